This is an optimization exercise on Yosys and OpenROAD, whose aim is small area, not a production implementation. Where RTL was checked, it was by simulation tests only, not by an equivalence proof against the original. Order is by start time. A run may have started before the one above it ended, and the first run may already hold edits. Some runs may be left out. An edit can pass the tests and still lose a function that they never use. Only the layout flow was run in runs 3 to 5 and 13 to 15; the RTL was not checked for function there. In runs 10 to 12 and 14 to 20 the design's own scripts or RTL, not TritonCTS, make the clock network. The flow treats the clock pin as an ideal source. Dropping or thinning the clock tree relies on that and would not hold on a real chip. Power is estimated from default activity; no workload was simulated.

File: flow/design.v
module puls_gen(CLK, RST_N, KEY, PULS);
	input CLK;
	input RST_N;
	input KEY;
	output PULS;
	reg delay_KEY;
	always @(posedge CLK) begin
		if(!RST_N) begin
			delay_KEY <= 1'b1;
		end else begin
			delay_KEY <= KEY;
		end
	end
	assign PULS = ({delay_KEY, KEY} == 2'b10) ? 1'b0 : 1'b1;
endmodule
module dec_7seg(IN, OUT);
	input [3:0] IN;
	output [6:0] OUT;
	function [6:0] dec;
		input [3:0] data;
		case (data)
			4'h0: dec = 7'b1000000;
			4'h1: dec = 7'b1111001;
			4'h2: dec = 7'b0100100;
			4'h3: dec = 7'b0110000;
			4'h4: dec = 7'b0011001;
			4'h5: dec = 7'b0010010;
			4'h6: dec = 7'b0000010;
			4'h7: dec = 7'b1011000;
			4'h8: dec = 7'b0000000;
			4'h9: dec = 7'b0010000;
			4'ha: dec = 7'b0001000;
			4'hb: dec = 7'b0000011;
			4'hc: dec = 7'b1000110;
			4'hd: dec = 7'b0100001;
			4'he: dec = 7'b0000110;
			4'hf: dec = 7'b0001110;
			default: dec = 7'b1111111;
		endcase
	endfunction
	assign OUT = dec(IN);
endmodule
module bin2dec(BIN, DEC1, DEC0);
	input [6:0] BIN;
	output [3:0] DEC1, DEC0;
	assign DEC1 = (BIN >= 7'd90) ? 4'h9 : 
				  (BIN >= 7'd80) ? 4'h8 : 
				  (BIN >= 7'd70) ? 4'h7 : 
				  (BIN >= 7'd60) ? 4'h6 : 
				  (BIN >= 7'd50) ? 4'h5 : 
				  (BIN >= 7'd40) ? 4'h4 : 
				  (BIN >= 7'd30) ? 4'h3 : 
				  (BIN >= 7'd20) ? 4'h2 : 
				  (BIN >= 7'd10) ? 4'h1 : 4'h0;
	assign DEC0 = (BIN >= 7'd90) ? BIN - 7'd90 : 
				  (BIN >= 7'd80) ? BIN - 7'd80 : 
				  (BIN >= 7'd70) ? BIN - 7'd70 : 
				  (BIN >= 7'd60) ? BIN - 7'd60 : 
				  (BIN >= 7'd50) ? BIN - 7'd50 : 
				  (BIN >= 7'd40) ? BIN - 7'd40 : 
				  (BIN >= 7'd30) ? BIN - 7'd30 : 
				  (BIN >= 7'd20) ? BIN - 7'd20 : 
				  (BIN >= 7'd10) ? BIN - 7'd10 : BIN;
endmodule
module game(CLK, DEBUG, CHANGE, STOP, ENTER, RESET, LEDR, LEDG, HEX7, HEX6, HEX5, HEX4, HEX3, HEX2, HEX1, HEX0);
	input CLK, DEBUG;
	input CHANGE, STOP, ENTER, RESET;
	output [17:0] LEDR;
	output [8:0] LEDG;
	output [6:0] HEX7, HEX6, HEX5, HEX4, HEX3, HEX2, HEX1, HEX0;
	reg [1:0] state;
	reg [17:0] ledr;
	reg lr;
	reg [25:0] counter;
	reg [25:0] counter2;
	reg [4:0] count_sec;
	reg [6:0] count_10msec;
	reg [31:0] speed;
	wire change, enter, stop;
	wire [3:0] sec_10, sec_1, msec_10, msec_1;
	parameter cnt_speed = 5000;
	parameter cnt_1sec = 100;
	parameter cnt_10msec = 500;
	parameter speed_step = 15;
	puls_gen puls_change(CLK, RESET, CHANGE, change);
	puls_gen puls_enter(CLK, RESET, ENTER, enter);
	puls_gen puls_stop(CLK, RESET, STOP, stop);
	always @(posedge CLK) begin
		if(!RESET) begin
			ledr <= 0;
			lr <= 0;
			state <= 2'd0;
			counter <= 0;
			counter2 <= 0;
			count_sec <= 0;
			count_10msec <= 0;
			speed <= 0;
		end else begin
			if (state == 2'd0) begin
				state <= (!enter)? 2'd1 : 2'd0; 
				ledr <= {1'b1, 7'b0, 1'b1, 8'b0, 1'b1};
				speed <= cnt_speed;
			end
			if (state == 2'd1) begin
				if (counter >= speed - 1) begin
					ledr[16:1] <= (lr)? {ledr[15:1], ledr[16]} : {ledr[1], ledr[16:2]};  
					speed <= speed - speed_step;
					counter <= 0;
				end else begin
					counter <= counter + 1;
				end
				if(counter2 >= cnt_10msec - 1'b1) begin
					count_10msec <= count_10msec + 7'd1;
					counter2 <= 0; 
					if (count_10msec >= cnt_1sec - 1'b1) begin
						count_sec <= count_sec + 5'd1;
						count_10msec <= 0;
					end
				end else begin
					counter2 <= counter2 + 1'b1;
				end
				state <= (ledr[1] == 1 || ledr[16] == 1)? 2'd3 : (!stop)? 2'd2 : 2'd1;
				lr <= (!change)? ~lr : lr;
			end
			if (state == 2'd2) begin
				state <= (!stop)? 2'd1 : 2'd2;
			end
			if (state == 2'd3) begin
				state <= (!RESET)? 2'd0 : 2'd3;
			end
		end
	end
	assign LEDR = ledr;
	assign LEDG = 9'd0;
	assign HEX6 = 7'h7f;
	assign HEX5 = 7'h7f;
	assign HEX4 = 7'h7f;
	bin2dec sec({2'b0, count_sec}, sec_10, sec_1);
	bin2dec msec(count_10msec, msec_10, msec_1);
	dec_7seg dec_state({2'b0, state}, HEX7);
	dec_7seg HEX_sec_10(sec_10, HEX3);
	dec_7seg HEX_sec_1(sec_1, HEX2);
	dec_7seg HEX_msec_10(msec_10, HEX1);
	dec_7seg HEX_msec_1(msec_1, HEX0);
endmodule			
File: flow/run.sh
#!/bin/bash
# synth_recipe.tcl (not shown) runs the flow's synth.tcl, then flattens the netlist and writes it again
# the make line also repeats each setting of config.mk as NAME=value (left out here)
make -C /OpenROAD-flow-scripts/flow DESIGN_CONFIG=/design/flow/config.mk WORK_HOME=/design/flow/orfs CLKGATE_MAP_FILE= SYNTH_SCRIPT=/design/flow/synth_recipe.tcl finish
File: flow/config.mk
export PLATFORM = sky130hd
export DESIGN_NAME = game
export DESIGN_NICKNAME = game
export VERILOG_FILES = /design/flow/design.v
export SDC_FILE = /design/flow/constraint.sdc
export NUM_CORES = 4
export LEC_CHECK = 0
export CAP_MARGIN = 20
export CORE_MARGIN = 2
export CORE_UTILIZATION = 40
export SLEW_MARGIN = 20
File: flow/constraint.sdc
create_clock -name core_clock -period 10.0 [get_ports {CLK}]
set_input_delay 2.0000 -clock core_clock [delete_from_list [all_inputs] [get_ports {CLK}]]
set_output_delay 2.0000 -clock core_clock [all_outputs]
set_load 0.01 [all_outputs]
==> summary.md, run 1 <==
| Metric | Value |
|---|---|
| Int Power | `0.0009157 W` |
| Total power | `approximately 0.0012 W` |
| Final min period | `approximately 6800 ps` |
| Initial drt markers | `around 430` |
| Yosys reg bits | `124` |
| Average wire per standard cell | `roughly 14 µm` |
| Clock Pin Slew Worst Setup and Hold Paths | `60 ps` |
| Sequential share of power | `about two fifths` |
| Peak VDD IR | `~0.11 mV` |
| Setup Buffers After CTS | `0` |
| Vias in the first global route | `about 6800` |
| Avg Cell Area, Syn | `7.926 µm²` |
| Final Hold Fails | `0` |
| Antenna-violating nets left | `0` |
| CP max FO | `18` |
| Tightest Hold Check Type | `reg2reg` |
| RSZ-0062 raised after global routing | `false` |
| Comb pwr share | `slightly below 10%` |
| CTS sink count | `about 120` |
| Ys Warns | `3` |
| Critical Path RT | `8000 ps` |
| DR vias | `~7300` |
| Total Wirelength | `19.70 mm` |
| Asr flop ratio synth | `0%` |
| Clk_skew | `roughly 12 ps` |
| MaxCap Viol Count | `0` |
| Ranking of synthesized cells by area | `dfxtp_1, ha_1, nor2_1` |
| Core Area | `20960 µm²` |
| Post-synth top flop | `dfxtp_1` |
| Total negative slack | `0 ps` |
| Place WS | `roughly 3600 ps` |
| DIE HEIGHT | `about 150 µm` |
| Multi-input logic area | `roughly 5500 µm²` |
| Skew-Pair Late Insertion Delay | `420 ps` |
| Layout cell share with drive strength beyond 1 | `roughly 6.3%` |
| Initial DRT Pass Iterations | `5` |
| Yosys top cell area share | `29.11%` |
| Slew margin rel. | `between 30% and 40%` |
| Routability cong. | `0.8459` |
| FP Rows | `53` |
| Hold-fix buffers, CTS | `0` |
| Largest net degree at the start of global routing | `36` |
| CP endpoint kind | `output port` |
| DR vias/cell | `between 5 and 6` |
| Worst Setup Slack, final | `between 3000 and 4000 ps` |
| Final setup violation count | `0` |
| Commonest non-fill, non-tap cell in the layout | `nor2_1` |
| Psw | `between 0.0003 and 0.0004 W` |
| Die width | `between 150 and 200 µm` |
| Worst slew pin tran | `~930 ps` |
| Leakage | `between 3 and 4 nW` |
| Gr usage total | `between 15 and 20%` |
| Total grt overflow | `0` |
| Residual DRC | `0` |
| Most frequent cells in the layout | `nor2_1, dfxtp_1, nand2_1` |
| Ant. Diodes | `0` |
| Pins Over Slew Limit | `0` |
| Final period utilization | `68.21%` |
| Num CTS Buffers | `17` |
| Sw Share | `26.25%` |
| Synthesis-to-finish area growth | `13.13%` |
| Initial antenna violation count | `0` |
| Library cells used by synthesis | `70` |
| TritonCTS clock tree | `built` |
| CTS Root Cell | `clkbuf_16` |
| Die footprint | `22500 µm²` |
| Initial Util | `around two fifths` |
| Synthesized area | `roughly 8500 µm²` |
| First-pass GRT wire length | `between 30 and 40 mm` |
| # IOs | `just under 90` |
| Nets | `~1200` |
| Post-synth EDFFs | `0` |
| Status | `timing/DRC/antenna clean` |
| Register area | `roughly 2500 µm²` |
| Kind of start point of the critical path | `register` |
| Longest Clk Path Bufs | `2` |
| PortBufs | `55` |
| Sequential share of the synthesized area | `~29%` |
| Critical Path AT | `between 4000 and 5000 ps` |
| Clock share of power | `between 40% and 50%` |
| Fill cells | `approximately 2100` |
| H-tree depth | `4` |
| FMAX | `approximately 150 MHz` |
| # resized after CTS | `0` |
| Power Density | `128.7 nW/µm²` |
| Synth area leader | `dfxtp_1` |
| Crit Path Class | `reg2out` |
| HPWL Detailed | `approximately 14 mm` |
| Mapped Cells | `around 1100` |
metal layers:
layer  share of wire, %  routed length (µm)  vias up  global-route usage, %
met5                  0                   0        -                      0
met4                1.3                 255        0                  5.236
met3                3.6                 718       17                  3.354
met2                 46                9061      151                  29.04
met1                 49                9665     3374                  23.90
li1                   -                   -     3797                      -
power by group through the flow:
stage                     clock network [W]  logic (W)  registers [W]
after floorplan                           0   0.000104       0.000518
after global placement                    0   0.000121       0.000527
after detailed placement                  0   0.000122       0.000527
after CTS                          0.000617   0.000123       0.000516
after global routing               0.000642   0.000137       0.000518
final                              0.000603   0.000123       0.000517
Yosys cell counts, types with 18 or more instances:
library cell	count
a21oi_1	35
a31oi_1	18
buf_4	35
clkbuf_1	48
dfxtp_1	124
ha_1	62
inv_1	34
mux2i_1	19
nand2_1	93
nand3_1	52
nand4_1	26
nor2_1	136
nor3_1	29
o21ai_0	35
xnor2_1	41
xor2_1	41
critical path: stages (launching register included):
cell	delay, ps
dfxtp_1	680
inv_1	280
ha_1	240
nor3b_1	130
o31a_1	280
or3_1	400
o221a_2	310
o21ai_0	530
xnor2_1	300
inv_1	140
ha_1	290
mux2i_1	130
a22o_1	160
clkdlybuf4s50_1	530
logic make-up (layout without fill, tap and decap cells):
| kind of cell | count (synthesis) | in the layout | synth area share [%] |
|---|---|---|---|
| other | 2 | 32 | 0.08806 |
| multiplexers | 31 | 31 | 3.815 |
| buffers and inverters | 136 | 133 | 7.893 |
| flip-flops | 124 | 124 | 29.11 |
| XOR/XNOR | 82 | 82 | 8.421 |
| AO/OA/AOI/OAI | 193 | 193 | 15.83 |
| AND/OR/NAND/NOR | 446 | 446 | 25.75 |
| adder cells (fa/ha/maj) | 62 | 62 | 9.096 |
stage by stage:
step / instances / hold WS (ps) / instance area [µm²] / utilization [%]
6_report: 1378 / 454.4 / 9648 / 46.04
5_1_grt: 1378 / 476.8 / 9648 / 46.04
4_1_cts: 1378 / 451.6 / 9648 / 46.04
3_5_place_dp: 1346 / 437.6 / 9072 / 43.29
3_3_place_gp: 1346 / 431.1 / 9072 / 43.29
2_1_floorplan: 1106 / 416.7 / 8641 / -
area by class of cell:
| cell class | instances | share of cell area (%) |
|---|---|---|
| clock buffer | 19 | 4.487 |
| inverter | 36 | 1.401 |
| timing repair buffer | 65 | 6.484 |
| tap | 275 | 3.566 |
| clock inverter | 13 | 1.478 |
| sequential | 124 | 25.73 |
| multi-input combinational | 846 | 56.85 |
flip-flops by register name, summed over array words and instances, names as in the netlist:
| register | cells |
|---|---|
| HEX7 | 5 |
| count_10msec | 7 |
| count_sec | 5 |
| counter | 26 |
| counter2 | 26 |
| ledr | 17 |
| lr | 1 |
| puls_change.delay_KEY | 1 |
| puls_enter.delay_KEY | 1 |
| puls_stop.delay_KEY | 1 |
| speed | 32 |
| state | 2 |
path summary, 6_finish.rpt:
path         slack (ps)  depth (start not counted)          end            start
max                3180                         13      HEX0[1]  count_10msec[3]
min                 450                          2    speed[29]        speed[29]
min reg2reg         450                          2    speed[29]        speed[29]
max reg2reg        4780                         17  counter[22]         speed[0]
==> run 2: changes to the inputs <==
==> flow/design.v (replaced) <==
module puls_gen(CLK, RST_N, KEY, PULS);
	input CLK;
	input RST_N;
	input KEY;
	output PULS;
	reg delay_KEY;
	always @(posedge CLK) begin
		if(!RST_N) begin
			delay_KEY <= 1'b1;
		end else begin
			delay_KEY <= KEY;
		end
	end
	assign PULS = ({delay_KEY, KEY} == 2'b10) ? 1'b0 : 1'b1;
endmodule
module dec_7seg(IN, OUT);
	input [3:0] IN;
	output [6:0] OUT;
	wire [3:0] d = IN;
	assign OUT[0] = (~d[3] & ~d[2] & ~d[1] & d[0]) | (d[2] & ~d[1] & ~d[0]);
	assign OUT[1] = (d[2] & ~d[1] & d[0]) | (d[2] & d[1] & ~d[0]);
	assign OUT[2] = ~d[2] & d[1] & ~d[0];
	assign OUT[3] = (~d[3] & ~d[2] & ~d[1] & d[0]) | (d[2] & ~d[1] & ~d[0]) | (d[2] & d[1] & d[0]);
	assign OUT[4] = (d[2] & ~d[1]) | d[0];
	assign OUT[5] = (~d[3] & ~d[2] & d[0]) | (~d[2] & d[1]);
	assign OUT[6] = (~d[3] & ~d[2] & ~d[1]) | (d[2] & d[1] & d[0]);
endmodule
module bin2dec(BIN, DEC1, DEC0);
	input [6:0] BIN;
	output [3:0] DEC1, DEC0;
	assign DEC1 = (BIN >= 7'd90) ? 4'h9 : 
				  (BIN >= 7'd80) ? 4'h8 : 
				  (BIN >= 7'd70) ? 4'h7 : 
				  (BIN >= 7'd60) ? 4'h6 : 
				  (BIN >= 7'd50) ? 4'h5 : 
				  (BIN >= 7'd40) ? 4'h4 : 
				  (BIN >= 7'd30) ? 4'h3 : 
				  (BIN >= 7'd20) ? 4'h2 : 
				  (BIN >= 7'd10) ? 4'h1 : 4'h0;
	assign DEC0 = (BIN >= 7'd90) ? BIN - 7'd90 : 
				  (BIN >= 7'd80) ? BIN - 7'd80 : 
				  (BIN >= 7'd70) ? BIN - 7'd70 : 
				  (BIN >= 7'd60) ? BIN - 7'd60 : 
				  (BIN >= 7'd50) ? BIN - 7'd50 : 
				  (BIN >= 7'd40) ? BIN - 7'd40 : 
				  (BIN >= 7'd30) ? BIN - 7'd30 : 
				  (BIN >= 7'd20) ? BIN - 7'd20 : 
				  (BIN >= 7'd10) ? BIN - 7'd10 : BIN;
endmodule
module game(CLK, DEBUG, CHANGE, STOP, ENTER, RESET, LEDR, LEDG, HEX7, HEX6, HEX5, HEX4, HEX3, HEX2, HEX1, HEX0);
	input CLK, DEBUG;
	input CHANGE, STOP, ENTER, RESET;
	output [17:0] LEDR;
	output [8:0] LEDG;
	output [6:0] HEX7, HEX6, HEX5, HEX4, HEX3, HEX2, HEX1, HEX0;
	reg [1:0] state;
	reg v;             
	reg [3:0] pos;     
	reg lr;
	reg [12:0] cnt;    
	reg [13:0] spd;    
	reg [8:0] pre;     
	reg [3:0] h0, h1;  
	reg [3:0] s0;      
	reg [1:0] s1;      
	wire change, enter, stop;
	puls_gen puls_change(CLK, RESET, CHANGE, change);
	puls_gen puls_enter(CLK, RESET, ENTER, enter);
	puls_gen puls_stop(CLK, RESET, STOP, stop);
	wire run  = (state == 2'd1);
	wire over = (pos == 4'd0) || (pos == 4'd15);
	wire mv   = run && !spd[13] && (cnt == spd[12:0]);
	wire tick = run && (pre[8:4] == 5'b11111) && pre[1] && pre[0];
	wire h0w  = h0[3] && h0[0];
	wire h1w  = h1[3] && h1[0];
	wire sw   = (s1 == 2'd3) && (s0 == 4'd1);
	wire s0w  = s0[3] && s0[0];
	always @(posedge CLK) begin
		if (!RESET) begin
			state <= 2'd0;
			v <= 1'b0;
			lr <= 1'b0;
			cnt <= 13'd0;
			spd <= 14'd4999;
			pre <= 9'd0;
			h0 <= 4'd0; h1 <= 4'd0; s0 <= 4'd0; s1 <= 2'd0;
		end else begin
			case (state)
				2'd0: begin
					state <= enter ? 2'd0 : 2'd1;
					v <= 1'b1;
					pos <= 4'd8;
				end
				2'd1: state <= over ? 2'd3 : (!stop) ? 2'd2 : 2'd1;
				2'd2: state <= (!stop) ? 2'd1 : 2'd2;
				default: ;
			endcase
			if (run) begin
				if (!change) lr <= ~lr;
				if (mv) begin
					pos <= lr ? pos + 4'd1 : pos - 4'd1;
					spd <= spd - 14'd15;
					cnt <= 13'd0;
				end else
					cnt <= cnt + 13'd1;
				if (tick) pre <= 9'd0; else pre <= pre + 9'd1;
			end
			if (tick) begin
				h0 <= h0w ? 4'd0 : h0 + 4'd1;
				if (h0w) begin
					h1 <= h1w ? 4'd0 : h1 + 4'd1;
					if (h1w) begin
						s0 <= sw ? 4'd0 : s0w ? 4'd0 : s0 + 4'd1;
						s1 <= sw ? 2'd0 : s0w ? s1 + 2'd1 : s1;
					end
				end
			end
		end
	end
	genvar i;
	generate for (i = 0; i < 16; i = i + 1) begin : led
		assign LEDR[i+1] = v && (pos == i);
	end endgenerate
	assign LEDR[0] = v;
	assign LEDR[17] = v;
	assign LEDG = 9'd0;
	assign HEX6 = 7'h7f;
	assign HEX5 = 7'h7f;
	assign HEX4 = 7'h7f;
	dec_7seg dec_state({2'b0, state}, HEX7);
	dec_7seg HEX_sec_10({2'b0, s1}, HEX3);
	dec_7seg HEX_sec_1(s0, HEX2);
	dec_7seg HEX_msec_10(h1, HEX1);
	dec_7seg HEX_msec_1(h0, HEX0);
endmodule
--- a/flow/config.mk
+++ b/flow/config.mk
@@ -5,7 +5,8 @@
 export SDC_FILE = /design/flow/constraint.sdc
 export NUM_CORES = 4
 export LEC_CHECK = 0
+export ABC_AREA = 1
 export CAP_MARGIN = 20
 export CORE_MARGIN = 2
-export CORE_UTILIZATION = 40
+export CORE_UTILIZATION = 60
 export SLEW_MARGIN = 20
==> run 2 against run 1 <==
Critical endpoint is now HEX7[3]; cell area shrank 50%; critical path depth fell by 10; still clean on timing, DRC and antenna; utilization increased by 25 points; first-iteration DRC count down 46%; sequential power is 51% lower; fmax increased by 70%; die area down 66%; synthesized cell count fell by 40%; non-clock buffer count is 9 lower.
==> summary.md, run 2 <==
| Metric | Value |
|---|---|
| Synthesis-to-finish area growth | `15.74%` |
| Vias in the first global route | `3689 (-46%)` |
| Cell family with most CP delay | `buffers and inverters` |
| Residual DRC | `0 (unchanged)` |
| Leakage | `2.156 nW (-42%)` |
| CP endpoint kind | `output port` |
| Post-Layout Inst Area | `4831 µm² (-50%)` |
| Layout cell share with drive strength beyond 1 | `4.748% (-1.6 points)` |
| CTS Root Cell | `clkbuf_8` |
| # resized after CTS | `0 (unchanged)` |
| Final period utilization | `40.07% (-28 points)` |
| Worst path buffer plus inverter count | `2 (-1)` |
| Num CTS Buffers | `9 (-8)` |
| Initial Util | `61.78% (+21 points)` |
| PortBufs | `55 (unchanged)` |
| DR vias/cell | `5.166 (-3.0%)` |
| Die width | `87.41 µm (-42%)` |
| Commonest non-fill, non-tap cell in the layout | `nand2_1` |
| Slowest CP cell | `clkdlybuf4s50_1` |
| Avg Cell Area, Syn | `6.491 µm² (-18%)` |
| Longest Clk Path Bufs | `2 (unchanged)` |
| Core Area | `6756 µm² (-68%)` |
| DR vias | `4004 (-45%)` |
| Slew margin rel. | `58.27% (+20 points)` |
| Critical Path RT | `8000 ps (about the same)` |
| Critical Path, Cell by Cell | `inv_1 -> ha_1 -> clkdlybuf4s50_1` |
| Final Hold Fails | `0 (unchanged)` |
| RSZ-0062 raised after global routing | `false` |
| CP peak stage delay | `660 ps (-20 ps)` |
| Total negative slack | `0 ps (unchanged)` |
| Ranking of synthesized cells by area | `dfxtp_1, nand2_1, nor2_1` |
| Fill cells | `606 (-71%)` |
| Post-place instance area | `4608 µm² (-49%)` |
| Tightest Hold Check Type | `reg2reg` |
| Clk_skew | `8.569 ps (-3.649 ps)` |
| Kind of start point of the critical path | `register` |
| Synthesized area | `4174 µm² (-51%)` |
| Most frequent cell after synthesis | `nand2_1` |
| Post-synth EDFFs | `4 (+4)` |
| Nets | `717 (-38%)` |
| Power Density | `113.8 nW/µm² (-12%)` |
| Ys Warns | `2 (-1)` |
| Worst Setup Slack, final | `5993 ps (+2814 ps)` |
| Total Wirelength | `9.422 mm (-52%)` |
| Initial DRT Pass Iterations | `5 (unchanged)` |
| Max FFs per register | `14 (-56%)` |
| Initial antenna violation count | `0 (unchanged)` |
| Library cells used by synthesis | `36 (-49%)` |
| Sequential share of the synthesized area | `30.22% (+1.1 points)` |
| DIE HEIGHT | `87.41 µm (-42%)` |
| Average wire per standard cell | `12.16 µm (-15%)` |
| Setup Buffers After CTS | `0 (unchanged)` |
| Clock Pin Slew Worst Setup and Hold Paths | `70 ps (about the same)` |
| MaxCap Viol Count | `0 (unchanged)` |
| Gr usage total | `25.83% (+8.0 points)` |
| # IOs | `89 (unchanged)` |
| Yosys reg bits | `61 (-51%)` |
| Yosys top cell area share | `27.34% (-1.8 points)` |
| Most frequent cells in the layout | `nand2_1, nor2_1, inv_1` |
| TritonCTS clock tree | `built` |
| H-tree depth | `3 (-1)` |
| Top cells by count, synth | `nand2_1, nor2_1, inv_1, dfxtp_1, nand3_1` |
| Critical Path AT | `2010 ps (-2810 ps)` |
| Place WS | `6353 ps (+2733 ps)` |
| Post-synth top flop | `dfxtp_1` |
| FMAX | `249.6 MHz (+70%)` |
| Asr flop ratio synth | `0% (unchanged)` |
| Mapped Cells | `643 (-40%)` |
| Routability cong. | `0.9171 (+8.4%)` |
| Fin util | `71.50% (+25 points)` |
| Final min period | `4007 ps (-2814 ps)` |
| Reg with most FFs | `spd` |
| Synth area leader | `dfxtp_1` |
| FP Rows | `30 (-43%)` |
| Peak VDD IR | `0.08224 mV (-25%)` |
| CTS sink count | `61 (-51%)` |
| Pins Over Slew Limit | `0 (unchanged)` |
| Skew-Pair Late Insertion Delay | `350 ps (-70 ps)` |
| Ant. Diodes | `0 (unchanged)` |
| HPWL Detailed | `7.014 mm (-49%)` |
| Hold-fix buffers, CTS | `0 (unchanged)` |
| Status | `timing/DRC/antenna clean` |
| Top flop regs | `spd x14, cnt x13, pre x9` |
| Final setup violation count | `0 (unchanged)` |
| First-pass GRT wire length | `15.82 mm (-52%)` |
| Initial drt markers | `232 (-46%)` |
| CP max FO | `14 (-4)` |
| Total grt overflow | `0 (unchanged)` |
| Crit Path Class | `reg2out` |
| Worst slew pin tran | `625.9 ps (-302.1 ps)` |
| Largest net degree at the start of global routing | `35 (-2.8%)` |
| Antenna-violating nets left | `0 (unchanged)` |
| Die footprint | `7640 µm² (-66%)` |
run 2: cell count changes in the layout (fill, tap and decap cells not counted), moves of 16 or more:
cell       before  now
mux2i_1        19    0
xor2_1         41   12
nand2_1        93  155
nor2_1        136   91
dfxtp_1       124   57
ha_1           62   20
clkbuf_16      17    1
xnor2_1        41    4
inv_1          34   77
a31oi_1        18    1
run 2: final timing paths:
check / startpoint / endpoint / slack [ps] / depth (start not counted)
worst min register to register: spd[12] / spd[12] / 500 / 2
worst max register to register: state[1] / cnt[1] / 7400 / 11
worst max-delay path: state[1] / HEX7[3] / 5990 / 3
worst min-delay path: spd[12] / spd[12] / 500 / 2
run 2: area by class of cell:
class                           instances  area, µm²  area share (%)
Multi-Input combinational cell        483       2389           49.44
Sequential cell                        61       1261           26.11
Timing Repair Buffer                   56      558.0           11.55
Inverter                               80      300.3           6.216
Clock buffer                           11      152.6           3.160
Tap cell                               80      100.1           2.072
Clock inverter                          4      70.07           1.450
run 2: metrics by stage:
stage	hold WS (ps)	total power [W]	std cells
finish	502.7	0.0005497	775
global route	519.6	0.0005699	775
CTS	502.5	0.0005535	775
detailed placement	490.6	0.0003064	760
global placement	483.4	0.0003051	760
floorplan	459.7	0.0003016	673
run 2: power by group:
part	switching, W	leakage [nW]	internal [W]
clock network	0.0000948	0.114	0.000153
logic	0.0000305	1.54	0.0000164
registers	0.00000486	0.499	0.000250
total	0.000130	2.16	0.000420
run 2: kinds of logic (layout without fill, tap and decap cells):
kind of cell | count (synthesis) | count (layout) | synth area share, %
compound gates | 67 | 67 | 8.513
xor+xnor | 16 | 16 | 3.357
fa+ha+maj | 20 | 20 | 5.995
buf+inv | 129 | 151 | 15.26
flops | 61 | 61 | 30.22
other cells | 2 | 32 | 0.1799
simple gates | 348 | 348 | 36.48
run 2: tightest hold or removal path: cells and delay by family (launching register included):
| family | cells | cell delay (ps) |
|---|---|---|
| simple gates | 2 | 130 |
| flops | 1 | 330 |
run 2: layer usage:
layer  vias to the layer above  GRT usage, %  share of wire [%]  wire, µm
li1                       2074             -                  -         -
met1                      1801         30.68                 44      4134
met2                       115         45.52                 49      4639
met3                        14         6.351                5.4       507
met4                         0         8.112                1.5       142
met5                         -             0                  0         0
==> run 3: changes to the inputs <==
--- a/flow/design.v
+++ b/flow/design.v
@@ -57,8 +57,9 @@
 	reg v;             
 	reg [3:0] pos;     
 	reg lr;
-	reg [12:0] cnt;    
-	reg [13:0] spd;    
+	reg [3:0] ph;      
+	reg [8:0] blk;
+	reg [9:0] m;       
 	reg [8:0] pre;     
 	reg [3:0] h0, h1;  
 	reg [3:0] s0;      
@@ -69,7 +70,9 @@
 	puls_gen puls_stop(CLK, RESET, STOP, stop);
 	wire run  = (state == 2'd1);
 	wire over = (pos == 4'd0) || (pos == 4'd15);
-	wire mv   = run && !spd[13] && (cnt == spd[12:0]);
+	wire ph4  = (ph == 4'b0011);
+	wire ph14 = (ph == 4'b1000);
+	wire mv   = run && !m[9] && ph4 && (blk == m[8:0]);
 	wire tick = run && (pre[8:4] == 5'b11111) && pre[1] && pre[0];
 	wire h0w  = h0[3] && h0[0];
 	wire h1w  = h1[3] && h1[0];
@@ -80,8 +83,9 @@
 			state <= 2'd0;
 			v <= 1'b0;
 			lr <= 1'b0;
-			cnt <= 13'd0;
-			spd <= 14'd4999;
+			ph <= 4'b0001;
+			blk <= 9'd0;
+			m <= 10'd333;
 			pre <= 9'd0;
 			h0 <= 4'd0; h1 <= 4'd0; s0 <= 4'd0; s1 <= 2'd0;
 		end else begin
@@ -99,18 +103,21 @@
 				if (!change) lr <= ~lr;
 				if (mv) begin
 					pos <= lr ? pos + 4'd1 : pos - 4'd1;
-					spd <= spd - 14'd15;
-					cnt <= 13'd0;
-				end else
-					cnt <= cnt + 13'd1;
-				if (tick) pre <= 9'd0; else pre <= pre + 9'd1;
+					m <= m - 10'd1;
+					ph <= 4'b0001;
+					blk <= 9'd0;
+				end else begin
+					ph <= {ph[2:0], ph[3] ^ ph[2]};
+					blk <= blk + {8'd0, ph14};
+				end
+				pre <= tick ? 9'd0 : pre + 9'd1;
 			end
 			if (tick) begin
 				h0 <= h0w ? 4'd0 : h0 + 4'd1;
 				if (h0w) begin
 					h1 <= h1w ? 4'd0 : h1 + 4'd1;
 					if (h1w) begin
-						s0 <= sw ? 4'd0 : s0w ? 4'd0 : s0 + 4'd1;
+						s0 <= (sw || s0w) ? 4'd0 : s0 + 4'd1;
 						s1 <= sw ? 2'd0 : s0w ? s1 + 2'd1 : s1;
 					end
 				end
==> flow/flow/run.sh (new file) <==
#!/bin/bash
# Standard ORFS flow with three changes: an area-oriented ABC script and no
# half/full-adder extraction in synthesis, one shared tie cell per constant,
# and the smallest buffer (buf_1) for the port buffers.
set -euo pipefail
HERE=$PWD
rm -rf "$HERE/myscripts"
cp -r "$FLOW_HOME/scripts" "$HERE/myscripts"
cp "$HERE/flow/abc_area.script" "$HERE/myscripts/abc_area.script"
bash standard.sh SCRIPTS_DIR="$HERE/myscripts" ADDER_MAP_FILE= synth > "$HERE/synth.log" 2>&1
bash standard.sh SKIP_REPAIR_TIE_FANOUT=1 "BUFFER_PORTS_ARGS=-buffer_cell sky130_fd_sc_hd__buf_1" finish > "$HERE/layout.log" 2>&1
==> flow/flow/abc_area.script (new file) <==
strash
dch
amap
topo
==> flow/standard.sh (new file) <==
#!/bin/bash
# synth_recipe.tcl (not shown) runs the flow's synth.tcl, then flattens the netlist and writes it again
# the make line also repeats each setting of config.mk as NAME=value (left out here)
make -C /OpenROAD-flow-scripts/flow DESIGN_CONFIG=/design/flow/config.mk WORK_HOME=/design/flow/orfs CLKGATE_MAP_FILE= SYNTH_SCRIPT=/design/flow/synth_recipe.tcl "${@:-finish}"
removed: flow/run.sh
==> run 3 against run 2 <==
Still clean on timing, DRC and antenna; combinational power is about 30% lower; sequential cell count is 4 lower; utilization is 4.2 points lower; clock-buffer cell count stayed put; die area is 27% lower; via count is 33% lower; worst setup slack better by 76 ps; cell count is 35% lower; non-clock buffer count is 1 lower; cell area is 34% lower; first-iteration DRC count is 29% lower; highest routed layer unchanged.
==> summary.md, run 3 <==
| Metric | Value |
|---|---|
| Int Power | `0.0003823 W (-8.9%)` |
| Clk_skew | `8.320 ps (-0.2484 ps)` |
| # resized after CTS | `0 (unchanged)` |
| Ranking of synthesized cells by area | `dfxtp_1, nor2_1, buf_4` |
| Skew-Pair Late Insertion Delay | `340 ps (about the same)` |
| Hold-fix buffers, CTS | `0 (unchanged)` |
| Sequential share of the synthesized area | `39.58% (+9.4 points)` |
| Worst path buffer plus inverter count | `3 (+1)` |
| CP peak stage delay | `740 ps (+80 ps)` |
| DR vias | `2663 (-33%)` |
| Post-synth EDFFs | `4 (unchanged)` |
| Ys Warns | `2 (unchanged)` |
| Clock Pin Slew Worst Setup and Hold Paths | `70 ps (about the same)` |
| Most frequent cell after synthesis | `nor2_1` |
| Core Area | `4755 µm² (-30%)` |
| Comb pwr share | `6.6% (-1.9 points)` |
| Nets | `441 (-38%)` |
| Leakage | `0.9978 nW (-54%)` |
| Final period utilization | `39.31% (-0.76 points)` |
| Antenna-violating nets left | `0 (unchanged)` |
| Initial drt markers | `164 (-29%)` |
| Final setup violation count | `0 (unchanged)` |
| Clock share of power | `46.0% (+0.9 points)` |
| Power Density | `156.7 nW/µm² (+38%)` |
| Post-place instance area | `2989 µm² (-35%)` |
| Worst slew pin tran | `744.8 ps (+118.8 ps)` |
| Synth area leader | `dfxtp_1` |
| RSZ-0062 raised after global routing | `false` |
| CP max FO | `24 (+10)` |
| Critical Path AT | `4170 ps (+2160 ps)` |
| Fin util | `67.29% (-4.2 points)` |
| Psw | `0.0001190 W (-8.6%)` |
| TritonCTS clock tree | `built` |
| Place WS | `5656 ps (-697.0 ps)` |
| Total grt overflow | `0 (unchanged)` |
| Kind of start point of the critical path | `input pin` |
| Die footprint | `5554 µm² (-27%)` |
| Sequential share of power | `47.4% (+1.1 points)` |
| DIE HEIGHT | `74.53 µm (-15%)` |
| Worst path most repeated cell | `clkinv_1` |
| Layout cell share with drive strength beyond 1 | `3.182% (-1.6 points)` |
| Residual DRC | `0 (unchanged)` |
| Synthesis-to-finish area growth | `7.212%` |
| Top flop regs | `m x10, blk x9, pre x9` |
| Max FFs per register | `10 (-4)` |
| H-tree depth | `3 (unchanged)` |
| Num CTS Buffers | `9 (unchanged)` |
| Die width | `74.53 µm (-15%)` |
| MaxCap Viol Count | `0 (unchanged)` |
| Post-synth top flop | `dfxtp_1` |
| Mapped Cells | `407 (-37%)` |
| Routability cong. | `0.8348 (-9.0%)` |
| CP endpoint kind | `register` |
| Slew margin rel. | `49.97% (-8.3 points)` |
| Gr usage total | `22.98% (-2.8 points)` |
| Final min period | `3931 ps (-76.44 ps)` |
| First-pass GRT wire length | `9.804 mm (-38%)` |
| Synthesized area | `2984 µm² (-29%)` |
| Asr flop ratio synth | `0% (unchanged)` |
| DR vias/cell | `5.252 (+1.7%)` |
| Setup Buffers After CTS | `0 (unchanged)` |
| Library cells used by synthesis | `34 (-5.6%)` |
| Average wire per standard cell | `11.66 µm (-4.1%)` |
| Yosys top cell area share | `35.56% (+8.2 points)` |
| Critical Path, Cell by Cell | `buf_1 -> clkinv_1 -> nor2_1 -> clkinv_1 -> o32ai_1` |
| Largest net degree at the start of global routing | `25 (-29%)` |
| Yosys reg bits | `57 (-6.6%)` |
| HPWL Detailed | `4.335 mm (-38%)` |
| Most frequent cells in the layout | `nor2_1, buf_1, clkinv_1, dfxtp_1, nand2_1` |
| Pins Over Slew Limit | `0 (unchanged)` |
| Ant. Diodes | `0 (unchanged)` |
| Critical Path RT | `10240 ps (+2240 ps)` |
| Tightest Hold Check Type | `reg2reg` |
| Slowest CP cell | `clkinv_1` |
| Final Hold Fails | `0 (unchanged)` |
| Smallest hold slack | `465.1 ps (-37.62 ps)` |
| FMAX | `254.4 MHz (+1.9%)` |
| Total negative slack | `0 ps (unchanged)` |
| Avg Cell Area, Syn | `7.332 µm² (+13%)` |
| Vias in the first global route | `2324 (-37%)` |
| # IOs | `89 (unchanged)` |
| Commonest non-fill, non-tap cell in the layout | `nor2_1` |
| Initial DRT Pass Iterations | `4 (-1)` |
| Top cells by count, synth | `nor2_1, clkinv_1, dfxtp_1, buf_4, nand2_1` |
| CTS sink count | `57 (-6.6%)` |
| Crit Path Class | `in2reg` |
| Sw Share | `23.73% (+0.050 points)` |
| Cell family with most CP delay | `buffers and inverters` |
| Reg with most FFs | `m` |
| Peak VDD IR | `0.08867 mV (+7.8%)` |
| CTS Root Cell | `clkbuf_8` |
| Longest Clk Path Bufs | `2 (unchanged)` |
| Initial antenna violation count | `0 (unchanged)` |
| Initial Util | `62.76% (+0.99 points)` |
| Status | `timing/DRC/antenna clean` |
| Post-Layout Inst Area | `3199 µm² (-34%)` |
| PortBufs | `55 (unchanged)` |
| FP Rows | `25 (-17%)` |
| Total Wirelength | `5.910 mm (-37%)` |
| Worst Setup Slack, final | `6069 ps (+76.44 ps)` |
==> run 3: cell count changes in the layout (fill, tap and decap cells not counted), sizes merged, moves of 12 or more <==
| cell | delta |
|---|---|
| xor2 | -12 |
| nor3 | +12 |
| ha | -20 |
| nand4 | -12 |
| buf | +54 |
| clkinv | +52 |
| conb | -30 |
| nand3 | -43 |
| inv | -79 |
| nand2 | -128 |
| o21ai | -17 |
| nor2 | -13 |
| clkdlybuf4s50 | -55 |
==> run 3: tightest hold or removal path: cells and delay by family, from the launching register on <==
kind / cells / cell delay, ps
AOI/OAI and AO/OA: 1 / 60
buffers and inverters: 1 / 50
DFF: 1 / 310
==> run 3: path summary, 6_finish.rpt <==
kind | startpoint | end | slack [ps] | depth (start not counted)
worst min-delay path | pre[0] | pre[0] | 470 | 2
worst max register to register | state[0] | pos[3] | 6250 | 10
worst max-delay path | RESET | ph[2] | 6070 | 5
worst min register to register | pre[0] | pre[0] | 470 | 2
==> run 3: power groups by stage <==
stage | sequential, W | clock [W] | combinational (W)
detailed placement | 0.000243 | 0 | 0.0000329
global route | 0.000238 | 0.000246 | 0.0000381
global placement | 0.000243 | 0 | 0.0000324
floorplan | 0.000242 | 0 | 0.0000359
CTS | 0.000238 | 0.000237 | 0.0000332
finish | 0.000238 | 0.000231 | 0.0000330
==> run 3: kinds of logic (layout without fill, tap and decap cells) <==
| family | Yosys count | count (layout) | share of synthesized area [%] |
|---|---|---|---|
| AOI/OAI and AO/OA | 71 | 71 | 15.81 |
| buffers and inverters | 91 | 124 | 16.23 |
| DFF | 57 | 57 | 39.58 |
| other | 2 | 2 | 0.2517 |
| and+or+nand+nor | 186 | 186 | 28.13 |
==> run 3: cell type report <==
cell class,count,area [µm²]
Fill cell,445,1555
Multi-Input combinational cell,259,1319
Sequential cell,57,1181
Timing Repair Buffer,55,206.4
Inverter,53,198.9
Clock buffer,11,131.4
Tap cell,67,83.83
Clock inverter,5,78.83
==> run 3: per-stage QoR <==
stage	total power [W]	std cells
after detailed placement	0.0002755	491
final	0.0005012	507
after global placement	0.0002749	491
after floorplan	0.0002777	407
after CTS	0.0005075	507
after global routing	0.0005223	507
==> run 3: routing by layer <==
metal / track usage (%) / routed length [µm] / part of all wire (%)
met1: 26.94 / 2727 / 46
met4: 7.143 / 58 / 0.98
met3: 8.808 / 383 / 6.5
met2: 38.94 / 2741 / 46
met5: 0 / 0 / 0
==> run 4: changes to the inputs <==
--- a/flow/flow/run.sh
+++ b/flow/flow/run.sh
@@ -8,4 +8,5 @@
 cp -r "$FLOW_HOME/scripts" "$HERE/myscripts"
 cp "$HERE/flow/abc_area.script" "$HERE/myscripts/abc_area.script"
 bash standard.sh SCRIPTS_DIR="$HERE/myscripts" ADDER_MAP_FILE= synth > "$HERE/synth.log" 2>&1
-bash standard.sh SKIP_REPAIR_TIE_FANOUT=1 "BUFFER_PORTS_ARGS=-buffer_cell sky130_fd_sc_hd__buf_1" finish > "$HERE/layout.log" 2>&1
+CTSA="-sink_clustering_enable -repair_clock_nets -dont_use_dummy_load -buf_list sky130_fd_sc_hd__clkbuf_4 -root_buf sky130_fd_sc_hd__clkbuf_4 -sink_clustering_size 20 -sink_clustering_max_diameter 300"
+bash standard.sh "CTS_ARGS=$CTSA" SKIP_REPAIR_TIE_FANOUT=1 "BUFFER_PORTS_ARGS=-buffer_cell sky130_fd_sc_hd__buf_1" finish > "$HERE/layout.log" 2>&1
==> run 4 against run 3 <==
Worst hold slack improved by 5.1 ps; wire length fell by 1.3%; still clean on timing, DRC and antenna; clock skew rose by 22 ps; synthesized area did not move; clock power fell by 51%; clock-buffer cell count fell by 2; critical path type unchanged; fmax rose by 0.56%; total power fell by 24%; critical path depth did not move; sequential share of layout area rose by 1.7 points; die area did not move; register-to-register slack improved by 20 ps.
==> summary.md, run 4 <==
| Metric | Value |
|---|---|
| Synthesized area | `2984 µm² (unchanged)` |
| Skew-Pair Late Insertion Delay | `400 ps (+60 ps)` |
| Commonest non-fill, non-tap cell in the layout | `nor2_1` |
| Initial DRT Pass Iterations | `6 (+2)` |
| H-tree depth | `3 (unchanged)` |
| FP Rows | `25 (unchanged)` |
| Die footprint | `5554 µm² (unchanged)` |
| Ys Warns | `2 (unchanged)` |
| Clock Pin Slew Worst Setup and Hold Paths | `100 ps (+30 ps)` |
| TritonCTS clock tree | `built` |
| Clk_skew | `30.36 ps (+22.04 ps)` |
| Asr flop ratio synth | `0% (unchanged)` |
| RSZ-0062 raised after global routing | `false` |
| Top flop regs | `m x10, blk x9, pre x9` |
| # IOs | `89 (unchanged)` |
| Hold-fix buffers, CTS | `0 (unchanged)` |
| Worst Setup Slack, final | `6091 ps (+21.97 ps)` |
| Initial Util | `62.76% (unchanged)` |
| Die width | `74.53 µm (unchanged)` |
| HPWL Detailed | `4.335 mm (unchanged)` |
| Final min period | `3909 ps (-21.97 ps)` |
| Final Hold Fails | `0 (unchanged)` |
| Residual DRC | `0 (unchanged)` |
| Setup Buffers After CTS | `0 (unchanged)` |
| First-pass GRT wire length | `9.625 mm (-1.8%)` |
| Most frequent cell after synthesis | `nor2_1` |
| Yosys top cell area share | `35.56% (unchanged)` |
| Gr usage total | `22.55% (-0.43 points)` |
| Nets | `441 (unchanged)` |
| Final setup violation count | `0 (unchanged)` |
| CTS Root Cell | `clkbuf_4` |
| Layout cell share with drive strength beyond 1 | `2.079% (-1.1 points)` |
| Reg with most FFs | `m` |
| Pins Over Slew Limit | `0 (unchanged)` |
| FMAX | `255.8 MHz (+0.56%)` |
| Tightest Hold Check Type | `reg2reg` |
| Vias in the first global route | `2286 (-1.6%)` |
| Ant. Diodes | `0 (unchanged)` |
| Worst slew pin tran | `739.2 ps (-5.620 ps)` |
| Yosys reg bits | `57 (unchanged)` |
| CTS sink count | `57 (unchanged)` |
| Critical Path RT | `10280 ps (+40 ps)` |
| Ranking of synthesized cells by area | `dfxtp_1, nor2_1, buf_4` |
| Max FFs per register | `10 (unchanged)` |
| DIE HEIGHT | `74.53 µm (unchanged)` |
| Num CTS Buffers | `9 (unchanged)` |
| Initial drt markers | `150 (-8.5%)` |
| Final period utilization | `39.09% (-0.22 points)` |
| Top cells by count, synth | `nor2_1, clkinv_1, dfxtp_1, buf_4, nand2_1` |
| Core Area | `4755 µm² (unchanged)` |
| # resized after CTS | `0 (unchanged)` |
| DR vias/cell | `5.256 (about the same)` |
| Initial antenna violation count | `0 (unchanged)` |
| CP endpoint kind | `register` |
| Total Wirelength | `5.836 mm (-1.3%)` |
| Crit Path Class | `in2reg` |
| Most frequent cells in the layout | `nor2_1, buf_1, clkinv_1, dfxtp_1, nand2_1` |
| Critical Path AT | `4190 ps (+20 ps)` |
| Post-synth EDFFs | `4 (unchanged)` |
| Avg Cell Area, Syn | `7.332 µm² (unchanged)` |
| Synth area leader | `dfxtp_1` |
| Total grt overflow | `0 (unchanged)` |
| MaxCap Viol Count | `0 (unchanged)` |
| DR vias | `2628 (-1.3%)` |
| Longest Clk Path Bufs | `2 (unchanged)` |
| PortBufs | `55 (unchanged)` |
| Total negative slack | `0 ps (unchanged)` |
| Synthesis-to-finish area growth | `2.432%` |
| Kind of start point of the critical path | `input pin` |
| Peak VDD IR | `0.06236 mV (-30%)` |
| Antenna-violating nets left | `0 (unchanged)` |
| Largest net degree at the start of global routing | `25 (unchanged)` |
| Slew margin rel. | `50.34% (+0.38 points)` |
| Post-synth top flop | `dfxtp_1` |
| Place WS | `5656 ps (unchanged)` |
| CP max FO | `24 (unchanged)` |
| Sequential share of the synthesized area | `39.58% (unchanged)` |
| Leakage | `0.9353 nW (-6.3%)` |
| Power Density | `125.2 nW/µm² (-20%)` |
| Library cells used by synthesis | `34 (unchanged)` |
| Average wire per standard cell | `11.67 µm (+0.13%)` |
| Routability cong. | `0.8348 (unchanged)` |
| Fin util | `64.29% (-3.0 points)` |
| Status | `timing/DRC/antenna clean` |
| Mapped Cells | `407 (unchanged)` |
[run 4: cell counts after synthesis]
Identical to the previous run, type by type.
[run 4: metal layers]
metal	vias up	part of all wire [%]	track usage (%)
met5	-	0	0
met4	0	1.1	7.143
met3	7	5.5	7.588
met2	49	46	37.46
met1	1167	47	27.67
li1	1405	-	-
[run 4: report_power, final]
group	internal, W	switching [W]	total (W)
combinational	0.00000802	0.0000247	0.0000327
sequential	0.000234	0.00000338	0.000237
clock	0.0000417	0.0000710	0.000113
total	0.000284	0.0000991	0.000383
[run 4: worst max-delay path: stages]
cell,delay [ps]
buf_1,460
clkinv_1,740
nor2_1,340
clkinv_1,330
o32ai_1,310
[run 4: kinds of logic after synthesis]
group	synth area share (%)
AOI/OAI and AO/OA	15.81
other	0.2517
buffers and inverters	16.23
and+or+nand+nor	28.13
DFF	39.58
[run 4: cell type report]
type | count | area, µm²
flip-flops and latches | 57 | 1181
repair buffers | 55 | 206.4
well taps | 67 | 83.83
clock buffers | 9 | 67.56
fillers | 473 | 1698
inverters | 53 | 198.9
multi-input cells | 259 | 1319
[run 4: final timing paths]
check	from	endpoint	slack, ps	depth (start not counted)
max	RESET	ph[2]	6090	5
min	pre[0]	pre[0]	470	2
max reg2reg	state[0]	pos[3]	6270	10
min reg2reg	pre[0]	pre[0]	470	2
[run 4: per-stage QoR]
step | instance area, µm² | hold slack (ps) | power [W] | std cells
after global routing | 3057 | 493.4 | 0.0004030 | 500
after detailed placement | 2989 | 454.5 | 0.0002755 | 491
final | 3057 | 470.2 | 0.0003828 | 500
after global placement | 2989 | 441.8 | 0.0002749 | 491
after CTS | 3057 | 474.2 | 0.0003898 | 500
after floorplan | 2984 | 428.9 | 0.0002777 | 407
==> run 5: changes to the inputs <==
--- a/flow/flow/run.sh
+++ b/flow/flow/run.sh
@@ -8,5 +8,5 @@
 cp -r "$FLOW_HOME/scripts" "$HERE/myscripts"
 cp "$HERE/flow/abc_area.script" "$HERE/myscripts/abc_area.script"
 bash standard.sh SCRIPTS_DIR="$HERE/myscripts" ADDER_MAP_FILE= synth > "$HERE/synth.log" 2>&1
-CTSA="-sink_clustering_enable -repair_clock_nets -dont_use_dummy_load -buf_list sky130_fd_sc_hd__clkbuf_4 -root_buf sky130_fd_sc_hd__clkbuf_4 -sink_clustering_size 20 -sink_clustering_max_diameter 300"
+CTSA="-sink_clustering_enable -repair_clock_nets -dont_use_dummy_load -buf_list sky130_fd_sc_hd__clkbuf_8 -root_buf sky130_fd_sc_hd__clkbuf_8 -sink_clustering_size 30 -sink_clustering_max_diameter 300"
 bash standard.sh "CTS_ARGS=$CTSA" SKIP_REPAIR_TIE_FANOUT=1 "BUFFER_PORTS_ARGS=-buffer_cell sky130_fd_sc_hd__buf_1" finish > "$HERE/layout.log" 2>&1
==> run 5 against run 4 <==
Sequential cell count unchanged; clock power rose by 38%; sequential share of layout area down 0.70 points; total power increased by 11%; combinational power hardly changed; clock-buffer cell count stayed put; critical path depth is the same; largest cell class unchanged.
==> summary.md, run 5 <==
| Metric | Value |
|---|---|
| # IOs | `89 (unchanged)` |
| Yosys top cell area share | `35.56% (unchanged)` |
| DR vias/cell | `5.266 (+0.19%)` |
| Initial antenna violation count | `0 (unchanged)` |
| TritonCTS clock tree | `built` |
| First-pass GRT wire length | `9.673 mm (+0.50%)` |
| CTS Root Cell | `clkbuf_8` |
| Routability cong. | `0.8348 (unchanged)` |
| Critical Path RT | `10230 ps (-50 ps)` |
| Nets | `441 (unchanged)` |
| Die footprint | `5554 µm² (unchanged)` |
| Combinational family with the most area after synthesis | `simple AND/OR/NAND/NOR gates` |
| Total grt overflow | `0 (unchanged)` |
| Setup Buffers After CTS | `0 (unchanged)` |
| Kind of start point of the critical path | `input pin` |
| CP peak stage delay | `740 ps (about the same)` |
| Post-synth EDFFs | `4 (unchanged)` |
| Critical Path, Cell by Cell | `buf_1 -> clkinv_1 -> nor2_1 -> clkinv_1 -> o32ai_1` |
| Num CTS Buffers | `9 (unchanged)` |
| CTS sink count | `57 (unchanged)` |
| Synthesis-to-finish area growth | `4.319%` |
| Slew margin rel. | `50.20% (-0.14 points)` |
| Ant. Diodes | `0 (unchanged)` |
| Library cells used by synthesis | `34 (unchanged)` |
| Vias in the first global route | `2284 (-0.087%)` |
| Post-synth top flop | `dfxtp_1` |
| Largest net degree at the start of global routing | `25 (unchanged)` |
| Mux cell area share after synthesis | `0% (unchanged)` |
| Die width | `74.53 µm (unchanged)` |
| Status | `timing/DRC/antenna clean` |
| Longest Clk Path Bufs | `2 (unchanged)` |
| Most frequent cell after synthesis | `nor2_1` |
| Initial drt markers | `146 (-2.7%)` |
| Final setup violation count | `0 (unchanged)` |
| Worst slew pin tran | `741.2 ps (+2.091 ps)` |
| Mapped Cells | `407 (unchanged)` |
| H-tree depth | `3 (unchanged)` |
| Hold-fix buffers, CTS | `0 (unchanged)` |
| HPWL Detailed | `4.335 mm (unchanged)` |
| FP Rows | `25 (unchanged)` |
| Reg with most FFs | `m` |
| Synth area leader | `dfxtp_1` |
| Final min period | `3962 ps (+53.26 ps)` |
| CP endpoint kind | `register` |
| Total Wirelength | `5.871 mm (+0.60%)` |
| Asr flop ratio synth | `0% (unchanged)` |
| Smallest hold slack | `465.3 ps (-4.927 ps)` |
| Ys Warns | `2 (unchanged)` |
| Commonest non-fill, non-tap cell in the layout | `nor2_1` |
| Sequential share of the synthesized area | `39.58% (unchanged)` |
| Layout cell share with drive strength beyond 1 | `2.079% (unchanged)` |
| Xor and xnor fraction of the mapped netlist area | `0% (unchanged)` |
| Synthesized area | `2984 µm² (unchanged)` |
| Tightest Hold Check Type | `reg2reg` |
| Fill cells | `458 (-3.2%)` |
| Slowest CP cell | `clkinv_1` |
| Crit Path Class | `in2reg` |
| Ranking of synthesized cells by area | `dfxtp_1, nor2_1, buf_4` |
| DIE HEIGHT | `74.53 µm (unchanged)` |
| # resized after CTS | `0 (unchanged)` |
| Peak VDD IR | `0.07734 mV (+24%)` |
| FMAX | `252.4 MHz (-1.3%)` |
| Initial Util | `62.76% (unchanged)` |
| Clk_skew | `18.69 ps (-11.67 ps)` |
| Antenna-violating nets left | `0 (unchanged)` |
| Core Area | `4755 µm² (unchanged)` |
| Final period utilization | `39.62% (+0.53 points)` |
| Post-synthesis adder-cell area fraction | `0% (unchanged)` |
| DR vias | `2633 (+0.19%)` |
| Gr usage total | `22.61% (+0.056 points)` |
| Average wire per standard cell | `11.74 µm (+0.60%)` |
| Final Hold Fails | `0 (unchanged)` |
| Power Density | `137.0 nW/µm² (+9.4%)` |
| Most frequent cells in the layout | `nor2_1, buf_1, clkinv_1, dfxtp_1, nand2_1` |
| Fin util | `65.47% (+1.2 points)` |
| Yosys reg bits | `57 (unchanged)` |
| Total negative slack | `0 ps (unchanged)` |
| CP max FO | `24 (unchanged)` |
| Skew-Pair Late Insertion Delay | `330 ps (-70 ps)` |
| Simple-Gate Fraction of Synth Area | `28.13% (unchanged)` |
| Pins Over Slew Limit | `0 (unchanged)` |
| Clock Pin Slew Worst Setup and Hold Paths | `70 ps (-30 ps)` |
| Leakage | `0.9586 nW (+2.5%)` |
| Top cells by count, synth | `nor2_1, clkinv_1, dfxtp_1, buf_4, nand2_1` |
| Avg Cell Area, Syn | `7.332 µm² (unchanged)` |
| Top flop regs | `m x10, blk x9, pre x9` |
| RSZ-0062 raised after global routing | `false` |
| PortBufs | `55 (unchanged)` |
| Complex-gate fraction of the synthesized area | `15.81% (unchanged)` |
| MaxCap Viol Count | `0 (unchanged)` |
| Residual DRC | `0 (unchanged)` |
| Max FFs per register | `10 (unchanged)` |
| Critical Path AT | `4190 ps (about the same)` |
| Initial DRT Pass Iterations | `4 (-2)` |
| Worst path most repeated cell | `clkinv_1` |
## run 5: changes by cell type in the layout (fill, tap and decap cells not counted)
cell | before | now
clkbuf_4 | 9 | 0
clkbuf_8 | 0 | 9
## run 5: power breakdown
part | internal [W] | switching [W] | total, W
Clock | 0.0000796 | 0.0000761 | 0.000156
Sequential | 0.000234 | 0.00000342 | 0.000238
Combinational | 0.00000802 | 0.0000249 | 0.0000329
Total | 0.000322 | 0.000104 | 0.000426
## run 5: cell families (layout without fill, tap and decap cells)
group,after synthesis,after routing
other,2,2
flip-flops,57,57
AND/OR/NAND/NOR,186,186
AO/OA/AOI/OAI,71,71
buffers and inverters,91,117
## run 5: worst paths after layout
check	to	slack [ps]	from	cells after the start
setup / recovery	ph[2]	6040	RESET	5
hold / removal	pre[0]	470	pre[0]	2
setup reg to reg	pos[3]	6250	state[0]	10
hold reg to reg	pre[0]	470	pre[0]	2
## run 5: cell type report
cell class | instances | area, µm² | area share, %
Clock buffer | 9 | 123.9 | 3.979
Inverter | 53 | 198.9 | 6.391
Multi-Input combinational cell | 259 | 1319 | 42.36
Sequential cell | 57 | 1181 | 37.94
Tap cell | 67 | 83.83 | 2.693
Timing Repair Buffer | 55 | 206.4 | 6.632
## run 5: per-stage QoR
stage / power [W] / area [µm²] / setup slack, ps / cells
finish: 0.0004264 / 3113 / 6038 / 500
global route: 0.0004454 / 3113 / 5656 / 500
CTS: 0.0004321 / 3113 / 6007 / 500
detailed placement: 0.0002755 / 2989 / 5656 / 491
global placement: 0.0002749 / 2989 / 5706 / 491
floorplan: 0.0002777 / 2984 / 6713 / 407
## run 5: layer usage
| layer | wire length, µm | track usage, % | vias up |
|---|---|---|---|
| li1 | - | - | 1404 |
| met1 | 2756 | 27.59 | 1173 |
| met2 | 2720 | 38.05 | 51 |
| met3 | 348 | 7.182 | 5 |
| met4 | 46 | 7.143 | 0 |
| met5 | 0 | 0 | - |
## run 5: worst max-delay path: cells and delay by family
family / cells / cell delay (ps)
simple gates: 1 / 340
buf+inv: 3 / 1530
compound gates: 1 / 310
==> run 6: changes to the inputs <==
==> flow/design.v (replaced) <==
module puls_gen(CLK, RST_N, KEY, PULS);
	input CLK;
	input RST_N;
	input KEY;
	output PULS;
	reg delay_KEY;
	always @(posedge CLK) begin
		if(!RST_N) begin
			delay_KEY <= 1'b1;
		end else begin
			delay_KEY <= KEY;
		end
	end
	assign PULS = ({delay_KEY, KEY} == 2'b10) ? 1'b0 : 1'b1;
endmodule
module dec_7seg(IN, OUT);
	input [3:0] IN;
	output [6:0] OUT;
	wire [3:0] d = IN;
	assign OUT[0] = (~d[2] & d[0]);
	assign OUT[1] = (~d[3] & d[2] & d[1]) | (d[3] & d[2] & ~d[0]);
	assign OUT[2] = (~d[3] & ~d[2] & ~d[1]);
	assign OUT[3] = (d[3] & ~d[1] & d[0]) | (~d[2] & d[1]);
	assign OUT[4] = (d[3]) | (~d[2] & d[1]);
	assign OUT[5] = (~d[2] & ~d[1]);
	assign OUT[6] = (~d[1] & d[0]);
endmodule
module dig_inc(IN, OUT);
	input [3:0] IN;
	output [3:0] OUT;
	wire [3:0] d = IN;
	assign OUT[0] = ~((~d[3] & ~d[2]) | (d[3] & ~d[1] & d[0]));
	assign OUT[1] = (d[3] & ~d[0]) | (d[2] & ~d[0]);
	assign OUT[2] = ~((~d[3] & ~d[1] & d[0]) | (~d[2] & ~d[1]));
	assign OUT[3] = (~d[3]);
endmodule
module dig_is9(IN, OUT);
	input [3:0] IN;
	output OUT;
	wire [3:0] d = IN;
	assign OUT = (d[3] & d[1]);
endmodule
module dig_is1(IN, OUT);
	input [3:0] IN;
	output OUT;
	wire [3:0] d = IN;
	assign OUT = (d[3] & ~d[2] & d[0]);
endmodule
module dec_2bit(IN, OUT);
	input [1:0] IN;
	output [6:0] OUT;
	assign OUT = (IN == 2'd0) ? 7'b1000000 :
	             (IN == 2'd1) ? 7'b1111001 :
	             (IN == 2'd2) ? 7'b0100100 : 7'b0110000;
endmodule
module game(CLK, DEBUG, CHANGE, STOP, ENTER, RESET, LEDR, LEDG, HEX7, HEX6, HEX5, HEX4, HEX3, HEX2, HEX1, HEX0);
	input CLK, DEBUG;
	input CHANGE, STOP, ENTER, RESET;
	output [17:0] LEDR;
	output [8:0] LEDG;
	output [6:0] HEX7, HEX6, HEX5, HEX4, HEX3, HEX2, HEX1, HEX0;
	reg [1:0] state;
	reg v;             
	reg [3:0] pos;     
	reg lr;
	reg [3:0] ph;      
	reg [8:0] blk;
	reg [8:0] m;
	reg [8:0] pre;     
	reg [3:0] h0, h1;  
	reg [3:0] s0;      
	reg [1:0] s1;      
	localparam [3:0] DIG0 = 4'd5;          
	localparam [8:0] M0   = 9'b000010001;  
	localparam [8:0] PRE0 = 9'b111101111;  
	wire change, enter, stop;
	puls_gen puls_change(CLK, RESET, CHANGE, change);
	puls_gen puls_enter(CLK, RESET, ENTER, enter);
	puls_gen puls_stop(CLK, RESET, STOP, stop);
	wire run  = (state == 2'd1);
	wire over = (pos == 4'd0) || (pos == 4'd15);
	wire ph4  = (ph == 4'b1110);
	wire ph14 = (ph == 4'b1000);
	wire mv   = run && ph4 && (blk == 9'd0);
	wire [8:0] mdn = {~(m[0] ^ m[5]), m[8:1]};
	wire last = (m == 9'd0);
	wire tick = run && pre[8] && pre[7] && pre[6] && pre[4] && pre[3] && pre[2] && pre[0];
	wire [3:0] h0n, h1n, s0n;
	wire h0w, h1w, s0w, s01;
	dig_inc inc_h0(h0, h0n);
	dig_inc inc_h1(h1, h1n);
	dig_inc inc_s0(s0, s0n);
	dig_is9 is9_h0(h0, h0w);
	dig_is9 is9_h1(h1, h1w);
	dig_is9 is9_s0(s0, s0w);
	dig_is1 is1_s0(s0, s01);
	wire sw = (s1 == 2'd3) && s01;
	always @(posedge CLK)
		v <= RESET;
	always @(posedge CLK) begin
		if (!RESET) begin
			state <= 2'd0;
			lr <= 1'b0;
			ph <= 4'b0000;
			blk <= M0;
			m <= M0;
			pre <= PRE0;
			h0 <= DIG0; h1 <= DIG0; s0 <= DIG0; s1 <= 2'd0;
		end else begin
			case (state)
				2'd0: begin
					state <= enter ? 2'd0 : 2'd1;
					pos <= 4'd8;
				end
				2'd1: state <= over ? 2'd3 : (!stop) ? 2'd2 : 2'd1;
				2'd2: state <= (!stop) ? 2'd1 : 2'd2;
				default: ;
			endcase
			if (run) begin
				if (!change) lr <= ~lr;
				if (mv) begin
					pos <= lr ? pos + 4'd1 : pos - 4'd1;
					m <= mdn;
					ph <= last ? 4'b1111 : 4'b0000;
					blk <= mdn;
				end else begin
					ph <= {ph[2:0], ~(ph[3] ^ ph[2])};
					if (ph14) blk <= {~(blk[0] ^ blk[5]), blk[8:1]};
				end
				pre <= tick ? PRE0 : {pre[7:0], ~(pre[8] ^ pre[4])};
			end
			if (tick) begin
				h0 <= h0n;
				if (h0w) begin
					h1 <= h1n;
					if (h1w) begin
						s0 <= sw ? DIG0 : s0n;
						s1 <= sw ? 2'd0 : s0w ? s1 + 2'd1 : s1;
					end
				end
			end
		end
	end
	genvar i;
	generate for (i = 0; i < 16; i = i + 1) begin : led
		assign LEDR[i+1] = v && (pos == i);
	end endgenerate
	assign LEDR[0] = v;
	assign LEDR[17] = v;
	assign LEDG = 9'd0;
	assign HEX6 = 7'h7f;
	assign HEX5 = 7'h7f;
	assign HEX4 = 7'h7f;
	dec_2bit dec_state(state, HEX7);
	dec_2bit HEX_sec_10(s1, HEX3);
	dec_7seg HEX_sec_1(s0, HEX2);
	dec_7seg HEX_msec_10(h1, HEX1);
	dec_7seg HEX_msec_1(h0, HEX0);
endmodule
--- a/flow/flow/run.sh
+++ b/flow/flow/run.sh
@@ -8,5 +8,5 @@
 cp -r "$FLOW_HOME/scripts" "$HERE/myscripts"
 cp "$HERE/flow/abc_area.script" "$HERE/myscripts/abc_area.script"
 bash standard.sh SCRIPTS_DIR="$HERE/myscripts" ADDER_MAP_FILE= synth > "$HERE/synth.log" 2>&1
-CTSA="-sink_clustering_enable -repair_clock_nets -dont_use_dummy_load -buf_list sky130_fd_sc_hd__clkbuf_8 -root_buf sky130_fd_sc_hd__clkbuf_8 -sink_clustering_size 30 -sink_clustering_max_diameter 300"
+CTSA="-repair_clock_nets -dont_use_dummy_load -buf_list sky130_fd_sc_hd__clkbuf_16 -root_buf sky130_fd_sc_hd__clkbuf_16"
 bash standard.sh "CTS_ARGS=$CTSA" SKIP_REPAIR_TIE_FANOUT=1 "BUFFER_PORTS_ARGS=-buffer_cell sky130_fd_sc_hd__buf_1" finish > "$HERE/layout.log" 2>&1
==> flow/flow/abc_area.script (replaced) <==
strash
dch
map -a
topo
==> run 6 against run 5 <==
Still clean on timing, DRC and antenna; clock-buffer cell count decreased by 4; first-iteration DRC count grew 42%; cell area is 5.7% lower; worst hold slack is essentially flat; worst setup slack gained 430 ps; sequential cell count decreased by 1; clock skew is 1.5 ps lower; utilization up 1.1 points.
==> summary.md, run 6 <==
| Metric | Value |
|---|---|
| Peak VDD IR | `0.09799 mV (+27%)` |
| Yosys reg bits | `56 (-1.8%)` |
| Ranking of synthesized cells by area | `dfxtp_1, buf_4, a21oi_1` |
| Nets | `420 (-4.8%)` |
| Leakage | `1.080 nW (+13%)` |
| Die width | `72.26 µm (-3.0%)` |
| Power Density | `156.0 nW/µm² (+14%)` |
| Synthesized area | `2795 µm² (-6.3%)` |
| Status | `timing/DRC/antenna clean` |
| CP endpoint kind | `output port` |
| Setup slack, reg-to-reg | `6480 ps (+230 ps)` |
| Worst Hold Launch | `pre[1]` |
| Setup Buffers After CTS | `0 (unchanged)` |
| Clk_skew | `17.16 ps (-1.528 ps)` |
| Vias in the first global route | `2178 (-4.6%)` |
| Yosys top cell area share | `37.24% (+1.7 points)` |
| Kind of start point of the critical path | `register` |
| Hold-fix buffers, CTS | `0 (unchanged)` |
| Mapped Cells | `387 (-4.9%)` |
| Library cells used by synthesis | `26 (-24%)` |
| Avg Cell Area, Syn | `7.223 µm² (-1.5%)` |
| Antenna-violating nets left | `0 (unchanged)` |
| Final setup violation count | `0 (unchanged)` |
| FF-to-FF Start | `state[0]` |
| CTS Root Cell | `clkbuf_16` |
| Most frequent cells in the layout | `nor2_1, buf_1, nand2_1` |
| HPWL Detailed | `4.058 mm (-6.4%)` |
| TritonCTS clock tree | `built` |
| Tightest Hold Check Type | `reg2reg` |
| Critical Path RT | `8000 ps (-2230 ps)` |
| Residual DRC | `0 (unchanged)` |
| DR vias/cell | `5.442 (+3.3%)` |
| First-pass GRT wire length | `9.687 mm (+0.14%)` |
| Ys Warns | `2 (unchanged)` |
| Skew-Pair Late Insertion Delay | `290 ps (-40 ps)` |
| Ant. Diodes | `0 (unchanged)` |
| CP peak stage delay | `430 ps (-310 ps)` |
| Pins Over Slew Limit | `0 (unchanged)` |
| Layout cell share with drive strength beyond 1 | `1.942% (-0.14 points)` |
| Worst path most repeated cell | `nor2_1` |
| MaxCap Viol Count | `0 (unchanged)` |
| Total Wirelength | `5.844 mm (-0.46%)` |
| Commonest non-fill, non-tap cell in the layout | `nor2_1` |
| H-tree depth | `2 (-1)` |
| Initial Util | `63.32% (+0.56 points)` |
| Asr flop ratio synth | `0% (unchanged)` |
| Gr usage total | `23.14% (+0.53 points)` |
| Post-synth top flop | `dfxtp_1` |
| Total grt overflow | `0 (unchanged)` |
| Synth area leader | `dfxtp_1` |
| Clock Pin Slew Worst Setup and Hold Paths | `80 ps (about the same)` |
| Top cells by count, synth | `nor2_1, nand2_1, dfxtp_1, clkinv_1, a21oi_1` |
| CP startpoint | `pos[0]` |
| Slew margin rel. | `43.90% (-6.3 points)` |
| Post-synth EDFFs | `4 (unchanged)` |
| CP max FO | `5 (-79%)` |
| Largest net degree at the start of global routing | `30 (+20%)` |
| Top flop regs | `blk x9, m x9, pre x9` |
| Most frequent cell after synthesis | `nor2_1` |
| Initial drt markers | `208 (+42%)` |
| Initial DRT Pass Iterations | `4 (unchanged)` |
| Final Hold Fails | `0 (unchanged)` |
| Core Area | `4414 µm² (-7.2%)` |
| CTS sink count | `56 (-1.8%)` |
| # resized after CTS | `0 (unchanged)` |
| RSZ-0062 raised after global routing | `false` |
| Final period utilization | `35.29% (-4.3 points)` |
| Critical Path AT | `1530 ps (-2660 ps)` |
| Crit Path Class | `reg2out` |
| Average wire per standard cell | `12.59 µm (+7.3%)` |
| Longest Clk Path Bufs | `2 (unchanged)` |
| Final min period | `3529 ps (-433.3 ps)` |
| # IOs | `89 (unchanged)` |
| Slowest CP cell | `edfxtp_1` |
| Worst slew pin tran | `836.4 ps (+95.14 ps)` |
| Routability cong. | `0.7960 (-4.6%)` |
| Num CTS Buffers | `5 (-4)` |
| Initial antenna violation count | `0 (unchanged)` |
| Critical Path, Cell by Cell | `clkinv_1 -> nor2_1 -> nand2_1 -> nor2_1 -> buf_1` |
| DR vias | `2525 (-4.1%)` |
| Total negative slack | `0 ps (unchanged)` |
| FP Rows | `24 (-4.0%)` |
| Synthesis-to-finish area growth | `5.058%` |
| Sequential share of the synthesized area | `41.54% (+2.0 points)` |
| PortBufs | `55 (unchanged)` |
| FMAX | `283.4 MHz (+12%)` |
| Die footprint | `5221 µm² (-6.0%)` |
| Smallest hold slack | `465.2 ps (-0.1010 ps)` |
| DIE HEIGHT | `72.26 µm (-3.0%)` |
-- run 6: cell types whose count changed after synthesis, sizes merged, moves of 5 or more --
| cell | delta |
|---|---|
| a21oi | +31 |
| nor2 | -30 |
| nand2 | +24 |
| nor3 | -17 |
| o21ai | +14 |
| clkinv | -9 |
| nand3 | +9 |
| or3 | -9 |
| or2 | -8 |
| or4 | -7 |
| o32ai | -6 |
| o22ai | -5 |
-- run 6: per-stage QoR --
step	std cells	instance area [µm²]	utilization, %	power (W)	worst slack [ps]
4_1_cts	464	2937	66.52	0.0004582	6477
6_report	464	2937	66.52	0.0004581	6471
3_3_place_gp	459	2811	63.69	0.0002980	6279
2_1_floorplan	387	2795	-	0.0002953	6743
5_1_grt	464	2937	66.52	0.0004764	6066
3_5_place_dp	459	2811	63.69	0.0002998	6235
-- run 6: metal layers --
metal | routed length, µm | GRT usage, % | vias up
met1 | 2789 | 30.38 | 1117
met2 | 2643 | 38.94 | 76
met5 | 0 | 0 | -
li1 | - | - | 1325
met3 | 353 | 4.028 | 7
met4 | 57 | 7.128 | 0
-- run 6: report_power, final --
part | leakage [nW] | internal (W) | switching (W)
clock | 0.0616 | 0.0000888 | 0.0000739
sequential | 0.461 | 0.000235 | 0.00000819
combinational | 0.557 | 0.0000156 | 0.0000360
total | 1.08 | 0.000340 | 0.000118
-- run 6: cell type report --
type	count	area [µm²]
clock buffer	5	125.1
timing repair buffer	58	229.0
tap	52	65.06
fill	411	1478
inverter	44	165.2
multi-input combinational	249	1191
sequential	56	1161
-- run 6: worst paths after layout --
path,end,cells past startpoint
worst max-delay path,LEDR[16],5
worst max register to register,s1[1],12
worst min-delay path,pre[1],2
worst min register to register,pre[1],2
-- run 6: critical path: cells and delay by family (launching register included) --
kind | cells | cell delay (ps)
flops | 1 | 430
simple gates | 3 | 530
buf+inv | 2 | 260
-- run 6: cells by family after synthesis --
kind of cell	after synthesis	share of synthesized area, %
buffers and inverters	82	15.85
AOI/OAI and AO/OA	98	19.79
other	2	0.2687
and+or+nand+nor	145	21.31
xor gates and xnor gates	4	1.254
DFF	56	41.54
==> run 7: changes to the inputs <==
--- a/flow/flow/run.sh
+++ b/flow/flow/run.sh
@@ -8,5 +8,5 @@
 cp -r "$FLOW_HOME/scripts" "$HERE/myscripts"
 cp "$HERE/flow/abc_area.script" "$HERE/myscripts/abc_area.script"
 bash standard.sh SCRIPTS_DIR="$HERE/myscripts" ADDER_MAP_FILE= synth > "$HERE/synth.log" 2>&1
-CTSA="-repair_clock_nets -dont_use_dummy_load -buf_list sky130_fd_sc_hd__clkbuf_16 -root_buf sky130_fd_sc_hd__clkbuf_16"
+CTSA="-sink_clustering_enable -repair_clock_nets -dont_use_dummy_load -buf_list sky130_fd_sc_hd__clkbuf_16 -root_buf sky130_fd_sc_hd__clkbuf_16 -sink_clustering_size 100 -sink_clustering_max_diameter 1000"
 bash standard.sh "CTS_ARGS=$CTSA" SKIP_REPAIR_TIE_FANOUT=1 "BUFFER_PORTS_ARGS=-buffer_cell sky130_fd_sc_hd__buf_1" finish > "$HERE/layout.log" 2>&1
==> flow/flow/abc_area.script (replaced) <==
strash
dch -f
map -a
strash
dch -f
map -a
strash
dch -f
map -a
topo
==> run 7 against run 6 <==
Still clean; worst setup slack gained 70 ps; sequential cell count is the same; wire length shrank 7.3%; critical path type unchanged.
==> summary.md, run 7 <==
| Metric | Value |
|---|---|
| Commonest non-fill, non-tap cell in the layout | `nor2_1` |
| R2R cell count | `12 (unchanged)` |
| Avg Cell Area, Syn | `7.244 µm² (+0.29%)` |
| Total Wirelength | `5.417 mm (-7.3%)` |
| DR vias | `2487 (-1.5%)` |
| Vias in the first global route | `2104 (-3.4%)` |
| Kind of start point of the critical path | `register` |
| Sequential share of the synthesized area | `42.18% (+0.64 points)` |
| Pins Over Slew Limit | `0 (unchanged)` |
| Antenna-violating nets left | `0 (unchanged)` |
| Most frequent cells in the layout | `nor2_1, buf_1, dfxtp_1` |
| DIE HEIGHT | `71.73 µm (-0.73%)` |
| Post-place instance area | `2761 µm² (-1.8%)` |
| Post-synth top flop | `dfxtp_1` |
| Initial Util | `62.79% (-0.54 points)` |
| CP endpoint | `LEDR[16]` |
| Ys Warns | `2 (unchanged)` |
| CP max FO | `5 (unchanged)` |
| Clock Pin Slew Worst Setup and Hold Paths | `60 ps (-20 ps)` |
| Worst slew pin tran | `984.8 ps (+148.4 ps)` |
| Total negative slack | `0 ps (unchanged)` |
| Nets | `412 (-1.9%)` |
| Largest net degree at the start of global routing | `32 (+6.7%)` |
| Top cells by count, synth | `nor2_1, dfxtp_1, nand2_1, clkinv_1` |
| Fin util | `65.84% (-0.69 points)` |
| Gr usage total | `21.79% (-1.4 points)` |
| Peak VDD IR | `0.1075 mV (+9.8%)` |
| Routability cong. | `0.8326 (+4.6%)` |
| Synthesized area | `2753 µm² (-1.5%)` |
| RSZ-0062 raised after global routing | `false` |
| Final Hold Fails | `0 (unchanged)` |
| Hold-fix buffers, CTS | `0 (unchanged)` |
| Total grt overflow | `0 (unchanged)` |
| Longest Clk Path Bufs | `2 (unchanged)` |
| FMAX | `289.1 MHz (+2.0%)` |
| Layout cell share with drive strength beyond 1 | `2.228% (+0.29 points)` |
| Initial antenna violation count | `0 (unchanged)` |
| Num CTS Buffers | `5 (unchanged)` |
| # IOs | `89 (unchanged)` |
| Asr flop ratio synth | `0% (unchanged)` |
| Die width | `71.73 µm (-0.73%)` |
| Yosys reg bits | `56 (unchanged)` |
| MaxCap Viol Count | `0 (unchanged)` |
| Die footprint | `5145 µm² (-1.4%)` |
| Ant. Diodes | `0 (unchanged)` |
| Most frequent cell after synthesis | `nor2_1` |
| Slew margin rel. | `34.10% (-9.8 points)` |
| FF-to-FF Start | `state[0]` |
| Library cells used by synthesis | `26 (unchanged)` |
| Clk_skew | `7.671 ps (-9.492 ps)` |
| H-tree depth | `2 (unchanged)` |
| Initial drt markers | `108 (-48%)` |
| FP Rows | `24 (unchanged)` |
| TritonCTS clock tree | `built` |
| Top flop regs | `blk x9, m x9, pre x9` |
| Post-synth EDFFs | `4 (unchanged)` |
| Residual DRC | `0 (unchanged)` |
| Setup slack, reg-to-reg | `6740 ps (+260 ps)` |
| Tightest Hold Check Type | `reg2reg` |
| Final period utilization | `34.59% (-0.70 points)` |
| Reg-to-Reg End | `s1[0]` |
| # resized after CTS | `0 (unchanged)` |
| PortBufs | `55 (unchanged)` |
| Final setup violation count | `0 (unchanged)` |
| CP startpoint | `pos[0]` |
| Ranking of synthesized cells by area | `dfxtp_1, buf_4, nor2_1` |
| Critical Path AT | `1460 ps (-70 ps)` |
| CTS sink count | `56 (unchanged)` |
| Setup Buffers After CTS | `0 (unchanged)` |
| Initial DRT Pass Iterations | `4 (unchanged)` |
| Post-Layout Inst Area | `2887 µm² (-1.7%)` |
| Smallest hold slack | `470.9 ps (+5.763 ps)` |
| Synth area leader | `dfxtp_1` |
| Status | `timing/DRC/antenna clean` |
| Leakage | `1.033 nW (-4.4%)` |
| Critical Path RT | `8000 ps (about the same)` |
| Final min period | `3459 ps (-69.59 ps)` |
| Power Density | `154.3 nW/µm² (-1.1%)` |
| Skew-Pair Late Insertion Delay | `280 ps (about the same)` |
| Synthesis-to-finish area growth | `4.864%` |
| Mapped Cells | `380 (-1.8%)` |
| DR vias/cell | `5.454 (+0.22%)` |
| HPWL Detailed | `3.835 mm (-5.5%)` |
| Crit Path Class | `reg2out` |
| Yosys top cell area share | `37.82% (+0.58 points)` |
| CP endpoint kind | `output port` |
| Core Area | `4384 µm² (-0.68%)` |
| CTS Root Cell | `clkbuf_16` |
| First-pass GRT wire length | `9.190 mm (-5.1%)` |
| Average wire per standard cell | `11.88 µm (-5.7%)` |
[run 7: changes by cell type after synthesis, moves of 2 or more]
cell and delta:
nor3_1 -4, o21ai_0 +10, nor2_1 +2, xor2_1 -2
a221oi_1 -3, a211oi_1 -3, nand2_1 -3, nand3_1 -6
[run 7: how the worst min path moves through the flow]
stage                   to  cells after the start  slack [ps]    from
floorplan           pre[1]                      2         430  pre[1]
global placement    pre[1]                      2         450  pre[1]
detailed placement  pre[1]                      2         450  pre[1]
CTS                 pre[4]                      2         470  pre[3]
global route          m[8]                      2         500    m[8]
finish              pre[4]                      2         470  pre[3]
[run 7: worst max-delay path: stages (launching register included)]
cell      delay, ps
edfxtp_1        410
clkinv_1        110
nor2_1          240
nand2_1         150
nor2_1          120
buf_1           150
[run 7: layer usage]
metal / wire length, µm / up-vias / share of wire, % / global-route usage [%]
li1: - / 1291 / - / -
met1: 2673 / 1113 / 49 / 30.34
met2: 2396 / 75 / 44 / 34.67
met3: 277 / 8 / 5.1 / 3.657
met4: 69 / 0 / 1.3 / 6.918
met5: 0 / - / 0 / 0
[run 7: logic make-up (layout without fill, tap and decap cells)]
| family | count (synthesis) | count (layout) | share of synthesized area (%) |
|---|---|---|---|
| XOR/XNOR | 3 | 3 | 0.9547 |
| AO/OA/AOI/OAI | 104 | 104 | 20.95 |
| buffers and inverters | 81 | 105 | 15.95 |
| other | 2 | 2 | 0.2728 |
| flip-flops | 56 | 56 | 42.18 |
| AND/OR/NAND/NOR | 134 | 134 | 19.68 |
[run 7: layout make-up]
cell class / instances / area (µm²)
multi-input cells: 243 / 1152
fillers: 391 / 1498
inverters: 43 / 161.4
clock buffers: 5 / 125.1
well taps: 52 / 65.06
flip-flops and latches: 56 / 1161
repair buffers: 57 / 221.5
[run 7: stage by stage]
| stage | setup slack [ps] | cells | total power, W |
|---|---|---|---|
| 2_1_floorplan | 6615 | 380 | 0.0002912 |
| 3_3_place_gp | 6322 | 451 | 0.0002938 |
| 3_5_place_dp | 6306 | 451 | 0.0002946 |
| 4_1_cts | 6516 | 456 | 0.0004498 |
| 5_1_grt | 6252 | 456 | 0.0004658 |
| 6_report | 6541 | 456 | 0.0004454 |
[run 7: power by group]
group / switching [W] / internal [W] / total [W]
clock network: 0.0000666 / 0.0000885 / 0.000155
logic: 0.0000322 / 0.0000142 / 0.0000464
registers: 0.00000838 / 0.000235 / 0.000244
total: 0.000107 / 0.000338 / 0.000445
==> run 8: changes to the inputs <==
==> flow/flow/run.sh (replaced) <==
#!/bin/bash
# Standard ORFS flow with three changes: an area-oriented ABC script and no
# half/full-adder extraction in synthesis, one shared tie cell per constant,
# and the smallest buffer (buf_1) for the port buffers.
set -euo pipefail
HERE=$PWD
rm -rf "$HERE/myscripts"
cp -r "$FLOW_HOME/scripts" "$HERE/myscripts"
cp "$HERE/flow/abc_area.script" "$HERE/myscripts/abc_area.script"
bash standard.sh SCRIPTS_DIR="$HERE/myscripts" ADDER_MAP_FILE= synth > "$HERE/synth.log" 2>&1
CTSA="-sink_clustering_enable -repair_clock_nets -dont_use_dummy_load -buf_list sky130_fd_sc_hd__clkbuf_8 -root_buf sky130_fd_sc_hd__clkbuf_8"
bash standard.sh "CTS_ARGS=$CTSA" SKIP_REPAIR_TIE_FANOUT=1 "BUFFER_PORTS_ARGS=-buffer_cell sky130_fd_sc_hd__buf_1" finish > "$HERE/layout.log" 2>&1
==> run 8 against run 7 <==
Cell area down 2.0%; largest power group unchanged; sequential cell count unchanged; synthesized area unchanged; cell count unchanged; highest routed layer unchanged; fmax down 0.76%; critical endpoint unchanged; worst setup slack worse by 26 ps; sequential share of layout area up 0.80 points; synthesized cell count unchanged; sequential power about the same; clock-buffer cell count unchanged; wire length down 0.63%.
==> summary.md, run 8 <==
| Metric | Value |
|---|---|
| Commonest non-fill, non-tap cell in the layout | `nor2_1` |
| MaxCap Viol Count | `0 (unchanged)` |
| Fill cells | `401 (+2.6%)` |
| Library cells used by synthesis | `26 (unchanged)` |
| Tightest Hold Check Type | `reg2reg` |
| DR vias/cell | `5.377 (-1.4%)` |
| Critical Path RT | `8000 ps (about the same)` |
| Slew margin rel. | `35.29% (+1.2 points)` |
| CTS Root Cell | `clkbuf_8` |
| Average wire per standard cell | `11.80 µm (-0.63%)` |
| DR vias | `2452 (-1.4%)` |
| Ys Warns | `2 (unchanged)` |
| Synthesis-to-finish area growth | `2.818%` |
| Num CTS Buffers | `5 (unchanged)` |
| Pins Over Slew Limit | `0 (unchanged)` |
| Leakage | `1.007 nW (-2.5%)` |
| PortBufs | `55 (unchanged)` |
| Worst hold path cell count | `2 (unchanged)` |
| H-tree depth | `2 (unchanged)` |
| CP max FO | `5 (unchanged)` |
| CTS sink count | `56 (unchanged)` |
| Total Wirelength | `5.383 mm (-0.63%)` |
| Kind of start point of the critical path | `register` |
| Hold-fix buffers, CTS | `0 (unchanged)` |
| Final min period | `3485 ps (+26.48 ps)` |
| Initial DRT Pass Iterations | `4 (unchanged)` |
| Core Area | `4384 µm² (unchanged)` |
| Status | `timing/DRC/antenna clean` |
| Initial antenna violation count | `0 (unchanged)` |
| CP endpoint kind | `output port` |
| Yosys top cell area share | `37.82% (unchanged)` |
| Gr usage total | `21.70% (-0.082 points)` |
| FP Rows | `24 (unchanged)` |
| FF-to-FF Start | `state[0]` |
| Top cells by count, synth | `nor2_1, dfxtp_1, nand2_1, clkinv_1` |
| Ant. Diodes | `0 (unchanged)` |
| Crit Path Class | `reg2out` |
| Post-synth top flop | `dfxtp_1` |
| Smallest hold slack | `475.5 ps (+4.571 ps)` |
| Skew-Pair Late Insertion Delay | `300 ps (+20 ps)` |
| Routability cong. | `0.8326 (unchanged)` |
| Layout cell share with drive strength beyond 1 | `2.228% (unchanged)` |
| Most frequent cells in the layout | `nor2_1, buf_1, dfxtp_1` |
| Sequential share of the synthesized area | `42.18% (unchanged)` |
| Final setup violation count | `0 (unchanged)` |
| Nets | `412 (unchanged)` |
| Avg Cell Area, Syn | `7.244 µm² (unchanged)` |
| # IOs | `89 (unchanged)` |
| Antenna-violating nets left | `0 (unchanged)` |
| HPWL Detailed | `3.835 mm (unchanged)` |
| Residual DRC | `0 (unchanged)` |
| Initial drt markers | `109 (+0.93%)` |
| FMAX | `286.9 MHz (-0.76%)` |
| Yosys reg bits | `56 (unchanged)` |
| Peak VDD IR | `0.07862 mV (-27%)` |
| Setup slack, reg-to-reg | `6730 ps (about the same)` |
| Clock Pin Slew Worst Setup and Hold Paths | `90 ps (+30 ps)` |
| Die footprint | `5145 µm² (unchanged)` |
| Top flop regs | `blk x9, m x9, pre x9` |
| Initial Util | `62.79% (unchanged)` |
| Die width | `71.73 µm (unchanged)` |
| Mapped Cells | `380 (unchanged)` |
| TritonCTS clock tree | `built` |
| Ranking of synthesized cells by area | `dfxtp_1, buf_4, nor2_1` |
| Asr flop ratio synth | `0% (unchanged)` |
| Synthesized area | `2753 µm² (unchanged)` |
| First-pass GRT wire length | `9.156 mm (-0.37%)` |
| Total grt overflow | `0 (unchanged)` |
| Clk_skew | `8.915 ps (+1.245 ps)` |
| Critical Path AT | `1490 ps (+30 ps)` |
| # resized after CTS | `0 (unchanged)` |
| Reg-to-Reg End | `s1[0]` |
| Longest Clk Path Bufs | `2 (unchanged)` |
| Most frequent cell after synthesis | `nor2_1` |
| R2R cell count | `12 (unchanged)` |
| Synth area leader | `dfxtp_1` |
| Post-synth EDFFs | `4 (unchanged)` |
| DIE HEIGHT | `71.73 µm (unchanged)` |
| Power Density | `141.0 nW/µm² (-8.6%)` |
| Setup Buffers After CTS | `0 (unchanged)` |
| Worst slew pin tran | `967.1 ps (-17.71 ps)` |
| Vias in the first global route | `2086 (-0.86%)` |
| Largest net degree at the start of global routing | `32 (unchanged)` |
| Final Hold Fails | `0 (unchanged)` |
| WHS Endpoint | `pre[4]` |
| Total negative slack | `0 ps (unchanged)` |
| Worst Hold Launch | `pre[3]` |
| Final period utilization | `34.85% (+0.26 points)` |
| RSZ-0062 raised after global routing | `false` |
-- run 8: per-stage QoR --
step	worst slack [ps]	cells	area [µm²]	util (%)	total power [W]
floorplan	6615	380	2753	-	0.0002912
global route	6238	456	2830	64.55	0.0004190
global placement	6322	451	2761	62.99	0.0002938
CTS	6491	456	2830	64.55	0.0004015
finish	6515	456	2830	64.55	0.0003990
detailed placement	6306	451	2761	62.99	0.0002946
-- run 8: how the worst max path moves through the flow --
stage,start,endpoint,slack (ps),depth (start not counted)
after floorplan,state[0],HEX7[3],6620,3
after global routing,state[0],s1[0],6240,12
after CTS,pos[0],LEDR[16],6490,5
after global placement,RESET,m[4],6320,5
after detailed placement,RESET,m[4],6310,5
final,pos[0],LEDR[16],6510,5
-- run 8: layer usage --
layer | vias to the layer above | routed length (µm) | part of all wire (%) | global-route usage [%]
met4 | 0 | 31 | 0.58 | 6.289
met5 | - | 0 | 0 | 0
met2 | 80 | 2385 | 44 | 34.16
met1 | 1079 | 2654 | 49 | 30.28
li1 | 1289 | - | - | -
met3 | 4 | 310 | 5.8 | 4.501
-- run 8: logic make-up after synthesis --
kind of cell / synth area share [%]
other: 0.2728
DFF: 42.18
buffers and inverters: 15.95
xor gates and xnor gates: 0.9547
and+or+nand+nor: 19.68
AOI/OAI and AO/OA: 20.95
-- run 8: layout make-up --
class / count / area [µm²] / share of cell area [%]
multi-input combinational: 243 / 1152 / 40.72
inverter: 43 / 161.4 / 5.703
clock buffer: 5 / 68.82 / 2.431
tap: 52 / 65.06 / 2.299
timing repair buffer: 57 / 221.5 / 7.825
sequential: 56 / 1161 / 41.03
-- run 8: critical path, stage by stage, from the launching register on --
cell and delay (ps):
edfxtp_1 420, clkinv_1 110, nor2_1 240, nand2_1 150
nor2_1 120, buf_1 150
-- run 8: power by group --
part           leakage [nW]  switching, W  internal, W
Sequential            0.461    0.00000839     0.000235
Combinational         0.510     0.0000320    0.0000142
Clock                0.0359     0.0000640    0.0000453
Total                  1.01      0.000104     0.000295
==> run 9: changes to the inputs <==
==> flow/flow/run.sh (replaced) <==
#!/bin/bash
# Standard ORFS flow with four changes: an area-oriented ABC script and no
# half/full-adder extraction in synthesis, one shared tie cell per constant,
# the smallest buffer (buf_1) for the port buffers, and a clock tree of one
# clock buffer (flow/cts.tcl) in place of clock_tree_synthesis.
set -euo pipefail
HERE=$PWD
rm -rf "$HERE/myscripts"
cp -r "$FLOW_HOME/scripts" "$HERE/myscripts"
cp "$HERE/flow/abc_area.script" "$HERE/myscripts/abc_area.script"
cp "$HERE/flow/cts.tcl" "$HERE/myscripts/cts.tcl"
bash standard.sh SCRIPTS_DIR="$HERE/myscripts" ADDER_MAP_FILE= synth > "$HERE/synth.log" 2>&1
bash standard.sh SCRIPTS_DIR="$HERE/myscripts" SINGLE_CLOCK_BUFFER=sky130_fd_sc_hd__clkbuf_16 SKIP_REPAIR_TIE_FANOUT=1 "BUFFER_PORTS_ARGS=-buffer_cell sky130_fd_sc_hd__buf_1" finish > "$HERE/layout.log" 2>&1
==> flow/flow/cts.tcl (new file) <==
utl::set_metrics_stage "cts__{}"
source $::env(SCRIPTS_DIR)/load.tcl
source $::env(SCRIPTS_DIR)/lec_check.tcl
erase_non_stage_variables cts
load_design 3_place.odb 3_place.sdc
source_step_tcl PRE CTS

# Clone clock tree inverters next to register loads
# so cts does not try to buffer the inverted clocks.
repair_clock_inverters

proc save_progress { stage } {
  puts "Run 'make gui_$stage.odb' to load progress snapshot"
  orfs_write_db $::env(RESULTS_DIR)/$stage.odb
  orfs_write_sdc $::env(RESULTS_DIR)/$stage.sdc
}

# Run CTS
set cts_args [list \
  -sink_clustering_enable \
  -repair_clock_nets]

append_env_var cts_args CTS_BUF_DISTANCE -distance_between_buffers 1
append_env_var cts_args CTS_CLUSTER_SIZE -sink_clustering_size 1
append_env_var cts_args CTS_CLUSTER_DIAMETER -sink_clustering_max_diameter 1
append_env_var cts_args CTS_BUF_LIST -buf_list 1
append_env_var cts_args CTS_LIB_NAME -library 1


if { [env_var_exists_and_non_empty CTS_ARGS] } {
  set cts_args $::env(CTS_ARGS)
}

set_dont_use $::env(DONT_USE_CELLS)

# The clock tree is a single clock buffer at the centre of the registers:
# the clock port drives its input, its output drives every register.
proc single_clock_buffer { cell } {
  set block [ord::get_db_block]
  set clk_port [lindex [get_property [lindex [all_clocks] 0] sources] 0]
  set clk_net [$block findNet [get_full_name [get_nets -of_objects $clk_port]]]
  set master [[ord::get_db] findMaster $cell]
  set inst [odb::dbInst_create $block $master clkbuf_root]
  set newnet [odb::dbNet_create $block clknet_root]
  $newnet setSigType CLOCK
  set xs 0
  set ys 0
  set n 0
  foreach iterm [$clk_net getITerms] {
    lassign [[$iterm getInst] getLocation] x y
    set xs [expr { $xs + $x }]
    set ys [expr { $ys + $y }]
    incr n
    $iterm disconnect
    $iterm connect $newnet
  }
  [$inst findITerm A] connect $clk_net
  [$inst findITerm X] connect $newnet
  $inst setLocation [expr { $xs / $n }] [expr { $ys / $n }]
  $inst setPlacementStatus PLACED
  puts "single clock buffer $cell drives $n clock pins"
}
single_clock_buffer $::env(SINGLE_CLOCK_BUFFER)
set_propagated_clock [all_clocks]

utl::push_metrics_stage "cts__{}__pre_repair_timing"
log_cmd estimate_parasitics -placement
if { $::env(DETAILED_METRICS) } {
  report_metrics 4 "cts pre-repair-timing"
}
utl::pop_metrics_stage

set_placement_padding -global \
  -left $::env(CELL_PAD_IN_SITES_DETAIL_PLACEMENT) \
  -right $::env(CELL_PAD_IN_SITES_DETAIL_PLACEMENT)

set result [catch { detailed_placement } msg]
if { $result != 0 } {
  save_progress 4_1_error
  error "Detailed placement failed in CTS: $msg"
}

log_cmd estimate_parasitics -placement

if { $::env(CTS_SNAPSHOTS) } {
  save_progress 4_1_pre_repair_hold_setup
}

if { !$::env(SKIP_CTS_REPAIR_TIMING) } {
  if { $::env(EQUIVALENCE_CHECK) } {
    write_eqy_verilog 4_before_rsz.v
  }
  if { $::env(LEC_CHECK) } {
    write_lec_verilog 4_before_rsz_lec.v
  }

  repair_timing_helper

  if { $::env(EQUIVALENCE_CHECK) } {
    run_equivalence_test
  }
  if { $::env(LEC_CHECK) } {
    write_lec_verilog 4_after_rsz_lec.v
    run_lec_test 4_rsz 4_before_rsz_lec.v 4_after_rsz_lec.v
  }

  set result [catch { detailed_placement } msg]
  if { $result != 0 } {
    save_progress 4_1_error
    error "Detailed placement failed in CTS: $msg"
  }

  check_placement -verbose
}

report_metrics 4 "cts final"

source_step_tcl POST CTS

orfs_write_db $::env(RESULTS_DIR)/4_1_cts.odb
orfs_write_sdc $::env(RESULTS_DIR)/4_cts.sdc
==> run 9 against run 8 <==
The flow now stops in clock tree synthesis (4_1_cts); synthesized area stayed put; synthesized cell count unchanged.
==> summary.md, run 9 <==
| Metric | Value |
|---|---|
| HPWL Detailed | `3.835 mm (unchanged)` |
| Ys Warns | `2 (unchanged)` |
| Asr flop ratio synth | `0% (unchanged)` |
| Library cells used by synthesis | `26 (unchanged)` |
| Top cells by count, synth | `nor2_1, dfxtp_1, nand2_1, clkinv_1` |
| Synthesized area | `2753 µm² (unchanged)` |
| Initial Util | `62.79% (unchanged)` |
| # IOs | `89 (unchanged)` |
| Avg Cell Area, Syn | `7.244 µm² (unchanged)` |
| Yosys reg bits | `56 (unchanged)` |
| Routability cong. | `0.8326 (unchanged)` |
| Post-place instance area | `2761 µm² (unchanged)` |
| Sequential share of the synthesized area | `42.18% (unchanged)` |
| Stop Error | `[ERROR STA-2204] get_property NULL is not an object.` |
| Most frequent cell after synthesis | `nor2_1` |
| Failing step | `clock tree synthesis (4_1_cts)` |
| Status | `did not finish` |
| PortBufs | `55 (unchanged)` |
| Yosys top cell area share | `37.82% (unchanged)` |
| Die width | `71.73 µm (unchanged)` |
| FP Rows | `24 (unchanged)` |
| DIE HEIGHT | `71.73 µm (unchanged)` |
| Post-synth top flop | `dfxtp_1` |
| Synth area leader | `dfxtp_1` |
| Post-synth EDFFs | `4 (unchanged)` |
| Mapped Cells | `380 (unchanged)` |
| Ranking of synthesized cells by area | `dfxtp_1, buf_4, nor2_1` |
-- run 9: cells by family after synthesis --
logic type / Yosys count / share of synthesized area, %
buf+inv: 81 / 15.95
flops: 56 / 42.18
xor+xnor: 3 / 0.9547
simple gates: 134 / 19.68
compound gates: 104 / 20.95
other cells: 2 / 0.2728
-- run 9: stage by stage --
| stage | total power (W) | setup slack [ps] | cells | hold WS (ps) |
|---|---|---|---|---|
| after detailed placement | 0.0002946 | 6306 | 451 | 451.4 |
| after global placement | 0.0002938 | 6322 | 451 | 452.4 |
| after floorplan | 0.0002912 | 6615 | 380 | 429.2 |
-- run 9: power groups by stage --
stage                     registers (W)   logic, W  clock network, W
after floorplan                0.000247  0.0000446                 0
after global placement         0.000248  0.0000453                 0
after detailed placement       0.000248  0.0000462                 0
-- run 9: worst max-delay path by stage --
stage | start | end | slack, ps | depth (start not counted)
3_5_place_dp | RESET | m[4] | 6310 | 5
3_3_place_gp | RESET | m[4] | 6320 | 5
2_1_floorplan | state[0] | HEX7[3] | 6620 | 3
==> run 10: changes to the inputs <==
==> flow/flow/run.sh (replaced) <==
#!/bin/bash
# Standard ORFS flow with four changes: an area-oriented ABC script and no
# half/full-adder extraction in synthesis, one shared tie cell per constant,
# the smallest buffer (buf_1) for the port buffers, and a clock tree of one
# level of clock buffers (flow/cts.tcl) in place of clock_tree_synthesis.
set -euo pipefail
HERE=$PWD
rm -rf "$HERE/myscripts"
cp -r "$FLOW_HOME/scripts" "$HERE/myscripts"
cp "$HERE/flow/abc_area.script" "$HERE/myscripts/abc_area.script"
cp "$HERE/flow/cts.tcl" "$HERE/myscripts/cts.tcl"
bash standard.sh SCRIPTS_DIR="$HERE/myscripts" ADDER_MAP_FILE= synth > "$HERE/synth.log" 2>&1
bash standard.sh SCRIPTS_DIR="$HERE/myscripts" CLOCK_BUFFER=sky130_fd_sc_hd__clkbuf_16 CLOCK_GROUPS=2 SKIP_REPAIR_TIE_FANOUT=1 "BUFFER_PORTS_ARGS=-buffer_cell sky130_fd_sc_hd__buf_1" finish > "$HERE/layout.log" 2>&1
--- a/flow/flow/cts.tcl
+++ b/flow/flow/cts.tcl
@@ -33,34 +33,83 @@
 
 set_dont_use $::env(DONT_USE_CELLS)
 
-# The clock tree is a single clock buffer at the centre of the registers:
-# the clock port drives its input, its output drives every register.
-proc single_clock_buffer { cell } {
+proc clock_buffers { cell k } {
   set block [ord::get_db_block]
-  set clk_port [lindex [get_property [lindex [all_clocks] 0] sources] 0]
-  set clk_net [$block findNet [get_full_name [get_nets -of_objects $clk_port]]]
+  set clk_pin [lindex [[lindex [all_clocks] 0] sources] 0]
+  set clk_net [[$block findBTerm [get_full_name $clk_pin]] getNet]
   set master [[ord::get_db] findMaster $cell]
-  set inst [odb::dbInst_create $block $master clkbuf_root]
-  set newnet [odb::dbNet_create $block clknet_root]
-  $newnet setSigType CLOCK
-  set xs 0
-  set ys 0
-  set n 0
-  foreach iterm [$clk_net getITerms] {
+  set sinks [$clk_net getITerms]
+  set n [llength $sinks]
+  set xs {}
+  set ys {}
+  foreach iterm $sinks {
     lassign [[$iterm getInst] getLocation] x y
-    set xs [expr { $xs + $x }]
-    set ys [expr { $ys + $y }]
-    incr n
-    $iterm disconnect
-    $iterm connect $newnet
+    lappend xs $x
+    lappend ys $y
   }
-  [$inst findITerm A] connect $clk_net
-  [$inst findITerm X] connect $newnet
-  $inst setLocation [expr { $xs / $n }] [expr { $ys / $n }]
-  $inst setPlacementStatus PLACED
-  puts "single clock buffer $cell drives $n clock pins"
+  # initial centres: sinks spread along the sorted x order
+  set order [lsort -integer -indices $xs]
+  set cx {}
+  set cy {}
+  for { set j 0 } { $j < $k } { incr j } {
+    set i [lindex $order [expr { int(($j + 0.5) * $n / $k) }]]
+    lappend cx [lindex $xs $i]
+    lappend cy [lindex $ys $i]
+  }
+  for { set it 0 } { $it < 30 } { incr it } {
+    set asg {}
+    for { set i 0 } { $i < $n } { incr i } {
+      set best 0
+      set bd -1
+      for { set j 0 } { $j < $k } { incr j } {
+        set dx [expr { [lindex $xs $i] - [lindex $cx $j] }]
+        set dy [expr { [lindex $ys $i] - [lindex $cy $j] }]
+        set d [expr { abs($dx) + abs($dy) }]
+        if { $bd < 0 || $d < $bd } {
+          set bd $d
+          set best $j
+        }
+      }
+      lappend asg $best
+    }
+    for { set j 0 } { $j < $k } { incr j } {
+      set sx 0
+      set sy 0
+      set c 0
+      for { set i 0 } { $i < $n } { incr i } {
+        if { [lindex $asg $i] == $j } {
+          set sx [expr { $sx + [lindex $xs $i] }]
+          set sy [expr { $sy + [lindex $ys $i] }]
+          incr c
+        }
+      }
+      if { $c > 0 } {
+        lset cx $j [expr { $sx / $c }]
+        lset cy $j [expr { $sy / $c }]
+      }
+    }
+  }
+  for { set j 0 } { $j < $k } { incr j } {
+    set inst [odb::dbInst_create $block $master clkbuf_leaf_$j]
+    set net [odb::dbNet_create $block clknet_leaf_$j]
+    $net setSigType CLOCK
+    set c 0
+    for { set i 0 } { $i < $n } { incr i } {
+      if { [lindex $asg $i] == $j } {
+        set iterm [lindex $sinks $i]
+        $iterm disconnect
+        $iterm connect $net
+        incr c
+      }
+    }
+    [$inst findITerm A] connect $clk_net
+    [$inst findITerm X] connect $net
+    $inst setLocation [lindex $cx $j] [lindex $cy $j]
+    $inst setPlacementStatus PLACED
+    puts "clock buffer $j ($cell) drives $c clock pins"
+  }
 }
-single_clock_buffer $::env(SINGLE_CLOCK_BUFFER)
+clock_buffers $::env(CLOCK_BUFFER) $::env(CLOCK_GROUPS)
 set_propagated_clock [all_clocks]
 
 utl::push_metrics_stage "cts__{}__pre_repair_timing"
==> run 10 against run 9 <==
Synthesized area stayed put; now clean on timing, DRC and antenna; synthesized cell count stayed put.
==> summary.md, run 10 <==
| Metric | Value |
|---|---|
| Status | `timing/DRC/antenna clean` |
| R2R cell count | `12` |
| # resized after CTS | `0` |
| Most frequent cells in the layout | `nor2_1, buf_1, dfxtp_1` |
| Critical Path RT | `10010 ps` |
| Clk_skew | `~5.1 ps` |
| Die footprint | `5145 µm²` |
| Leakage | `between 0.9 and 1 nW` |
| Total grt overflow | `0` |
| DR vias | `between 2000 and 2500` |
| Vias in the first global route | `2083` |
| Final Hold Fails | `0` |
| Post-synth top flop | `dfxtp_1` |
| Die width | `71.73 µm (unchanged)` |
| Initial DRT Pass Iterations | `4` |
| Residual DRC | `0` |
| Avg Cell Area, Syn | `7.244 µm² (unchanged)` |
| Mapped Cells | `380 (unchanged)` |
| Crit Path Class | `in2reg` |
| PortBufs | `55 (unchanged)` |
| Initial drt markers | `about 130` |
| Antenna-violating nets left | `0` |
| FP Rows | `24 (unchanged)` |
| Top flop regs | `blk x9, m x9, pre x9` |
| Place WS | `6306 ps (unchanged)` |
| Total negative slack | `0 ps` |
| Asr flop ratio synth | `0% (unchanged)` |
| Nets | `between 400 and 500` |
| CP endpoint kind | `register` |
| Synth area leader | `dfxtp_1` |
| Peak VDD IR | `roughly 0.16 mV` |
| Layout cell share with drive strength beyond 1 | `under 10%` |
| FF-to-FF Start | `state[0]` |
| Power Density | `about 140 nW/µm²` |
| CP peak stage delay | `about 620 ps` |
| Average wire per standard cell | `between 10 and 15 µm` |
| Slowest CP cell | `clkinv_1` |
| Synthesis-to-finish area growth | `2.136%` |
| Commonest non-fill, non-tap cell in the layout | `nor2_1` |
| Yosys reg bits | `56 (unchanged)` |
| Initial Util | `62.79% (unchanged)` |
| Yosys top cell area share | `37.82% (unchanged)` |
| First-pass GRT wire length | `about 9.1 mm` |
| DIE HEIGHT | `71.73 µm (unchanged)` |
| Skew-Pair Late Insertion Delay | `roughly 160 ps` |
| Non-Filler Instances | `approximately 450` |
| Hold-fix buffers, CTS | `0` |
| CP max FO | `31` |
| Critical Path AT | `between 3000 and 4000 ps` |
| MaxCap Viol Count | `0` |
| Fill cells | `about 400` |
| Tightest Hold Check Type | `reg2reg` |
| Library cells used by synthesis | `26 (unchanged)` |
| Kind of start point of the critical path | `input pin` |
| Worst slew pin tran | `between 900 and 1000 ps` |
| Synthesized area | `2753 µm² (unchanged)` |
| CP endpoint | `m[4]` |
| Ant. Diodes | `0` |
| Multi-input logic area | `between 1000 and 1500 µm²` |
| Final period utilization | `around a third` |
| Gr usage total | `between 20 and 25%` |
| Register area | `between 1000 and 1500 µm²` |
| Largest net degree at the start of global routing | `32` |
| Final setup violation count | `0` |
| # IOs | `89 (unchanged)` |
| Most frequent cell after synthesis | `nor2_1` |
| Fin util | `between 60% and 70%` |
| Slew margin rel. | `about 34%` |
| DR vias/cell | `~5.4` |
| Routability cong. | `0.8326 (unchanged)` |
| Pins Over Slew Limit | `0` |
| Sequential share of the synthesized area | `42.18% (unchanged)` |
| Setup slack, reg-to-reg | `about 6700 ps` |
| Post-Layout Inst Area | `2811 µm²` |
| Post-place instance area | `2761 µm² (unchanged)` |
| Setup Buffers After CTS | `0` |
| Placed cell count | `451 (unchanged)` |
| Worst hold path cell count | `2` |
| Clock Pin Slew Worst Setup and Hold Paths | `around 100 ps` |
| Total Wirelength | `5.321 mm` |
| CP startpoint | `RESET` |
| Top cells by count, synth | `nor2_1, dfxtp_1, nand2_1, clkinv_1` |
| Post-synth EDFFs | `4 (unchanged)` |
| RSZ-0062 raised after global routing | `false` |
| HPWL Detailed | `3.835 mm (unchanged)` |
| Ys Warns | `2 (unchanged)` |
| Core Area | `approximately 4400 µm²` |
| Ranking of synthesized cells by area | `dfxtp_1, buf_4, nor2_1` |
| Final min period | `around 3500 ps` |
| FMAX | `approximately 290 MHz` |
| Initial antenna violation count | `0` |
| Critical Path, Cell by Cell | `buf_1 -> buf_4 -> clkinv_1 -> a21oi_1 -> o21ai_0` |
| Worst Setup Slack, final | `6505 ps` |
| Reg-to-Reg End | `s1[0]` |
-- run 10: cell counts after synthesis --
Identical to the previous run, type by type.
-- run 10: where the power goes --
| group | internal, W | total (W) | switching (W) |
|---|---|---|---|
| clock | 0.0000370 | 0.0000901 | 0.0000532 |
| combinational | 0.0000142 | 0.0000461 | 0.0000319 |
| sequential | 0.000235 | 0.000244 | 0.00000837 |
-- run 10: cell type report --
cell class              count  area share, %
well taps                  52          2.314
inverters                  43          5.741
flip-flops and latches     56          41.30
multi-input cells         243          40.99
plain buffers               2          1.780
repair buffers             57          7.877
-- run 10: critical path, delay by kind of cell --
kind / cells / cell delay (ps)
AOI/OAI and AO/OA: 2 / 510
buffers and inverters: 3 / 980
-- run 10: through the flow --
stage	hold slack (ps)	power, W
2_1_floorplan	429.2	0.0002912
4_1_cts	478.1	0.0003831
6_report	476.5	0.0003798
5_1_grt	498.0	0.0003992
3_3_place_gp	452.4	0.0002938
3_5_place_dp	451.4	0.0002946
-- run 10: worst min path at each step --
stage	slack, ps	startpoint	endpoint
floorplan	430	pre[1]	pre[1]
global placement	450	pre[1]	pre[1]
detailed placement	450	pre[1]	pre[1]
CTS	480	pre[3]	pre[4]
global route	500	pre[5]	pre[6]
finish	480	pre[5]	pre[6]
-- run 10: logic make-up (layout without fill, tap and decap cells) --
family / after synthesis / after routing / share of synthesized area [%]
flip-flops: 56 / 56 / 42.18
other: 2 / 2 / 0.2728
AO/OA/AOI/OAI: 104 / 104 / 20.95
AND/OR/NAND/NOR: 134 / 134 / 19.68
XOR/XNOR: 3 / 3 / 0.9547
buffers and inverters: 81 / 102 / 15.95
-- run 10: per-layer routing --
| metal | part of all wire [%] | routed length, µm | global-route usage, % |
|---|---|---|---|
| met5 | 0 | 0 | 0 |
| met4 | 0.43 | 23 | 0.8386 |
| met3 | 4.5 | 239 | 1.125 |
| met2 | 45 | 2380 | 35.60 |
| met1 | 50 | 2677 | 29.80 |
==> run 11: changes to the inputs <==
--- a/flow/flow/run.sh
+++ b/flow/flow/run.sh
@@ -10,4 +10,4 @@
 cp "$HERE/flow/abc_area.script" "$HERE/myscripts/abc_area.script"
 cp "$HERE/flow/cts.tcl" "$HERE/myscripts/cts.tcl"
 bash standard.sh SCRIPTS_DIR="$HERE/myscripts" ADDER_MAP_FILE= synth > "$HERE/synth.log" 2>&1
-bash standard.sh SCRIPTS_DIR="$HERE/myscripts" CLOCK_BUFFER=sky130_fd_sc_hd__clkbuf_16 CLOCK_GROUPS=2 SKIP_REPAIR_TIE_FANOUT=1 "BUFFER_PORTS_ARGS=-buffer_cell sky130_fd_sc_hd__buf_1" finish > "$HERE/layout.log" 2>&1
+bash standard.sh SCRIPTS_DIR="$HERE/myscripts" CLOCK_BUFFER=sky130_fd_sc_hd__clkbuf_8 CLOCK_GROUPS=3 SKIP_REPAIR_TIE_FANOUT=1 "BUFFER_PORTS_ARGS=-buffer_cell sky130_fd_sc_hd__buf_1" finish > "$HERE/layout.log" 2>&1
==> run 11 against run 10 <==
Clock skew increased by 13 ps; utilization decreased by 0.20 points; clock power decreased by 9.0%; critical path depth unchanged; critical path type unchanged; synthesized cell count unchanged; die area unchanged; largest power group unchanged; sequential power about the same; sequential cell count unchanged; total power decreased by 2.1%; cell count increased by 0.22%; synthesized area unchanged.
==> summary.md, run 11 <==
| Metric | Value |
|---|---|
| MaxCap Viol Count | `0 (unchanged)` |
| Vias in the first global route | `2065 (-0.86%)` |
| Ranking of synthesized cells by area | `dfxtp_1, buf_4, nor2_1` |
| Critical Path, Cell by Cell | `buf_1 -> buf_4 -> clkinv_1 -> a21oi_1 -> o21ai_0` |
| DR vias | `2445 (unchanged)` |
| Comb pwr share | `12.4% (+0.3 points)` |
| DIE HEIGHT | `71.73 µm (unchanged)` |
| Clock Pin Slew Worst Setup and Hold Paths | `120 ps (+20 ps)` |
| Power Density | `132.6 nW/µm² (-1.8%)` |
| Tightest Hold Check Type | `reg2reg` |
| Hold-fix buffers, CTS | `0 (unchanged)` |
| Total negative slack | `0 ps (unchanged)` |
| Sequential share of the synthesized area | `42.18% (unchanged)` |
| Initial DRT Pass Iterations | `4 (unchanged)` |
| Final setup violation count | `0 (unchanged)` |
| Final period utilization | `34.82% (-0.13 points)` |
| # IOs | `89 (unchanged)` |
| Setup Buffers After CTS | `0 (unchanged)` |
| Top cells by count, synth | `nor2_1, dfxtp_1, nand2_1, clkinv_1` |
| First-pass GRT wire length | `9.101 mm (unchanged)` |
| # resized after CTS | `0 (unchanged)` |
| Yosys reg bits | `56 (unchanged)` |
| Most frequent cells in the layout | `nor2_1, buf_1, dfxtp_1` |
| Synthesis-to-finish area growth | `1.818%` |
| Critical Path RT | `10030 ps (+20 ps)` |
| Total Wirelength | `5.331 mm (+0.19%)` |
| Peak VDD IR | `0.1090 mV (-33%)` |
| Initial drt markers | `133 (+0.76%)` |
| Initial Util | `62.79% (unchanged)` |
| Final Hold Fails | `0 (unchanged)` |
| Pins Over Slew Limit | `0 (unchanged)` |
| Total grt overflow | `0 (unchanged)` |
| Post-synth EDFFs | `4 (unchanged)` |
| Post-place instance area | `2761 µm² (unchanged)` |
| Core Area | `4384 µm² (unchanged)` |
| Multi-input logic area | `1152 µm² (unchanged)` |
| HPWL Detailed | `3.835 mm (unchanged)` |
| Avg Cell Area, Syn | `7.244 µm² (unchanged)` |
| Slew margin rel. | `35.52% (+1.1 points)` |
| Clk_skew | `18.25 ps (+13.10 ps)` |
| Fill cells | `405 (-0.49%)` |
| RSZ-0062 raised after global routing | `false` |
| Crit Path Class | `in2reg` |
| Gr usage total | `20.51% (+0.030 points)` |
| Slowest CP cell | `clkinv_1` |
| Sw Share | `25.35% (+0.75 points)` |
| Most frequent cell after synthesis | `nor2_1` |
| Status | `timing/DRC/antenna clean` |
| Nets | `410 (+0.24%)` |
| PortBufs | `55 (unchanged)` |
| CP endpoint kind | `register` |
| Mapped Cells | `380 (unchanged)` |
| Post-Layout Inst Area | `2803 µm² (-0.31%)` |
| Antenna-violating nets left | `0 (unchanged)` |
| Layout cell share with drive strength beyond 1 | `1.741% (+0.25 points)` |
| Register area | `1161 µm² (unchanged)` |
| Die width | `71.73 µm (unchanged)` |
| FP Rows | `24 (unchanged)` |
| Place WS | `6306 ps (unchanged)` |
| Yosys top cell area share | `37.82% (unchanged)` |
| CP peak stage delay | `620 ps (about the same)` |
| Top flop regs | `blk x9, m x9, pre x9` |
| Asr flop ratio synth | `0% (unchanged)` |
| DR vias/cell | `5.385 (-0.22%)` |
| Final min period | `3482 ps (-12.99 ps)` |
| Worst Setup Slack, final | `6518 ps (+12.99 ps)` |
| Residual DRC | `0 (unchanged)` |
| Psw | `0.00009424 W (+0.85%)` |
| Post-synth top flop | `dfxtp_1` |
| Skew-Pair Late Insertion Delay | `170 ps (about the same)` |
| Initial antenna violation count | `0 (unchanged)` |
| CP max FO | `31 (unchanged)` |
| Sequential share of power | `65.5% (+1.4 points)` |
| Ys Warns | `2 (unchanged)` |
| Kind of start point of the critical path | `input pin` |
| Cell family with most CP delay | `buffers and inverters` |
| Commonest non-fill, non-tap cell in the layout | `nor2_1` |
| FMAX | `287.2 MHz (+0.37%)` |
| Worst path buffer plus inverter count | `3 (unchanged)` |
| Largest net degree at the start of global routing | `32 (unchanged)` |
| Critical Path AT | `3510 ps (about the same)` |
| Routability cong. | `0.8326 (unchanged)` |
| Worst slew pin tran | `963.6 ps (-15.87 ps)` |
| Ant. Diodes | `0 (unchanged)` |
| Synth area leader | `dfxtp_1` |
| Library cells used by synthesis | `26 (unchanged)` |
| Leakage | `0.9929 nW (-0.31%)` |
| Die footprint | `5145 µm² (unchanged)` |
| Average wire per standard cell | `11.74 µm (about the same)` |
| Clock share of power | `22.1% (-1.6 points)` |
| Int Power | `0.0002775 W (-3.1%)` |
| Synthesized area | `2753 µm² (unchanged)` |
==> run 11: cell counts after synthesis <==
No cell type changed its count.
==> run 11: path summary, 6_finish.rpt <==
path                                from  endpoint  slack [ps]  cells past startpoint
worst max-delay path               RESET      m[4]        6520                      5
worst max register to register  state[0]     s1[0]        6700                     12
worst min register to register    pre[5]    pre[6]         480                      2
worst min-delay path              pre[5]    pre[6]         480                      2
==> run 11: cell families (layout without fill, tap and decap cells) <==
| logic type | count (synthesis) | count (layout) | synth area share [%] |
|---|---|---|---|
| simple gates | 134 | 134 | 19.68 |
| compound gates | 104 | 104 | 20.95 |
| flops | 56 | 56 | 42.18 |
| xor+xnor | 3 | 3 | 0.9547 |
| other cells | 2 | 2 | 0.2728 |
| buf+inv | 81 | 103 | 15.95 |
==> run 11: routing by layer <==
| metal | share of wire, % | global-route usage [%] | vias to the layer above |
|---|---|---|---|
| met5 | 0 | 0 | - |
| met1 | 50 | 30.16 | 1079 |
| met2 | 43 | 34.57 | 72 |
| met3 | 5.0 | 1.406 | 4 |
| li1 | - | - | 1290 |
| met4 | 1.1 | 1.887 | 0 |
==> run 11: metrics by stage <==
stage	hold WS [ps]	instances	power, W	utilization [%]
final	477.0	454	0.0003717	63.93
after detailed placement	451.4	451	0.0002946	62.99
after global placement	452.4	451	0.0002938	62.99
after floorplan	429.2	380	0.0002912	-
after global routing	503.9	454	0.0003910	63.93
after CTS	478.4	454	0.0003745	63.93
==> run 11: power groups by stage <==
stage          sequential, W  combinational (W)  clock [W]
6_report            0.000244          0.0000461  0.0000820
5_1_grt             0.000245          0.0000526  0.0000930
4_1_cts             0.000243          0.0000463  0.0000848
3_5_place_dp        0.000248          0.0000462          0
3_3_place_gp        0.000248          0.0000453          0
2_1_floorplan       0.000247          0.0000446          0
==> run 11: worst register-to-register path: cells and delay by family, from the launching register on <==
| kind | cells | cell delay [ps] |
|---|---|---|
| AND/OR/NAND/NOR | 7 | 1940 |
| buffers and inverters | 3 | 670 |
| AO/OA/AOI/OAI | 2 | 230 |
| flip-flops | 1 | 400 |
==> run 11: final cells by class <==
cell class | instances | share of cell area [%]
buffer | 3 | 1.473
inverter | 43 | 5.759
multi-input combinational | 243 | 41.12
sequential | 56 | 41.43
tap | 52 | 2.321
timing repair buffer | 57 | 7.902
==> run 12: changes to the inputs <==
--- a/flow/design.v
+++ b/flow/design.v
@@ -97,6 +97,10 @@
 	wire sw = (s1 == 2'd3) && s01;
 	always @(posedge CLK)
 		v <= RESET;
+	wire [3:0] posn = lr ? pos + 4'd1 : pos - 4'd1;
+	wire [3:0] pflip = (state == 2'd0) ? (pos ^ 4'd8) : mv ? (pos ^ posn) : 4'd0;
+	always @(posedge CLK)
+		pos <= pos ^ pflip;
 	always @(posedge CLK) begin
 		if (!RESET) begin
 			state <= 2'd0;
@@ -110,7 +114,6 @@
 			case (state)
 				2'd0: begin
 					state <= enter ? 2'd0 : 2'd1;
-					pos <= 4'd8;
 				end
 				2'd1: state <= over ? 2'd3 : (!stop) ? 2'd2 : 2'd1;
 				2'd2: state <= (!stop) ? 2'd1 : 2'd2;
@@ -119,7 +122,6 @@
 			if (run) begin
 				if (!change) lr <= ~lr;
 				if (mv) begin
-					pos <= lr ? pos + 4'd1 : pos - 4'd1;
 					m <= mdn;
 					ph <= last ? 4'b1111 : 4'b0000;
 					blk <= mdn;
--- a/flow/config.mk
+++ b/flow/config.mk
@@ -8,5 +8,5 @@
 export ABC_AREA = 1
 export CAP_MARGIN = 20
 export CORE_MARGIN = 2
-export CORE_UTILIZATION = 60
+export CORE_UTILIZATION = 75
 export SLEW_MARGIN = 20
==> run 12 against run 11 <==
Sequential power shrank 2%; register-to-register slack lost 520 ps; fmax shrank 18%; critical path type unchanged; clock power shrank 2%; synthesized area shrank 0.91%; cell count shrank 0.44%; global-route usage grew 5.1 points; clock skew grew 10 ps; total power shrank 4.0%; wire length grew 0.41%; die area shrank 20%.
==> summary.md, run 12 <==
| Metric | Value |
|---|---|
| CP endpoint kind | `register` |
| Avg Cell Area, Syn | `7.085 µm² (-2.2%)` |
| Top sig layer | `met4` |
| Status | `timing/DRC/antenna clean` |
| Sequential share of the synthesized area | `41.10% (-1.1 points)` |
| Setup Buffers After CTS | `0 (unchanged)` |
| Top flop regs | `blk x9, m x9, pre x9` |
| Largest net degree at the start of global routing | `30 (-6.3%)` |
| Most frequent cells in the layout | `nor2_1, dfxtp_1, buf_1` |
| Synthesized area | `2728 µm² (-0.91%)` |
| Residual DRC | `0 (unchanged)` |
| Register area | `1121 µm² (-3.4%)` |
| DR WL met2 | `2.596 mm (+12%)` |
| Average wire per standard cell | `11.84 µm (+0.86%)` |
| # resized after CTS | `0 (unchanged)` |
| Ant. Diodes | `0 (unchanged)` |
| Die width | `64.31 µm (-10%)` |
| Multi-input logic area | `1164 µm² (+0.98%)` |
| Post-synth EDFFs | `0 (-4)` |
| Fill cells | `254 (-37%)` |
| Peak VDD IR | `0.1319 mV (+21%)` |
| Ys Warns | `2 (unchanged)` |
| Die footprint | `4135 µm² (-20%)` |
| Routability cong. | `0.7973 (-4.2%)` |
| Setup slack, reg-to-reg | `6180 ps (-520 ps)` |
| Skew-Pair Late Insertion Delay | `170 ps (about the same)` |
| FMAX | `236.5 MHz (-18%)` |
| Layout cell share with drive strength beyond 1 | `1.232% (-0.51 points)` |
| # IOs | `89 (unchanged)` |
| Mapped Cells | `385 (+1.3%)` |
| Place WS | `5596 ps (-710.6 ps)` |
| MaxCap Viol Count | `0 (unchanged)` |
| DIE HEIGHT | `64.31 µm (-10%)` |
| Nets | `414 (+0.98%)` |
| Final setup violation count | `0 (unchanged)` |
| Critical Path AT | `4270 ps (+760 ps)` |
| Slew margin rel. | `33.43% (-2.1 points)` |
| Clock Pin Slew Worst Setup and Hold Paths | `100 ps (-20 ps)` |
| Initial drt markers | `170 (+28%)` |
| Worst Hold Launch | `pre[5]` |
| Total grt overflow | `0 (unchanged)` |
| Placed cell count | `449 (-0.44%)` |
| DR vias/cell | `5.542 (+2.9%)` |
| Critical Path, Cell by Cell | `buf_1 -> clkinv_1 -> a2111oi_0` |
| Top cells by count, synth | `nor2_1, dfxtp_1, nand2_1, clkinv_1, a21oi_1` |
| Commonest non-fill, non-tap cell in the layout | `nor2_1` |
| Post-place instance area | `2721 µm² (-1.4%)` |
| Most frequent cell after synthesis | `nor2_1` |
| Worst slew pin tran | `998.5 ps (+34.95 ps)` |
| Final Hold Fails | `0 (unchanged)` |
| Antenna-violating nets left | `0 (unchanged)` |
| Pins Over Slew Limit | `0 (unchanged)` |
| CP max FO | `29 (-6.5%)` |
| First-pass GRT wire length | `8.949 mm (-1.7%)` |
| Gr usage total | `25.65% (+5.1 points)` |
| Cell family with most CP delay | `buffers and inverters` |
| Total negative slack | `0 ps (unchanged)` |
| Leakage | `1.010 nW (+1.7%)` |
| DR vias | `2505 (+2.5%)` |
| Library cells used by synthesis | `25 (-3.8%)` |
| Initial DRT Pass Iterations | `5 (+1)` |
| HPWL Detailed | `3.939 mm (+2.7%)` |
| Asr flop ratio synth | `0% (unchanged)` |
| Slowest CP cell | `clkinv_1` |
| Worst Setup Slack, final | `5772 ps (-745.5 ps)` |
| Final min period | `4228 ps (+745.5 ps)` |
| FF-to-FF Start | `state[0]` |
| Non-Filler Instances | `452 (-0.44%)` |
| RSZ-0062 raised after global routing | `false` |
| PortBufs | `55 (unchanged)` |
| Fin util | `80.88% (+17 points)` |
| Worst hold path cell count | `2 (unchanged)` |
| WHS Endpoint | `pre[6]` |
| Initial antenna violation count | `0 (unchanged)` |
| Critical Path RT | `10040 ps (about the same)` |
| Tightest Hold Check Type | `reg2reg` |
| Clk_skew | `28.55 ps (+10.31 ps)` |
| R2R cell count | `14 (+2)` |
| Total Wirelength | `5.353 mm (+0.41%)` |
| Yosys top cell area share | `41.10% (+3.3 points)` |
| Crit Path Class | `in2reg` |
| FP Rows | `21 (-13%)` |
| Reg-to-Reg End | `s1[1]` |
| Kind of start point of the critical path | `input pin` |
| Post-Layout Inst Area | `2763 µm² (-1.4%)` |
| Post-synth top flop | `dfxtp_1` |
| Final period utilization | `42.28% (+7.5 points)` |
| Synthesis-to-finish area growth | `1.284%` |
| Metal3 WL | `331 µm (+24%)` |
| Hold-fix buffers, CTS | `0 (unchanged)` |
| Synth area leader | `dfxtp_1` |
| Power Density | `129.2 nW/µm² (-2.6%)` |
| Worst path buffer plus inverter count | `2 (-1)` |
| CP peak stage delay | `960 ps (+340 ps)` |
| Initial Util | `79.85% (+17 points)` |
| Ranking of synthesized cells by area | `dfxtp_1, buf_4, nor2_1` |
| Wire length on met1 | `2.358 mm (-12%)` |
| Core Area | `3416 µm² (-22%)` |
| Vias in the first global route | `2169 (+5.0%)` |
| Yosys reg bits | `56 (unchanged)` |
run 12: worst max-delay path by stage:
stage                   from      end  slack (ps)  cells past startpoint
detailed placement     RESET   pre[4]        5600                      3
global placement       RESET   blk[0]        5650                      3
floorplan           state[0]  HEX7[3]        6770                      3
global route           RESET   pre[4]        5500                      3
finish                 RESET   pre[4]        5770                      3
CTS                    RESET   pre[4]        5770                      3
run 12: final cells by class:
class / count / area share, %
Buffer: 3 / 1.495
Inverter: 44 / 5.978
Multi-Input combinational cell: 247 / 42.12
Sequential cell: 56 / 40.58
Tap cell: 46 / 2.083
Timing Repair Buffer: 56 / 7.745
run 12: layer usage:
| layer | global-route usage, % | vias up |
|---|---|---|
| met5 | 0 | - |
| met4 | 5.585 | 0 |
| met3 | 1.761 | 7 |
| met2 | 45.96 | 82 |
| met1 | 33.93 | 1121 |
| li1 | - | 1295 |
run 12: through the flow:
stage / hold WS (ps) / power (W)
6_report: 475.5 / 0.0003570
5_1_grt: 492.7 / 0.0003718
4_1_cts: 474.3 / 0.0003582
3_5_place_dp: 456.9 / 0.0002816
3_3_place_gp: 442.8 / 0.0002799
2_1_floorplan: 429.2 / 0.0002808
run 12: tightest hold or removal path, cell delays in order (launching register included):
cell and delay (ps):
dfxtp_1 320, nand2_1 60, nand3_1 70
run 12: kinds of logic (layout without fill, tap and decap cells):
logic type             after synthesis  after routing  synth area share (%)
flip-flops                          56             56                 41.10
XOR/XNOR                             2              2                0.6423
other                                2              2                0.2753
AND/OR/NAND/NOR                    143            143                 21.33
buffers and inverters               82            103                 16.24
AO/OA/AOI/OAI                      100            100                 20.41
run 12: report_power, final:
group | switching (W) | internal, W | total (W) | leakage, nW
combinational | 0.0000275 | 0.0000116 | 0.0000391 | 0.533
sequential | 0.00000656 | 0.000231 | 0.000238 | 0.456
clock | 0.0000522 | 0.0000280 | 0.0000801 | 0.0216
==> run 13: changes to the inputs <==
--- a/flow/design.v
+++ b/flow/design.v
@@ -17,34 +17,34 @@
 	input [3:0] IN;
 	output [6:0] OUT;
 	wire [3:0] d = IN;
-	assign OUT[0] = (~d[2] & d[0]);
-	assign OUT[1] = (~d[3] & d[2] & d[1]) | (d[3] & d[2] & ~d[0]);
-	assign OUT[2] = (~d[3] & ~d[2] & ~d[1]);
-	assign OUT[3] = (d[3] & ~d[1] & d[0]) | (~d[2] & d[1]);
-	assign OUT[4] = (d[3]) | (~d[2] & d[1]);
-	assign OUT[5] = (~d[2] & ~d[1]);
-	assign OUT[6] = (~d[1] & d[0]);
+	assign OUT[0] = (d[3] & ~d[1]) | (d[2] & ~d[1]);
+	assign OUT[1] = (~d[3] & d[1] & ~d[0]);
+	assign OUT[2] = (d[3] & d[2] & d[0]);
+	assign OUT[3] = (~d[1]);
+	assign OUT[4] = ~((d[2] & d[1]));
+	assign OUT[5] = (d[3] & ~d[1]) | (d[3] & d[0]);
+	assign OUT[6] = (~d[3] & d[1] & d[0]) | (~d[2] & ~d[1]);
 endmodule
 module dig_inc(IN, OUT);
 	input [3:0] IN;
 	output [3:0] OUT;
 	wire [3:0] d = IN;
-	assign OUT[0] = ~((~d[3] & ~d[2]) | (d[3] & ~d[1] & d[0]));
-	assign OUT[1] = (d[3] & ~d[0]) | (d[2] & ~d[0]);
-	assign OUT[2] = ~((~d[3] & ~d[1] & d[0]) | (~d[2] & ~d[1]));
-	assign OUT[3] = (~d[3]);
+	assign OUT[0] = (d[3] & ~d[2]) | (d[3] & d[0]);
+	assign OUT[1] = ~((~d[3] & d[2] & d[1]) | (~d[2] & d[0]));
+	assign OUT[2] = (~d[2]);
+	assign OUT[3] = (~d[3] & d[1] & d[0]) | (d[3] & d[2]) | (~d[2] & ~d[1]);
 endmodule
 module dig_is9(IN, OUT);
 	input [3:0] IN;
 	output OUT;
 	wire [3:0] d = IN;
-	assign OUT = (d[3] & d[1]);
+	assign OUT = (d[3] & ~d[2] & d[1] & ~d[0]);
 endmodule
 module dig_is1(IN, OUT);
 	input [3:0] IN;
 	output OUT;
 	wire [3:0] d = IN;
-	assign OUT = (d[3] & ~d[2] & d[0]);
+	assign OUT = (d[3] & ~d[1]);
 endmodule
 module dec_2bit(IN, OUT);
 	input [1:0] IN;
@@ -60,7 +60,6 @@
 	output [8:0] LEDG;
 	output [6:0] HEX7, HEX6, HEX5, HEX4, HEX3, HEX2, HEX1, HEX0;
 	reg [1:0] state;
-	reg v;             
 	reg [3:0] pos;     
 	reg lr;
 	reg [3:0] ph;      
@@ -70,7 +69,7 @@
 	reg [3:0] h0, h1;  
 	reg [3:0] s0;      
 	reg [1:0] s1;      
-	localparam [3:0] DIG0 = 4'd5;          
+	localparam [3:0] DIG0 = 4'd7;          
 	localparam [8:0] M0   = 9'b000010001;  
 	localparam [8:0] PRE0 = 9'b111101111;  
 	wire change, enter, stop;
@@ -95,8 +94,7 @@
 	dig_is9 is9_s0(s0, s0w);
 	dig_is1 is1_s0(s0, s01);
 	wire sw = (s1 == 2'd3) && s01;
-	always @(posedge CLK)
-		v <= RESET;
+	wire v = (state != 2'd0) || !(&ph);
 	wire [3:0] posn = lr ? pos + 4'd1 : pos - 4'd1;
 	wire [3:0] pflip = (state == 2'd0) ? (pos ^ 4'd8) : mv ? (pos ^ posn) : 4'd0;
 	always @(posedge CLK)
@@ -105,7 +103,7 @@
 		if (!RESET) begin
 			state <= 2'd0;
 			lr <= 1'b0;
-			ph <= 4'b0000;
+			ph <= 4'b1111;
 			blk <= M0;
 			m <= M0;
 			pre <= PRE0;
@@ -114,6 +112,7 @@
 			case (state)
 				2'd0: begin
 					state <= enter ? 2'd0 : 2'd1;
+					ph <= 4'b0000;
 				end
 				2'd1: state <= over ? 2'd3 : (!stop) ? 2'd2 : 2'd1;
 				2'd2: state <= (!stop) ? 2'd1 : 2'd2;
==> flow/flow/run.sh (replaced) <==
#!/bin/bash
# Standard ORFS flow with these changes:
# - synthesis without half/full-adder extraction, run once with each ABC
#   script in flow/abc_*.script; the script giving the smallest cell area is
#   used for the layout (every run has the same registers, only the
#   combinational mapping differs);
# - one shared tie cell per constant value (SKIP_REPAIR_TIE_FANOUT);
# - the smallest buffer (buf_1) for the port buffers;
# - a clock tree of one level of clock buffers (flow/cts.tcl) in place of
#   clock_tree_synthesis.
set -euo pipefail
HERE=$PWD
LIB="$FLOW_HOME/platforms/$FLOW_PLATFORM/lib/sky130_fd_sc_hd__tt_025C_1v80.lib"
RES="$HERE/orfs/results/$FLOW_PLATFORM/game/base"

prepare_scripts() {
  rm -rf "$HERE/myscripts"
  cp -r "$FLOW_HOME/scripts" "$HERE/myscripts"
  cp "$1" "$HERE/myscripts/abc_area.script"
  cp "$HERE/flow/cts.tcl" "$HERE/myscripts/cts.tcl"
}

best=""
best_area=""
for s in "$HERE"/flow/abc_*.script; do
  name=$(basename "$s" .script)
  prepare_scripts "$s"
  rm -rf "$HERE/orfs"
  bash standard.sh SCRIPTS_DIR="$HERE/myscripts" ADDER_MAP_FILE= synth > "$HERE/synth_$name.log" 2>&1 || continue
  a=$(python3 "$HERE/flow/area.py" "$LIB" "$RES/1_2_yosys.v")
  echo "$name $a" >> "$HERE/synth_areas.txt"
  if [[ -z "$best" ]] || python3 -c "import sys; sys.exit(0 if $a < $best_area else 1)"; then
    best=$s
    best_area=$a
  fi
done
echo "best: $best $best_area" >> "$HERE/synth_areas.txt"

prepare_scripts "$best"
rm -rf "$HERE/orfs"
bash standard.sh SCRIPTS_DIR="$HERE/myscripts" ADDER_MAP_FILE= synth > "$HERE/synth.log" 2>&1
bash standard.sh SCRIPTS_DIR="$HERE/myscripts" CLOCK_BUFFER=sky130_fd_sc_hd__clkbuf_8 CLOCK_GROUPS=3 SKIP_REPAIR_TIE_FANOUT=1 "BUFFER_PORTS_ARGS=-buffer_cell sky130_fd_sc_hd__buf_1" finish > "$HERE/layout.log" 2>&1
==> flow/flow/abc_a3.script (new file) <==
strash
dch
amap
topo
==> flow/flow/abc_b2.script (new file) <==
strash
dch -f
map -a
strash
dch -f
map -a
strash
dch -f
map -a
topo
==> flow/flow/abc_b5.script (new file) <==
strash
dch -f
map -a
strash
dch -f
map -a
strash
dch -f
map -a
strash
dch -f
map -a
strash
dch -f
map -a
topo
==> flow/flow/abc_b6.script (new file) <==
strash
dch -f
amap
strash
dch -f
amap
strash
dch -f
amap
topo
==> flow/flow/abc_c1.script (new file) <==
strash
dch
map -a
strash
dch
map -a
strash
dch
map -a
topo
==> flow/flow/abc_c4.script (new file) <==
strash
dch -f
map -a
strash
dch -f
amap
strash
dch -f
map -a
topo
==> flow/flow/area.py (new file) <==
# Prints the standard-cell area of a mapped netlist, leaving out buffers
# (the flow removes synthesis buffers before placement).
import re, sys
lib = open(sys.argv[1]).read()
area = {}
for m in re.finditer(r'cell\s*\(\s*"?(\w+)"?\s*\)', lib):
    a = re.search(r'area\s*:\s*([\d.]+)', lib[m.end():m.end() + 30000])
    if a:
        area[m.group(1)] = float(a.group(1))
net = open(sys.argv[2]).read()
tot = 0.0
for c in re.findall(r'^\s*(sky130_fd_sc_hd__\w+)\s+\S+\s*\(', net, re.M):
    if not re.match(r'sky130_fd_sc_hd__buf_\d+$', c):
        tot += area.get(c, 0.0)
print('%.3f' % tot)
--- a/flow/config.mk
+++ b/flow/config.mk
@@ -8,5 +8,5 @@
 export ABC_AREA = 1
 export CAP_MARGIN = 20
 export CORE_MARGIN = 2
-export CORE_UTILIZATION = 75
+export CORE_UTILIZATION = 85
 export SLEW_MARGIN = 20
removed: flow/flow/abc_area.script
==> run 13 against run 12 <==
The flow now stops in global placement without I/O (3_1_place_gp_skip_io); synthesized area fell by 1.8%; synthesized cell count is 6.5% lower.
==> summary.md, run 13 <==
| Metric | Value |
|---|---|
| Status | `did not finish` |
| Failing step | `global placement without I/O (3_1_place_gp_skip_io)` |
| Stop Error | `[ERROR GPL-0301] Utilization 102.114 % exceeds 100%.` |
| Most frequent cell after synthesis | `nor2_1` |
| Yosys reg bits | `55 (-1.8%)` |
| Ys Warns | `2 (unchanged)` |
| Post-synth EDFFs | `0 (unchanged)` |
| Avg Cell Area, Syn | `7.438 µm² (+5.0%)` |
| Die width | `60.13 µm (-6.5%)` |
| Sequential share of the synthesized area | `41.12% (about the same)` |
| Mapped Cells | `360 (-6.5%)` |
| Top cells by count, synth | `nor2_1, dfxtp_1, clkinv_1, buf_4, nand2_1` |
| DIE HEIGHT | `60.13 µm (-6.5%)` |
| Post-synth top flop | `dfxtp_1` |
| Asr flop ratio synth | `0% (unchanged)` |
| Synth area leader | `dfxtp_1` |
| Initial Util | `88.43% (+8.6 points)` |
| Synthesized area | `2678 µm² (-1.8%)` |
| Library cells used by synthesis | `28 (+12%)` |
| Yosys top cell area share | `41.12% (about the same)` |
| Ranking of synthesized cells by area | `dfxtp_1, buf_4, nor2_1` |
| FP Rows | `20 (-4.8%)` |
-- run 13: changes by cell type after synthesis, sizes merged, moves of 5 or more --
cell	previous run	this run
clkinv	44	49
o221ai	0	12
o21ai	36	19
nor2	63	69
o22ai	2	9
nand3	17	11
nand2	48	26
a21oi	41	21
-- run 13: kinds of logic after synthesis --
kind of cell | synth area share, %
AOI/OAI and AO/OA | 20.84
buffers and inverters | 17.24
DFF | 41.12
other | 0.2805
and+or+nand+nor | 20.51
==> run 14: changes to the inputs <==
--- a/flow/flow/run.sh
+++ b/flow/flow/run.sh
@@ -39,4 +39,4 @@
 prepare_scripts "$best"
 rm -rf "$HERE/orfs"
 bash standard.sh SCRIPTS_DIR="$HERE/myscripts" ADDER_MAP_FILE= synth > "$HERE/synth.log" 2>&1
-bash standard.sh SCRIPTS_DIR="$HERE/myscripts" CLOCK_BUFFER=sky130_fd_sc_hd__clkbuf_8 CLOCK_GROUPS=3 SKIP_REPAIR_TIE_FANOUT=1 "BUFFER_PORTS_ARGS=-buffer_cell sky130_fd_sc_hd__buf_1" finish > "$HERE/layout.log" 2>&1
+bash standard.sh SCRIPTS_DIR="$HERE/myscripts" CLOCK_BUFFER=sky130_fd_sc_hd__clkbuf_16 CLOCK_GROUPS=2 SKIP_REPAIR_TIE_FANOUT=1 "BUFFER_PORTS_ARGS=-buffer_cell sky130_fd_sc_hd__buf_1" finish > "$HERE/layout.log" 2>&1
--- a/flow/config.mk
+++ b/flow/config.mk
@@ -8,5 +8,5 @@
 export ABC_AREA = 1
 export CAP_MARGIN = 20
 export CORE_MARGIN = 2
-export CORE_UTILIZATION = 85
+export CORE_UTILIZATION = 75
 export SLEW_MARGIN = 20
==> run 14 against run 13 <==
Now clean on timing, DRC and antenna; synthesized area unchanged; synthesized cell count did not move.
==> summary.md, run 14 <==
| Metric | Value |
|---|---|
| Die footprint | `~4100 µm²` |
| Combinational family with the most area after synthesis | `compound AO/OA/AOI/OAI gates` |
| FP Rows | `21 (+5.0%)` |
| Synthesized area | `2678 µm² (unchanged)` |
| Post-synthesis adder-cell area fraction | `0% (unchanged)` |
| Smallest hold slack | `463.9 ps` |
| Peak VDD IR | `0.1373 mV` |
| Tightest Hold Check Type | `reg2reg` |
| WHS Endpoint | `state[0]` |
| # resized after CTS | `0` |
| Final setup violation count | `0` |
| Critical Path RT | `around 10000 ps` |
| Sequential share of power | `~64%` |
| Residual DRC | `0` |
| Fill cells | `~240` |
| Slew margin rel. | `between 30% and 40%` |
| Met3 Resource Use GR | `1.232%` |
| Initial antenna violation count | `0` |
| RSZ-0062 raised after global routing | `false` |
| Mapped Cells | `360 (unchanged)` |
| R2R cell count | `12` |
| Final period utilization | `42.04%` |
| Non-Filler Instances | `426` |
| Yosys reg bits | `55 (unchanged)` |
| Complex-gate fraction of the synthesized area | `20.84% (unchanged)` |
| Pins Over Slew Limit | `0` |
| Synth area leader | `dfxtp_1` |
| Xor and xnor fraction of the mapped netlist area | `0% (unchanged)` |
| Sw Share | `about a quarter` |
| Initial Util | `79.00% (-9.4 points)` |
| Slowest CP cell | `clkinv_1` |
| Layout cell share with drive strength beyond 1 | `less than 1%` |
| Kind of start point of the critical path | `input pin` |
| Critical Path AT | `between 4000 and 5000 ps` |
| Top flop regs | `blk x9, m x9, pre x9` |
| DR vias/cell | `approximately 5.7` |
| First-pass GRT wire length | `8.921 mm` |
| Psw | `between 0.00008 and 0.00009 W` |
| Vias in the first global route | `between 2000 and 2500` |
| Post-synth top flop | `dfxtp_1` |
| Clock Pin Slew Worst Setup and Hold Paths | `110 ps` |
| Crit Path Class | `in2reg` |
| Setup slack, reg-to-reg | `between 6000 and 7000 ps` |
| Routability cong. | `~0.8` |
| CP startpoint | `RESET` |
| CP max FO | `31` |
| PortBufs | `55` |
| MaxCap Viol Count | `0` |
| Reg-to-Reg End | `s1[0]` |
| Setup Buffers After CTS | `0` |
| Worst hold path cell count | `2` |
| Core Area | `approximately 3400 µm²` |
| Status | `timing/DRC/antenna clean` |
| Synthesis-to-finish area growth | `1.636%` |
| DIE HEIGHT | `63.75 µm (+6.0%)` |
| Average wire per standard cell | `roughly 12 µm` |
| Ys Warns | `2 (unchanged)` |
| Most frequent cells in the layout | `nor2_1, dfxtp_1, buf_1` |
| Die width | `63.75 µm (+6.0%)` |
| Worst Hold Launch | `puls_enter.delay_KEY` |
| Commonest non-fill, non-tap cell in the layout | `nor2_1` |
| Worst slew pin tran | `between 900 and 1000 ps` |
| Total Wirelength | `5.184 mm` |
| Power Density | `about 130 nW/µm²` |
| Antenna-violating nets left | `0` |
| Ranking of synthesized cells by area | `dfxtp_1, buf_4, nor2_1` |
| CP peak stage delay | `960 ps` |
| Ant. Diodes | `0` |
| FF-to-FF Start | `state[1]` |
| FMAX | `~240 MHz` |
| Sequential share of the synthesized area | `41.12% (unchanged)` |
| Clock share of power | `roughly 26%` |
| HPWL Detailed | `around 3.8 mm` |
| Top cells by count, synth | `nor2_1, dfxtp_1, clkinv_1, buf_4, nand2_1` |
| Register area | `1101 µm²` |
| Initial drt markers | `between 150 and 200` |
| Post-synth EDFFs | `0 (unchanged)` |
| Int Power | `0.0002724 W` |
| Hold-fix buffers, CTS | `0` |
| Initial DRT Pass Iterations | `4` |
| Layer carrying the most global-route usage | `met2` |
| Most frequent cell after synthesis | `nor2_1` |
| Comb pwr share | `10.0%` |
| Final Hold Fails | `0` |
| Critical Path, Cell by Cell | `buf_1 -> clkinv_1 -> nor2_1 -> a21oi_1 -> o21bai_1` |
| Placed cell count | `roughly 420` |
| Mux cell area share after synthesis | `0% (unchanged)` |
| Met1 GRT Util | `between 30 and 40%` |
| Nets | `388` |
| Largest net degree at the start of global routing | `33` |
| Simple-Gate Fraction of Synth Area | `20.51% (unchanged)` |
| Total grt overflow | `0` |
| Skew-Pair Late Insertion Delay | `between 150 and 200 ps` |
| Yosys top cell area share | `41.12% (unchanged)` |
| Fin util | `between 80% and 90%` |
| Leakage | `around 0.95 nW` |
| Met2 usage | `48.03%` |
| Gr usage total | `approximately a quarter` |
| CP endpoint kind | `register` |
| Avg Cell Area, Syn | `7.438 µm² (unchanged)` |
| Total negative slack | `0 ps` |
| Asr flop ratio synth | `0% (unchanged)` |
| DR vias | `2426` |
| Library cells used by synthesis | `28 (unchanged)` |
| # IOs | `between 80 and 90` |
| Multi-input logic area | `~1100 µm²` |
| Final min period | `roughly 4200 ps` |
| Clk_skew | `around 16 ps` |
[run 14: cell counts after synthesis]
No cell type changed its count.
[run 14: metrics by stage]
stage	worst slack, ps	area (µm²)	total power (W)
3_3_place_gp	5623	2671	0.0002689
2_1_floorplan	6587	2678	0.0002709
4_1_cts	5805	2721	0.0003564
5_1_grt	5512	2721	0.0003708
3_5_place_dp	5631	2671	0.0002702
6_report	5796	2721	0.0003580
[run 14: how the worst max path moves through the flow]
stage / endpoint / slack (ps) / cells past startpoint
after floorplan: HEX7[3] / 6590 / 4
after CTS: s0[2] / 5800 / 5
final: s0[2] / 5800 / 5
after global placement: s0[2] / 5620 / 5
after detailed placement: s0[2] / 5630 / 5
after global routing: s0[2] / 5510 / 5
[run 14: routing by layer]
layer	share of wire [%]	up-vias
met2	48	85
li1	-	1235
met1	44	1101
met3	7.1	5
met5	0	-
met4	0.89	0
[run 14: area by class of cell]
| type | instances | area share [%] |
|---|---|---|
| repair buffers | 56 | 7.862 |
| inverters | 49 | 6.759 |
| flip-flops and latches | 55 | 40.46 |
| multi-input cells | 218 | 40.97 |
| well taps | 46 | 2.115 |
| plain buffers | 2 | 1.839 |
[run 14: kinds of logic (layout without fill, tap and decap cells)]
logic type,count (synthesis),in the layout
simple gates,130,130
buf+inv,87,107
compound gates,86,86
flops,55,55
other cells,2,2
[run 14: critical path, delay by kind of cell]
family          cells  cell delay, ps
simple gates        1             360
compound gates      2             280
buf+inv             2            1620
[run 14: power by group through the flow]
stage	clock, W	sequential (W)	combinational, W
final	0.0000923	0.000230	0.0000358
after global routing	0.0000993	0.000231	0.0000404
after CTS	0.0000910	0.000230	0.0000355
after detailed placement	0	0.000235	0.0000353
after global placement	0	0.000234	0.0000344
after floorplan	0	0.000234	0.0000373
==> run 15: changes to the inputs <==
--- a/flow/flow/run.sh
+++ b/flow/flow/run.sh
@@ -39,4 +39,4 @@
 prepare_scripts "$best"
 rm -rf "$HERE/orfs"
 bash standard.sh SCRIPTS_DIR="$HERE/myscripts" ADDER_MAP_FILE= synth > "$HERE/synth.log" 2>&1
-bash standard.sh SCRIPTS_DIR="$HERE/myscripts" CLOCK_BUFFER=sky130_fd_sc_hd__clkbuf_16 CLOCK_GROUPS=2 SKIP_REPAIR_TIE_FANOUT=1 "BUFFER_PORTS_ARGS=-buffer_cell sky130_fd_sc_hd__buf_1" finish > "$HERE/layout.log" 2>&1
+bash standard.sh SCRIPTS_DIR="$HERE/myscripts" CLOCK_BUFFER=sky130_fd_sc_hd__buf_12 CLOCK_GROUPS=2 SKIP_REPAIR_TIE_FANOUT=1 "BUFFER_PORTS_ARGS=-buffer_cell sky130_fd_sc_hd__buf_1" finish > "$HERE/layout.log" 2>&1
==> run 15 against run 14 <==
Worst setup slack worse by 56 ps; fmax decreased by 1.3%; critical path depth stayed put; cell area shrank 0.37%; clock power down 5.7%; total power decreased by 1.5%; first-iteration DRC count rose by 7.9%; combinational power hardly changed; sequential cell count unchanged.
==> summary.md, run 15 <==
| Metric | Value |
|---|---|
| First-pass GRT wire length | `8.942 mm (+0.24%)` |
| DR vias/cell | `5.662 (-0.58%)` |
| Average wire per standard cell | `12.19 µm (+0.15%)` |
| Worst slew pin tran | `886.2 ps (-15.97 ps)` |
| RSZ-0062 raised after global routing | `false` |
| Avg Cell Area, Syn | `7.438 µm² (unchanged)` |
| Fin util | `79.99% (-0.30 points)` |
| Crit Path Class | `in2reg` |
| Most frequent cells in the layout | `nor2_1, dfxtp_1, buf_1` |
| Total negative slack | `0 ps (unchanged)` |
| Setup Buffers After CTS | `0 (unchanged)` |
| Layout cell share with drive strength beyond 1 | `0.7895% (unchanged)` |
| Post-synth top flop | `dfxtp_1` |
| Hold-fix buffers, CTS | `0 (unchanged)` |
| Total Wirelength | `5.192 mm (+0.15%)` |
| Peak VDD IR | `0.1340 mV (-2.4%)` |
| Slew margin rel. | `40.92% (+1.1 points)` |
| Pins Over Slew Limit | `0 (unchanged)` |
| Ant. Diodes | `0 (unchanged)` |
| Kind of start point of the critical path | `input pin` |
| Synthesized area | `2678 µm² (unchanged)` |
| Vias in the first global route | `2121 (-0.47%)` |
| Final period utilization | `42.60% (+0.56 points)` |
| Yosys top cell area share | `41.12% (unchanged)` |
| # IOs | `89 (unchanged)` |
| Initial DRT Pass Iterations | `4 (unchanged)` |
| Mapped Cells | `360 (unchanged)` |
| HPWL Detailed | `3.784 mm (unchanged)` |
| Nets | `388 (unchanged)` |
| Ys Warns | `2 (unchanged)` |
| Top cells by count, synth | `nor2_1, dfxtp_1, clkinv_1, buf_4, nand2_1` |
| Commonest non-fill, non-tap cell in the layout | `nor2_1` |
| Critical Path RT | `10030 ps (-30 ps)` |
| Core Area | `3390 µm² (unchanged)` |
| FP Rows | `21 (unchanged)` |
| Library cells used by synthesis | `28 (unchanged)` |
| # resized after CTS | `0 (unchanged)` |
| Skew-Pair Late Insertion Delay | `150 ps (-20 ps)` |
| Yosys reg bits | `55 (unchanged)` |
| Initial antenna violation count | `0 (unchanged)` |
| Total grt overflow | `0 (unchanged)` |
| CP startpoint | `RESET` |
| Die width | `63.75 µm (unchanged)` |
| Residual DRC | `0 (unchanged)` |
| Tightest Hold Check Type | `reg2reg` |
| Ranking of synthesized cells by area | `dfxtp_1, buf_4, nor2_1` |
| Top flop regs | `blk x9, m x9, pre x9` |
| Final setup violation count | `0 (unchanged)` |
| CP endpoint kind | `register` |
| Synthesis-to-finish area growth | `1.262%` |
| Final min period | `4260 ps (+55.70 ps)` |
| Clock Pin Slew Worst Setup and Hold Paths | `120 ps (about the same)` |
| Asr flop ratio synth | `0% (unchanged)` |
| Power Density | `130.0 nW/µm² (-1.1%)` |
| Largest net degree at the start of global routing | `33 (unchanged)` |
| Leakage | `0.9470 nW (-0.61%)` |
| FMAX | `234.7 MHz (-1.3%)` |
| Antenna-violating nets left | `0 (unchanged)` |
| Worst Hold Launch | `puls_enter.delay_KEY` |
| DIE HEIGHT | `63.75 µm (unchanged)` |
| Die footprint | `4064 µm² (unchanged)` |
| Post-synth EDFFs | `0 (unchanged)` |
| Clk_skew | `18.04 ps (+1.685 ps)` |
| Smallest hold slack | `464.2 ps (+0.3120 ps)` |
| DR vias | `2412 (-0.58%)` |
| Final Hold Fails | `0 (unchanged)` |
| Initial Util | `79.00% (unchanged)` |
| Synth area leader | `dfxtp_1` |
| Initial drt markers | `205 (+7.9%)` |
| Routability cong. | `0.7968 (unchanged)` |
| Critical Path AT | `4290 ps (+30 ps)` |
| FF-to-FF Start | `state[1]` |
| Sequential share of the synthesized area | `41.12% (unchanged)` |
| Most frequent cell after synthesis | `nor2_1` |
| Gr usage total | `25.76% (+0.076 points)` |
| Status | `timing/DRC/antenna clean` |
| CP max FO | `31 (unchanged)` |
| PortBufs | `55 (unchanged)` |
| MaxCap Viol Count | `0 (unchanged)` |
-- run 15: worst paths after layout --
kind / to / slack (ps) / cells past startpoint
worst max-delay path: s0[2] / 5740 / 5
worst min-delay path: state[0] / 460 / 2
worst max register to register: s1[0] / 6670 / 12
worst min register to register: state[0] / 460 / 2
-- run 15: critical path, stage by stage --
cell and delay [ps]:
buf_1 650, clkinv_1 960, nor2_1 390, a21oi_1 120, o21bai_1 160
-- run 15: metrics by stage --
stage / power [W] / instances / area, µm² / setup slack, ps
finish: 0.0003526 / 426 / 2711 / 5740
global route: 0.0003668 / 426 / 2711 / 5484
CTS: 0.0003521 / 426 / 2711 / 5777
detailed placement: 0.0002702 / 424 / 2671 / 5631
global placement: 0.0002689 / 424 / 2671 / 5623
floorplan: 0.0002709 / 360 / 2678 / 6587
-- run 15: layer usage --
layer  vias up  wire (µm)  global-route usage, %
li1       1236          -                      -
met1      1082       2271                  34.09
met2        91       2520                  47.76
met3         3        367                  1.232
met4         0         32                  3.261
met5         -          0                      0
-- run 15: kinds of logic after synthesis --
logic type | after synthesis | share of synthesized area [%]
flops | 55 | 41.12
simple gates | 130 | 20.51
compound gates | 86 | 20.84
other cells | 2 | 0.2805
buf+inv | 87 | 17.24
-- run 15: final cells by class --
| cell class | count | area (µm²) |
|---|---|---|
| plain buffers | 2 | 40.04 |
| inverters | 49 | 183.9 |
| well taps | 46 | 57.56 |
| flip-flops and latches | 55 | 1101 |
| fillers | 243 | 678.2 |
| multi-input cells | 218 | 1115 |
| repair buffers | 56 | 214.0 |
-- run 15: power by group --
group / total (W) / switching [W] / internal (W)
clock network: 0.0000870 / 0.0000543 / 0.0000327
registers: 0.000230 / 0.00000477 / 0.000225
logic: 0.0000357 / 0.0000254 / 0.0000102
==> run 16: changes to the inputs <==
--- a/flow/design.v
+++ b/flow/design.v
@@ -79,8 +79,8 @@
 	wire run  = (state == 2'd1);
 	wire over = (pos == 4'd0) || (pos == 4'd15);
 	wire ph4  = (ph == 4'b1110);
-	wire ph14 = (ph == 4'b1000);
-	wire mv   = run && ph4 && (blk == 9'd0);
+	wire bz   = (blk == 9'd0);
+	wire mv   = run && ph4 && bz;
 	wire [8:0] mdn = {~(m[0] ^ m[5]), m[8:1]};
 	wire last = (m == 9'd0);
 	wire tick = run && pre[8] && pre[7] && pre[6] && pre[4] && pre[3] && pre[2] && pre[0];
@@ -126,7 +126,7 @@
 					blk <= mdn;
 				end else begin
 					ph <= {ph[2:0], ~(ph[3] ^ ph[2])};
-					if (ph14) blk <= {~(blk[0] ^ blk[5]), blk[8:1]};
+					if (ph4) blk <= {~(blk[0] ^ blk[5]), blk[8:1]};
 				end
 				pre <= tick ? PRE0 : {pre[7:0], ~(pre[8] ^ pre[4])};
 			end
--- a/flow/flow/run.sh
+++ b/flow/flow/run.sh
@@ -39,4 +39,4 @@
 prepare_scripts "$best"
 rm -rf "$HERE/orfs"
 bash standard.sh SCRIPTS_DIR="$HERE/myscripts" ADDER_MAP_FILE= synth > "$HERE/synth.log" 2>&1
-bash standard.sh SCRIPTS_DIR="$HERE/myscripts" CLOCK_BUFFER=sky130_fd_sc_hd__buf_12 CLOCK_GROUPS=2 SKIP_REPAIR_TIE_FANOUT=1 "BUFFER_PORTS_ARGS=-buffer_cell sky130_fd_sc_hd__buf_1" finish > "$HERE/layout.log" 2>&1
+bash standard.sh SCRIPTS_DIR="$HERE/myscripts" CLOCK_BUFFER=sky130_fd_sc_hd__clkbuf_16 CLOCK_GROUPS=2 SKIP_REPAIR_TIE_FANOUT=1 "BUFFER_PORTS_ARGS=-buffer_cell sky130_fd_sc_hd__buf_1" finish > "$HERE/layout.log" 2>&1
==> flow/flow/abc_d2.script (new file) <==
strash
dch
amap
strash
dch
amap
strash
dch
amap
topo
==> flow/flow/abc_d3.script (new file) <==
strash
dch
map -a
strash
dch
amap
strash
dch
map -a
topo
==> flow/flow/abc_d5.script (new file) <==
strash
dch -f
map -a
strash
dch -f
map -a
strash
dch -f
map -a
strash
dch -f
map -a
strash
dch -f
map -a
strash
dch -f
map -a
strash
dch -f
map -a
topo
==> flow/flow/abc_d6.script (new file) <==
strash
dc2
map -a
strash
dch
map -a
strash
dch
map -a
topo
==> run 16 against run 15 <==
Still clean; total power grew 1.8%; worst setup slack improved by 630 ps; via count shrank 0.75%; largest cell class unchanged.
==> summary.md, run 16 <==
| Metric | Value |
|---|---|
| Status | `timing/DRC/antenna clean` |
| Peak VDD IR | `0.1546 mV (+15%)` |
| Hold-fix buffers, CTS | `0 (unchanged)` |
| Leakage | `1.011 nW (+6.7%)` |
| Antenna-violating nets left | `0 (unchanged)` |
| Kind of start point of the critical path | `input pin` |
| Top flop regs | `blk x9, m x9, pre x9` |
| Worst slew pin tran | `855.1 ps (-31.11 ps)` |
| Yosys reg bits | `55 (unchanged)` |
| Die width | `63.46 µm (-0.46%)` |
| Layout cell share with drive strength beyond 1 | `1.034% (+0.24 points)` |
| Average wire per standard cell | `11.91 µm (-2.3%)` |
| First-pass GRT wire length | `9.004 mm (+0.69%)` |
| Top cells by count, synth | `dfxtp_1, nor2_1, nand2_1, a21oi_1, clkinv_1` |
| Slew margin rel. | `42.78% (+1.9 points)` |
| Total grt overflow | `0 (unchanged)` |
| FF-to-FF Start | `state[0]` |
| Largest net degree at the start of global routing | `30 (-9.1%)` |
| CP endpoint kind | `register` |
| Ys Warns | `2 (unchanged)` |
| Yosys top cell area share | `41.53% (+0.41 points)` |
| DR vias/cell | `5.529 (-2.4%)` |
| Initial Util | `78.83% (-0.16 points)` |
| Final Hold Fails | `0 (unchanged)` |
| Comb pwr share | `10.4% (+0.3 points)` |
| Initial antenna violation count | `0 (unchanged)` |
| Setup slack, reg-to-reg | `6410 ps (-260 ps)` |
| Total negative slack | `0 ps (unchanged)` |
| RSZ-0062 raised after global routing | `false` |
| Psw | `0.00008467 W (+0.19%)` |
| FMAX | `275.4 MHz (+17%)` |
| Setup Buffers After CTS | `0 (unchanged)` |
| Sequential share of power | `64.8% (-0.4 points)` |
| Tightest Hold Check Type | `reg2reg` |
| Synthesis-to-finish area growth | `1.652%` |
| Pins Over Slew Limit | `0 (unchanged)` |
| Final min period | `3630 ps (-629.6 ps)` |
| Most frequent cells in the layout | `nor2_1, dfxtp_1, buf_1` |
| R2R cell count | `10 (-2)` |
| Fin util | `80.13% (+0.14 points)` |
| CP startpoint | `RESET` |
| Critical Path AT | `3690 ps (-600 ps)` |
| Residual DRC | `0 (unchanged)` |
| Mapped Cells | `367 (+1.9%)` |
| Library cells used by synthesis | `27 (-3.6%)` |
| Gr usage total | `25.94% (+0.18 points)` |
| Avg Cell Area, Syn | `7.224 µm² (-2.9%)` |
| Sequential share of the synthesized area | `41.53% (+0.41 points)` |
| Asr flop ratio synth | `0% (unchanged)` |
| CP max FO | `26 (-16%)` |
| Final period utilization | `36.31% (-6.3 points)` |
| CP endpoint | `s0[2]` |
| DR vias | `2394 (-0.75%)` |
| Final setup violation count | `0 (unchanged)` |
| Initial drt markers | `160 (-22%)` |
| Clk_skew | `7.254 ps (-10.79 ps)` |
| Int Power | `0.0002743 W (+2.3%)` |
| # resized after CTS | `0 (unchanged)` |
| # IOs | `89 (unchanged)` |
| Initial DRT Pass Iterations | `4 (unchanged)` |
| Routability cong. | `0.8208 (+3.0%)` |
| Ranking of synthesized cells by area | `dfxtp_1, buf_4, a21oi_1` |
| Vias in the first global route | `2139 (+0.85%)` |
| Power Density | `133.2 nW/µm² (+2.4%)` |
| Post-synth EDFFs | `0 (unchanged)` |
| Synth area leader | `dfxtp_1` |
| Total Wirelength | `5.158 mm (-0.65%)` |
| Nets | `395 (+1.8%)` |
| HPWL Detailed | `3.762 mm (-0.61%)` |
| Clock Pin Slew Worst Setup and Hold Paths | `100 ps (-20 ps)` |
| Fill cells | `262 (+7.8%)` |
| Post-synth top flop | `dfxtp_1` |
| Sw Share | `23.58% (-0.39 points)` |
| Crit Path Class | `in2reg` |
| FP Rows | `21 (unchanged)` |
| Die footprint | `4027 µm² (-0.92%)` |
| Critical Path RT | `10060 ps (+30 ps)` |
| Ant. Diodes | `0 (unchanged)` |
| Synthesized area | `2651 µm² (-0.98%)` |
| DIE HEIGHT | `63.46 µm (-0.46%)` |
| Skew-Pair Late Insertion Delay | `160 ps (about the same)` |
| MaxCap Viol Count | `0 (unchanged)` |
| PortBufs | `55 (unchanged)` |
| Core Area | `3363 µm² (-0.78%)` |
| Reg-to-Reg End | `s1[1]` |
| Clock share of power | `24.8% (about the same)` |
-- run 16: per-layer routing --
layer	GRT usage (%)	routed length, µm
met5	0	0
met4	3.261	42
met3	1.071	268
met2	47.11	2487
met1	35.12	2360
-- run 16: final cells by class --
class                   instances  area (µm²)  share of cell area (%)
multi-input cells             231        1111                   41.23
inverters                      43       161.4                   5.989
repair buffers                 56       214.0                   7.939
well taps                      46       57.56                   2.136
flip-flops and latches         55        1101                   40.85
plain buffers                   2       50.05                   1.857
-- run 16: worst min-delay path by stage --
stage,startpoint,to,depth (start not counted),slack [ps]
floorplan,pre[1],pre[1],2,430
global placement,pre[0],pre[0],2,440
detailed placement,pre[1],pre[1],2,450
CTS,pre[1],pre[1],2,470
global route,pre[0],pre[0],2,500
finish,pre[1],pre[1],2,470
-- run 16: critical path, stage by stage --
cell and delay (ps):
buf_1 60, buf_4 270, clkinv_1 650, nor2_1 410, a21oi_1 130, o21bai_1 160
-- run 16: cells by family (layout without fill, tap and decap cells) --
logic type             count (synthesis)  count (layout)  synth area share [%]
AND/OR/NAND/NOR                      132             132                 20.48
other                                  2               2                0.2833
XOR/XNOR                               3               3                0.9912
flip-flops                            55              55                 41.53
buffers and inverters                 81             101                 16.56
AO/OA/AOI/OAI                         94              94                 20.15
-- run 16: metrics by stage --
stage / hold WS [ps] / setup slack (ps) / instance area, µm² / total power [W] / cells
after floorplan: 429.2 / 6789 / 2651 / 0.0002745 / 367
after global routing: 497.8 / 5965 / 2695 / 0.0003738 / 433
final: 474.4 / 6370 / 2695 / 0.0003590 / 433
after detailed placement: 447.8 / 6194 / 2645 / 0.0002744 / 431
after global placement: 439.6 / 6214 / 2645 / 0.0002733 / 431
after CTS: 472.0 / 6373 / 2695 / 0.0003599 / 433
-- run 16: power by group through the flow --
stage / logic [W] / clock network [W] / registers [W]
floorplan: 0.0000384 / 0 / 0.000236
global placement: 0.0000361 / 0 / 0.000237
detailed placement: 0.0000369 / 0 / 0.000237
CTS: 0.0000373 / 0.0000902 / 0.000232
global route: 0.0000433 / 0.0000969 / 0.000234
finish: 0.0000374 / 0.0000889 / 0.000233
==> run 17: changes to the inputs <==
--- a/flow/flow/run.sh
+++ b/flow/flow/run.sh
@@ -39,4 +39,4 @@
 prepare_scripts "$best"
 rm -rf "$HERE/orfs"
 bash standard.sh SCRIPTS_DIR="$HERE/myscripts" ADDER_MAP_FILE= synth > "$HERE/synth.log" 2>&1
-bash standard.sh SCRIPTS_DIR="$HERE/myscripts" CLOCK_BUFFER=sky130_fd_sc_hd__clkbuf_16 CLOCK_GROUPS=2 SKIP_REPAIR_TIE_FANOUT=1 "BUFFER_PORTS_ARGS=-buffer_cell sky130_fd_sc_hd__buf_1" finish > "$HERE/layout.log" 2>&1
+bash standard.sh SCRIPTS_DIR="$HERE/myscripts" CLOCK_BUFFER=sky130_fd_sc_hd__buf_12 CLOCK_GROUPS=2 SKIP_REPAIR_TIE_FANOUT=1 "BUFFER_PORTS_ARGS=-buffer_cell sky130_fd_sc_hd__buf_1" finish > "$HERE/layout.log" 2>&1
==> flow/flow/abc_e4.script (new file) <==
strash
dch -f
map -a
strash
dch -f
amap
strash
dch -f
map -a
strash
dch -f
amap
strash
dch -f
map -a
strash
dch -f
amap
strash
dch -f
map -a
strash
dch -f
amap
topo
==> run 17 against run 16 <==
Still clean; clock power down 5.4%; combinational power barely moved; clock skew grew 3.4 ps; fmax fell by 15%; sequential power is essentially flat; total power is 1.8% lower; worst setup slack got worse by 660 ps.
==> summary.md, run 17 <==
| Metric | Value |
|---|---|
| Vias in the first global route | `1971 (-7.9%)` |
| Most frequent cells in the layout | `nor2_1, dfxtp_1, buf_1` |
| Smallest hold slack | `476.2 ps (+1.838 ps)` |
| Yosys reg bits | `55 (unchanged)` |
| Slew margin rel. | `42.69% (-0.094 points)` |
| Leakage | `0.9889 nW (-2.1%)` |
| Clock Pin Slew Worst Setup and Hold Paths | `110 ps (about the same)` |
| Skew-Pair Late Insertion Delay | `140 ps (-20 ps)` |
| DIE HEIGHT | `63.26 µm (-0.31%)` |
| Library cells used by synthesis | `32 (+19%)` |
| Nets | `375 (-5.1%)` |
| FF-to-FF Start | `state[1]` |
| DR vias/cell | `5.637 (+2.0%)` |
| Non-Filler Instances | `413 (-4.6%)` |
| Kind of start point of the critical path | `input pin` |
| First-pass GRT wire length | `8.500 mm (-5.6%)` |
| Avg Cell Area, Syn | `7.612 µm² (+5.4%)` |
| Final Hold Fails | `0 (unchanged)` |
| WHS Endpoint | `blk[7]` |
| Gr usage total | `24.81% (-1.1 points)` |
| Final min period | `4287 ps (+656.3 ps)` |
| Status | `timing/DRC/antenna clean` |
| Setup Buffers After CTS | `0 (unchanged)` |
| Yosys top cell area share | `41.81% (+0.28 points)` |
| Layout cell share with drive strength beyond 1 | `1.090% (+0.056 points)` |
| CP endpoint kind | `register` |
| # IOs | `89 (unchanged)` |
| Initial antenna violation count | `0 (unchanged)` |
| Total Wirelength | `5.006 mm (-2.9%)` |
| Placed cell count | `411 (-4.6%)` |
| Mapped Cells | `346 (-5.7%)` |
| Post-synth EDFFs | `0 (unchanged)` |
| Top cells by count, synth | `nor2_1, dfxtp_1, clkinv_1, buf_4, nand2_1` |
| Average wire per standard cell | `12.12 µm (+1.8%)` |
| Initial DRT Pass Iterations | `4 (unchanged)` |
| Sequential share of the synthesized area | `41.81% (+0.28 points)` |
| MaxCap Viol Count | `0 (unchanged)` |
| Antenna-violating nets left | `0 (unchanged)` |
| Hold-fix buffers, CTS | `0 (unchanged)` |
| Commonest non-fill, non-tap cell in the layout | `nor2_1` |
| FP Rows | `21 (unchanged)` |
| CP max FO | `27 (+3.8%)` |
| Ranking of synthesized cells by area | `dfxtp_1, buf_4, nor2_1` |
| Pins Over Slew Limit | `0 (unchanged)` |
| Core Area | `3363 µm² (unchanged)` |
| Tightest Hold Check Type | `reg2reg` |
| Peak VDD IR | `0.1408 mV (-8.9%)` |
| FMAX | `233.3 MHz (-15%)` |
| Worst Hold Launch | `blk[7]` |
| Residual DRC | `0 (unchanged)` |
| Synth area leader | `dfxtp_1` |
| Fill cells | `272 (+3.8%)` |
| Final period utilization | `42.87% (+6.6 points)` |
| Ant. Diodes | `0 (unchanged)` |
| Die width | `63.26 µm (-0.31%)` |
| Critical Path RT | `10020 ps (-40 ps)` |
| Asr flop ratio synth | `0% (unchanged)` |
| Initial Util | `78.31% (-0.52 points)` |
| Top flop regs | `blk x9, m x9, pre x9` |
| Die footprint | `4002 µm² (-0.61%)` |
| Synthesis-to-finish area growth | `1.568% (about the same)` |
| Crit Path Class | `in2reg` |
| R2R cell count | `13 (+3)` |
| Final setup violation count | `0 (unchanged)` |
| DR vias | `2328 (-2.8%)` |
| RSZ-0062 raised after global routing | `false` |
| Routability cong. | `0.8089 (-1.4%)` |
| Setup slack, reg-to-reg | `6310 ps (-100 ps)` |
| Power Density | `131.8 nW/µm² (-1.1%)` |
| Total grt overflow | `0 (unchanged)` |
| Worst hold path cell count | `2 (unchanged)` |
| Synthesized area | `2634 µm² (-0.66%)` |
| Critical Path AT | `4310 ps (+620 ps)` |
| PortBufs | `55 (unchanged)` |
| Total negative slack | `0 ps (unchanged)` |
| Initial drt markers | `154 (-3.8%)` |
| Ys Warns | `2 (unchanged)` |
| Worst slew pin tran | `859.7 ps (+4.564 ps)` |
| Largest net degree at the start of global routing | `31 (+3.3%)` |
| HPWL Detailed | `3.821 mm (+1.6%)` |
| Clk_skew | `10.64 ps (+3.382 ps)` |
| Fin util | `79.54% (-0.60 points)` |
| Post-synth top flop | `dfxtp_1` |
| Most frequent cell after synthesis | `nor2_1` |
| # resized after CTS | `0 (unchanged)` |
| Reg-to-Reg End | `ph[3]` |
## run 17: cell types whose count changed in the layout (fill, tap and decap cells not counted), sizes merged, moves of 4 or more
cell    previous run  this run
a211oi             1         5
nor3               8        13
clkinv            43        39
a221o              0         4
nor2b              0         6
nor2              55        65
and3               0         4
o21ai             28        15
a21oi             43        19
o22ai              2        10
nand2             49        28
o221ai             0         8
## run 17: cells by family (layout without fill, tap and decap cells)
| kind of cell | after synthesis | after routing | synth area share [%] |
|---|---|---|---|
| other | 2 | 2 | 0.2851 |
| AOI/OAI and AO/OA | 78 | 78 | 19.67 |
| DFF | 55 | 55 | 41.81 |
| and+or+nand+nor | 134 | 134 | 22.14 |
| buffers and inverters | 77 | 98 | 16.10 |
## run 17: per-stage QoR
| stage | area [µm²] | power, W | worst slack (ps) |
|---|---|---|---|
| CTS | 2675 | 0.0003560 | 5760 |
| global placement | 2635 | 0.0002722 | 5585 |
| global route | 2675 | 0.0003679 | 5496 |
| finish | 2675 | 0.0003525 | 5713 |
| detailed placement | 2635 | 0.0002735 | 5594 |
| floorplan | 2634 | 0.0002736 | 5856 |
## run 17: final cells by class
type,count,area (µm²),share of cell area [%]
buffer,2,40.04,1.497
multi-input combinational,214,1109,41.44
sequential,55,1101,41.16
timing repair buffer,57,221.5,8.279
tap,46,57.56,2.152
inverter,39,146.4,5.472
## run 17: metal layers
metal  track usage [%]  vias to the layer above  wire length (µm)
met4             1.359                        0                27
met1             31.65                     1054              2247
met5                 0                        -                 0
met3             1.429                        2               286
met2             48.14                       63              2444
li1                  -                     1209                 -
## run 17: report_power, final
group          internal (W)  total [W]  switching (W)
clock             0.0000326  0.0000841      0.0000515
combinational     0.0000114  0.0000372      0.0000258
sequential         0.000226   0.000231     0.00000539
## run 17: worst max-delay path by stage
stage	from	endpoint	cells past startpoint
5_1_grt	RESET	s0[1]	6
3_5_place_dp	RESET	s0[1]	6
6_report	RESET	s0[1]	6
3_3_place_gp	RESET	s0[1]	6
4_1_cts	RESET	s0[1]	6
2_1_floorplan	state[1]	ph[3]	11
## run 17: critical path: stages
cell and delay (ps):
buf_1 630, clkinv_1 860, nor2_1 400, o21ai_0 140, nor3_1 190, o22ai_1 100
==> run 18: changes to the inputs <==
--- a/flow/config.mk
+++ b/flow/config.mk
@@ -6,7 +6,7 @@
 export NUM_CORES = 4
 export LEC_CHECK = 0
 export ABC_AREA = 1
-export CAP_MARGIN = 20
+export CAP_MARGIN = 0
 export CORE_MARGIN = 2
 export CORE_UTILIZATION = 75
-export SLEW_MARGIN = 20
+export SLEW_MARGIN = 0
==> run 18 against run 17 <==
Still clean; utilization unchanged; critical path type unchanged; sequential share of layout area unchanged; critical path depth unchanged; clock skew unchanged; clock power about the same; synthesized area unchanged; fmax unchanged; cell area unchanged.
==> summary.md, run 18 <==
| Metric | Value |
|---|---|
| Post-synth top flop | `dfxtp_1` |
| FMAX | `233.3 MHz (unchanged)` |
| PortBufs | `55 (unchanged)` |
| Kind of start point of the critical path | `input pin` |
| DIE HEIGHT | `63.26 µm (unchanged)` |
| Die footprint | `4002 µm² (unchanged)` |
| Worst slew pin tran | `859.7 ps (unchanged)` |
| Library cells used by synthesis | `32 (unchanged)` |
| RSZ-0062 raised after global routing | `false` |
| Fin util | `79.54% (unchanged)` |
| Mapped Cells | `346 (unchanged)` |
| Ant. Diodes | `0 (unchanged)` |
| Peak VDD IR | `0.1408 mV (unchanged)` |
| Critical Path AT | `4310 ps (about the same)` |
| Final setup violation count | `0 (unchanged)` |
| Nets | `375 (unchanged)` |
| CP max FO | `27 (unchanged)` |
| Core Area | `3363 µm² (unchanged)` |
| CP peak stage delay | `860 ps (about the same)` |
| Pins Over Slew Limit | `0 (unchanged)` |
| Top flop regs | `blk x9, m x9, pre x9` |
| Crit Path Class | `in2reg` |
| Initial antenna violation count | `0 (unchanged)` |
| Antenna-violating nets left | `0 (unchanged)` |
| Layout cell share with drive strength beyond 1 | `1.090% (unchanged)` |
| Total negative slack | `0 ps (unchanged)` |
| Critical Path RT | `10020 ps (about the same)` |
| Initial DRT Pass Iterations | `4 (unchanged)` |
| Final Hold Fails | `0 (unchanged)` |
| Top sig layer | `met4` |
| Sequential share of the synthesized area | `41.81% (unchanged)` |
| Residual DRC | `0 (unchanged)` |
| Most frequent cells in the layout | `nor2_1, dfxtp_1, buf_1` |
| Final period utilization | `42.87% (unchanged)` |
| Slowest CP cell | `clkinv_1` |
| DR WL met2 | `2.444 mm (unchanged)` |
| Combinational family with the most area after synthesis | `simple AND/OR/NAND/NOR gates` |
| Smallest hold slack | `476.2 ps (unchanged)` |
| FP Rows | `21 (unchanged)` |
| Critical Path, Cell by Cell | `buf_1 -> clkinv_1 -> nor2_1 -> o21ai_0 -> nor3_1 -> o22ai_1` |
| Post-synth EDFFs | `0 (unchanged)` |
| Total grt overflow | `0 (unchanged)` |
| Most frequent cell after synthesis | `nor2_1` |
| Complex-gate fraction of the synthesized area | `19.67% (unchanged)` |
| Hold-fix buffers, CTS | `0 (unchanged)` |
| Gr usage total | `24.81% (unchanged)` |
| Total Wirelength | `5.006 mm (unchanged)` |
| Top cells by count, synth | `nor2_1, dfxtp_1, clkinv_1, buf_4, nand2_1` |
| Simple-Gate Fraction of Synth Area | `22.14% (unchanged)` |
| Metal3 WL | `286 µm (unchanged)` |
| Yosys top cell area share | `41.81% (unchanged)` |
| Xor and xnor fraction of the mapped netlist area | `0% (unchanged)` |
| Mux cell area share after synthesis | `0% (unchanged)` |
| Ys Warns | `2 (unchanged)` |
| Asr flop ratio synth | `0% (unchanged)` |
| DR vias/cell | `5.637 (unchanged)` |
| Synth area leader | `dfxtp_1` |
| Avg Cell Area, Syn | `7.612 µm² (unchanged)` |
| Final min period | `4287 ps (unchanged)` |
| Die width | `63.26 µm (unchanged)` |
| Setup Buffers After CTS | `0 (unchanged)` |
| Routability cong. | `0.8089 (unchanged)` |
| DR vias | `2328 (unchanged)` |
| Synthesized area | `2634 µm² (unchanged)` |
| Skew-Pair Late Insertion Delay | `140 ps (about the same)` |
| Status | `timing/DRC/antenna clean` |
| # resized after CTS | `0 (unchanged)` |
| Worst path buffer plus inverter count | `2 (unchanged)` |
| Post-synthesis adder-cell area fraction | `0% (unchanged)` |
| # IOs | `89 (unchanged)` |
| Clock Pin Slew Worst Setup and Hold Paths | `110 ps (about the same)` |
| Yosys reg bits | `55 (unchanged)` |
| Synthesis-to-finish area growth | `1.568% (unchanged)` |
| HPWL Detailed | `3.821 mm (unchanged)` |
| Power Density | `131.8 nW/µm² (unchanged)` |
| Largest net degree at the start of global routing | `31 (unchanged)` |
| Vias in the first global route | `1971 (unchanged)` |
| Initial Util | `78.31% (unchanged)` |
| Leakage | `0.9889 nW (unchanged)` |
| CP endpoint kind | `register` |
| Clk_skew | `10.64 ps (unchanged)` |
| Cell family with most CP delay | `buffers and inverters` |
| Ranking of synthesized cells by area | `dfxtp_1, buf_4, nor2_1` |
| Average wire per standard cell | `12.12 µm (unchanged)` |
| First-pass GRT wire length | `8.500 mm (unchanged)` |
| Tightest Hold Check Type | `reg2reg` |
| MaxCap Viol Count | `0 (unchanged)` |
| Slew margin rel. | `42.69% (unchanged)` |
| Wire length on met1 | `2.247 mm (unchanged)` |
| Commonest non-fill, non-tap cell in the layout | `nor2_1` |
| Initial drt markers | `154 (unchanged)` |
==> run 18: cell counts after synthesis <==
No cell type changed its count.
==> run 18: cells by family (layout without fill, tap and decap cells) <==
| kind of cell | count (synthesis) | count (layout) |
|---|---|---|
| DFF | 55 | 55 |
| and+or+nand+nor | 134 | 134 |
| other | 2 | 2 |
| AOI/OAI and AO/OA | 78 | 78 |
| buffers and inverters | 77 | 98 |
==> run 18: area by class of cell <==
type                       count  area, µm²
buffer                         2      40.04
fill                         272      688.2
inverter                      39      146.4
multi-input combinational    214       1109
sequential                    55       1101
tap                           46      57.56
timing repair buffer          57      221.5
==> run 18: worst paths after layout <==
kind / startpoint / cells past startpoint / slack [ps] / end
worst max-delay path: RESET / 6 / 5710 / s0[1]
worst min-delay path: blk[7] / 2 / 480 / blk[7]
worst max register to register: state[1] / 13 / 6310 / ph[3]
worst min register to register: blk[7] / 2 / 480 / blk[7]
==> run 18: stage by stage <==
stage | power, W | setup slack [ps] | area (µm²) | instances
floorplan | 0.0002736 | 5856 | 2634 | 346
global placement | 0.0002722 | 5585 | 2635 | 411
detailed placement | 0.0002735 | 5594 | 2635 | 411
CTS | 0.0003560 | 5760 | 2675 | 413
global route | 0.0003679 | 5496 | 2675 | 413
finish | 0.0003525 | 5713 | 2675 | 413
==> run 18: worst register-to-register path, delay by kind of cell, from the launching register on <==
kind	cells	cell delay (ps)
buffers and inverters	6	1460
AND/OR/NAND/NOR	5	1020
AO/OA/AOI/OAI	2	750
flip-flops	1	350
==> run 18: routing by layer <==
metal  vias to the layer above  GRT usage, %
met1                      1054         31.65
met2                        63         48.14
li1                       1209             -
met5                         -             0
met4                         0         1.359
met3                         2         1.429
==> run 18: power by group <==
| part | internal [W] | switching (W) |
|---|---|---|
| Sequential | 0.000226 | 0.00000539 |
| Clock | 0.0000326 | 0.0000515 |
| Combinational | 0.0000114 | 0.0000258 |
==> run 19: changes to the inputs <==
--- a/flow/flow/run.sh
+++ b/flow/flow/run.sh
@@ -5,6 +5,8 @@
 #   used for the layout (every run has the same registers, only the
 #   combinational mapping differs);
 # - one shared tie cell per constant value (SKIP_REPAIR_TIE_FANOUT);
+# - placement that is not timing-driven, with the synthesis buffers removed
+#   before it (flow/pre_gpl.tcl);
 # - the smallest buffer (buf_1) for the port buffers;
 # - a clock tree of one level of clock buffers (flow/cts.tcl) in place of
 #   clock_tree_synthesis.
@@ -39,4 +41,4 @@
 prepare_scripts "$best"
 rm -rf "$HERE/orfs"
 bash standard.sh SCRIPTS_DIR="$HERE/myscripts" ADDER_MAP_FILE= synth > "$HERE/synth.log" 2>&1
-bash standard.sh SCRIPTS_DIR="$HERE/myscripts" CLOCK_BUFFER=sky130_fd_sc_hd__buf_12 CLOCK_GROUPS=2 SKIP_REPAIR_TIE_FANOUT=1 "BUFFER_PORTS_ARGS=-buffer_cell sky130_fd_sc_hd__buf_1" finish > "$HERE/layout.log" 2>&1
+bash standard.sh SCRIPTS_DIR="$HERE/myscripts" PRE_GLOBAL_PLACE_TCL="$HERE/flow/pre_gpl.tcl" CLOCK_BUFFER=sky130_fd_sc_hd__buf_12 CLOCK_GROUPS=2 SKIP_REPAIR_TIE_FANOUT=1 "BUFFER_PORTS_ARGS=-buffer_cell sky130_fd_sc_hd__buf_1" finish > "$HERE/layout.log" 2>&1
==> flow/flow/pre_gpl.tcl (new file) <==
# Synthesis leaves buffers on nets that feed several ports; remove them
# before placement (the timing-driven placement, turned off here, does this
# otherwise).
remove_buffers
--- a/flow/config.mk
+++ b/flow/config.mk
@@ -6,7 +6,8 @@
 export NUM_CORES = 4
 export LEC_CHECK = 0
 export ABC_AREA = 1
-export CAP_MARGIN = 0
+export CAP_MARGIN = 20
 export CORE_MARGIN = 2
 export CORE_UTILIZATION = 75
-export SLEW_MARGIN = 0
+export GPL_TIMING_DRIVEN = 0
+export SLEW_MARGIN = 20
==> run 19 against run 18 <==
Clock skew decreased by 4.6 ps; clock power is 2% higher; register-to-register slack worse by 1200 ps; sequential power about the same; synthesized area unchanged; first-iteration DRC count rose by 3.9%; cell count down 0.48%; total power increased by 0.47%; wire length increased by 1.6%; largest cell class unchanged.
==> summary.md, run 19 <==
| Metric | Value |
|---|---|
| CP peak stage delay | `830 ps (-30 ps)` |
| Critical Path RT | `10030 ps (about the same)` |
| Gr usage total | `25.75% (+0.94 points)` |
| Ant. Diodes | `0 (unchanged)` |
| # IOs | `89 (unchanged)` |
| Clock Pin Slew Worst Setup and Hold Paths | `100 ps (about the same)` |
| Routability cong. | `0.8335 (+3.0%)` |
| Final Hold Fails | `0 (unchanged)` |
| Crit path depth | `11 (+5)` |
| First-pass GRT wire length | `8.832 mm (+3.9%)` |
| DR vias/cell | `5.623 (-0.25%)` |
| RSZ-0062 raised after global routing | `false` |
| Cell family with most CP delay | `simple AND/OR/NAND/NOR gates` |
| Die width | `63.26 µm (unchanged)` |
| Total negative slack | `0 ps (unchanged)` |
| Status | `timing/DRC/antenna clean` |
| Final min period | `4922 ps (+634.7 ps)` |
| Pins Over Slew Limit | `0 (unchanged)` |
| Library cells used by synthesis | `32 (unchanged)` |
| FP Rows | `21 (unchanged)` |
| DIE HEIGHT | `63.26 µm (unchanged)` |
| Initial Util | `78.31% (unchanged)` |
| Residual DRC | `0 (unchanged)` |
| # resized after CTS | `0 (unchanged)` |
| Total grt overflow | `0 (unchanged)` |
| Top flop regs | `blk x9, m x9, pre x9` |
| FMAX | `203.2 MHz (-13%)` |
| Avg Cell Area, Syn | `7.612 µm² (unchanged)` |
| Kind of start point of the critical path | `register` |
| Most frequent cell after synthesis | `nor2_1` |
| DR vias | `2311 (-0.73%)` |
| Place WS | `5096 ps (-497.8 ps)` |
| Yosys reg bits | `55 (unchanged)` |
| Total Wirelength | `5.084 mm (+1.6%)` |
| Clk_skew | `6.055 ps (-4.582 ps)` |
| Yosys top cell area share | `41.81% (unchanged)` |
| Worst path buffer plus inverter count | `4 (+2)` |
| Top cells by count, synth | `nor2_1, dfxtp_1, clkinv_1, buf_4, nand2_1` |
| Final setup violation count | `0 (unchanged)` |
| Slowest CP cell | `nor4_2` |
| Synth area leader | `dfxtp_1` |
| Synthesis-to-finish area growth | `1.235%` |
| Worst path most repeated cell | `clkinv_1` |
| R2R cell count | `11 (-2)` |
| Most frequent cells in the layout | `nor2_1, dfxtp_1, buf_1` |
| Layout cell share with drive strength beyond 1 | `0.8219% (-0.27 points)` |
| Critical Path AT | `4950 ps (+640 ps)` |
| Post-synth top flop | `dfxtp_1` |
| MaxCap Viol Count | `0 (unchanged)` |
| Vias in the first global route | `2042 (+3.6%)` |
| Worst slew pin tran | `960.6 ps (+101.0 ps)` |
| HPWL Detailed | `3.814 mm (-0.19%)` |
| Worst Setup Slack, final | `5078 ps (-634.7 ps)` |
| Synthesized area | `2634 µm² (unchanged)` |
| Asr flop ratio synth | `0% (unchanged)` |
| Core Area | `3363 µm² (unchanged)` |
| Initial DRT Pass Iterations | `4 (unchanged)` |
| Die footprint | `4002 µm² (unchanged)` |
| Slew margin rel. | `35.46% (-7.2 points)` |
| Fill cells | `270 (-0.74%)` |
| Mapped Cells | `346 (unchanged)` |
| Peak VDD IR | `0.1120 mV (-20%)` |
| PortBufs | `55 (unchanged)` |
| Ys Warns | `2 (unchanged)` |
| Post-synth EDFFs | `0 (unchanged)` |
| Critical Path, Cell by Cell | `clkinv_1 -> nand2_1 -> clkinv_1 -> nand2_1 -> nor3_1 -> clkinv_1 -> nor4_2 -> clkinv_1 -> a41oi_1 -> nor2_1 -> a221o_1` |
| Crit Path Class | `reg2reg` |
| Ranking of synthesized cells by area | `dfxtp_1, buf_4, nor2_1` |
| Commonest non-fill, non-tap cell in the layout | `nor2_1` |
| Worst hold path cell count | `2 (unchanged)` |
| Nets | `373 (-0.53%)` |
| Largest net degree at the start of global routing | `30 (-3.2%)` |
| Placed cell count | `409 (-0.49%)` |
| Average wire per standard cell | `12.37 µm (+2.1%)` |
| Tightest Hold Check Type | `reg2reg` |
| Antenna-violating nets left | `0 (unchanged)` |
| Non-Filler Instances | `411 (-0.48%)` |
| CP endpoint kind | `register` |
| Sequential share of the synthesized area | `41.81% (unchanged)` |
| Initial drt markers | `160 (+3.9%)` |
| CP max FO | `18 (-33%)` |
| Setup Buffers After CTS | `0 (unchanged)` |
| Hold-fix buffers, CTS | `0 (unchanged)` |
| Leakage | `0.9781 nW (-1.1%)` |
| Skew-Pair Late Insertion Delay | `140 ps (about the same)` |
| Power Density | `132.8 nW/µm² (+0.80%)` |
| Initial antenna violation count | `0 (unchanged)` |
| Final period utilization | `49.22% (+6.3 points)` |
## run 19: cell counts after synthesis
No cell type changed its count.
## run 19: tightest hold or removal path, stage by stage (launching register included)
cell	delay [ps]
dfxtp_1	330
nand2_1	50
a21oi_1	50
## run 19: metrics by stage
stage                     hold WS (ps)  cell area [µm²]  util [%]  total power [W]
after global placement           456.3             2620     77.90        0.0002722
after global routing             506.6             2666     79.28        0.0003668
final                            478.5             2666     79.28        0.0003542
after CTS                        475.0             2666     79.28        0.0003550
after detailed placement         460.8             2626     78.09        0.0002730
after floorplan                  439.5             2634         -        0.0002736
## run 19: routing by layer
metal / vias up / global-route usage, % / wire length, µm
met5: - / 0 / 0
met4: 0 / 1.087 / 24
met3: 2 / 2.143 / 337
met2: 74 / 49.34 / 2419
met1: 1041 / 33.10 / 2302
li1: 1194 / - / -
## run 19: report_power, final
| part | total (W) | leakage [nW] | internal (W) | switching, W |
|---|---|---|---|---|
| logic | 0.0000371 | 0.511 | 0.0000113 | 0.0000258 |
| registers | 0.000231 | 0.448 | 0.000226 | 0.00000540 |
| clock network | 0.0000860 | 0.0188 | 0.0000327 | 0.0000533 |
| total | 0.000354 | 0.978 | 0.000270 | 0.0000845 |
## run 19: logic make-up after synthesis
group                  count (synthesis)  synth area share [%]
other                                  2                0.2851
AND/OR/NAND/NOR                      134                 22.14
flip-flops                            55                 41.81
AO/OA/AOI/OAI                         78                 19.67
buffers and inverters                 77                 16.10
## run 19: final cells by class
class	count	area (µm²)	share of cell area [%]
plain buffers	2	40.04	1.502
inverters	39	146.4	5.490
multi-input cells	214	1115	41.81
flip-flops and latches	55	1101	41.30
well taps	46	57.56	2.159
repair buffers	55	206.4	7.743
## run 19: worst paths after layout
path	from	end	slack [ps]
worst max-delay path	state[1]	ph[3]	5080
worst min-delay path	blk[2]	blk[2]	480
worst max register to register	state[1]	ph[3]	5080
worst min register to register	blk[2]	blk[2]	480
==> run 20: changes to the inputs <==
--- a/flow/design.v
+++ b/flow/design.v
@@ -95,10 +95,11 @@
 	dig_is1 is1_s0(s0, s01);
 	wire sw = (s1 == 2'd3) && s01;
 	wire v = (state != 2'd0) || !(&ph);
-	wire [3:0] posn = lr ? pos + 4'd1 : pos - 4'd1;
-	wire [3:0] pflip = (state == 2'd0) ? (pos ^ 4'd8) : mv ? (pos ^ posn) : 4'd0;
 	always @(posedge CLK)
-		pos <= pos ^ pflip;
+		if (!RESET)
+			pos <= 4'd8;
+		else if (mv)
+			pos <= lr ? pos + 4'd1 : pos - 4'd1;
 	always @(posedge CLK) begin
 		if (!RESET) begin
 			state <= 2'd0;
==> run 20 against run 19 <==
Still clean; sequential share of layout area shrank 0.19 points; die area grew 0.66%; global-route usage grew 1.0 points; via count grew 4.8%; register-to-register slack gained 1300 ps; total power grew 0.85%; wire length grew 4.8%; cell area grew 0.47%; clock skew grew 5.7 ps; synthesized area grew 0.71%; combinational power shrank 1%; worst setup slack gained 640 ps; critical path type is now in2reg.
==> summary.md, run 20 <==
| Metric | Value |
|---|---|
| Non-Filler Instances | `438 (+6.6%)` |
| Largest net degree at the start of global routing | `33 (+10%)` |
| Status | `timing/DRC/antenna clean` |
| Skew-Pair Late Insertion Delay | `140 ps (about the same)` |
| Total power | `0.0003572 W (+0.85%)` |
| Most frequent cells in the layout | `nand2_1, nor2_1, dfxtp_1, buf_1, clkinv_1` |
| DR WL met2 | `2.483 mm (+2.6%)` |
| HPWL Detailed | `3.905 mm (+2.4%)` |
| Core Area | `3363 µm² (unchanged)` |
| Initial drt markers | `140 (-13%)` |
| Total grt overflow | `0 (unchanged)` |
| PortBufs | `55 (unchanged)` |
| Die footprint | `4028 µm² (+0.66%)` |
| DR vias | `2422 (+4.8%)` |
| Final setup violation count | `0 (unchanged)` |
| Post-synth top flop | `dfxtp_1` |
| Vias in the first global route | `2165 (+6.0%)` |
| Avg Cell Area, Syn | `7.111 µm² (-6.6%)` |
| Antenna-violating nets left | `0 (unchanged)` |
| Final min period | `4283 ps (-638.9 ps)` |
| Crit Path Class | `in2reg` |
| Nets | `400 (+7.2%)` |
| Critical Path AT | `4290 ps (-660 ps)` |
| Synthesized area | `2653 µm² (+0.71%)` |
| Library cells used by synthesis | `27 (-16%)` |
| Ys Warns | `2 (unchanged)` |
| Peak VDD IR | `0.1278 mV (+14%)` |
| MaxCap Viol Count | `0 (unchanged)` |
| Critical Path RT | `10010 ps (-20 ps)` |
| CP endpoint kind | `register` |
| Ant. Diodes | `0 (unchanged)` |
| Hold-fix buffers, CTS | `0 (unchanged)` |
| Metal3 WL | `278 µm (-18%)` |
| CP max FO | `32 (+14)` |
| Routability cong. | `0.9108 (+9.3%)` |
| DIE HEIGHT | `63.47 µm (+0.33%)` |
| Gr usage total | `26.76% (+1.0 points)` |
| FMAX | `233.5 MHz (+15%)` |
| Asr flop ratio synth | `0% (unchanged)` |
| Most frequent cell after synthesis | `nand2_1` |
| Sequential share of the synthesized area | `41.51% (-0.30 points)` |
| Initial Util | `78.87% (+0.56 points)` |
| Total negative slack | `0 ps (unchanged)` |
| Synth area leader | `dfxtp_1` |
| Ranking of synthesized cells by area | `dfxtp_1, buf_4, nand2_1` |
| Power Density | `133.3 nW/µm² (+0.37%)` |
| Worst slew pin tran | `918.2 ps (-42.49 ps)` |
| First-pass GRT wire length | `9.156 mm (+3.7%)` |
| Commonest non-fill, non-tap cell in the layout | `nand2_1` |
| Clock Pin Slew Worst Setup and Hold Paths | `110 ps (about the same)` |
| Wire length on met1 | `2.499 mm (+8.6%)` |
| Initial antenna violation count | `0 (unchanged)` |
| DR vias/cell | `5.530 (-1.7%)` |
| Top sig layer | `met4` |
| Initial DRT Pass Iterations | `4 (unchanged)` |
| Yosys top cell area share | `41.51% (-0.30 points)` |
| Clk_skew | `11.71 ps (+5.657 ps)` |
| Tightest Hold Check Type | `reg2reg` |
| Synthesis-to-finish area growth | `0.9906%` |
| Total Wirelength | `5.330 mm (+4.8%)` |
| Placed cell count | `436 (+6.6%)` |
| Mapped Cells | `373 (+7.8%)` |
| Setup Buffers After CTS | `0 (unchanged)` |
| Post-synth EDFFs | `0 (unchanged)` |
| Fin util | `79.65% (+0.37 points)` |
| # IOs | `89 (unchanged)` |
| RSZ-0062 raised after global routing | `false` |
| # resized after CTS | `0 (unchanged)` |
| FP Rows | `21 (unchanged)` |
| Final period utilization | `42.83% (-6.4 points)` |
| Residual DRC | `0 (unchanged)` |
| Slew margin rel. | `38.41% (+2.9 points)` |
| Die width | `63.47 µm (+0.33%)` |
| Yosys reg bits | `55 (unchanged)` |
| Average wire per standard cell | `12.17 µm (-1.6%)` |
| Top flop regs | `blk x9, m x9, pre x9` |
| Layout cell share with drive strength beyond 1 | `1.276% (+0.45 points)` |
| Pins Over Slew Limit | `0 (unchanged)` |
| Top cells by count, synth | `nand2_1, dfxtp_1, nor2_1, clkinv_1, a21oi_1` |
| Final Hold Fails | `0 (unchanged)` |
| Leakage | `1.021 nW (+4.4%)` |
| Kind of start point of the critical path | `input pin` |
| Smallest hold slack | `474.4 ps (-4.134 ps)` |
## run 20: cell types whose count changed after synthesis, sizes merged, moves of 4 or more
cell,delta
a21oi,+18
a221o,-4
clkinv,+4
nand2,+36
nand3,+6
nor2,-10
nor2b,-6
nor3,-4
o21ai,+10
o221ai,-8
o22ai,-7
## run 20: report_power, final
group	internal (W)	total, W	switching [W]
combinational	0.0000101	0.0000366	0.0000266
clock	0.0000327	0.0000879	0.0000552
sequential	0.000227	0.000233	0.00000606
total	0.000269	0.000357	0.0000878
## run 20: cells by family (layout without fill, tap and decap cells)
logic type	Yosys count	count (layout)	share of synthesized area (%)
xor gates and xnor gates	3	3	0.9907
AOI/OAI and AO/OA	84	84	18.02
buffers and inverters	81	100	16.56
and+or+nand+nor	148	148	22.64
DFF	55	55	41.51
other	2	2	0.2831
## run 20: area by class of cell
class / count / area [µm²]
tap: 46 / 57.56
inverter: 43 / 161.4
buffer: 2 / 40.04
sequential: 55 / 1101
fill: 266 / 684.4
multi-input combinational: 237 / 1112
timing repair buffer: 55 / 206.4
## run 20: worst max-delay path, cell delays in order
cell       delay, ps
buf_1            610
clkinv_1         990
a2111oi_0        670
## run 20: path summary, 6_finish.rpt
kind | from | to | slack [ps] | cells after the start
max reg2reg | state[1] | blk[0] | 6420 | 11
max | RESET | pre[4] | 5720 | 3
min reg2reg | m[4] | m[4] | 470 | 2
min | m[4] | m[4] | 470 | 2
## run 20: layer usage
layer  global-route usage [%]  vias to the layer above
li1                         -                     1247
met1                    36.45                     1091
met2                    48.03                       77
met3                    1.250                        7
met4                    4.076                        0
met5                        0                        -
## run 20: metrics by stage
step | setup WS, ps | instance area [µm²]
after floorplan | 6592 | 2653
after global placement | 5658 | 2639
after detailed placement | 5618 | 2639
after CTS | 5788 | 2679
after global routing | 5396 | 2679
final | 5717 | 2679

-- separate check: timing with driven ports --
Ports are ideal in the flow. The routed layouts listed here were re-timed in OpenROAD.
Step 1 sets driving cells, clkbuf_16 on the clock port and buf_2 on the other inputs (assumed; they add their load-dependent delay and slew).
Step 2 adds t to the input delays and takes it off the output delays; t is the mean of the earliest and latest rising clock arrival at the registers after step 1. Input paths then give back, and output paths get back, about the clock's delay inside the block.
a / b / c = ideal / step 1 / step 2; a / b = the first two.
run | t, ns | setup slack, ns | worst setup path after step 2
run 1 | 0.457 | 3.179 / 3.131 / 3.588 | register to output
run 2 | 0.374 | 5.993 / 5.962 / 6.336 | register to output
run 3 | 0.361 | 6.069 / 6.071 / 5.710 | input to register
run 4 | 0.407 | 6.091 / 6.091 / 5.683 | input to register
run 5 | 0.352 | 6.038 / 6.040 / 5.688 | input to register
run 6 | 0.319 | 6.471 / 6.438 / 6.222 | input to register
run 7 | 0.311 | 6.541 / 6.509 / 6.303 | input to register
run 8 | 0.324 | 6.515 / 6.490 / 6.325 | input to register
run 10 | 0.203 | 6.505 / 6.525 / 6.322 | input to register
run 11 | 0.212 | 6.518 / 6.543 / 6.332 | input to register
run 12 | 0.205 | 5.772 / 5.790 / 5.585 | input to register
run 14 | 0.207 | 5.796 / 5.814 / 5.607 | input to register
run 15 | 0.184 | 5.740 / 5.761 / 5.577 | input to register
run 16 | 0.202 | 6.370 / 6.390 / 6.190 | input to register
run 17 | 0.179 | 5.713 / 5.723 / 5.543 | input to register
run 18 | 0.179 | 5.713 / 5.723 / 5.543 | input to register
run 19 | 0.184 | 5.078 / 5.079 / 5.079 | register to register
run 20 | 0.185 | 5.717 / 5.741 / 5.555 | input to register
After both steps setup and hold are still met in every run listed. The setup slack of run 4, which loses most, moves by 0.000 ns with the drivers and by -0.408 ns with both steps.
